From an optimization exercise on the open Yosys and OpenROAD flow, aimed at small area; shortcuts taken in it are not production practice.
RTL that was checked went through simulation tests only; none was proved equivalent to the original.
Order is by start time. A run may have started before the one above it ended, and the first run may already hold edits.
The series may have gaps, and a smaller design here may also do less where the tests do not look.
No functional check of the RTL was part of runs 1 and 6 to 9.
Power figures rest on the tool's default switching activity, not on a simulated workload.

### flow/config.mk
export PLATFORM = sky130hd
export DESIGN_NAME = maquina_estados
export DESIGN_NICKNAME = maquina_estados
export VERILOG_FILES = /design/flow/design.v
export SDC_FILE = /design/flow/constraint.sdc
export NUM_CORES = 8
export LEC_CHECK = 0
export CAP_MARGIN = 20
export CORE_MARGIN = 2
export CORE_UTILIZATION = 25
export GPL_ROUTABILITY_DRIVEN = 1
export PLACE_DENSITY = 0.4
export SLEW_MARGIN = 20
### flow/design.v
`timescale 1ns / 1ps
module fruta(
	input clk,
	input init,
	input comer,
	input rst,
	output reg [10:0] fruitPositionX,
	output reg [10:0] fruitPositionY,
	output reg [2:0] Rfruta,
	output reg [2:0] Gfruta,
	output reg [1:0] Bfruta
    );
parameter FRUIT_BOX_WIDTH		  	= 10;
parameter Number_of_locationsX	= 80;
parameter Number_of_locationsY	= 60;
reg [10:0] randomX;
reg [10:0] randomY;
reg[6:0] posicionesX;
reg[5:0] posicionesY;
reg comido;
always @ (posedge clk)
	begin
		if (init)
			begin
				fruitPositionX <= 395;
				fruitPositionY <= 295;
				Rfruta <= 3'b111;
				Gfruta <= 3'b000;
				Bfruta <= 2'b00;
				comido <= 0;
			end
		else if (rst)
			begin
				fruitPositionX <= randomX;
				fruitPositionY <= randomY;
			end
		else
			begin
				if (comer == 0) begin
					comido <= 1;
				end else
					begin
						if (comido == 1)
							begin
								comido <= 0;
								fruitPositionX <= randomX;
								fruitPositionY <= randomY;
							end
					end
			end
	end
always @ (posedge clk)
	begin
		if (init)
			posicionesX <= 5;
		else if (posicionesX < 81)
			posicionesX <= posicionesX + 5;
		else
			posicionesX <= 0;
	end
always @ (posedge clk)
	begin
		if (init)
			posicionesY <= 5;
		else if (posicionesY < 61)
			posicionesY <= posicionesY + 3;
		else
			posicionesY <= 0;
	end
always @ (posedge clk)
	begin
		if (init)
			randomX <= 395;
		else if (posicionesX>=80)
			randomX <= 795;
		else if (posicionesX < 1)
			randomX <= 5;
		else
			randomX <= (posicionesX * 10) - 5;
	end
always @ (posedge clk)
	begin
		if (init)
			randomY <= 295;
		else if (posicionesY>=60)
			randomY <= 595;
		else if (posicionesY < 1)
			randomY <= 5;
		else
			randomY <= (posicionesY * 10) - 5;
	end
endmodule
`timescale 1ns / 1ps
module manejo_entradas(
	input clk,
	input rst,
	input arriba,
	input abajo,
	input izquierda,
	input derecha,
	input pausa,
	output reg [2:0] boton_pres
    );
reg nuevoboton;
reg [2:0] bp;
reg nb;
always @ (posedge clk)
	begin
		bp = boton_pres;
		nb = nuevoboton;
		if (rst) begin
			bp = 0;
			nb = 1;
		end
		else if (~arriba && ~abajo && ~izquierda && ~derecha && ~pausa) begin
			nb = 1;
			bp = 0;
		end
		else if (nb == 1) begin
			nb = 0;
			if (arriba) begin
				bp = 1;
			end else if (abajo) begin
				bp = 2;
			end else if (izquierda) begin
				bp = 3;
			end else if (derecha) begin
				bp = 4;
			end else if (pausa) begin
				bp = 5;
			end else begin
				bp = 0;
				end
		end
		boton_pres <= bp;
		nuevoboton <= nb;
	end
endmodule
`timescale 1ns / 1ps
module manejo_memoria(
    input clk,
	 input init,
	 input rst,
	 input LE,
	 input [2:0] boton_pres,  
	 output reg [2:0] memoria  
    );
reg [2:0] RAM [0:5];
reg [2:0] R [0:5];
reg [2:0] indice_encontrado;
integer contador;
reg insertado;
reg obteniendo;
reg obt;
reg encontrado;
reg [2:0] mem;
always @ (posedge clk)
	begin
		for (contador = 0; contador <= 5; contador = contador + 1)
			R[contador] = RAM[contador];
		mem = memoria;
		obt = obteniendo;
		insertado = 0;
		encontrado = 0;
		indice_encontrado = 7;
		if (init)
			begin
				obt = 0;
				mem = 0;
				for (contador = 0; contador <= 5; contador = contador + 1)
					R[contador] = 0;
			end
		else if (rst)
			begin
				mem = 0;
				R[0] = 0;
				R[1] = 0;
				R[2] = 0;
				R[3] = 0;
				R[4] = 0;
				R[5] = 0;
			end
		else
			if (LE == 1)
				begin
					obt = 1;
					insertado = 0;
					indice_encontrado = 7;
					if (boton_pres == 0)
						R[5] = 0;
					else
						for (contador = 5; contador >= 0; contador = contador - 1)
							begin
								if (R[contador] == boton_pres)
									begin
										indice_encontrado = contador;
									end
							end
						if (indice_encontrado == 7)
							begin
								for (contador = 5; contador >= 0; contador = contador - 1)
									if ((R[contador] == 0) && (insertado == 0))
										begin
											insertado = 1;
											R[contador] = boton_pres;
										end
							end
				end
			else
				begin
					if (obt == 1)
						begin
							encontrado = 0;
							obt = 0;
							for (contador = 5; contador >= 0; contador = contador - 1)
								begin
									if (encontrado == 0)
										begin
											if (R[contador] == 1) begin
												R[contador] = 0;
												encontrado = 1;
												mem = 1;
											end else if (R[contador] == 2) begin
												R[contador] = 0;
												encontrado = 1;
												mem = 2;
											end else if (R[contador] == 3) begin
												R[contador] = 0;
												encontrado = 1;
												mem = 3;
											end else if (R[contador] == 4) begin
												R[contador] = 0;
												encontrado = 1;
												mem = 4;
											end else if (R[contador] == 5) begin
												R[contador] = 0;
												encontrado = 1;
												mem = 5;
											end
										end
								end
							if (encontrado == 0)
								mem = 0;
						end
				end
		for (contador = 0; contador <= 5; contador = contador + 1)
			RAM[contador] <= R[contador];
		memoria <= mem;
		obteniendo <= obt;
	end
endmodule
`timescale 1ns / 1ps
module vga_800x600(input wire clk,
input wire init,
input wire en,
input wire clr,
output reg hsync,
output reg vsync,
output reg [10:0] PixelX,
output reg [10:0] PixelY,
output reg vidon
    );
parameter TotalHorizontalPixels = 11'd1040;
parameter HorizontalSyncWidth = 11'd120;
parameter VerticalSyncWidth = 11'd6;
parameter TotalVerticalLines = 11'd666;
parameter HorizontalBackPorchTime = 11'd184 ;
parameter HorizontalFrontPorchTime = 11'd984 ;
parameter VerticalBackPorchTime = 11'd43 ;
parameter VerticalFrontPorchTime = 11'd643;
reg VerticalSyncEnable;
reg [10:0] HorizontalCounter;
reg [10:0] VerticalCounter;
always @(posedge clk)
begin
	if(init == 1)
		begin
			HorizontalCounter <= 0;
			VerticalSyncEnable <= 0;
		end
	else if (en)
	begin
	if(clr == 1)
		HorizontalCounter <= 0;
	else
		begin
			if(HorizontalCounter == TotalHorizontalPixels - 1)
				begin  
					HorizontalCounter<=0;
					VerticalSyncEnable <= 1;
				end
			else
				begin
					HorizontalCounter<=HorizontalCounter+1;
					VerticalSyncEnable <=0;
				end
		end
	end
end
always @(*)
begin
	if((HorizontalCounter<HorizontalSyncWidth))
		hsync = 1;
	else
		hsync = 0;
end
always @(posedge clk)
begin
	if(init == 1)
		VerticalCounter<=0;
	else if (en)
	begin
	if(clr == 1)
		VerticalCounter<=0;
	else
	begin
		if(VerticalSyncEnable == 1)
			begin
				if(VerticalCounter==TotalVerticalLines-1)
					VerticalCounter<=0;
				else
					VerticalCounter<=VerticalCounter+1;
			end
	end
	end
end
always @(*)
begin
	if(VerticalCounter < VerticalSyncWidth)
		vsync = 1;
	else
		vsync = 0;
end
always @(posedge clk)
begin
	if (init == 1)
		begin
			vidon <= 0;
			PixelX<=0;
			PixelY<=0;
		end
	else if (en)
	begin
	if((HorizontalCounter<HorizontalFrontPorchTime) && (HorizontalCounter>HorizontalBackPorchTime) && (VerticalCounter<VerticalFrontPorchTime) && (VerticalCounter>VerticalBackPorchTime))
		begin
			vidon <= 1;
			PixelX<= HorizontalCounter - HorizontalBackPorchTime;
			PixelY<= VerticalCounter - VerticalBackPorchTime;
		end
	else
		begin
			vidon <= 0;
			PixelX<=0;
			PixelY<=0;
		end
	end
end
endmodule
`timescale 1ns / 1ps
module GameLogic(
							 input uclk,
							 input pix_en,
							 input mover,
							 input [10:0] PixelX,
							 input [10:0] PixelY,
							 input rst,
							 input [2:0] accion,
							 output reg [2:0] R,
							 output reg [2:0] G,
							 output reg [1:0] B,
							 output reg reset
							 );
	parameter PLAYER_BOX_WIDTH		  	= 10;
	parameter PLAYER_BOX_WIDTH_HALF	= PLAYER_BOX_WIDTH/2;
	parameter INITIAL_START_POS_X 	= 40;
	parameter INITIAL_START_POS_Y 	= 40;
	wire [10:0] fruitPositionX;
	wire [10:0] fruitPositionY;
	wire [2:0] Rfruta;
	wire [2:0] Gfruta;
	wire [1:0] Bfruta;
	reg comer;
	integer i;
	integer j;
	reg [10:0] stackX [0:40];
	reg [10:0] stackY [0:40];
	reg signed [10:0] UserCurrentPositionX;
	reg signed [10:0] UserCurrentPositionY;
	reg movido;
	reg estaCola;
	reg choque;
	integer ptr;
	reg [10:0] sX [0:40];
	reg [10:0] sY [0:40];
	reg signed [10:0] ux;
	reg signed [10:0] uy;
	reg rs;
	reg cm;
	reg mv;
	integer p;
	reg [2:0] r_n;
	reg [2:0] g_n;
	reg [1:0] b_n;
	 fruta Comida(
	 uclk,
	 rst,
	 comer,
	 reset,
	 fruitPositionX,
	 fruitPositionY,
	 Rfruta,
	 Gfruta,
	 Bfruta
	 );
	always @(posedge uclk)
		begin
		ux = UserCurrentPositionX;
		uy = UserCurrentPositionY;
		rs = reset;
		cm = comer;
		mv = movido;
		p = ptr;
		for (i = 0; i < 41; i = i + 1)
			begin
				sX[i] = stackX[i];
				sY[i] = stackY[i];
			end
		if (rst)
			begin
				ux = INITIAL_START_POS_X + PLAYER_BOX_WIDTH_HALF;
				uy = INITIAL_START_POS_X + PLAYER_BOX_WIDTH_HALF;
				rs = 1;
				p = -1;
				mv = 0;
				cm = 0;
				for ( i = 0; i < 41; i = i + 1)
					begin
						sX[i] = 11'b0;
						sY[i] = 11'b0;
					end
			end
		else
			begin
				rs = 0;
				if (mover == 0) begin
					mv = 1;
					cm = 0;
					rs = 0;
				end else
					if (mv == 1)
						begin
							mv = 0;
							begin
								if (accion != 0)
									begin
										if (ux == fruitPositionX && uy == fruitPositionY)
											begin
												cm = 1;
												if (p == 40)
													p = 40;
												else
													begin
														p = p + 1;
														sX[p] = ux;
														sY[p] = uy;
													end
											end
										else
											begin
												begin
													for (i = 0; i < 41; i = i + 1)
														begin
															if (i==40)	begin
																sX[i]=0;
																sY[i]=0;
															end else
																begin
																	sX[i]=sX[i+1];
																	sY[i]=sY[i+1];
																end
														end
												end
												if (p >= 0)
													begin
														sX[p] = ux;
														sY[p] = uy;
													end
											end
									end
								end
							if (accion == 2) begin
								uy = uy + PLAYER_BOX_WIDTH;
							end
							if (accion == 1) begin
								uy = uy - PLAYER_BOX_WIDTH;
							end
							if (accion == 4) begin
								ux = ux + PLAYER_BOX_WIDTH;
							end
							if (accion == 3) begin
								ux = ux - PLAYER_BOX_WIDTH;
							end
							choque = 0;
							for (i = 0; i < 41; i = i + 1)
								begin
									if (ux == sX[i] &&
										uy == sY[i])
										begin
											choque = 1;
										end
								end
							if (choque)
								begin
									ux = INITIAL_START_POS_X + PLAYER_BOX_WIDTH_HALF;
									uy = INITIAL_START_POS_X + PLAYER_BOX_WIDTH_HALF;
									rs = 1;
									p = -1;
									for ( i = 0; i<41; i = i + 1)
										begin
											sX[i] = 0;
											sY[i] = 0;
										end
								end
							if ($signed(uy) < $signed(1)) begin
									rs = 1;
									p = -1;
									for ( i = 0; i<41; i = i + 1)
										begin
											sX[i] = 0;
											sY[i] = 0;
										end
									ux = INITIAL_START_POS_X + PLAYER_BOX_WIDTH_HALF;
									uy = INITIAL_START_POS_X + PLAYER_BOX_WIDTH_HALF;
							end
							else if ($signed(uy) > $signed(599)) begin
									rs = 1;
									p = -1;
									for ( i = 0; i<41; i = i + 1)
										begin
											sX[i] = 0;
											sY[i] = 0;
										end
									ux = INITIAL_START_POS_X + PLAYER_BOX_WIDTH_HALF;
									uy = INITIAL_START_POS_X + PLAYER_BOX_WIDTH_HALF;
							end
							else if ($signed(ux) < $signed(1)) begin
									rs = 1;
									p = -1;
									for ( i = 0; i<41; i = i + 1)
										begin
											sX[i] = 0;
											sY[i] = 0;
										end
									ux = INITIAL_START_POS_X + PLAYER_BOX_WIDTH_HALF;
									uy = INITIAL_START_POS_X + PLAYER_BOX_WIDTH_HALF;
							end
							else if ($signed(ux) > $signed(799)) begin
									rs = 1;
									p = -1;
									for ( i = 0; i<41; i = i + 1)
										begin
											sX[i] = 0;
											sY[i] = 0;
										end
									ux = INITIAL_START_POS_X + PLAYER_BOX_WIDTH_HALF;
									uy = INITIAL_START_POS_X + PLAYER_BOX_WIDTH_HALF;
							end
						end
			end
		UserCurrentPositionX <= ux;
		UserCurrentPositionY <= uy;
		reset <= rs;
		comer <= cm;
		movido <= mv;
		ptr <= p;
		for (i = 0; i < 41; i = i + 1)
			begin
				stackX[i] <= sX[i];
				stackY[i] <= sY[i];
			end
	end
	always @(posedge uclk)
	begin
		r_n = R;
		g_n = G;
		b_n = B;
		if (rst)
		begin
			r_n = 3'b000;
			g_n = 3'b000;
			b_n = 2'b00;
		end
		else if (pix_en)
		begin
		if (PixelX >= (UserCurrentPositionX - PLAYER_BOX_WIDTH_HALF) &&
			 PixelX <= (UserCurrentPositionX + PLAYER_BOX_WIDTH_HALF) &&
			 PixelY >= (UserCurrentPositionY - PLAYER_BOX_WIDTH_HALF) &&
			 PixelY <= (UserCurrentPositionY + PLAYER_BOX_WIDTH_HALF))
		begin
			r_n = 3'b000;
			g_n = 3'b000;
			b_n = 2'b11;
		end
		else if (PixelX >= (fruitPositionX - PLAYER_BOX_WIDTH_HALF) &&
			 PixelX <= (fruitPositionX + PLAYER_BOX_WIDTH_HALF) &&
			 PixelY >= (fruitPositionY - PLAYER_BOX_WIDTH_HALF) &&
			 PixelY <= (fruitPositionY + PLAYER_BOX_WIDTH_HALF))
		begin
			r_n = Rfruta;
			g_n = Gfruta;
			b_n = Bfruta;
		end
		else
		begin
			estaCola = 0;
			for ( j = 40; j >= 0 ; j = j - 1)
				begin
					if (estaCola == 0)
						begin
						if (PixelX >= (stackX[j] - PLAYER_BOX_WIDTH_HALF) &&
							 PixelX <= (stackX[j] + PLAYER_BOX_WIDTH_HALF) &&
							 PixelY >= (stackY[j] - PLAYER_BOX_WIDTH_HALF) &&
							 PixelY <= (stackY[j] + PLAYER_BOX_WIDTH_HALF))
							begin
								if (stackX[j] > 0 || stackY[j] > 0)
									begin
										estaCola = 1;
										r_n = 3'b000;
										g_n = 3'b000;
										b_n = 2'b11;
									end
							end
						 end
				end
			if (estaCola == 0)
				begin
					r_n = 3'b111;
					g_n = 3'b111;
					b_n = 2'b11;
				end
		end
		end
		R <= r_n;
		G <= g_n;
		B <= b_n;
	end
endmodule
`timescale 1ns / 1ps
module maquina_estados(
	 input clk,  
	 input rst,  
	 input arriba,
	 input abajo,
	 input izquierda,
	 input derecha,
	 input pausa,
	 output hsync,
	 output vsync,
	 output reg [2:0] RED,
	 output reg [2:0] GREEN,
	 output reg [1:0] BLUE
	 );
	parameter TICK = 1000;  
	reg [2:0] accion;  
	parameter Inicio=0, MArr=1, MAba=2, MIzq=3, MDer=4, PArr=5, PAba=6, PDer=7, PIzq= 8;  
	reg [3:0] e_actual;  
	reg [3:0] e_siguiente;  
	wire [2:0] memoria;  
	wire [2:0] boton_pres;  
	reg LE;
	reg mover;
	reg cambiarestado;
	reg [24:0] clk_counter;
	reg clk_50mhz;
	wire pix_en = ~clk_50mhz;  
	wire hsync_out;
	wire vsync_out;
	wire vidon;
	wire [10:0] PixelX;
	wire [10:0] PixelY;
	wire [2:0] RObtenido;
	wire [2:0] GObtenido;
	wire [1:0] BObtenido;
	wire reset;
	reg [2:0] ac;
	reg [3:0] ea;
	reg [3:0] es;
	reg le_n;
	reg mv_n;
	reg ce_n;
	assign hsync = ~hsync_out;
	assign vsync = ~vsync_out;
	manejo_entradas entradas(
	clk,
	rst,
	arriba,
	abajo,
	izquierda,
	derecha,
	pausa,
	boton_pres
    );
	manejo_memoria memoria_movimiento(
   clk,
	rst,
	reset,
	LE,
	boton_pres,  
	memoria  
    );
	 vga_800x600 controlador(
	 .clk(clk),
	 .init(rst),
	 .en(pix_en),
	 .clr(reset),
	 .hsync(hsync_out),
	 .vsync(vsync_out),
	 .PixelX(PixelX),
	 .PixelY(PixelY),
	 .vidon(vidon)
	 );
	 GameLogic pintador(
	 clk,
	 pix_en,
	 mover,
	 PixelX,
	 PixelY,
	 rst,
	 accion,
	 RObtenido,
	 GObtenido,
	 BObtenido,
	 reset
	 );
	always @ (posedge clk)
	   begin
			ac = accion;
			ea = e_actual;
			es = e_siguiente;
			le_n = LE;
			mv_n = mover;
			ce_n = cambiarestado;
			if (rst == 1)
				begin
					ac = 0;
					ea = Inicio;
					es = Inicio;
					le_n = 1;
					mv_n = 0;
					ce_n = 0;
				end
			else if(reset == 1)
			   begin
				   ea = Inicio;
					le_n = 1;
				end
			else
				begin
					mv_n = 0;
					le_n = 1;
					if (clk_counter >= TICK) begin
						ce_n = 1;
					end else if (ce_n == 1)
						begin
							ce_n = 0;
						   le_n = 0;
							case(ea)
								Inicio:begin
									case(memoria)
										0,5:  
											begin
												ac = 0;
												es=Inicio;
											end
										1:  
											begin
												ac = 1;
												es=MArr;
											end
										2:  
											begin
												ac = 2;
												es=MAba;
											end
										3:  
											begin
												ac = 3;
												es=MIzq;
											end
										4:  
											begin
												ac = 4;
												es=MDer;
											end
										default:es=Inicio;
									endcase
								end
								MArr:begin
									case(memoria)
										0,1,2:  
											begin
												ac = 1;  
												es=MArr;
											end
										3:  
											begin
												ac = 3;
												es=MIzq;
											end
										4:  
											begin
												ac = 4;
												es=MDer;
											end
										5:  
											begin
												ac = 0;  
												es=PArr;
											end
										default:es=Inicio;
									endcase
									end
								MAba:begin
									case(memoria)
										0,1,2:  
											begin
												ac = 2;  
												es=MAba;
											end
										3:  
											begin
												ac = 3;
												es=MIzq;
											end
										4:  
											begin
												ac = 4;
												es=MDer;
											end
										5:  
											begin
												ac = 0;  
												es=PAba;
											end
										default:es=Inicio;
									endcase
									end
								MIzq:begin
									case(memoria)
										0,3,4:  
											begin
												ac = 3;  
												es=MIzq;
											end
										1:  
											begin
												ac = 1;
												es=MArr;
											end
										2:  
											begin
												ac = 2;
												es=MAba;
											end
										5:  
											begin
												ac = 0;  
												es=PIzq;
											end
										default:es=Inicio;
									endcase
									end
								MDer:begin
									case(memoria)
										0,3,4:  
											begin
												ac = 4;  
												es=MDer;
											end
										1:  
											begin
												ac = 1;
												es=MArr;
											end
										2:  
											begin
												ac = 2;
												es=MAba;
											end
										5:  
											begin
												ac = 0;  
												es=PDer;
											end
										default:es=Inicio;
									endcase
									end
								PArr:begin
									case(memoria)
										0,1,2,3,4:  
											begin
												ac = 0;  
												es=PArr;
											end
										5:  
											begin
												ac = 1;
												es=MArr;
											end
										default:es=Inicio;
									endcase
									end	
								PAba:begin
									case(memoria)
										0,1,2,3,4:  
											begin
												ac = 0;  
												es=PAba;
											end
										5:  
											begin
												ac = 2;
												es=MAba;
											end
										default:es=Inicio;
									endcase
									end	
								PIzq:begin
									case(memoria)
										0,1,2,3,4:  
											begin
												ac = 0;  
												es=PIzq;
											end
										5:  
											begin
												ac = 3;
												es=MIzq;
											end
										default:es=Inicio;
									endcase
									end
								PDer:begin
									case(memoria)
										0,1,2,3,4:  
											begin
												ac = 0;  
												es=PDer;
											end
										5:  
											begin
												ac = 4;
												es=MDer;
											end
										default:es=Inicio;
									endcase
									end	
								default: es=Inicio; 
							endcase
							ea = es;
							mv_n = 1;
						end
				end
			accion <= ac;
			e_actual <= ea;
			e_siguiente <= es;
			LE <= le_n;
			mover <= mv_n;
			cambiarestado <= ce_n;
		end
		always @(posedge clk)
	 begin
			if (rst)
				clk_50mhz <= 0;
			else
				clk_50mhz <= ~clk_50mhz;
	 end
	always @(posedge clk)
	begin
		if (rst || reset) begin
			clk_counter <= 0;
		end else if (clk_counter >= 0 && clk_counter < TICK + 100) begin
			clk_counter <= clk_counter + 1;
		end else
			begin
				clk_counter <= 0;
			end
	end
	always @(posedge clk)
	 begin
		if (rst)
			begin
			RED[2:0] <= 3'b000;
			GREEN[2:0] <= 3'b000;
			BLUE[1:0] <= 2'b00;
			end
		else if (pix_en)
		begin
		if (vidon)
			begin
				RED[2:0] <= RObtenido;
				GREEN[2:0] <= GObtenido;
				BLUE[1:0] <= BObtenido;
			end
		else
			begin
			RED[2:0] <= 3'b000;
			GREEN[2:0] <= 3'b000;
			BLUE[1:0] <= 2'b00;
			end
		end
	 end
endmodule
### flow/run.sh
#!/bin/bash
# synth_recipe.tcl (not shown) runs the flow's synth.tcl, then flattens the netlist and writes it again
# the make line also repeats each setting of config.mk as NAME=value (left out here)
make -C /OpenROAD-flow-scripts/flow DESIGN_CONFIG=/design/flow/config.mk WORK_HOME=/design/flow/orfs CLKGATE_MAP_FILE= SYNTH_SCRIPT=/design/flow/synth_recipe.tcl finish
### flow/constraint.sdc
create_clock -name core_clock -period 12.0 [get_ports {clk}]
set_input_delay 2.4000 -clock core_clock [delete_from_list [all_inputs] [get_ports {clk}]]
set_output_delay 2.4000 -clock core_clock [all_outputs]
set_load 0.01 [all_outputs]
==> reports/metrics.yaml, run 1 <==
sta:
  fin_ws_ps: 674
  tightest_slew_ps: 1400
  slew-limit-headroom_pct: 6.35
  period_needed_ps: 11330
  max_freq_ghz: 0.0883
  rsz0062_at_grt: "false"
  hold_violations: 0
  clock_skew_ps: 85.2
  maxSlewViolCount: 0
  min_period_over_period_pct: 94.4
  setup-violations-final: 0
  timing.setup.tns_ps: 0
yosys:
  synth_area_leaders: "ha_1, dfxtp_1, xnor2_1"
  yosysSeqAreaShare_pct: 15.0
  synth_edf_count: 0
  synth_top_area_cell: "ha_1"
  synthArstFlopShare_pct: 0
  syn_area_mm2: 0.152
  synth_cell_types: 112
  yosysWarnings: 12
  yosysTopAreaCellShare_pct: 17.3
  synth_area_per_cell_um2: 7.27
  netlist_instances: 20900
  synth_flop_cell: "dfxtp_1"
  ys_ff_latch: 1137
global_route:
  grt_overflow_total: 0
  antenna_found_initial: 155
  grt_max_degree: 144
  grt_pass1_wl_mm: 1380
  track_usage_pct: 31.8
  grt_pass1_vias: 157000
setup_path:
  timing.rr.end: "pintador.stackY[26][4]$_SDFFE_PP0P_"
  arrival_ps: 12220
  crit_chain: "xor2_1 -> nor4_1 -> nand3_4 -> buf_4 -> nor2_4 -> buf_4 -> a21oi_1 -> buf_4 -> o221ai_1 -> xnor2_1 -> nor4_1 -> nand3_1 -> or4_1 -> o2111ai_1 -> nor4_2 -> nand4_4 -> or4_2 -> nor2_4 -> a22o_1"
  worst_path_most_repeated_cell: "buf_4"
  slowest_delay_ps: 1500
  regToRegSetupSlack_ps: 670
  worstPathRequired_ps: 12900
  r2r_cells: 19
  cp_top_family: "simple AND/OR/NAND/NOR gates"
  path_class: "register to register"
  crit_slowest_cell: "or4_2"
  worstSetupEndpointType: "register"
  setup.worst_path.start_class: "register"
  rr_startpoint: "pintador.UserCurrentPositionX[5]$_SDFFE_PP1P_"
  path_max_fanout: 23
  critical_path_buf_inv_count: 3
  critPathLaunch: "pintador.UserCurrentPositionX[5]$_SDFFE_PP1P_"
clocking:
  cts_resized: 0
  cts_max_level: 4
  numCtsBuffers: 166
  clkSinkCount: 1137
  cts_buffer_depth: 4
  clock_latency_ps: 1000
  post_cts_buffers: 0
  clk_pin_slew_worst_paths_ps: 60
  ctsRootBufferMaster: "clkbuf_16"
  postCtsHoldBufs: 0
  tritoncts: "yes"
final_layout:
  final_core_util_pct: 27.7
  area_growth_pct: 10.5
  fillers: 66800
  drive_gt1_share_pct: 6.58
  fin_cells: 28200
  final_common_cell: "ha_1"
  final_cell_mix: "ha_1, nor2_1, a21oi_1"
  final_nets: 22000
die:
  dieWidth_um: 784
  boundaryPins: 17
  initial_core_util_pct: 25.1
  fp.dieArea_mm2: 0.614
  core-area_mm2: 0.606
  die_h_um: 784
  num_rows: 286
placement:
  place_ws_ps: 1620
  dpl.cell_count: 27800
  gp_congestion: 1.02
  dpl.hpwl_mm: 733
  io_buffers: 16
hold_path:
  hp-class: "register to register"
  hold_path.startpoint: "pintador.Comida.randomY[7]$_SDFF_PP0_"
  holdPathEnd: "pintador.Comida.fruitPositionY[7]$_SDFFE_PP0P_"
  whs_path_depth: 2
detailed_routing:
  drc_errors: 0
  dr.first_iter.drc_count: 24400
  wl_mm: 1030
  first_pass_iters: 9
  vias: 173000
  wl_per_cell_um: 36.4
  avgViaCountPerCell: 6.11
  ant_nets: 0
flow_run:
  drv_cap: 0
outcome:
  status: "complete, no violations"
## worst register-to-register path: stages (launching register included)
cell and delay, ps:
dfxtp_4 920, xor2_1 170, nor4_1 770, nand3_4 650
buf_4 520, nor2_4 870, buf_4 500, a21oi_1 150
buf_4 260, o221ai_1 620, xnor2_1 390, nor4_1 120
nand3_1 90, or4_1 700, o2111ai_1 610, nor4_2 440
nand4_4 660, or4_2 1550, nor2_4 940, a22o_1 300
## area by class of cell
| cell class | instances | area [um2] | area share [%] |
|---|---|---|---|
| inverter | 494 | 1880 | 1.12 |
| clock inverter | 65 | 837 | 0.498 |
| tap | 8064 | 10100 | 6.01 |
| sequential | 1137 | 22900 | 13.6 |
| timing repair buffer | 681 | 5730 | 3.41 |
| multi-input combinational | 17400 | 121000 | 72.3 |
| clock buffer | 234 | 4820 | 2.87 |
| antenna | 107 | 268 | 0.159 |
## logic make-up (layout without fill, tap and decap cells)
kind of cell	after synthesis	count (layout)	share of synthesized area, %
simple gates	6405	6405	20.1
fa+ha+maj	2106	2106	17.3
xor+xnor	2490	2490	14.4
flops	1137	1137	15.0
buf+inv	2345	1474	6.02
other cells	1	121	0.00247
compound gates	6341	6341	26.6
mux	90	90	0.598
## cells in the mapped netlist, types with 59 or more instances
cell type,number
a22oi_1,231
o211ai_1,201
o21ai_0,1422
o21a_1,381
a21oi_1,1718
buf_2,204
mux2i_1,84
nor2b_1,274
buf_1,269
a21o_1,585
inv_1,487
dfxtp_1,1137
a31oi_1,150
xor2_1,938
nor3_1,594
or4_1,72
ha_1,2104
and3_1,121
o221ai_1,211
nand4_1,384
a221oi_1,59
o21bai_1,96
o22ai_1,351
a211oi_1,214
nand2b_1,276
nand3_1,612
nor2_1,1892
or3_1,107
xnor2_1,1549
nand2_1,1464
nor4_1,376
clkbuf_1,1346
## how the worst max path moves through the flow
stage	to	slack, ps	cells past startpoint
5_1_grt	pintador.stackY[26][4]$_SDFFE_PP0P_	1340	19
2_1_floorplan	pintador.stackY[25][2]$_SDFFE_PP0P_	6270	23
3_5_place_dp	pintador.stackY[26][4]$_SDFFE_PP0P_	1620	19
6_report	pintador.stackY[26][4]$_SDFFE_PP0P_	670	19
3_3_place_gp	pintador.stackY[22][1]$_SDFFE_PP0P_	1740	19
4_1_cts	pintador.stackY[26][4]$_SDFFE_PP0P_	1560	19
## registers in the layout, summed over array words and instances (netlist names), 4 cells and up
register and cells:
pintador.stackX 451, pintador.stackY 451, pintador.ptr 32, clk_counter 25
memoria_movimiento.RAM 18, controlador.HorizontalCounter 11, controlador.PixelX 11, controlador.PixelY 11
controlador.VerticalCounter 11, pintador.UserCurrentPositionX 11, pintador.UserCurrentPositionY 11, pintador.Comida.fruitPositionX 10
pintador.Comida.fruitPositionY 10, pintador.Comida.randomX 10, pintador.Comida.randomY 10, pintador.Comida.posicionesX 7
pintador.Comida.posicionesY 6, e_actual 4
## per-layer routing
metal	up-vias	GRT usage, %	share of wire [%]
met5	-	0.0235	0.054
met4	76	22.6	8.8
met3	3210	9.10	11
met2	11400	45.7	40
met1	84100	40.5	40
li1	73800	-	-
## metrics by stage
stage | hold WS [ps] | instance area [um2]
after floorplan | 415 | 152000
after global placement | 425 | 162000
after detailed placement | 427 | 162000
after CTS | 426 | 168000
after global routing | 455 | 168000
final | 432 | 168000
Power of run 1 is not shown: the default activity estimate is doubtful for this run.
==> run 2: changes to the inputs <==
==> flow/design.v (replaced) <==
`timescale 1ns / 1ps
module maquina_estados(
	input clk,
	input rst,
	input arriba,
	input abajo,
	input izquierda,
	input derecha,
	input pausa,
	output hsync,
	output vsync,
	output [2:0] RED,
	output [2:0] GREEN,
	output [1:0] BLUE
	);
	reg [2:0] bp;
	wire anyb = arriba | abajo | izquierda | derecha | pausa;
	wire [2:0] code = arriba ? 3'd1 : abajo ? 3'd2 : izquierda ? 3'd3 : derecha ? 3'd4 : 3'd5;
	always @(posedge clk)
		if (rst | ~anyb) bp <= 3'd0;
		else if (bp == 3'd0) bp <= code;
	reg [10:0] cnt;        
	reg reset_r;           
	reg mover;
	reg [1:0] mode;        
	reg [1:0] dir;         
	reg [2:0] mem;         
	wire step = (cnt == 11'd1101) & ~rst & ~reset_r;
	always @(posedge clk) begin
		if (rst | reset_r) cnt <= 11'd0;
		else if (cnt == 11'd1101) cnt <= 11'd1;
		else cnt <= cnt + 11'd1;
		mover <= step;
		if (rst | reset_r) begin
			mode <= 2'd0;
			mem <= 3'd0;
		end else if (step) begin
			mem <= bp;
			case (mode)
				2'd0: if (mem >= 3'd1 && mem <= 3'd4) begin mode <= 2'd1; dir <= mem[1:0] - 2'd1; end
				2'd1: if (mem == 3'd5) mode <= 2'd2;
				      else if (~dir[1] && (mem == 3'd3 || mem == 3'd4)) dir <= mem[1:0] - 2'd1;
				      else if (dir[1] && (mem == 3'd1 || mem == 3'd2)) dir <= mem[1:0] - 2'd1;
				default: if (mem == 3'd5) mode <= 2'd1;
			endcase
		end
	end
	reg c50;
	wire pix_en = ~c50;
	reg [6:0] pq;               
	reg [3:0] pr;
	reg [6:0] vq;               
	reg [3:0] vr;
	reg vse;
	reg clrd;              
	wire p_last = (pq == 7'd85) && (pr == 4'd5);         
	wire p_1038 = (pq == 7'd85) && (pr == 4'd4);
	wire [6:0] pq_inc = pr == 4'd9 ? pq + 7'd1 : pq;
	wire [3:0] pr_inc = pr == 4'd9 ? 4'd0 : pr + 4'd1;
	wire [6:0] hq = clrd ? 7'd109 : p_last ? 7'd109 : pq_inc;   
	wire [3:0] hr = clrd ? 4'd6 : p_last ? 4'd6 : pr_inc;
	wire [6:0] vbq = clrd ? 7'd123 : vq;                           
	wire [3:0] vbr = clrd ? 4'd7 : vr;
	wire v_last = (vbq == 7'd62) && (vbr == 4'd2);
	wire [6:0] vq_inc = v_last ? 7'd123 : (vbr == 4'd9 ? vbq + 7'd1 : vbq);
	wire [3:0] vr_inc = v_last ? 4'd7 : (vbr == 4'd9 ? 4'd0 : vbr + 4'd1);
	always @(posedge clk) begin
		if (rst) c50 <= 1'b0; else c50 <= ~c50;
		if (rst) begin
			pq <= 7'd85; pr <= 4'd5;
			vq <= 7'd123; vr <= 4'd7;
			vse <= 1'b0; clrd <= 1'b0;
		end else if (pix_en) begin
			pq <= hq; pr <= hr;
			clrd <= reset_r;
			if (reset_r) begin
				vq <= vbq; vr <= vbr;
			end else begin
				vse <= ~clrd & p_1038;
				if (vse) begin vq <= vq_inc; vr <= vr_inc; end
				else begin vq <= vbq; vr <= vbr; end
			end
		end
	end
	assign hsync = ~clrd & ~p_last & ((pq <= 7'd85) || (pq >= 7'd122) || (pq == 7'd121 && pr >= 4'd5));
	assign vsync = ~clrd & ((vq <= 7'd62) || (vq >= 7'd125) || (vq == 7'd124 && vr >= 4'd3));
	wire visx = (pq <= 7'd79) && !(pq == 7'd0 && pr == 4'd0);
	wire visy = (vq <= 7'd59) && !(vq == 7'd0 && vr == 4'd0);
	wire vis = visx & visy;
	wire [6:0] cx = vis ? pq : 7'd0;
	wire bx = vis & (pr == 4'd0);
	wire [6:0] cy = vis ? vq : 7'd0;
	wire by = vis & (vr == 4'd0);
	function inbox;
		input [6:0] kx;
		input [5:0] ky;
		input [6:0] cx_, cy_;
		input bx_, by_;
		begin
			inbox = ((kx == cx_) || (bx_ && (kx + 7'd1) == cx_)) &&
			        (({1'b0, ky} == cy_) || (by_ && ({1'b0, ky} + 7'd1) == cy_));
		end
	endfunction
	reg [4:0] mX, nY;      
	reg [4:0] fm, fn;      
	reg first;
	reg comer;
	wire [6:0] fx = (fm == 5'd0) ? 7'd0 : (fm >= 5'd16) ? 7'd79 : ({fm, 2'b00} + {2'b00, fm} - 7'd1);
	wire [5:0] fy = (fn == 5'd0) ? 6'd0 : (fn >= 5'd20) ? 6'd59 : ({fn, 1'b0} + {1'b0, fn} - 6'd1);
	always @(posedge clk) begin
		first <= rst;
		if (rst) begin
			mX <= 5'd0; nY <= 5'd1;
			fm <= 5'd8; fn <= 5'd10;
		end else begin
			mX <= (mX == 5'd17) ? 5'd0 : mX + 5'd1;
			nY <= (nY == 5'd21) ? 5'd0 : nY + 5'd1;
			if (comer | (reset_r & ~first)) begin
				fm <= mX; fn <= nY;
			end
		end
	end
	reg [6:0] hx;
	reg [5:0] hy;
	reg [6:0] tx;          
	reg [5:0] ty;
	reg tv;                
	reg [5:0] nl;          
	reg [5:0] kc;          
	reg pdrop, ppush;      
	reg pv;                
	reg [3:0] ll;          
	reg corner;            
	reg [3:0] nbf;         
	reg [6:0] ax;
	reg [5:0] ay;
	reg [159:0] ring;
	reg a1, a2, ch, chp;   
	wire domove = mover & (mode == 2'd1);
	wire [6:0] nhx = hx + {6'd0, dir == 2'd3} - {6'd0, dir == 2'd2};
	wire [5:0] nhy = hy + {5'd0, dir == 2'd1} - {5'd0, dir == 2'd0};
	wire outb = (dir == 2'd0 && hy == 6'd0) || (dir == 2'd1 && hy == 6'd59) ||
	            (dir == 2'd2 && hx == 7'd0) || (dir == 2'd3 && hx == 7'd79);
	wire eat = (hx == fx) && (hy == fy);
	wire tailhit = tv && (tx == nhx) && (ty == nhy);
	wire coll = nbf[dir] | (eat & tailhit) | outb;
	wire hz = (hx == 7'd0) && (hy == 6'd0);
	wire tz = (tx == 7'd0) && (ty == 6'd0);
	wire [1:0] rel = (dir == ll[3:2]) ? 2'd1 :
	                 (~ll[3] ? (dir == 2'd2 ? 2'd2 : 2'd3) : (dir == 2'd0 ? 2'd2 : 2'd3));
	wire [3:0] lk = ring[159:156];
	wire k0 = (kc == 6'd0);
	wire valid = (kc < nl);
	wire [6:0] axi = k0 ? tx : ax;
	wire [5:0] ayi = k0 ? ty : ay;
	wire vert = ~lk[3];
	wire two = (lk[1:0] == 2'd1);
	wire [6:0] ddx = vert ? ((lk[1:0] == 2'd2) ? 7'h7f : (lk[1:0] == 2'd3) ? 7'd1 : 7'd0)
	                      : (lk[2] ? (two ? 7'd2 : 7'd1) : (two ? 7'h7e : 7'h7f));
	wire [5:0] ddy = ~vert ? ((lk[1:0] == 2'd2) ? 6'h3f : (lk[1:0] == 2'd3) ? 6'd1 : 6'd0)
	                       : (lk[2] ? (two ? 6'd2 : 6'd1) : (two ? 6'h3e : 6'h3f));
	wire [6:0] ex = axi + ddx;
	wire [5:0] ey = ayi + ddy;
	wire resolve = pdrop & k0;
	wire wr = ppush & ~pdrop & (kc == nl);
	wire [3:0] nbhit;
	assign nbhit[0] = (ex == hx) && (ey == hy - 6'd1);
	assign nbhit[1] = (ex == hx) && (ey == hy + 6'd1);
	assign nbhit[2] = (ey == hy) && (ex == hx - 7'd1);
	assign nbhit[3] = (ey == hy) && (ex == hx + 7'd1);
	wire ym = ({1'b0, ey} == vq) || ((vr == 4'd0) && ({1'b0, ey} + 7'd1) == vq);
	wire m1 = valid & ym & (ex == pq + 7'd1);
	wire m2 = valid & ym & (ex == pq + 7'd2);
	wire shift = pix_en & ((pr == 4'd9) | p_last | clrd);
	wire [6:0] pbx = hx - {6'd0, dir == 2'd3} + {6'd0, dir == 2'd2};
	wire [5:0] pby = hy - {5'd0, dir == 2'd1} + {5'd0, dir == 2'd0};
	wire headb = inbox(hx, hy, cx, cy, bx, by);
	wire fruitb = inbox(fx, fy, cx, cy, bx, by);
	wire tailb = tv & ~pdrop & inbox(tx, ty, cx, cy, bx, by);
	wire pushb = pv & inbox(pbx, pby, cx, cy, bx, by);
	wire bodyw = vis ? (ch | (bx & chp)) : corner;
	wire body = bodyw | tailb | pushb;
	wire col_r = ~headb & (fruitb | ~body);
	wire col_b = headb | ~fruitb;
	reg colr, colb, ored, oblue;
	always @(posedge clk) begin
		ax <= ex;
		ay <= ey;
		ring <= {ring[155:0], wr ? ll : lk};
		if (rst) begin
			hx <= 7'd4; hy <= 6'd4;
			reset_r <= 1'b1;
			comer <= 1'b0;
			tv <= 1'b0; nl <= 6'd0; kc <= 6'd0;
			pdrop <= 1'b0; ppush <= 1'b0; pv <= 1'b0;
			corner <= 1'b0; nbf <= 4'd0;
			a1 <= 1'b0; a2 <= 1'b0; ch <= 1'b0; chp <= 1'b0;
		end else begin
			reset_r <= 1'b0;
			comer <= domove & eat;
			kc <= (resolve | kc == 6'd39) ? 6'd0 : kc + 6'd1;
			if (step) pv <= 1'b0;
			if (shift) begin
				chp <= ch; ch <= a1 | m1; a1 <= a2 | m2; a2 <= 1'b0;
			end else begin
				a1 <= a1 | m1; a2 <= a2 | m2;
			end
			if (resolve) begin
				tx <= ex; ty <= ey;
				nl <= nl - 6'd1;
				pdrop <= 1'b0;
				nbf <= 4'd0;
			end else begin
				if (valid) nbf <= nbf | nbhit;
			end
			if (wr) begin
				nl <= nl + 6'd1;
				ppush <= 1'b0;
				ll <= {dir, 2'b00};
			end
			if (domove) begin
				nbf <= 4'd0;
				if (coll) begin
					hx <= 7'd4; hy <= 6'd4;
					reset_r <= 1'b1;
					tv <= 1'b0; nl <= 6'd0;
					pdrop <= 1'b0; ppush <= 1'b0; pv <= 1'b0;
					corner <= 1'b0;
					a1 <= 1'b0; a2 <= 1'b0; ch <= 1'b0; chp <= 1'b0;
				end else begin
					hx <= nhx; hy <= nhy;
					if (eat) begin
						if (~tv) begin
							tx <= hx; ty <= hy; tv <= 1'b1;
							ll <= {dir, 2'b00}; pv <= 1'b1;
							corner <= corner | hz;
						end else if (nl != 6'd40) begin
							ppush <= 1'b1; pv <= 1'b1;
							corner <= corner | hz;
						end else begin
							ll <= {ll[3:2], rel}; pv <= 1'b0;
						end
					end else begin
						if (~tv) pv <= 1'b0;
						else if (nl == 6'd0) begin
							tx <= hx; ty <= hy;
							ll <= {dir, 2'b00}; pv <= 1'b1;
							corner <= (corner & ~tz) | hz;
						end else begin
							pdrop <= 1'b1; ppush <= 1'b1; pv <= 1'b1;
							corner <= (corner & ~tz) | hz;
						end
					end
				end
			end
		end
		if (pix_en) begin
			colr <= col_r;
			colb <= col_b;
		end
		if (rst) begin
			ored <= 1'b0; oblue <= 1'b0;
		end else if (pix_en) begin
			ored <= vis & colr;
			oblue <= vis & colb;
		end
	end
	assign RED = {3{ored}};
	assign GREEN = {3{ored & oblue}};
	assign BLUE = {2{oblue}};
endmodule
==> run 2 against run 1 <==
Flip-flop and latch count down 835; register-to-register slack better by 6300 ps; global-route usage down 18 points; hold slack worse by 120 ps; critical endpoint is now hsync; sequential share of layout area up 19 points; clock skew down 56 ps; routed wire length down 95%; maximum frequency up 83%; core utilization up 0.76 points; die area down 89%; non-clock buffer count down 644; design area down 89%; critical path type is now register to primary output.
==> reports/metrics.yaml, run 2 <==
yosys:
  synth_flop_cell: "dfxtp_1"
  netlist_instances: 1914
  yosysTopAreaCellShare_pct: 33.2
  yosysWarnings: 1
  synthTopCellsByCount: "dfxtp_1, nor2_1, xnor2_1"
  synth_edf_count: 21
  yosysMostFrequentCell: "dfxtp_1"
  synth_area_leaders: "dfxtp_1, ha_1, xnor2_1"
  yosysSeqAreaShare_pct: 36.9
  ys_ff_latch: 302
  synthArstFlopShare_pct: 0
  syn_area_mm2: 0.0169
  synth_cell_types: 97
  synth_top_area_cell: "dfxtp_1"
  synth_area_per_cell_um2: 8.85
final_layout:
  reg.largest.list: "ring (160), cnt (11)"
  diodes: 0
  ff_latch_area_mm2: 0.00626
  drive_gt1_share_pct: 7.00
  multi_input_area_mm2: 0.00979
  largest_reg_flops: 160
  top_register: "ring"
  final_cell_mix: "dfxtp_1, nor2_1, xnor2_1"
  area_growth_pct: 12.8
  fillers: 7004
  final_nets: 1993
  design_area_mm2: 0.0191
  final_common_cell: "dfxtp_1"
placement:
  gp_congestion: 0.892
  io_buffers: 16
  place_area_mm2: 0.0178
  dpl.hpwl_mm: 35.8
setup_path:
  crit_slowest_cell: "dfxtp_1"
  worstSetupEndpointType: "primary output"
  critical_path_buf_inv_count: 2
  worstPathRequired_ps: 9600
  crit_chain: "inv_1 -> ha_1 -> nand3_1 -> nor3_1 -> a21oi_1 -> a21boi_0 -> clkdlybuf4s50_1"
  setup.worst_path.start_class: "register"
  cp.depth: 7
  path_class: "register to primary output"
  arrival_ps: 3780
  slowest_delay_ps: 790
  r2r_cells: 16
  path_max_fanout: 15
  cp_top_family: "compound AO/OA/AOI/OAI gates"
sta:
  max_freq_ghz: 0.162
  clock_skew_ps: 28.9
  hold_violations: 0
  tightest_slew_ps: 1100
  maxSlewViolCount: 0
  min_period_over_period_pct: 51.5
  setup-violations-final: 0
  hold_slack_ps: 314
  slew-limit-headroom_pct: 26.0
  period_needed_ps: 6180
  timing.setup.tns_ps: 0
  rsz0062_at_grt: "false"
detailed_routing:
  wl_per_cell_um: 17.8
  avgViaCountPerCell: 4.88
  ant_nets: 0
  vias: 13500
  first_pass_iters: 6
  dr.first_iter.drc_count: 963
  drc_errors: 0
  wl_mm: 49.3
outcome:
  status: "complete, no violations"
clocking:
  clk_pin_slew_worst_paths_ps: 60
  ctsRootBufferMaster: "clkbuf_16"
  clkSinkCount: 302
  tritoncts: "yes"
  numCtsBuffers: 37
  cts_max_level: 2
  clock_latency_ps: 580
  cts_buffer_depth: 3
  postCtsHoldBufs: 0
  post_cts_buffers: 0
  cts_resized: 0
die:
  die_h_um: 264
  core-area_mm2: 0.0672
  initial_core_util_pct: 25.2
  fp.dieArea_mm2: 0.0699
  num_rows: 95
  boundaryPins: 17
  dieWidth_um: 264
hold_path:
  whs_path_depth: 0
  hp-class: "register to register"
flow_run:
  drv_cap: 0
global_route:
  track_usage_pct: 14.1
  grt_pass1_wl_mm: 77.2
  grt_max_degree: 38
  grt_overflow_total: 0
  antenna_found_initial: 0
  grt_pass1_vias: 13000
power_and_ir_drop:
  power_density_mw_per_mm2: 148
  ir_drop_v: 0.0000845
  totalPowerFinal_uw: 2830
  p_leak_uw: 0.00722
run 2: layout make-up:
cell class / count / area share [%]
clock buffer: 49 / 5.55
inverter: 103 / 2.02
tap: 873 / 5.71
clock inverter: 17 / 1.13
sequential: 302 / 32.7
timing repair buffer: 37 / 1.64
multi-input combinational: 1391 / 51.2
run 2: cells by family (layout without fill, tap and decap cells):
group           count (synthesis)  after routing  synth area share, %
flops                         302            302                 36.9
fa+ha+maj                     114            114                 8.73
mux                            54             54                 3.34
buf+inv                       221            206                 5.35
compound gates                383            383                 14.9
xor+xnor                      225            225                 12.4
simple gates                  615            615                 18.4
run 2: where the power goes:
part           switching, uW  internal [uW]  leakage (uW)
combinational            339            242       0.00414
sequential              48.3           1050       0.00248
clock                    473            677      0.000607
total                    860           1970       0.00722
run 2: final timing paths:
check                       to  slack (ps)          startpoint
max                      hsync        5820  pq[1]$_SDFFE_PP0P_
min          ring[110]$_DFF_P_         310   ring[106]$_DFF_P_
max reg2reg      ch$_SDFF_PP0_        6960    kc[0]$_SDFF_PP0_
min reg2reg  ring[110]$_DFF_P_         310   ring[106]$_DFF_P_
run 2: metrics by stage:
| stage | util, % | cells | worst slack (ps) |
|---|---|---|---|
| 6_report | 28.5 | 2772 | 5820 |
| 5_1_grt | 28.5 | 2772 | 5550 |
| 4_1_cts | 28.5 | 2772 | 5800 |
| 3_5_place_dp | 26.6 | 2706 | 6410 |
| 3_3_place_gp | 26.6 | 2706 | 6590 |
| 2_1_floorplan | - | 1914 | 7840 |
run 2: layer usage:
| metal | global-route usage, % | routed length (um) | vias to the layer above | part of all wire [%] |
|---|---|---|---|---|
| met3 | 2.29 | 2340 | 75 | 4.7 |
| met4 | 4.68 | 1350 | 0 | 2.7 |
| met5 | 0 | 0 | - | 0 |
| li1 | - | - | 6647 | - |
| met2 | 22.0 | 21600 | 268 | 44 |
| met1 | 19.7 | 24100 | 6545 | 49 |
==> run 3: changes to the inputs <==
--- a/flow/design.v
+++ b/flow/design.v
@@ -36,14 +36,21 @@
 			mem <= 3'd0;
 		end else if (step) begin
 			mem <= bp;
-			case (mode)
-				2'd0: if (mem >= 3'd1 && mem <= 3'd4) begin mode <= 2'd1; dir <= mem[1:0] - 2'd1; end
-				2'd1: if (mem == 3'd5) mode <= 2'd2;
-				      else if (~dir[1] && (mem == 3'd3 || mem == 3'd4)) dir <= mem[1:0] - 2'd1;
-				      else if (dir[1] && (mem == 3'd1 || mem == 3'd2)) dir <= mem[1:0] - 2'd1;
-				default: if (mem == 3'd5) mode <= 2'd1;
-			endcase
-		end
+			mode <= nmode;
+			dir <= ndir;
+		end
+	end
+	reg [1:0] nmode, ndir;
+	always @(*) begin
+		nmode = mode;
+		ndir = dir;
+		case (mode)
+			2'd0: if (mem >= 3'd1 && mem <= 3'd4) begin nmode = 2'd1; ndir = mem[1:0] - 2'd1; end
+			2'd1: if (mem == 3'd5) nmode = 2'd2;
+			      else if (~dir[1] && (mem == 3'd3 || mem == 3'd4)) ndir = mem[1:0] - 2'd1;
+			      else if (dir[1] && (mem == 3'd1 || mem == 3'd2)) ndir = mem[1:0] - 2'd1;
+			default: if (mem == 3'd5) nmode = 2'd1;
+		endcase
 	end
 	reg c50;
 	wire pix_en = ~c50;
@@ -87,18 +94,22 @@
 	wire visx = (pq <= 7'd79) && !(pq == 7'd0 && pr == 4'd0);
 	wire visy = (vq <= 7'd59) && !(vq == 7'd0 && vr == 4'd0);
 	wire vis = visx & visy;
-	wire [6:0] cx = vis ? pq : 7'd0;
-	wire bx = vis & (pr == 4'd0);
-	wire [6:0] cy = vis ? vq : 7'd0;
-	wire by = vis & (vr == 4'd0);
+	wire [6:0] cx = pq;
+	wire bx = (pr == 4'd0);
+	wire [6:0] cy = vq;
+	wire by = (vr == 4'd0);
+	wire [6:0] pqm1 = pq - 7'd1;
+	wire [6:0] vqm1 = vq - 7'd1;
+	wire [6:0] cxm1 = pqm1;
+	wire [6:0] cym1 = vqm1;
 	function inbox;
 		input [6:0] kx;
 		input [5:0] ky;
-		input [6:0] cx_, cy_;
+		input [6:0] cx_, cxm1_, cy_, cym1_;
 		input bx_, by_;
 		begin
-			inbox = ((kx == cx_) || (bx_ && (kx + 7'd1) == cx_)) &&
-			        (({1'b0, ky} == cy_) || (by_ && ({1'b0, ky} + 7'd1) == cy_));
+			inbox = ((kx == cx_) || (bx_ && kx == cxm1_)) &&
+			        (({1'b0, ky} == cy_) || (by_ && {1'b0, ky} == cym1_));
 		end
 	endfunction
 	reg [4:0] mX, nY;      
@@ -131,19 +142,21 @@
 	reg pv;                
 	reg [3:0] ll;          
 	reg corner;            
-	reg [3:0] nbf;         
+	reg hitb, hitt;        
 	reg [6:0] ax;
 	reg [5:0] ay;
 	reg [159:0] ring;
-	reg a1, a2, ch, chp;   
+	reg a0, a1, d0, d1, dp;   
 	wire domove = mover & (mode == 2'd1);
-	wire [6:0] nhx = hx + {6'd0, dir == 2'd3} - {6'd0, dir == 2'd2};
-	wire [5:0] nhy = hy + {5'd0, dir == 2'd1} - {5'd0, dir == 2'd0};
+	wire [6:0] hxp = hx + 7'd1, hxm = hx - 7'd1;
+	wire [5:0] hyp = hy + 6'd1, hym = hy - 6'd1;
+	wire [6:0] nhx = (dir == 2'd3) ? hxp : (dir == 2'd2) ? hxm : hx;
+	wire [5:0] nhy = (dir == 2'd1) ? hyp : (dir == 2'd0) ? hym : hy;
 	wire outb = (dir == 2'd0 && hy == 6'd0) || (dir == 2'd1 && hy == 6'd59) ||
 	            (dir == 2'd2 && hx == 7'd0) || (dir == 2'd3 && hx == 7'd79);
 	wire eat = (hx == fx) && (hy == fy);
-	wire tailhit = tv && (tx == nhx) && (ty == nhy);
-	wire coll = nbf[dir] | (eat & tailhit) | outb;
+	wire rev = tv && (ll[1:0] == 2'd0) && (dir == {ll[3], ~ll[2]});
+	wire coll = hitb | (eat & hitt) | (rev & ((nl != 6'd0) | eat)) | outb;
 	wire hz = (hx == 7'd0) && (hy == 6'd0);
 	wire tz = (tx == 7'd0) && (ty == 6'd0);
 	wire [1:0] rel = (dir == ll[3:2]) ? 2'd1 :
@@ -163,25 +176,29 @@
 	wire [5:0] ey = ayi + ddy;
 	wire resolve = pdrop & k0;
 	wire wr = ppush & ~pdrop & (kc == nl);
-	wire [3:0] nbhit;
-	assign nbhit[0] = (ex == hx) && (ey == hy - 6'd1);
-	assign nbhit[1] = (ex == hx) && (ey == hy + 6'd1);
-	assign nbhit[2] = (ey == hy) && (ex == hx - 7'd1);
-	assign nbhit[3] = (ey == hy) && (ex == hx + 7'd1);
-	wire ym = ({1'b0, ey} == vq) || ((vr == 4'd0) && ({1'b0, ey} + 7'd1) == vq);
-	wire m1 = valid & ym & (ex == pq + 7'd1);
-	wire m2 = valid & ym & (ex == pq + 7'd2);
-	wire shift = pix_en & ((pr == 4'd9) | p_last | clrd);
-	wire [6:0] pbx = hx - {6'd0, dir == 2'd3} + {6'd0, dir == 2'd2};
-	wire [5:0] pby = hy - {5'd0, dir == 2'd1} + {5'd0, dir == 2'd0};
-	wire headb = inbox(hx, hy, cx, cy, bx, by);
-	wire fruitb = inbox(fx, fy, cx, cy, bx, by);
-	wire tailb = tv & ~pdrop & inbox(tx, ty, cx, cy, bx, by);
-	wire pushb = pv & inbox(pbx, pby, cx, cy, bx, by);
-	wire bodyw = vis ? (ch | (bx & chp)) : corner;
-	wire body = bodyw | tailb | pushb;
-	wire col_r = ~headb & (fruitb | ~body);
-	wire col_b = headb | ~fruitb;
+	wire [6:0] pnx = (ndir == 2'd3) ? hxp : (ndir == 2'd2) ? hxm : hx;
+	wire [5:0] pny = (ndir == 2'd1) ? hyp : (ndir == 2'd0) ? hym : hy;
+	wire pnhit = valid && (axi == pnx) && (ayi == pny);
+	wire ym = ({1'b0, ey} == vq) || ((vr == 4'd0) && {1'b0, ey} == vqm1);
+	wire [5:0] tpair = pq[6:1] + 6'd1;
+	wire mp = valid & ym & (ex[6:1] == tpair);
+	wire m0 = mp & ~ex[0];
+	wire m1 = mp & ex[0];
+	wire shift = pix_en & (pr == 4'd9) & pq[0];
+	wire [6:0] pbx = (dir == 2'd3) ? hxm : (dir == 2'd2) ? hxp : hx;
+	wire [5:0] pby = (dir == 2'd1) ? hym : (dir == 2'd0) ? hyp : hy;
+	wire headb = inbox(hx, hy, cx, cxm1, cy, cym1, bx, by);
+	wire fruitb = inbox(fx, fy, cx, cxm1, cy, cym1, bx, by);
+	wire tailb = tv & ~pdrop & inbox(tx, ty, cx, cxm1, cy, cym1, bx, by);
+	wire pushb = pv & inbox(pbx, pby, cx, cxm1, cy, cym1, bx, by);
+	wire hcur = pq[0] ? d1 : d0;
+	wire hprev = pq[0] ? d0 : dp;
+	wire f00 = (fm == 5'd0) && (fn == 5'd0);
+	wire headc = vis ? headb : hz;
+	wire fruitc = vis ? fruitb : f00;
+	wire body = vis ? (hcur | (bx & hprev) | tailb | pushb) : corner;
+	wire col_r = ~headc & (fruitc | ~body);
+	wire col_b = headc | ~fruitc;
 	reg colr, colb, ored, oblue;
 	always @(posedge clk) begin
 		ax <= ex;
@@ -193,25 +210,28 @@
 			comer <= 1'b0;
 			tv <= 1'b0; nl <= 6'd0; kc <= 6'd0;
 			pdrop <= 1'b0; ppush <= 1'b0; pv <= 1'b0;
-			corner <= 1'b0; nbf <= 4'd0;
-			a1 <= 1'b0; a2 <= 1'b0; ch <= 1'b0; chp <= 1'b0;
+			corner <= 1'b0; hitb <= 1'b0; hitt <= 1'b0;
+			a0 <= 1'b0; a1 <= 1'b0; d0 <= 1'b0; d1 <= 1'b0; dp <= 1'b0;
 		end else begin
 			reset_r <= 1'b0;
 			comer <= domove & eat;
 			kc <= (resolve | kc == 6'd39) ? 6'd0 : kc + 6'd1;
 			if (step) pv <= 1'b0;
 			if (shift) begin
-				chp <= ch; ch <= a1 | m1; a1 <= a2 | m2; a2 <= 1'b0;
+				dp <= d1; d0 <= a0 | m0; d1 <= a1 | m1; a0 <= 1'b0; a1 <= 1'b0;
 			end else begin
-				a1 <= a1 | m1; a2 <= a2 | m2;
+				a0 <= a0 | m0; a1 <= a1 | m1;
 			end
 			if (resolve) begin
 				tx <= ex; ty <= ey;
 				nl <= nl - 6'd1;
 				pdrop <= 1'b0;
-				nbf <= 4'd0;
-			end else begin
-				if (valid) nbf <= nbf | nbhit;
+				hitb <= 1'b0; hitt <= 1'b0;
+			end else if (pnhit) begin
+				if (k0) hitt <= 1'b1; else hitb <= 1'b1;
+			end
+			if (mover) begin
+				hitb <= 1'b0; hitt <= 1'b0;
 			end
 			if (wr) begin
 				nl <= nl + 6'd1;
@@ -219,14 +239,13 @@
 				ll <= {dir, 2'b00};
 			end
 			if (domove) begin
-				nbf <= 4'd0;
 				if (coll) begin
 					hx <= 7'd4; hy <= 6'd4;
 					reset_r <= 1'b1;
 					tv <= 1'b0; nl <= 6'd0;
 					pdrop <= 1'b0; ppush <= 1'b0; pv <= 1'b0;
 					corner <= 1'b0;
-					a1 <= 1'b0; a2 <= 1'b0; ch <= 1'b0; chp <= 1'b0;
+					a0 <= 1'b0; a1 <= 1'b0; d0 <= 1'b0; d1 <= 1'b0; dp <= 1'b0;
 				end else begin
 					hx <= nhx; hy <= nhy;
 					if (eat) begin
==> run 3 against run 2 <==
Critical path type unchanged; routed wire length fell by 8.6%; maximum frequency grew 9.8%; cell count is 8.7% lower; largest cell class unchanged; combinational power shrank 43%; clock power hardly changed; global-route usage rose by 0.12 points; synthesized cell count shrank 10%; largest power group unchanged; synthesized area shrank 9.1%; design area down 7.7%; sequential share of layout area increased by 2.6 points.
==> reports/metrics.yaml, run 3 <==
power_and_ir_drop:
  power_density_mw_per_mm2: 145
  p_leak_uw: 0.00664
  ir_drop_v: 0.0000985
  totalPowerFinal_uw: 2560
placement:
  dpl.hpwl_mm: 32.7
  io_buffers: 16
  place_ws_ps: 6970
  gp_congestion: 0.858
detailed_routing:
  wl_mm: 45.1
  vias: 12300
  dr.first_iter.drc_count: 935
  ant_nets: 0
  first_pass_iters: 6
  drc_errors: 0
  avgViaCountPerCell: 4.88
  wl_per_cell_um: 17.8
clocking:
  post_cts_buffers: 0
  cts_max_level: 2
  clock_latency_ps: 570
  tritoncts: "yes"
  clkSinkCount: 301
  cts_resized: 0
  ctsRootBufferMaster: "clkbuf_16"
  cts_buffer_depth: 3
  clk_pin_slew_worst_paths_ps: 60
  postCtsHoldBufs: 0
  numCtsBuffers: 38
sta:
  setup-violations-final: 0
  slew-limit-headroom_pct: 38.3
  maxSlewViolCount: 0
  min_period_over_period_pct: 46.9
  max_freq_ghz: 0.178
  hold_violations: 0
  clock_skew_ps: 26.4
  rsz0062_at_grt: "false"
  fin_ws_ps: 6370
  timing.setup.tns_ps: 0
  tightest_slew_ps: 921
  period_needed_ps: 5630
setup_path:
  path_class: "register to primary output"
  arrival_ps: 3230
  timing.rr.end: "tx[4]$_DFFE_PN_"
  slowest_delay_ps: 610
  worstSetupEndpointType: "primary output"
  crit_chain: "inv_1 -> ha_1 -> and3b_1 -> and3_1 -> a31oi_1 -> nor2b_1 -> clkdlybuf4s50_1"
  setup.worst_path.start_class: "register"
  regToRegSetupSlack_ps: 7330
  path_max_fanout: 11
  crit_slowest_cell: "dfxtp_1"
  r2r_cells: 14
  worstPathRequired_ps: 9600
  rr_startpoint: "fm[4]$_SDFFE_PP0P_"
global_route:
  grt_pass1_wl_mm: 70.7
  grt_pass1_vias: 12000
  use_met3_pct: 2.31
  grt.busiest_layer: "met2"
  track_usage_pct: 14.2
  antenna_found_initial: 0
  grt_overflow_total: 0
  grt_use_met1_pct: 19.3
  grt_max_degree: 44
  grtUsageMet2_pct: 22.8
yosys:
  yosysMostFrequentCell: "dfxtp_1"
  yosysTopAreaCellShare_pct: 36.4
  synth_edf_count: 21
  yosysSeqAreaShare_pct: 40.5
  yosysWarnings: 1
  syn_area_mm2: 0.0154
  synthTopCellsByCount: "dfxtp_1, nor2_1, xnor2_1"
  synth_area_leaders: "dfxtp_1, xnor2_1, ha_1"
  synth_area_per_cell_um2: 8.96
  ys_ff_latch: 301
  synth_cell_types: 90
  synthArstFlopShare_pct: 0
  synth_flop_cell: "dfxtp_1"
  netlist_instances: 1720
  synth_top_area_cell: "dfxtp_1"
final_layout:
  largest_reg_flops: 160
  area_growth_pct: 14.5
  final_cell_mix: "dfxtp_1, nor2_1, xnor2_1"
  final_nets: 1793
  top_register: "ring"
  reg.largest.list: "ring (160), cnt (11)"
  final_common_cell: "dfxtp_1"
  diodes: 0
  drive_gt1_share_pct: 6.89
hold_path:
  whs_path_depth: 0
  hp-class: "register to register"
  hold_path.startpoint: "ring[71]$_DFF_P_"
  holdPathEnd: "ring[75]$_DFF_P_"
outcome:
  status: "complete, no violations"
die:
  boundaryPins: 17
  num_rows: 91
  core-area_mm2: 0.0614
  die_h_um: 252
  fp.dieArea_mm2: 0.0636
  dieWidth_um: 252
  initial_core_util_pct: 25.1
flow_run:
  drv_cap: 0
[run 3: layer usage]
layer  vias to the layer above  wire length [um]
li1                       6047                 -
met2                       281             20200
met1                      5941             21600
met3                        70              2030
met5                         -                 0
met4                         0              1220
[run 3: critical path: cells and delay by family, from the launching register on]
kind                     cells  cell delay, ps
adder cells (fa/ha/maj)      1             270
AO/OA/AOI/OAI                1             380
buffers and inverters        2             840
AND/OR/NAND/NOR              3             560
flip-flops                   1             610
[run 3: cell type report]
| type | instances | area, um2 |
|---|---|---|
| clock buffers | 50 | 1040 |
| clock inverters | 20 | 254 |
| fillers | 6455 | 43700 |
| inverters | 88 | 330 |
| multi-input cells | 1244 | 8490 |
| flip-flops and latches | 301 | 6240 |
| well taps | 790 | 988 |
| repair buffers | 38 | 318 |
[run 3: per-stage QoR]
step                hold slack, ps  cell area, um2  std cells  util (%)
finish                         316           17600       2531      28.8
global route                   321           17600       2531      28.8
CTS                            323           17600       2530      28.7
detailed placement             312           16400       2460      26.6
global placement               310           16400       2460      26.6
floorplan                      310           15400       1720         -
[run 3: logic make-up after synthesis]
logic type / synth area share [%]
XOR/XNOR: 11.1
buffers and inverters: 4.51
adder cells (fa/ha/maj): 6.24
multiplexers: 4.06
flip-flops: 40.5
AO/OA/AOI/OAI: 14.2
AND/OR/NAND/NOR: 19.4
[run 3: where the power goes]
group,internal [uW],switching [uW]
Clock,686,465
Sequential,1040,36.3
Combinational,137,192
[run 3: how the worst max path moves through the flow]
stage,cells past startpoint,slack [ps],end,start
2_1_floorplan,7,7690,hsync,pq[1]$_SDFFE_PP0P_
3_3_place_gp,7,7080,hsync,pq[1]$_SDFFE_PP0P_
3_5_place_dp,7,6970,hsync,pq[1]$_SDFFE_PP0P_
4_1_cts,7,6320,hsync,pq[1]$_SDFFE_PP0P_
5_1_grt,7,6170,hsync,pq[1]$_SDFFE_PP0P_
6_report,7,6370,hsync,pq[1]$_SDFFE_PP0P_
==> run 4: changes to the inputs <==
--- a/flow/config.mk
+++ b/flow/config.mk
@@ -7,7 +7,8 @@
 export LEC_CHECK = 0
 export CAP_MARGIN = 20
 export CORE_MARGIN = 2
-export CORE_UTILIZATION = 25
+export CORE_UTILIZATION = 70
+export CTS_BUF_LIST = sky130_fd_sc_hd__clkbuf_4
 export GPL_ROUTABILITY_DRIVEN = 1
-export PLACE_DENSITY = 0.4
+export PLACE_DENSITY = 0.75
 export SLEW_MARGIN = 20
==> run 4 against run 3 <==
Still clean; global-route usage increased by 20 points; maximum frequency fell by 2.1%; routed wire length down 10%; core utilization is 48 points higher; die area fell by 64%; non-clock buffer count shrank 9; first-iteration DRC count up 18%; combinational power barely moved; sequential share of layout area grew 2.1 points; clock-buffer cell count increased by 61; via count rose by 5.3%; largest power group is now registers.
==> reports/metrics.yaml, run 4 <==
clocking:
  postCtsHoldBufs: 0
  post_cts_buffers: 0
  ctsRootBufferMaster: "clkbuf_4"
  tritoncts: "yes"
  cts_resized: 0
  clk_pin_slew_worst_paths_ps: 80
  cts_buffer_depth: 3
  clock_latency_ps: 730
  clkSinkCount: 301
  numCtsBuffers: 75
  cts_max_level: 3
global_route:
  grt_pass1_vias: 12600
  antenna_found_initial: 1
  grt_overflow_total: 0
  grt_pass1_wl_mm: 65.1
  grt_max_degree: 44
  track_usage_pct: 34.5
setup_path:
  worstPathRequired_ps: 9600
  critical_path_buf_inv_count: 2
  crit_slowest_cell: "dfxtp_1"
  crit_chain: "inv_1 -> ha_1 -> and3b_1 -> and3_1 -> a31oi_1 -> nor2b_1 -> clkdlybuf4s50_1"
  setup.worst_path.start_class: "register"
  path_max_fanout: 11
  path_class: "register to primary output"
  worstSetupEndpointType: "primary output"
  slowest_delay_ps: 640
  arrival_ps: 3360
  cp_top_family: "buffers and inverters"
yosys:
  synthArstFlopShare_pct: 0
  yosysSeqAreaShare_pct: 40.5
  yosysTopAreaCellShare_pct: 36.4
  synth_cell_types: 90
  ys_ff_latch: 301
  synth_top_area_cell: "dfxtp_1"
  syn_area_mm2: 0.0154
  synth_edf_count: 21
  netlist_instances: 1720
  synth_flop_cell: "dfxtp_1"
  synthTopCellsByCount: "dfxtp_1, nor2_1, xnor2_1"
  synth_area_leaders: "dfxtp_1, xnor2_1, ha_1"
  synth_area_per_cell_um2: 8.96
  yosysWarnings: 1
  yosysMostFrequentCell: "dfxtp_1"
flow_run:
  drv_cap: 0
sta:
  hold_violations: 0
  slew-limit-headroom_pct: 32.5
  rsz0062_at_grt: "false"
  setup-violations-final: 0
  tightest_slew_ps: 1010
  max_freq_ghz: 0.174
  period_needed_ps: 5760
  maxSlewViolCount: 0
  clock_skew_ps: 42.0
  timing.setup.tns_ps: 0
  min_period_over_period_pct: 48.0
  fin_ws_ps: 6240
detailed_routing:
  dr.first_iter.drc_count: 1099
  ant_nets: 0
  avgViaCountPerCell: 6.26
  first_pass_iters: 6
  vias: 13000
  wl_per_cell_um: 19.4
  wl_mm: 40.4
  drc_errors: 0
final_layout:
  multi_input_area_mm2: 0.00849
  final_nets: 1821
  final_core_util_pct: 76.8
  top_register: "ring"
  final_cell_mix: "dfxtp_1, nor2_1, xnor2_1"
  ff_latch_area_mm2: 0.00624
  fillers: 1603
  final_common_cell: "dfxtp_1"
  area_growth_pct: 8.07
  largest_reg_flops: 160
  drive_gt1_share_pct: 9.52
  reg.largest.list: "ring (160), cnt (11)"
placement:
  dpl.hpwl_mm: 28.1
  gp_congestion: 0.997
  place_ws_ps: 7030
  io_buffers: 16
power_and_ir_drop:
  p_leak_uw: 0.00656
  power_density_mw_per_mm2: 138
  ir_drop_v: 0.000157
hold_path:
  hp-class: "register to register"
die:
  die_h_um: 152
  fp.dieArea_mm2: 0.0232
  dieWidth_um: 152
  boundaryPins: 17
  num_rows: 54
  core-area_mm2: 0.0217
  initial_core_util_pct: 71.1
outcome:
  status: "complete, no violations"
[run 4: cell counts after synthesis]
Identical to the previous run, type by type.
[run 4: logic make-up after synthesis]
logic type / Yosys count / synth area share, %
DFF: 301 / 40.5
muxes: 61 / 4.06
AOI/OAI and AO/OA: 337 / 14.2
and+or+nand+nor: 586 / 19.4
buffers and inverters: 175 / 4.51
xor gates and xnor gates: 185 / 11.1
adders and majority gates: 75 / 6.24
[run 4: final timing paths]
check	start	to	slack (ps)	cells past startpoint
max	pq[1]$_SDFFE_PP0P_	hsync	6240	7
min	ring[54]$_DFF_P_	ring[58]$_DFF_P_	290	0
max reg2reg	kc[0]$_SDFF_PP0_	d0$_SDFF_PP0_	7310	16
min reg2reg	ring[54]$_DFF_P_	ring[58]$_DFF_P_	290	0
[run 4: worst register-to-register path: stages, from the launching register on]
cell and delay [ps]:
dfxtp_1 370, inv_1 80, ha_1 210, nor4b_2 170, buf_4 180, nand2_1 540, mux2_2 460, ha_1 310
a21o_1 150, a21oi_1 260, o21ai_0 140, a211oi_1 510, xnor3_1 340, xor2_1 160, o21ai_1 320, nand4b_1 190
a211oi_1 220
[run 4: metal layers]
metal	share of wire [%]	GRT usage [%]	up-vias
met1	41	44.6	6071
li1	-	-	6159
met3	7.8	6.48	149
met5	0	0	-
met4	4.8	17.3	0
met2	46	56.0	618
[run 4: stage by stage]
stage | hold slack (ps) | cell area (um2) | total power (uW) | std cells
4_1_cts | 275 | 16700 | 2310 | 2076
6_report | 288 | 16700 | 2290 | 2077
2_1_floorplan | 310 | 15400 | 1330 | 1720
5_1_grt | 292 | 16700 | 2390 | 2077
3_3_place_gp | 310 | 15700 | 1400 | 1942
3_5_place_dp | 312 | 15700 | 1410 | 1942
[run 4: area by class of cell]
class,instances,area share [%]
flip-flops and latches,301,37.4
well taps,280,2.10
inverters,88,1.98
repair buffers,29,1.52
clock inverters,23,0.984
diodes,1,0.0150
multi-input cells,1244,51.0
clock buffers,111,5.00
[run 4: report_power, final]
part           internal, uW  switching [uW]
logic                   138             191
clock network           472             425
registers              1040            31.9
==> run 5: changes to the inputs <==
--- a/flow/config.mk
+++ b/flow/config.mk
@@ -7,8 +7,9 @@
 export LEC_CHECK = 0
 export CAP_MARGIN = 20
 export CORE_MARGIN = 2
-export CORE_UTILIZATION = 70
-export CTS_BUF_LIST = sky130_fd_sc_hd__clkbuf_4
+export CORE_UTILIZATION = 50
+export CTS_BUF_LIST = sky130_fd_sc_hd__clkbuf_2 sky130_fd_sc_hd__clkbuf_4
+export CTS_CLUSTER_SIZE = 30
 export GPL_ROUTABILITY_DRIVEN = 1
-export PLACE_DENSITY = 0.75
+export PLACE_DENSITY = 0.6
 export SLEW_MARGIN = 20
==> run 5 against run 4 <==
Non-clock buffer count grew 2; global-route usage shrank 9.6 points; clock-buffer cell count shrank 6; total power shrank 1.4%; synthesized cell count is the same; via count shrank 2.9%; combinational power shrank 2%; routed wire length is essentially flat; die area grew 39%; hold slack lost 31 ps.
==> reports/metrics.yaml, run 5 <==
outcome:
  status: "complete, no violations"
power_and_ir_drop:
  power_density_mw_per_mm2: 135
  p_leak_uw: 0.00657
  ir_drop_v: 0.0000801
global_route:
  grtUsageMet2_pct: 38.0
  grt.busiest_layer: "met2"
  use_met3_pct: 4.98
  grt_max_degree: 42
  track_usage_pct: 24.9
  grt_use_met1_pct: 34.0
  grt_pass1_vias: 12200
  antenna_found_initial: 2
  grt_overflow_total: 0
  grt_pass1_wl_mm: 64.7
setup_path:
  arrival_ps: 3320
  path_class: "register to primary output"
  worstSetupEndpointType: "primary output"
  path_max_fanout: 11
  worstPathRequired_ps: 9600
  setup.worst_path.start_class: "register"
final_layout:
  largest_reg_flops: 160
  fillers: 2846
  top_register: "ring"
  final_nets: 1828
  final_common_cell: "dfxtp_1"
  drive_gt1_share_pct: 9.38
  reg.largest.list: "ring (160), cnt (11)"
  final_cell_mix: "dfxtp_1, nor2_1, xnor2_1"
  multi_input_area_mm2: 0.00849
  ff_latch_area_mm2: 0.00624
  area_growth_pct: 9.07
  fin_cells: 2201
detailed_routing:
  avgViaCountPerCell: 5.73
  ant_nets: 0
  dr.first_iter.drc_count: 946
  first_pass_iters: 5
  wl_mm: 40.3
  vias: 12600
  wl_per_cell_um: 18.3
  drc_errors: 0
placement:
  io_buffers: 16
  gp_congestion: 0.904
  dpl.cell_count: 2060
  dpl.hpwl_mm: 28.5
yosys:
  yosysWarnings: 1
  synth_top_area_cell: "dfxtp_1"
  yosysTopAreaCellShare_pct: 36.4
  synthArstFlopShare_pct: 0
  synth_flop_cell: "dfxtp_1"
  syn_area_mm2: 0.0154
  yosysSeqAreaShare_pct: 40.5
  synth_area_leaders: "dfxtp_1, xnor2_1, ha_1"
  synth_edf_count: 21
  synthTopCellsByCount: "dfxtp_1, nor2_1, xnor2_1"
  ys_ff_latch: 301
  netlist_instances: 1720
  synth_area_per_cell_um2: 8.96
  yosysMostFrequentCell: "dfxtp_1"
  synth_cell_types: 90
clocking:
  clock_latency_ps: 790
  postCtsHoldBufs: 0
  ctsRootBufferMaster: "clkbuf_4"
  cts_resized: 0
  cts_max_level: 3
  tritoncts: "yes"
  clk_pin_slew_worst_paths_ps: 60
  post_cts_buffers: 0
  clkSinkCount: 301
  numCtsBuffers: 80
  cts_buffer_depth: 3
hold_path:
  hp-class: "register to register"
die:
  dieWidth_um: 180
  initial_core_util_pct: 50.5
  boundaryPins: 17
  die_h_um: 180
  num_rows: 64
  core-area_mm2: 0.0305
  fp.dieArea_mm2: 0.0322
sta:
  period_needed_ps: 5720
  max_freq_ghz: 0.175
  hold_violations: 0
  setup-violations-final: 0
  slew-limit-headroom_pct: 27.6
  clock_skew_ps: 82.5
  tightest_slew_ps: 1080
  timing.setup.tns_ps: 0
  maxSlewViolCount: 0
  min_period_over_period_pct: 47.7
  rsz0062_at_grt: "false"
flow_run:
  drv_cap: 0
-- run 5: cell counts after synthesis --
Identical to the previous run, type by type.
-- run 5: worst max-delay path, cell delays in order (launching register included) --
cell and delay, ps:
dfxtp_1 590, inv_1 280, ha_1 270, and3b_1 170, and3_1 180, a31oi_1 330
nor2b_1 210, clkdlybuf4s50_1 550
-- run 5: layer usage --
metal  wire [um]  part of all wire, %
met1       18500                   46
met4        1530                  3.8
met5           0                    0
met3        2560                  6.4
met2       17800                   44
-- run 5: cells by family (layout without fill, tap and decap cells) --
group	count (synthesis)	in the layout	synth area share (%)
and+or+nand+nor	586	586	19.4
DFF	301	301	40.5
AOI/OAI and AO/OA	337	337	14.2
other	0	3	0
adders and majority gates	75	75	6.24
xor gates and xnor gates	185	185	11.1
muxes	61	61	4.06
buffers and inverters	175	257	4.51
-- run 5: worst paths after layout --
kind,endpoint,startpoint,slack [ps],cells after the start
worst max-delay path,hsync,pq[1]$_SDFFE_PP0P_,6280,7
worst min register to register,ring[14]$_DFF_P_,ring[10]$_DFF_P_,260,0
worst max register to register,d1$_SDFF_PP0_,kc[2]$_SDFF_PP0_,7460,13
worst min-delay path,ring[14]$_DFF_P_,ring[10]$_DFF_P_,260,0
-- run 5: area by class of cell --
cell class,instances,area share [%]
Inverter,88,1.97
Sequential cell,301,37.1
Tap cell,396,2.95
Clock buffer,105,4.69
Clock inverter,33,1.18
Timing Repair Buffer,31,1.59
Antenna cell,3,0.0447
Multi-Input combinational cell,1244,50.5
-- run 5: report_power, final --
| group | total (uW) | internal (uW) | switching, uW |
|---|---|---|---|
| clock | 871 | 454 | 417 |
| combinational | 322 | 137 | 185 |
| sequential | 1070 | 1040 | 31.6 |
| total | 2260 | 1630 | 634 |
-- run 5: per-stage QoR --
step,hold WS (ps),total power [uW],worst slack (ps),util (%),cell area (um2)
floorplan,310,1330,7690,-,15400
global placement,310,1410,7120,51.8,15800
detailed placement,312,1410,7040,51.8,15800
CTS,282,2300,6200,55.1,16800
global route,299,2390,5970,55.1,16800
finish,257,2260,6280,55.1,16800
==> run 6: changes to the inputs <==
--- a/flow/design.v
+++ b/flow/design.v
@@ -113,21 +113,22 @@
 		end
 	endfunction
 	reg [4:0] mX, nY;      
-	reg [4:0] fm, fn;      
+	reg [6:0] fx;          
+	reg [5:0] fy;
 	reg first;
 	reg comer;
-	wire [6:0] fx = (fm == 5'd0) ? 7'd0 : (fm >= 5'd16) ? 7'd79 : ({fm, 2'b00} + {2'b00, fm} - 7'd1);
-	wire [5:0] fy = (fn == 5'd0) ? 6'd0 : (fn >= 5'd20) ? 6'd59 : ({fn, 1'b0} + {1'b0, fn} - 6'd1);
+	wire [6:0] rx = (mX == 5'd0) ? 7'd0 : (mX >= 5'd16) ? 7'd79 : ({mX, 2'b00} + {2'b00, mX} - 7'd1);
+	wire [5:0] ry = (nY == 5'd0) ? 6'd0 : (nY >= 5'd20) ? 6'd59 : ({nY, 1'b0} + {1'b0, nY} - 6'd1);
 	always @(posedge clk) begin
 		first <= rst;
 		if (rst) begin
 			mX <= 5'd0; nY <= 5'd1;
-			fm <= 5'd8; fn <= 5'd10;
+			fx <= 7'd39; fy <= 6'd29;
 		end else begin
 			mX <= (mX == 5'd17) ? 5'd0 : mX + 5'd1;
 			nY <= (nY == 5'd21) ? 5'd0 : nY + 5'd1;
 			if (comer | (reset_r & ~first)) begin
-				fm <= mX; fn <= nY;
+				fx <= rx; fy <= ry;
 			end
 		end
 	end
@@ -139,7 +140,6 @@
 	reg [5:0] nl;          
 	reg [5:0] kc;          
 	reg pdrop, ppush;      
-	reg pv;                
 	reg [3:0] ll;          
 	reg corner;            
 	reg hitb, hitt;        
@@ -161,9 +161,11 @@
 	wire tz = (tx == 7'd0) && (ty == 6'd0);
 	wire [1:0] rel = (dir == ll[3:2]) ? 2'd1 :
 	                 (~ll[3] ? (dir == 2'd2 ? 2'd2 : 2'd3) : (dir == 2'd0 ? 2'd2 : 2'd3));
-	wire [3:0] lk = ring[159:156];
+	wire [3:0] lr = ring[159:156];
+	wire wr;
+	wire [3:0] lk = wr ? ll : lr;       
 	wire k0 = (kc == 6'd0);
-	wire valid = (kc < nl);
+	wire valid = (kc < nl) | wr;
 	wire [6:0] axi = k0 ? tx : ax;
 	wire [5:0] ayi = k0 ? ty : ay;
 	wire vert = ~lk[3];
@@ -175,7 +177,7 @@
 	wire [6:0] ex = axi + ddx;
 	wire [5:0] ey = ayi + ddy;
 	wire resolve = pdrop & k0;
-	wire wr = ppush & ~pdrop & (kc == nl);
+	assign wr = ppush & (kc == nl);
 	wire [6:0] pnx = (ndir == 2'd3) ? hxp : (ndir == 2'd2) ? hxm : hx;
 	wire [5:0] pny = (ndir == 2'd1) ? hyp : (ndir == 2'd0) ? hym : hy;
 	wire pnhit = valid && (axi == pnx) && (ayi == pny);
@@ -185,42 +187,56 @@
 	wire m0 = mp & ~ex[0];
 	wire m1 = mp & ex[0];
 	wire shift = pix_en & (pr == 4'd9) & pq[0];
-	wire [6:0] pbx = (dir == 2'd3) ? hxm : (dir == 2'd2) ? hxp : hx;
-	wire [5:0] pby = (dir == 2'd1) ? hym : (dir == 2'd0) ? hyp : hy;
-	wire headb = inbox(hx, hy, cx, cxm1, cy, cym1, bx, by);
+	wire push = domove & ~coll & (eat ? (~tv | (nl != 6'd40)) : tv);
+	wire ph = push & hrow;
+	wire hxa = (hx[6:1] == tpair);
+	wire pd0 = ph & hxe & ~hx[0];
+	wire pd1 = ph & hxe & hx[0];
+	wire pdp = ph & hxb;
+	wire pa0 = ph & hxa & ~hx[0];
+	wire pa1 = ph & hxa & hx[0];
+	wire hxn = (hx[6:1] == pq[6:1] + 6'd2);
+	wire pn0 = ph & hxn & ~hx[0];
+	wire pn1 = ph & hxn & hx[0];
+	reg q0, q1;            
+	wire hrow = ({1'b0, hy} == cy) || (by && {1'b0, hy} == cym1);
+	wire hxe = (hx[6:1] == pq[6:1]);
+	wire hxb = (hx == pqm1);
+	wire headb = hrow && ((hxe && hx[0] == pq[0]) || (bx && hxb));
 	wire fruitb = inbox(fx, fy, cx, cxm1, cy, cym1, bx, by);
 	wire tailb = tv & ~pdrop & inbox(tx, ty, cx, cxm1, cy, cym1, bx, by);
-	wire pushb = pv & inbox(pbx, pby, cx, cxm1, cy, cym1, bx, by);
 	wire hcur = pq[0] ? d1 : d0;
 	wire hprev = pq[0] ? d0 : dp;
-	wire f00 = (fm == 5'd0) && (fn == 5'd0);
+	wire f00 = (fx == 7'd0) && (fy == 6'd0);
 	wire headc = vis ? headb : hz;
 	wire fruitc = vis ? fruitb : f00;
-	wire body = vis ? (hcur | (bx & hprev) | tailb | pushb) : corner;
+	wire body = vis ? (hcur | (bx & hprev) | tailb) : corner;
 	wire col_r = ~headc & (fruitc | ~body);
 	wire col_b = headc | ~fruitc;
 	reg colr, colb, ored, oblue;
 	always @(posedge clk) begin
 		ax <= ex;
 		ay <= ey;
-		ring <= {ring[155:0], wr ? ll : lk};
+		ring <= {ring[155:0], lk};
 		if (rst) begin
 			hx <= 7'd4; hy <= 6'd4;
 			reset_r <= 1'b1;
 			comer <= 1'b0;
 			tv <= 1'b0; nl <= 6'd0; kc <= 6'd0;
-			pdrop <= 1'b0; ppush <= 1'b0; pv <= 1'b0;
+			pdrop <= 1'b0; ppush <= 1'b0;
 			corner <= 1'b0; hitb <= 1'b0; hitt <= 1'b0;
-			a0 <= 1'b0; a1 <= 1'b0; d0 <= 1'b0; d1 <= 1'b0; dp <= 1'b0;
+			a0 <= 1'b0; a1 <= 1'b0; d0 <= 1'b0; d1 <= 1'b0; dp <= 1'b0; q0 <= 1'b0; q1 <= 1'b0;
 		end else begin
 			reset_r <= 1'b0;
 			comer <= domove & eat;
 			kc <= (resolve | kc == 6'd39) ? 6'd0 : kc + 6'd1;
-			if (step) pv <= 1'b0;
 			if (shift) begin
-				dp <= d1; d0 <= a0 | m0; d1 <= a1 | m1; a0 <= 1'b0; a1 <= 1'b0;
+				dp <= d1 | pd1; d0 <= a0 | m0 | pa0; d1 <= a1 | m1 | pa1;
+				a0 <= q0 | pn0; a1 <= q1 | pn1; q0 <= 1'b0; q1 <= 1'b0;
 			end else begin
-				a0 <= a0 | m0; a1 <= a1 | m1;
+				dp <= dp | pdp; d0 <= d0 | pd0; d1 <= d1 | pd1;
+				a0 <= a0 | m0 | pa0; a1 <= a1 | m1 | pa1;
+				q0 <= q0 | pn0; q1 <= q1 | pn1;
 			end
 			if (resolve) begin
 				tx <= ex; ty <= ey;
@@ -243,30 +259,30 @@
 					hx <= 7'd4; hy <= 6'd4;
 					reset_r <= 1'b1;
 					tv <= 1'b0; nl <= 6'd0;
-					pdrop <= 1'b0; ppush <= 1'b0; pv <= 1'b0;
+					pdrop <= 1'b0; ppush <= 1'b0;
 					corner <= 1'b0;
-					a0 <= 1'b0; a1 <= 1'b0; d0 <= 1'b0; d1 <= 1'b0; dp <= 1'b0;
+					a0 <= 1'b0; a1 <= 1'b0; d0 <= 1'b0; d1 <= 1'b0; dp <= 1'b0; q0 <= 1'b0; q1 <= 1'b0;
 				end else begin
 					hx <= nhx; hy <= nhy;
 					if (eat) begin
 						if (~tv) begin
 							tx <= hx; ty <= hy; tv <= 1'b1;
-							ll <= {dir, 2'b00}; pv <= 1'b1;
+							ll <= {dir, 2'b00};
 							corner <= corner | hz;
 						end else if (nl != 6'd40) begin
-							ppush <= 1'b1; pv <= 1'b1;
+							ppush <= 1'b1;
 							corner <= corner | hz;
 						end else begin
-							ll <= {ll[3:2], rel}; pv <= 1'b0;
+							ll <= {ll[3:2], rel};
 						end
 					end else begin
-						if (~tv) pv <= 1'b0;
+						if (~tv) begin end
 						else if (nl == 6'd0) begin
 							tx <= hx; ty <= hy;
-							ll <= {dir, 2'b00}; pv <= 1'b1;
+							ll <= {dir, 2'b00};
 							corner <= (corner & ~tz) | hz;
 						end else begin
-							pdrop <= 1'b1; ppush <= 1'b1; pv <= 1'b1;
+							pdrop <= 1'b1; ppush <= 1'b1;
 							corner <= (corner & ~tz) | hz;
 						end
 					end
==> flow/config.mk (replaced) <==
export PLATFORM = sky130hd
export DESIGN_NAME = maquina_estados
export DESIGN_NICKNAME = maquina_estados
export VERILOG_FILES = /design/flow/design.v
export SDC_FILE = /design/flow/constraint.sdc
export NUM_CORES = 8
export LEC_CHECK = 0
export CAP_MARGIN = 20
export CORE_MARGIN = 2
export CORE_UTILIZATION = 70
export CTS_BUF_LIST = sky130_fd_sc_hd__clkbuf_8
export CTS_CLUSTER_DIAMETER = 50
export CTS_CLUSTER_SIZE = 16
export GPL_ROUTABILITY_DRIVEN = 1
export PLACE_DENSITY = 0.75
export SLEW_MARGIN = 20
==> run 6 against run 5 <==
Register-to-register slack lost 450 ps; via count shrank 11%; non-clock buffer count is the same; largest cell class unchanged; largest power group unchanged.
==> reports/metrics.yaml, run 6 <==
final_layout:
  top_register: "ring"
  design_area_mm2: 0.0152
  area_growth_pct: 5.40
  final_cell_mix: "dfxtp_1, nand2_1, nor2_1"
  final_nets: 1623
  final_common_cell: "dfxtp_1"
  largest_reg_flops: 160
  fillers: 1495
  diodes: 0
  fin_cells: 1824
  drive_gt1_share_pct: 6.24
  reg.largest.list: "ring (160), cnt (11)"
sta:
  hold_violations: 0
  timing.setup.tns_ps: 0
  max_freq_ghz: 0.181
  min_period_over_period_pct: 46.0
  setup-violations-final: 0
  maxSlewViolCount: 0
  period_needed_ps: 5520
  clock_skew_ps: 36.5
  slew-limit-headroom_pct: 45.5
  tightest_slew_ps: 812
  rsz0062_at_grt: "false"
detailed_routing:
  vias: 11200
  first_pass_iters: 7
  ant_nets: 0
  drc_errors: 0
  wl_per_cell_um: 18.8
  wl_mm: 34.3
  dr.first_iter.drc_count: 880
  avgViaCountPerCell: 6.15
flow_run:
  drv_cap: 0
die:
  dieWidth_um: 148
  num_rows: 52
  initial_core_util_pct: 71.4
  die_h_um: 148
  boundaryPins: 17
  fp.dieArea_mm2: 0.0218
  core-area_mm2: 0.0202
clocking:
  tritoncts: "yes"
  cts_resized: 0
  numCtsBuffers: 27
  ctsRootBufferMaster: "clkbuf_8"
  post_cts_buffers: 0
  postCtsHoldBufs: 0
  clkSinkCount: 305
  clk_pin_slew_worst_paths_ps: 90
  cts_buffer_depth: 3
  clock_latency_ps: 590
  cts_max_level: 1
yosys:
  yosysMostFrequentCell: "dfxtp_1"
  synth_area_leaders: "dfxtp_1, xnor2_1, ha_1"
  netlist_instances: 1561
  yosysWarnings: 1
  synth_area_per_cell_um2: 9.26
  synth_cell_types: 92
  syn_area_mm2: 0.0145
  synth_edf_count: 21
  synth_flop_cell: "dfxtp_1"
  ys_ff_latch: 305
  yosysTopAreaCellShare_pct: 39.3
  synthTopCellsByCount: "dfxtp_1, nand2_1, nor2_1"
  synthArstFlopShare_pct: 0
  yosysSeqAreaShare_pct: 43.7
  synth_top_area_cell: "dfxtp_1"
setup_path:
  rr_startpoint: "nl[3]$_SDFF_PP0_"
  timing.rr.end: "d0$_SDFF_PP0_"
  worstSetupEndpointType: "primary output"
  critPathLaunch: "pq[1]$_SDFFE_PP0P_"
  slowest_delay_ps: 660
  worstPathRequired_ps: 9600
  r2r_cells: 17
  critPathCapture: "hsync"
  path_max_fanout: 12
  regToRegSetupSlack_ps: 7010
  arrival_ps: 3120
  path_class: "register to primary output"
  crit_slowest_cell: "dfxtp_1"
  crit_chain: "inv_1 -> ha_1 -> nand2_1 -> nor4_1 -> a31oi_1 -> a21boi_0 -> clkdlybuf4s50_1"
  setup.worst_path.start_class: "register"
global_route:
  grt_overflow_total: 0
  grt_pass1_vias: 10900
  track_usage_pct: 31.4
  grt_max_degree: 35
  grt_pass1_wl_mm: 55.3
  antenna_found_initial: 1
power_and_ir_drop:
  power_density_mw_per_mm2: 135
  p_leak_uw: 0.00604
  ir_drop_v: 0.000132
placement:
  dpl.cell_count: 1778
  gp_congestion: 0.981
  io_buffers: 16
  place_area_mm2: 0.0147
  dpl.hpwl_mm: 24.7
outcome:
  status: "complete, no violations"
hold_path:
  hp-class: "register to register"
-- run 6: worst min-delay path by stage --
stage / start / endpoint / slack, ps / cells after the start
2_1_floorplan: ring[96]$_DFF_P_ / ring[100]$_DFF_P_ / 310 / 0
3_3_place_gp: ring[28]$_DFF_P_ / ring[32]$_DFF_P_ / 310 / 0
3_5_place_dp: ring[125]$_DFF_P_ / ring[129]$_DFF_P_ / 310 / 0
4_1_cts: ring[87]$_DFF_P_ / ring[91]$_DFF_P_ / 330 / 0
5_1_grt: ring[90]$_DFF_P_ / ring[94]$_DFF_P_ / 330 / 0
6_report: ring[126]$_DFF_P_ / ring[130]$_DFF_P_ / 330 / 0
-- run 6: cells by family after synthesis --
kind of cell | count (synthesis) | synth area share, %
mux | 29 | 2.37
compound gates | 272 | 12.4
simple gates | 529 | 18.0
buf+inv | 163 | 4.75
flops | 305 | 43.7
fa+ha+maj | 79 | 7.00
xor+xnor | 184 | 11.8
-- run 6: power by group --
part / internal (uW) / switching [uW] / total [uW] / leakage, uW
combinational: 152 / 193 / 345 / 0.00324
sequential: 1060 / 41.5 / 1100 / 0.00250
clock: 263 / 354 / 617 / 0.000296
total: 1470 / 588 / 2060 / 0.00604
-- run 6: cell type report --
type	count	area, um2	share of cell area [%]
Multi-Input combinational cell	1093	7460	49.0
Clock buffer	30	413	2.71
Tap cell	270	338	2.22
Clock inverter	16	145	0.953
Timing Repair Buffer	31	268	1.76
Sequential cell	305	6320	41.5
Inverter	79	297	1.95
-- run 6: per-stage QoR --
step | util [%] | power (uW) | hold WS (ps) | setup WS [ps]
2_1_floorplan | - | 1380 | 310 | 7510
3_3_place_gp | 72.5 | 1450 | 310 | 7160
3_5_place_dp | 72.5 | 1460 | 312 | 7090
4_1_cts | 75.2 | 2060 | 327 | 6480
5_1_grt | 75.3 | 2150 | 332 | 6290
6_report | 75.3 | 2060 | 327 | 6480
-- run 6: critical path: cells and delay by family (launching register included) --
family | cells | cell delay, ps
fa+ha+maj | 1 | 260
flops | 1 | 660
buf+inv | 2 | 840
compound gates | 2 | 590
simple gates | 2 | 160
-- run 6: metal layers --
layer  GRT usage [%]  up-vias  part of all wire, %
li1                -     5341                    -
met1            40.2     5355                   42
met2            54.2      421                   48
met3            4.07       90                  6.6
met4            11.8        2                  3.8
met5               0        -                0.035
==> run 7: changes to the inputs <==
--- a/flow/design.v
+++ b/flow/design.v
@@ -19,17 +19,18 @@
 	always @(posedge clk)
 		if (rst | ~anyb) bp <= 3'd0;
 		else if (bp == 3'd0) bp <= code;
-	reg [10:0] cnt;        
+	reg [10:0] cnt;
 	reg reset_r;           
 	reg mover;
 	reg [1:0] mode;        
 	reg [1:0] dir;         
 	reg [2:0] mem;         
-	wire step = (cnt == 11'd1101) & ~rst & ~reset_r;
+	wire cnt_end = (cnt == 11'h33c);
+	wire step = cnt_end & ~rst & ~reset_r;
 	always @(posedge clk) begin
-		if (rst | reset_r) cnt <= 11'd0;
-		else if (cnt == 11'd1101) cnt <= 11'd1;
-		else cnt <= cnt + 11'd1;
+		if (rst | reset_r) cnt <= 11'h001;
+		else if (cnt_end) cnt <= 11'h002;
+		else cnt <= {cnt[9:0], cnt[10] ^ cnt[8]};
 		mover <= step;
 		if (rst | reset_r) begin
 			mode <= 2'd0;
@@ -112,21 +113,24 @@
 			        (({1'b0, ky} == cy_) || (by_ && {1'b0, ky} == cym1_));
 		end
 	endfunction
-	reg [4:0] mX, nY;      
+	reg [6:0] rx;
+	reg [5:0] ry;
+	reg rx2, ry2;
 	reg [6:0] fx;          
 	reg [5:0] fy;
 	reg first;
 	reg comer;
-	wire [6:0] rx = (mX == 5'd0) ? 7'd0 : (mX >= 5'd16) ? 7'd79 : ({mX, 2'b00} + {2'b00, mX} - 7'd1);
-	wire [5:0] ry = (nY == 5'd0) ? 6'd0 : (nY >= 5'd20) ? 6'd59 : ({nY, 1'b0} + {1'b0, nY} - 6'd1);
 	always @(posedge clk) begin
 		first <= rst;
 		if (rst) begin
-			mX <= 5'd0; nY <= 5'd1;
+			rx <= 7'd0; rx2 <= 1'b0;
+			ry <= 6'd2; ry2 <= 1'b0;
 			fx <= 7'd39; fy <= 6'd29;
 		end else begin
-			mX <= (mX == 5'd17) ? 5'd0 : mX + 5'd1;
-			nY <= (nY == 5'd21) ? 5'd0 : nY + 5'd1;
+			rx2 <= (rx == 7'd79) & ~rx2;
+			rx <= rx2 ? 7'd0 : (rx == 7'd79) ? 7'd79 : (rx == 7'd0) ? 7'd4 : rx + 7'd5;
+			ry2 <= (ry == 6'd59) & ~ry2;
+			ry <= ry2 ? 6'd0 : (ry == 6'd59) ? 6'd59 : (ry == 6'd0) ? 6'd2 : ry + 6'd3;
 			if (comer | (reset_r & ~first)) begin
 				fx <= rx; fy <= ry;
 			end
==> flow/flow/run.sh (new file) <==
#!/bin/bash
# Layout flow: the standard flow (standard.sh), except that synthesis maps the
# combinational logic with an area-oriented ABC script (flow/abc_area.script) in place
# of ORFS's abc_speed.script. Registers, synthesis passes, flattening and renaming are
# the standard ones (same synth_recipe.tcl); only the ABC mapping script differs.
set -euo pipefail
here=$(pwd)
rm -rf "$here/scripts_area"
cp -r "$FLOW_HOME/scripts" "$here/scripts_area"
cp "$here/flow/abc_area.script" "$here/scripts_area/abc_speed.script"
# standard.sh's make command, with SCRIPTS_DIR pointing at the copy, for synthesis only
sed "s#^make -C #make SCRIPTS_DIR=$here/scripts_area -C #" standard.sh > std_area.sh
grep -q "SCRIPTS_DIR=$here/scripts_area" std_area.sh
bash std_area.sh synth > synth.log 2>&1
# the rest of the layout, unchanged
bash standard.sh > layout.log 2>&1
==> flow/flow/abc_area.script (new file) <==
&get -n
&st
&dch -f
&nf -a -R 1000
&st
&syn2
&dch -f
&nf -a -R 1000
&st
&syn2
&dch -f
&nf -a -R 1000
&put
topo
stime -c
dnsize -c
==> flow/standard.sh (new file) <==
#!/bin/bash
# synth_recipe.tcl (not shown) runs the flow's synth.tcl, then flattens the netlist and writes it again
# the make line also repeats each setting of config.mk as NAME=value (left out here)
make -C /OpenROAD-flow-scripts/flow DESIGN_CONFIG=/design/flow/config.mk WORK_HOME=/design/flow/orfs CLKGATE_MAP_FILE= SYNTH_SCRIPT=/design/flow/synth_recipe.tcl "${@:-finish}"
removed: flow/run.sh
==> run 7 against run 6 <==
Sequential power barely moved; hold slack gained 1.4 ps; clock-buffer cell count up 1; clock power decreased by 1%; worst setup slack worse by 40 ps; design area down 8.1%; critical path type is now register to register; global-route usage shrank 0.57 points.
==> reports/metrics.yaml, run 7 <==
power_and_ir_drop:
  p_comb_share_pct: 13.6
  swShare_pct: 28.1
  power.switching_uw: 567
  p_leak_uw: 0.00532
  ir_drop_v: 0.000163
  pwr-share-seq_pct: 56.1
  power_density_mw_per_mm2: 144
  power_frac_clock_pct: 30.3
  internal_power_uw: 1450
final_layout:
  top_register: "ring"
  reg.largest.list: "ring (160), cnt (11)"
  largest_reg_flops: 160
  final_cell_mix: "dfxtp_1, nand2_1, nor2_1"
  drive_gt1_share_pct: 3.17
  final_nets: 1496
  area_growth_pct: 7.47
  fin_cells: 1680
  fillers: 1267
  final_common_cell: "dfxtp_1"
global_route:
  track_usage_pct: 30.8
  grt_overflow_total: 0
  antenna_found_initial: 1
  grt_max_degree: 52
  grt_pass1_wl_mm: 49.1
  grt_pass1_vias: 9591
sta:
  slew-limit-headroom_pct: 37.2
  max_freq_ghz: 0.180
  timing.setup.tns_ps: 0
  min_period_over_period_pct: 46.3
  tightest_slew_ps: 940
  fin_ws_ps: 6450
  rsz0062_at_grt: "false"
  clock_skew_ps: 21.1
  maxSlewViolCount: 0
  period_needed_ps: 5550
  setup-violations-final: 0
  hold_violations: 0
yosys:
  syn_area_mm2: 0.0130
  synth_edf_count: 21
  synthTopCellsByCount: "dfxtp_1, nand2_1, nor2_1"
  synth_flop_cell: "dfxtp_1"
  yosysWarnings: 1
  synth_top_area_cell: "dfxtp_1"
  synthArstFlopShare_pct: 0
  yosysSeqAreaShare_pct: 49.3
  yosysTopAreaCellShare_pct: 44.4
  yosysMostFrequentCell: "dfxtp_1"
  synth_area_leaders: "dfxtp_1, xnor2_1, ha_1"
  synth_cell_types: 55
  netlist_instances: 1392
  ys_ff_latch: 310
  synth_area_per_cell_um2: 9.36
placement:
  place_ws_ps: 6570
  gp_congestion: 0.967
  dpl.hpwl_mm: 21.6
  dpl.cell_count: 1634
  io_buffers: 16
clocking:
  numCtsBuffers: 28
  postCtsHoldBufs: 0
  tritoncts: "yes"
  cts_resized: 0
  post_cts_buffers: 0
  clkSinkCount: 310
  cts_max_level: 1
  clock_latency_ps: 590
  ctsRootBufferMaster: "clkbuf_8"
  clk_pin_slew_worst_paths_ps: 90
  cts_buffer_depth: 3
die:
  fp.dieArea_mm2: 0.0197
  core-area_mm2: 0.0181
  num_rows: 49
  boundaryPins: 17
  die_h_um: 140
  initial_core_util_pct: 72.0
  dieWidth_um: 140
setup_path:
  path_max_fanout: 21
  setup.worst_path.start_class: "register"
  worstPathRequired_ps: 12490
  worstSetupEndpointType: "register"
  arrival_ps: 6050
  regToRegSetupSlack_ps: 6450
  path_class: "register to register"
hold_path:
  hp-class: "register to register"
detailed_routing:
  wl_per_cell_um: 18.2
  ant_nets: 0
  first_pass_iters: 5
  wl_mm: 30.5
  dr.first_iter.drc_count: 824
  vias: 10200
  drc_errors: 0
  avgViaCountPerCell: 6.06
flow_run:
  drv_cap: 0
outcome:
  status: "complete, no violations"
-- run 7: final timing paths --
path | to | depth (start not counted) | startpoint
worst max-delay path | a1$_SDFF_PP0_ | 22 | nl[2]$_SDFF_PP0_
worst max register to register | a1$_SDFF_PP0_ | 22 | nl[2]$_SDFF_PP0_
worst min-delay path | ring[78]$_DFF_P_ | 0 | ring[74]$_DFF_P_
worst min register to register | ring[78]$_DFF_P_ | 0 | ring[74]$_DFF_P_
-- run 7: area by class of cell --
| type | count | area (um2) | share of cell area, % |
|---|---|---|---|
| Antenna cell | 1 | 2.50 | 0.0179 |
| Inverter | 65 | 244 | 1.74 |
| Clock buffer | 31 | 427 | 3.05 |
| Sequential cell | 310 | 6420 | 45.8 |
| Timing Repair Buffer | 20 | 185 | 1.32 |
| Clock inverter | 14 | 124 | 0.885 |
| Multi-Input combinational cell | 1010 | 6310 | 45.1 |
| Tap cell | 229 | 287 | 2.05 |
-- run 7: power by group through the flow --
stage	registers, uW	logic (uW)	clock network (uW)
6_report	1130	273	611
5_1_grt	1140	303	661
4_1_cts	1130	270	623
3_5_place_dp	1150	267	0
3_3_place_gp	1150	262	0
2_1_floorplan	1140	211	0
-- run 7: through the flow --
stage	total power, uW	utilization [%]	instance area (um2)	hold slack, ps
final	2010	77.4	14000	328
after detailed placement	1420	74.3	13400	312
after global routing	2100	77.4	14000	336
after global placement	1410	74.3	13400	311
after CTS	2020	77.4	14000	330
after floorplan	1350	-	13000	310
-- run 7: kinds of logic (layout without fill, tap and decap cells) --
logic type,Yosys count,count (layout),synth area share [%]
AND/OR/NAND/NOR,505,505,17.8
flip-flops,310,310,49.3
AO/OA/AOI/OAI,266,266,12.7
XOR/XNOR,168,168,11.3
buffers and inverters,72,130,2.28
adder cells (fa/ha/maj),54,54,5.30
multiplexers,17,17,1.34
other,0,1,0
-- run 7: routing by layer --
layer  wire length [um]  up-vias  track usage, %  share of wire [%]
met2              13600      406            48.9                 44
met3               2540       79            4.99                8.3
li1                   -     4947               -                  -
met4                994        0            9.84                3.3
met1              13400     4754            43.4                 44
met5                  0        -               0                  0
-- run 7: worst max-delay path: stages, from the launching register on --
cell and delay, ps:
dfxtp_1 490, clkinv_1 150, ha_1 300, and4_1 210, and3_1 190, nand2_1 540
mux2i_1 480, clkinv_1 220, o21ai_0 210, ha_1 200, clkinv_1 80, fa_1 400
xnor2_1 390, xor2_1 100, or4_1 410, nor3_1 270, nand2_1 90, nand3_1 100
o21a_1 150, nand4_1 110, o211ai_1 140, nor2_1 60, a211oi_1 200
==> run 8: changes to the inputs <==
==> flow/run.sh (new file) <==
#!/bin/bash
# synth_recipe.tcl (not shown) runs the flow's synth.tcl, then flattens the netlist and writes it again
# the make line also repeats each setting of config.mk as NAME=value (left out here)
make -C /OpenROAD-flow-scripts/flow DESIGN_CONFIG=/design/flow/config.mk WORK_HOME=/design/flow/orfs CLKGATE_MAP_FILE= SYNTH_SCRIPT=/design/flow/synth_recipe.tcl finish
removed: flow/flow/run.sh
removed: flow/flow/abc_area.script
removed: flow/standard.sh
==> run 8 against run 7 <==
Still clean on timing, DRC and antenna; design area increased by 6.2%; critical path type is now register to primary output; sequential share of layout area decreased by 2.7 points; largest cell class is now multi-input combinational cells; combinational power increased by 16%; cell count increased by 4.9%; total power increased by 2.4%; largest power group unchanged.
==> reports/metrics.yaml, run 8 <==
placement:
  io_buffers: 16
  gp_congestion: 0.980
  dpl.cell_count: 1715
  place_area_mm2: 0.0143
  dpl.hpwl_mm: 23.0
final_layout:
  top_register: "ring"
  multi_input_area_mm2: 0.00703
  drive_gt1_share_pct: 6.43
  reg.largest.list: "ring (160), cnt (11)"
  final_cell_mix: "dfxtp_1, nor2_1, nand2_1"
  final_nets: 1536
  design_area_mm2: 0.0149
  fin_cells: 1763
  area_growth_pct: 4.95
  fillers: 1525
  final_core_util_pct: 74.2
  largest_reg_flops: 160
  ff_latch_area_mm2: 0.00642
  diodes: 0
  final_common_cell: "dfxtp_1"
die:
  die_h_um: 146
  num_rows: 52
  fp.dieArea_mm2: 0.0214
  core-area_mm2: 0.0200
  initial_core_util_pct: 70.7
  dieWidth_um: 146
  boundaryPins: 17
yosys:
  syn_area_mm2: 0.0142
  yosys.area_share.simple_pct: 17.8
  yosysMostFrequentCell: "dfxtp_1"
  synthAdderAreaFrac_pct: 4.88
  synth_area_per_cell_um2: 9.38
  synthTopCellsByCount: "dfxtp_1, nor2_1, nand2_1"
  synth_xor_area_share_pct: 10.6
  synth_top_area_cell: "dfxtp_1"
  netlist_instances: 1510
  synth_edf_count: 21
  synthArstFlopShare_pct: 0
  synth_top_family_by_area: "simple AND/OR/NAND/NOR gates"
  yosysSeqAreaShare_pct: 45.3
  synth_flop_cell: "dfxtp_1"
  yosysTopAreaCellShare_pct: 40.8
  synth_area_leaders: "dfxtp_1, xnor2_1, ha_1"
  ys_ff_latch: 310
  synth_cell_types: 85
  synth-compound-area-share_pct: 12.3
  synthMuxAreaShare_pct: 3.93
  yosysWarnings: 1
setup_path:
  slowest_delay_ps: 700
  crit_chain: "inv_1 -> ha_1 -> nand3_1 -> nor3_1 -> a31oi_1 -> a21boi_0 -> clkdlybuf4s50_1"
  path_class: "register to primary output"
  setup.worst_path.start_class: "register"
  worstPathRequired_ps: 9600
  worstSetupEndpointType: "primary output"
  cp_top_family: "buffers and inverters"
  critical_path_buf_inv_count: 2
  crit_slowest_cell: "dfxtp_1"
  arrival_ps: 3010
  path_max_fanout: 14
detailed_routing:
  first_pass_iters: 6
  vias: 10700
  avgViaCountPerCell: 6.08
  drc_errors: 0
  ant_nets: 0
  wl_met3_mm: 2.75
  wl_mm: 32.6
  drt-met1-wl_mm: 14.4
  wl_met2_mm: 14.5
  wl_per_cell_um: 18.5
  dr.first_iter.drc_count: 887
  top_layer: "met4"
global_route:
  antenna_found_initial: 0
  track_usage_pct: 30.7
  grt_pass1_wl_mm: 53.5
  grt_overflow_total: 0
  grt_max_degree: 45
  grt_pass1_vias: 10300
sta:
  slew-limit-headroom_pct: 36.0
  hold_violations: 0
  timing.setup.tns_ps: 0
  hold_slack_ps: 323
  tightest_slew_ps: 960
  setup-violations-final: 0
  clock_skew_ps: 34.4
  max_freq_ghz: 0.185
  period_needed_ps: 5410
  min_period_over_period_pct: 45.1
  maxSlewViolCount: 0
  rsz0062_at_grt: "false"
power_and_ir_drop:
  swShare_pct: 28.6
  power_frac_clock_pct: 29.7
  power.switching_uw: 589
  p_leak_uw: 0.00586
  power_density_mw_per_mm2: 139
  p_comb_share_pct: 15.4
  pwr-share-seq_pct: 54.9
  internal_power_uw: 1470
  ir_drop_v: 0.000141
clocking:
  tritoncts: "yes"
  postCtsHoldBufs: 0
  numCtsBuffers: 28
  clk_pin_slew_worst_paths_ps: 90
  post_cts_buffers: 0
  clock_latency_ps: 590
  cts_buffer_depth: 3
  cts_max_level: 1
  clkSinkCount: 310
  ctsRootBufferMaster: "clkbuf_8"
  cts_resized: 0
hold_path:
  hp-class: "register to register"
outcome:
  status: "complete, no violations"
flow_run:
  drv_cap: 0
==> run 8: cell count changes in the layout (fill, tap and decap cells not counted), moves of 9 or more <==
cell / change
nand4_1: +17
nand2_1: -66
and2_1: +11
clkinv_1: -64
inv_1: +70
nor2_1: -20
xnor2_1: -12
a22oi_1: -9
nor3_1: +14
mux2_2: +9
buf_4: +10
mux2i_1: +30
==> run 8: metrics by stage <==
| step | worst slack, ps | power [uW] |
|---|---|---|
| CTS | 6560 | 2070 |
| finish | 6590 | 2060 |
| detailed placement | 7050 | 1470 |
| floorplan | 7760 | 1390 |
| global placement | 7280 | 1460 |
| global route | 6430 | 2160 |
==> run 8: worst paths after layout <==
path / start / endpoint / slack [ps] / cells after the start
setup / recovery: pq[3]$_SDFFE_PP0P_ / hsync / 6590 / 7
hold / removal: ring[50]$_DFF_P_ / ring[54]$_DFF_P_ / 320 / 0
setup reg to reg: kc[2]$_SDFF_PP0_ / a0$_SDFF_PP0_ / 7030 / 16
hold reg to reg: ring[50]$_DFF_P_ / ring[54]$_DFF_P_ / 320 / 0
==> run 8: cell type report <==
cell class	instances	area share [%]
clock inverter	17	0.867
sequential	310	43.2
inverter	72	1.82
clock buffer	31	2.87
timing repair buffer	30	1.75
multi-input combinational	1033	47.3
tap	270	2.27
==> run 8: cells by family (layout without fill, tap and decap cells) <==
group | after synthesis | after routing
adder cells (fa/ha/maj) | 54 | 54
buffers and inverters | 167 | 150
AND/OR/NAND/NOR | 491 | 491
multiplexers | 54 | 54
AO/OA/AOI/OAI | 268 | 268
flip-flops | 310 | 310
XOR/XNOR | 166 | 166
==> run 8: worst reg2reg max path: cells and delay by family (launching register included) <==
family	cells	cell delay, ps
compound gates	3	710
xor+xnor	2	510
fa+ha+maj	3	820
buf+inv	1	70
flops	1	660
mux	1	470
simple gates	6	1660
==> run 8: power by group through the flow <==
| stage | clock network [uW] | logic [uW] | registers, uW |
|---|---|---|---|
| 5_1_grt | 665 | 352 | 1140 |
| 2_1_floorplan | 0 | 269 | 1120 |
| 3_3_place_gp | 0 | 304 | 1150 |
| 4_1_cts | 629 | 315 | 1130 |
| 3_5_place_dp | 0 | 312 | 1150 |
| 6_report | 613 | 318 | 1130 |
==> run 8: layer usage <==
layer | up-vias | track usage (%)
li1 | 5200 | -
met3 | 72 | 5.59
met4 | 0 | 8.98
met5 | - | 0
met1 | 5044 | 43.9
met2 | 410 | 48.1
==> run 9: changes to the inputs <==
==> flow/flow/run.sh (new file) <==
#!/bin/bash
# Layout flow: the standard flow (standard.sh), except that synthesis maps the
# combinational logic with an area-oriented ABC script (flow/abc_area.script) in place
# of ORFS's abc_speed.script. Registers, synthesis passes, flattening and renaming are
# the standard ones (same synth_recipe.tcl); only the ABC mapping script differs.
set -euo pipefail
here=$(pwd)
rm -rf "$here/scripts_area"
cp -r "$FLOW_HOME/scripts" "$here/scripts_area"
cp "$here/flow/abc_area.script" "$here/scripts_area/abc_speed.script"
# standard.sh's make command, with SCRIPTS_DIR pointing at the copy, for synthesis only
sed "s#^make -C #make SCRIPTS_DIR=$here/scripts_area -C #" standard.sh > std_area.sh
grep -q "SCRIPTS_DIR=$here/scripts_area" std_area.sh
bash std_area.sh synth > synth.log 2>&1
# the rest of the layout, unchanged
bash standard.sh > layout.log 2>&1
==> flow/flow/abc_area.script (new file) <==
&get -n
&st
&deepsyn -T 60
&dch -f
&nf -a -R 1000
&put
topo
stime -c
dnsize -c
==> flow/standard.sh (new file) <==
#!/bin/bash
# synth_recipe.tcl (not shown) runs the flow's synth.tcl, then flattens the netlist and writes it again
# the make line also repeats each setting of config.mk as NAME=value (left out here)
make -C /OpenROAD-flow-scripts/flow DESIGN_CONFIG=/design/flow/config.mk WORK_HOME=/design/flow/orfs CLKGATE_MAP_FILE= SYNTH_SCRIPT=/design/flow/synth_recipe.tcl "${@:-finish}"
removed: flow/run.sh
==> run 9 against run 8 <==
First-iteration DRC count grew 23%; design area fell by 8.8%; synthesized area fell by 12%; clock skew down 12 ps; combinational power down 15%; largest power group unchanged; highest routed layer unchanged.
==> reports/metrics.yaml, run 9 <==
setup_path:
  worstPathRequired_ps: 9600
  path_class: "register to primary output"
  path_max_fanout: 11
  critPathLaunch: "pq[1]$_SDFFE_PP0P_"
  rr_startpoint: "nl[2]$_SDFF_PP0_"
  worstSetupEndpointType: "primary output"
  arrival_ps: 3060
  setup.worst_path.start_class: "register"
placement:
  place_ws_ps: 6750
  dpl.cell_count: 1522
  place_area_mm2: 0.0129
  dpl.hpwl_mm: 21.0
  io_buffers: 16
  gp_congestion: 1.01
final_layout:
  drive_gt1_share_pct: 3.95
  final_cell_mix: "dfxtp_1, nor2_1, nand2_1"
  largest_reg_flops: 160
  final_nets: 1388
  top_register: "ring"
  final_common_cell: "dfxtp_1"
  ff_latch_area_mm2: 0.00642
  fillers: 1188
  multi_input_area_mm2: 0.00577
  diodes: 0
  design_area_mm2: 0.0136
  fin_cells: 1568
  reg.largest.list: "ring (160), cnt (11)"
  area_growth_pct: 8.49
global_route:
  grt_pass1_wl_mm: 46.9
  grt_pass1_vias: 9112
  antenna_found_initial: 0
  track_usage_pct: 31.7
  grt_max_degree: 24
  grt_overflow_total: 0
yosys:
  synth_cell_types: 62
  synthTopCellsByCount: "dfxtp_1, nor2_1, nand2_1"
  synthArstFlopShare_pct: 0
  synth_flop_cell: "dfxtp_1"
  synth_edf_count: 21
  yosysMostFrequentCell: "dfxtp_1"
  yosysSeqAreaShare_pct: 51.3
  syn_area_mm2: 0.0125
  synth_top_area_cell: "dfxtp_1"
  synth_area_leaders: "dfxtp_1, xnor2_1, ha_1"
  synth_area_per_cell_um2: 9.76
  yosysTopAreaCellShare_pct: 46.3
  netlist_instances: 1281
  ys_ff_latch: 310
  yosysWarnings: 1
detailed_routing:
  wl_mm: 29.5
  dr.first_iter.drc_count: 1094
  avgViaCountPerCell: 6.17
  ant_nets: 0
  first_pass_iters: 5
  wl_per_cell_um: 18.8
  drc_errors: 0
  vias: 9667
sta:
  max_freq_ghz: 0.183
  clock_skew_ps: 22.8
  maxSlewViolCount: 0
  hold_slack_ps: 327
  timing.setup.tns_ps: 0
  slew-limit-headroom_pct: 42.3
  tightest_slew_ps: 864
  period_needed_ps: 5460
  hold_violations: 0
  fin_ws_ps: 6540
  min_period_over_period_pct: 45.5
  rsz0062_at_grt: "false"
  setup-violations-final: 0
power_and_ir_drop:
  power_density_mw_per_mm2: 152
  p_leak_uw: 0.00505
  ir_drop_v: 0.000148
clocking:
  postCtsHoldBufs: 0
  tritoncts: "yes"
  cts_resized: 0
  ctsRootBufferMaster: "clkbuf_8"
  numCtsBuffers: 28
  post_cts_buffers: 0
  cts_max_level: 1
  clk_pin_slew_worst_paths_ps: 90
  clkSinkCount: 310
  cts_buffer_depth: 3
  clock_latency_ps: 590
die:
  fp.dieArea_mm2: 0.0189
  dieWidth_um: 138
  die_h_um: 138
  boundaryPins: 17
  num_rows: 48
  core-area_mm2: 0.0174
  initial_core_util_pct: 72.0
hold_path:
  hold_path.startpoint: "ring[19]$_DFF_P_"
  hp-class: "register to register"
outcome:
  status: "complete, no violations"
flow_run:
  drv_cap: 0
run 9: layout make-up:
class / count / area share, %
clock inverters: 17 / 1.51
multi-input cells: 891 / 42.6
flip-flops and latches: 310 / 47.3
clock buffers: 29 / 2.94
repair buffers: 23 / 1.57
inverters: 73 / 2.02
well taps: 225 / 2.08
run 9: power by group:
part	leakage, uW	switching (uW)	internal, uW
logic	0.00220	158	112
registers	0.00253	45.4	1080
clock network	0.000322	363	304
total	0.00505	567	1490
run 9: worst paths after layout:
path	slack [ps]	cells past startpoint	endpoint
max reg2reg	6630	22	d0$_SDFF_PP0_
max	6540	6	hsync
min	330	0	ring[23]$_DFF_P_
min reg2reg	330	0	ring[23]$_DFF_P_
run 9: critical path, stage by stage (launching register included):
cell and delay [ps]:
dfxtp_1 670, clkinv_1 340, ha_1 310, a2111oi_0 380, o21ai_0 140, and2_0 170
clkdlybuf4s50_1 470
run 9: metrics by stage:
stage               utilization (%)  power, uW
floorplan                         -       1340
global placement               74.6       1400
detailed placement             74.6       1410
CTS                            78.0       2060
global route                   78.1       2140
finish                         78.1       2060
run 9: per-layer routing:
layer | up-vias | global-route usage, % | part of all wire, %
met5 | - | 0 | 0
met4 | 0 | 12.1 | 3.4
met3 | 89 | 6.33 | 8.5
met2 | 447 | 48.7 | 43
met1 | 4533 | 44.4 | 45
li1 | 4598 | - | -
run 9: kinds of logic (layout without fill, tap and decap cells):
logic type | Yosys count | in the layout | share of synthesized area [%]
simple gates | 422 | 422 | 15.9
flops | 310 | 310 | 51.3
compound gates | 261 | 261 | 13.6
xor+xnor | 139 | 139 | 9.74
buf+inv | 80 | 142 | 2.61
fa+ha+maj | 54 | 54 | 5.53
mux | 15 | 15 | 1.20
==> run 10: changes to the inputs <==
--- a/flow/design.v
+++ b/flow/design.v
@@ -118,10 +118,8 @@
 	reg rx2, ry2;
 	reg [6:0] fx;          
 	reg [5:0] fy;
-	reg first;
 	reg comer;
 	always @(posedge clk) begin
-		first <= rst;
 		if (rst) begin
 			rx <= 7'd0; rx2 <= 1'b0;
 			ry <= 6'd2; ry2 <= 1'b0;
@@ -131,7 +129,7 @@
 			rx <= rx2 ? 7'd0 : (rx == 7'd79) ? 7'd79 : (rx == 7'd0) ? 7'd4 : rx + 7'd5;
 			ry2 <= (ry == 6'd59) & ~ry2;
 			ry <= ry2 ? 6'd0 : (ry == 6'd59) ? 6'd59 : (ry == 6'd0) ? 6'd2 : ry + 6'd3;
-			if (comer | (reset_r & ~first)) begin
+			if (comer | (reset_r & (cnt != 11'h001))) begin
 				fx <= rx; fy <= ry;
 			end
 		end
@@ -146,7 +144,7 @@
 	reg pdrop, ppush;      
 	reg [3:0] ll;          
 	reg corner;            
-	reg hitb, hitt;        
+	reg hit;               
 	reg [6:0] ax;
 	reg [5:0] ay;
 	reg [159:0] ring;
@@ -160,7 +158,7 @@
 	            (dir == 2'd2 && hx == 7'd0) || (dir == 2'd3 && hx == 7'd79);
 	wire eat = (hx == fx) && (hy == fy);
 	wire rev = tv && (ll[1:0] == 2'd0) && (dir == {ll[3], ~ll[2]});
-	wire coll = hitb | (eat & hitt) | (rev & ((nl != 6'd0) | eat)) | outb;
+	wire coll = hit | (rev & ((nl != 6'd0) | eat)) | outb;
 	wire hz = (hx == 7'd0) && (hy == 6'd0);
 	wire tz = (tx == 7'd0) && (ty == 6'd0);
 	wire [1:0] rel = (dir == ll[3:2]) ? 2'd1 :
@@ -228,7 +226,7 @@
 			comer <= 1'b0;
 			tv <= 1'b0; nl <= 6'd0; kc <= 6'd0;
 			pdrop <= 1'b0; ppush <= 1'b0;
-			corner <= 1'b0; hitb <= 1'b0; hitt <= 1'b0;
+			corner <= 1'b0; hit <= 1'b0;
 			a0 <= 1'b0; a1 <= 1'b0; d0 <= 1'b0; d1 <= 1'b0; dp <= 1'b0; q0 <= 1'b0; q1 <= 1'b0;
 		end else begin
 			reset_r <= 1'b0;
@@ -246,12 +244,12 @@
 				tx <= ex; ty <= ey;
 				nl <= nl - 6'd1;
 				pdrop <= 1'b0;
-				hitb <= 1'b0; hitt <= 1'b0;
-			end else if (pnhit) begin
-				if (k0) hitt <= 1'b1; else hitb <= 1'b1;
+				hit <= 1'b0;
+			end else if (pnhit & (~k0 | eat)) begin
+				hit <= 1'b1;
 			end
-			if (mover) begin
-				hitb <= 1'b0; hitt <= 1'b0;
+			if (mover | comer) begin
+				hit <= 1'b0;
 			end
 			if (wr) begin
 				nl <= nl + 6'd1;
==> flow/flow/run.sh (replaced) <==
#!/bin/bash
# Layout flow: the standard flow (standard.sh) with two changes:
#  - synthesis maps the combinational logic with an area-oriented ABC script
#    (flow/abc_area.script) in place of ORFS's abc_speed.script; registers, synthesis
#    passes, flattening and renaming stay the standard ones (same synth_recipe.tcl);
#  - clock tree synthesis runs without dummy loads (flow/cts_args).
# Each step's output goes to its own log in this folder (synth.log, layout.log).
set -euo pipefail
here=$(pwd)
rm -rf "$here/scripts_area"
cp -r "$FLOW_HOME/scripts" "$here/scripts_area"
cp "$here/flow/abc_area.script" "$here/scripts_area/abc_speed.script"
cts=$(tr '\n' ' ' < "$here/flow/cts_args")
sed "s#^make -C #make SCRIPTS_DIR=$here/scripts_area CTS_ARGS='$cts' -C #" standard.sh > std_mod.sh
grep -q "SCRIPTS_DIR=$here/scripts_area CTS_ARGS=" std_mod.sh
bash std_mod.sh synth > synth.log 2>&1
bash std_mod.sh > layout.log 2>&1
==> flow/flow/cts_args (new file) <==
-sink_clustering_enable -repair_clock_nets -dont_use_dummy_load -sink_clustering_size 16 -sink_clustering_max_diameter 50 -buf_list sky130_fd_sc_hd__clkbuf_8
--- a/flow/config.mk
+++ b/flow/config.mk
@@ -8,9 +8,6 @@
 export CAP_MARGIN = 20
 export CORE_MARGIN = 2
 export CORE_UTILIZATION = 70
-export CTS_BUF_LIST = sky130_fd_sc_hd__clkbuf_8
-export CTS_CLUSTER_DIAMETER = 50
-export CTS_CLUSTER_SIZE = 16
 export GPL_ROUTABILITY_DRIVEN = 1
 export PLACE_DENSITY = 0.75
 export SLEW_MARGIN = 20
==> run 10 against run 9 <==
Still clean on timing, DRC and antenna; sequential power about the same; sequential share of layout area grew 0.94 points; critical path depth grew 12; die area shrank 1.0%; design area is 2.6% lower; worst setup slack worse by 630 ps; routed wire length shrank 0.64%; largest power group unchanged.
==> reports/metrics.yaml, run 10 <==
final_layout:
  reg.largest.list: "ring (160), cnt (11)"
  top_register: "ring"
  area_growth_pct: 6.84
  final_common_cell: "dfxtp_1"
  final_nets: 1382
  largest_reg_flops: 160
  final_cell_mix: "dfxtp_1, nor2_1, nand2_1"
  fillers: 1251
  final_core_util_pct: 76.4
  drive_gt1_share_pct: 2.88
detailed_routing:
  wl_met2_mm: 13.3
  ant_nets: 0
  avgViaCountPerCell: 6.15
  top_layer: "met4"
  drt-met1-wl_mm: 12.6
  dr.first_iter.drc_count: 915
  wl_met3_mm: 2.49
  first_pass_iters: 5
  drc_errors: 0
  wl_per_cell_um: 19.0
  vias: 9504
  wl_mm: 29.3
global_route:
  grt_max_degree: 29
  grt_overflow_total: 0
  grt_pass1_wl_mm: 47.2
  grt_pass1_vias: 9075
  antenna_found_initial: 1
  track_usage_pct: 32.2
clocking:
  tritoncts: "yes"
  post_cts_buffers: 0
  numCtsBuffers: 27
  clock_latency_ps: 590
  cts_max_level: 1
  cts_buffer_depth: 3
  clk_pin_slew_worst_paths_ps: 90
  ctsRootBufferMaster: "clkbuf_8"
  clkSinkCount: 308
  cts_resized: 0
  postCtsHoldBufs: 0
setup_path:
  worstSetupEndpointType: "register"
  crit_slowest_cell: "a2111oi_0"
  path_class: "register to register"
  path_max_fanout: 12
  setup.worst_path.start_class: "register"
  worstPathRequired_ps: 12460
  arrival_ps: 6540
  slowest_delay_ps: 850
  cp_top_family: "compound AO/OA/AOI/OAI gates"
  crit_chain: "clkinv_1 -> ha_1 -> nand2_1 -> nor2_1 -> and2_0 -> mux2i_1 -> o22ai_1 -> a31o_1 -> fa_1 -> xor2_1 -> xnor2_1 -> a21oi_1 -> o211ai_1 -> a2111oi_0 -> o21ai_0 -> a2111oi_0 -> a221oi_1 -> o22ai_1"
  critical_path_buf_inv_count: 1
yosys:
  synth_cell_types: 58
  synth_area_leaders: "dfxtp_1, xnor2_1, ha_1"
  synth_area_per_cell_um2: 9.72
  ys_ff_latch: 308
  yosysWarnings: 1
  synth_edf_count: 21
  synth_top_area_cell: "dfxtp_1"
  synth_flop_cell: "dfxtp_1"
  yosysMostFrequentCell: "dfxtp_1"
  syn_area_mm2: 0.0124
  synthArstFlopShare_pct: 0
  netlist_instances: 1272
  yosysTopAreaCellShare_pct: 46.5
  yosysSeqAreaShare_pct: 51.6
  synthTopCellsByCount: "dfxtp_1, nor2_1, nand2_1"
hold_path:
  hp-class: "register to register"
sta:
  min_period_over_period_pct: 50.7
  timing.setup.tns_ps: 0
  period_needed_ps: 6080
  setup-violations-final: 0
  clock_skew_ps: 79.7
  hold_violations: 0
  max_freq_ghz: 0.164
  slew-limit-headroom_pct: 30.1
  maxSlewViolCount: 0
  tightest_slew_ps: 1040
  rsz0062_at_grt: "false"
outcome:
  status: "complete, no violations"
die:
  core-area_mm2: 0.0173
  fp.dieArea_mm2: 0.0187
  num_rows: 48
  die_h_um: 137
  dieWidth_um: 137
  boundaryPins: 17
  initial_core_util_pct: 71.5
placement:
  io_buffers: 16
  gp_congestion: 0.937
  dpl.hpwl_mm: 21.0
flow_run:
  drv_cap: 0
power_and_ir_drop:
  totalPowerFinal_uw: 1890
  p_leak_uw: 0.00500
  power_density_mw_per_mm2: 143
  ir_drop_v: 0.000128
[run 10: power by group]
part,switching [uW],internal [uW],total [uW]
Sequential,43.3,1070,1120
Combinational,153,115,268
Clock,309,200,509
[run 10: kinds of logic (layout without fill, tap and decap cells)]
group | after synthesis | after routing | share of synthesized area, %
AO/OA/AOI/OAI | 242 | 242 | 12.6
XOR/XNOR | 139 | 139 | 9.85
multiplexers | 15 | 15 | 1.21
other | 0 | 1 | 0
adder cells (fa/ha/maj) | 54 | 54 | 5.59
flip-flops | 308 | 308 | 51.6
buffers and inverters | 73 | 120 | 2.43
AND/OR/NAND/NOR | 441 | 441 | 16.7
[run 10: cell type report]
class,instances,area [um2],share of cell area (%)
sequential,308,6380,48.3
multi-input combinational,891,5690,43.1
inverter,66,248,1.88
clock buffer,27,372,2.81
timing repair buffer,27,243,1.84
tap,225,282,2.13
antenna,1,2.50,0.0189
[run 10: through the flow]
stage / hold WS [ps] / area [um2] / cells / setup WS, ps
finish: 307 / 13200 / 1545 / 5920
global route: 291 / 13200 / 1544 / 5320
CTS: 286 / 13200 / 1544 / 5920
detailed placement: 312 / 12800 / 1517 / 6060
global placement: 310 / 12800 / 1517 / 6310
floorplan: 310 / 12400 / 1272 / 7260
[run 10: worst paths after layout]
path | start | to | slack, ps | cells past startpoint
worst max-delay path | nl[2]$_SDFF_PP0_ | d0$_SDFF_PP0_ | 5920 | 18
worst min-delay path | ring[3]$_DFF_P_ | ring[7]$_DFF_P_ | 310 | 0
worst max register to register | nl[2]$_SDFF_PP0_ | d0$_SDFF_PP0_ | 5920 | 18
worst min register to register | ring[3]$_DFF_P_ | ring[7]$_DFF_P_ | 310 | 0
[run 10: per-layer routing]
layer / GRT usage (%) / vias up
met5: 0 / -
met4: 11.5 / 0
met3: 6.04 / 77
met2: 51.6 / 384
met1: 43.7 / 4477
li1: - / 4566
==> run 11: changes to the inputs <==
==> flow/flow/run.sh (replaced) <==
#!/bin/bash
# Layout flow: the standard flow (standard.sh) with three changes:
#  - synthesis maps the combinational logic with an area-oriented ABC script
#    (flow/abc_area.script) in place of ORFS's abc_speed.script; registers, synthesis
#    passes, flattening and renaming stay the standard ones (same synth_recipe.tcl);
#  - clock tree synthesis runs without dummy loads (flow/cts_args);
#  - every input and output port still gets its buffer, a buf_1 (flow/port_args).
# Each step's output goes to its own log in this folder (synth.log, layout.log).
set -euo pipefail
here=$(pwd)
rm -rf "$here/scripts_area"
cp -r "$FLOW_HOME/scripts" "$here/scripts_area"
cp "$here/flow/abc_area.script" "$here/scripts_area/abc_speed.script"
cts=$(tr '\n' ' ' < "$here/flow/cts_args")
ports=$(tr '\n' ' ' < "$here/flow/port_args")
sed "s#^make -C #make SCRIPTS_DIR=$here/scripts_area CTS_ARGS='$cts' BUFFER_PORTS_ARGS='$ports' -C #" standard.sh > std_mod.sh
grep -q "SCRIPTS_DIR=$here/scripts_area CTS_ARGS=" std_mod.sh
bash std_mod.sh synth > synth.log 2>&1
bash std_mod.sh > layout.log 2>&1
==> flow/flow/port_args (new file) <==
-buffer_cell sky130_fd_sc_hd__buf_1
==> run 11 against run 10 <==
Non-clock buffer count stayed put; maximum frequency is 1.1% higher; core utilization down 0.43 points; hold slack lost 5.7 ps; synthesized cell count did not move; critical endpoint unchanged; largest cell class unchanged.
==> reports/metrics.yaml, run 11 <==
outcome:
  status: "complete, no violations"
sta:
  slew-limit-headroom_pct: 26.8
  max_freq_ghz: 0.166
  hold_violations: 0
  tightest_slew_ps: 1090
  rsz0062_at_grt: "false"
  clock_skew_ps: 77.5
  period_needed_ps: 6020
  min_period_over_period_pct: 50.2
  timing.setup.tns_ps: 0
  setup-violations-final: 0
  maxSlewViolCount: 0
setup_path:
  setup.worst_path.start_class: "register"
  crit_chain: "clkinv_1 -> ha_1 -> nand2_1 -> nor2_1 -> and2_0 -> mux2i_1 -> o22ai_1 -> a31o_1 -> fa_1 -> xor2_1 -> xnor2_1 -> a21oi_1 -> o211ai_1 -> a2111oi_0 -> o21ai_0 -> a2111oi_0 -> a221oi_1 -> o22ai_1"
  crit_slowest_cell: "a2111oi_0"
  path_class: "register to register"
  worstPathRequired_ps: 12470
  slowest_delay_ps: 860
  regToRegSetupSlack_ps: 5980
  worstSetupEndpointType: "register"
  arrival_ps: 6480
  path_max_fanout: 12
yosys:
  yosysMostFrequentCell: "dfxtp_1"
  synthTopCellsByCount: "dfxtp_1, nor2_1, nand2_1"
  synth_cell_types: 58
  synth_top_area_cell: "dfxtp_1"
  yosysSeqAreaShare_pct: 51.6
  synth_edf_count: 21
  synth_area_leaders: "dfxtp_1, xnor2_1, ha_1"
  netlist_instances: 1272
  ys_ff_latch: 308
  synthArstFlopShare_pct: 0
  syn_area_mm2: 0.0124
  synth_area_per_cell_um2: 9.72
  yosysTopAreaCellShare_pct: 46.5
  yosysWarnings: 1
  synth_flop_cell: "dfxtp_1"
detailed_routing:
  drc_errors: 0
  vias: 9452
  avgViaCountPerCell: 6.11
  wl_mm: 29.0
  wl_per_cell_um: 18.7
  first_pass_iters: 5
  ant_nets: 0
  dr.first_iter.drc_count: 731
die:
  boundaryPins: 17
  num_rows: 48
  die_h_um: 137
  initial_core_util_pct: 71.5
  fp.dieArea_mm2: 0.0187
  dieWidth_um: 137
  core-area_mm2: 0.0173
clocking:
  ctsRootBufferMaster: "clkbuf_8"
  cts_max_level: 1
  clkSinkCount: 308
  cts_resized: 0
  cts_buffer_depth: 3
  postCtsHoldBufs: 0
  clk_pin_slew_worst_paths_ps: 90
  post_cts_buffers: 0
  tritoncts: "yes"
  clock_latency_ps: 600
  numCtsBuffers: 29
global_route:
  track_usage_pct: 31.4
  antenna_found_initial: 0
  grt_pass1_wl_mm: 46.3
  grt_overflow_total: 0
  grt_max_degree: 29
  grt_pass1_vias: 8977
placement:
  gp_congestion: 0.970
  place_area_mm2: 0.0127
  dpl.hpwl_mm: 20.9
  io_buffers: 16
final_layout:
  multi_input_area_mm2: 0.00569
  reg.largest.list: "ring (160), cnt (11)"
  area_growth_pct: 6.23
  top_register: "ring"
  final_cell_mix: "dfxtp_1, nor2_1, nand2_1"
  diodes: 0
  ff_latch_area_mm2: 0.00638
  final_common_cell: "dfxtp_1"
  drive_gt1_share_pct: 3.03
  largest_reg_flops: 160
  final_nets: 1384
  fillers: 1238
  design_area_mm2: 0.0131
hold_path:
  hp-class: "register to register"
flow_run:
  drv_cap: 0
power_and_ir_drop:
  ir_drop_v: 0.000147
  p_leak_uw: 0.00498
  power_density_mw_per_mm2: 145
run 11: cell counts after synthesis:
No cell type changed its count.
run 11: kinds of logic (layout without fill, tap and decap cells):
logic type	count (synthesis)	count (layout)	share of synthesized area, %
xor+xnor	139	139	9.85
compound gates	242	242	12.6
flops	308	308	51.6
mux	15	15	1.21
fa+ha+maj	54	54	5.59
simple gates	441	441	16.7
buf+inv	73	122	2.43
run 11: per-stage QoR:
step	std cells	hold WS (ps)	total power [uW]	setup WS (ps)	utilization [%]
final	1546	302	1900	5980	75.9
after global routing	1546	292	1980	5520	75.9
after CTS	1546	296	1910	5970	75.9
after detailed placement	1517	312	1400	6130	73.6
after global placement	1517	310	1390	6280	73.6
after floorplan	1272	310	1330	7260	-
run 11: path summary, 6_finish.rpt:
check,start,to,cells after the start
worst min-delay path,ring[7]$_DFF_P_,ring[11]$_DFF_P_,0
worst max-delay path,nl[2]$_SDFF_PP0_,d0$_SDFF_PP0_,18
worst max register to register,nl[2]$_SDFF_PP0_,d0$_SDFF_PP0_,18
worst min register to register,ring[7]$_DFF_P_,ring[11]$_DFF_P_,0
run 11: critical path, delay by kind of cell, from the launching register on:
| kind | cells | cell delay (ps) |
|---|---|---|
| AND/OR/NAND/NOR | 3 | 750 |
| flip-flops | 1 | 430 |
| multiplexers | 1 | 550 |
| XOR/XNOR | 2 | 510 |
| buffers and inverters | 1 | 170 |
| AO/OA/AOI/OAI | 9 | 2710 |
| adder cells (fa/ha/maj) | 2 | 760 |
run 11: final cells by class:
cell class | instances | area share, %
Clock buffer | 29 | 3.04
Inverter | 66 | 1.89
Multi-Input combinational cell | 891 | 43.3
Sequential cell | 308 | 48.5
Tap cell | 225 | 2.14
Timing Repair Buffer | 27 | 1.09
run 11: metal layers:
layer / GRT usage, % / up-vias / wire length [um]
met1: 43.3 / 4411 / 12700
li1: - / 4580 / -
met5: 0 / - / 0
met3: 5.67 / 80 / 2440
met4: 10.3 / 0 / 835
met2: 50.4 / 381 / 13000
run 11: power by group:
group	total, uW	switching (uW)	internal (uW)
registers	1120	42.8	1070
logic	265	153	112
clock network	523	309	214
total	1900	504	1400
==> run 12: changes to the inputs <==
==> flow/flow/cts_args (replaced) <==
-sink_clustering_enable -repair_clock_nets -dont_use_dummy_load -sink_clustering_size 10 -sink_clustering_max_diameter 40 -buf_list sky130_fd_sc_hd__clkbuf_4
==> run 12 against run 11 <==
Still clean on timing, DRC and antenna; design area down 0.68%; die area stayed put; flip-flop and latch count unchanged; critical path depth unchanged; non-clock buffer count stayed put; critical path type unchanged; critical endpoint is now a1$_SDFF_PP0_; highest routed layer unchanged.
==> reports/metrics.yaml, run 12 <==
die:
  die_h_um: 137
  num_rows: 48
  core-area_mm2: 0.0173
  initial_core_util_pct: 71.5
  dieWidth_um: 137
  fp.dieArea_mm2: 0.0187
  boundaryPins: 17
flow_run:
  drv_cap: 0
final_layout:
  reg.largest.list: "ring (160), cnt (11)"
  fillers: 1274
  final_cell_mix: "dfxtp_1, nor2_1, nand2_1"
  drive_gt1_share_pct: 3.90
  top_register: "ring"
  multi_input_area_mm2: 0.00569
  largest_reg_flops: 160
  area_growth_pct: 5.52
  design_area_mm2: 0.0130
  final_core_util_pct: 75.4
  final_nets: 1396
  ff_latch_area_mm2: 0.00638
  final_common_cell: "dfxtp_1"
detailed_routing:
  vias: 9516
  first_pass_iters: 7
  ant_nets: 0
  avgViaCountPerCell: 6.10
  wl_per_cell_um: 18.8
  top_layer: "met4"
  wl_mm: 29.4
  drt-met1-wl_mm: 12.8
  dr.first_iter.drc_count: 671
  drc_errors: 0
  wl_met2_mm: 13.2
  wl_met3_mm: 2.37
yosys:
  yosysTopAreaCellShare_pct: 46.5
  synth_cell_types: 58
  yosysMostFrequentCell: "dfxtp_1"
  synth_edf_count: 21
  yosysWarnings: 1
  netlist_instances: 1272
  synth_area_leaders: "dfxtp_1, xnor2_1, ha_1"
  synth_area_per_cell_um2: 9.72
  yosysSeqAreaShare_pct: 51.6
  synthArstFlopShare_pct: 0
  synth_flop_cell: "dfxtp_1"
  syn_area_mm2: 0.0124
  ys_ff_latch: 308
  synth_top_area_cell: "dfxtp_1"
  synthTopCellsByCount: "dfxtp_1, nor2_1, nand2_1"
global_route:
  grt_pass1_wl_mm: 46.9
  grt_overflow_total: 0
  grt_pass1_vias: 9153
  track_usage_pct: 32.0
  grt_max_degree: 29
  antenna_found_initial: 1
placement:
  gp_congestion: 0.970
  place_area_mm2: 0.0127
  dpl.hpwl_mm: 20.9
  io_buffers: 16
hold_path:
  hold_path.startpoint: "ring[104]$_DFF_P_"
  hp-class: "register to register"
setup_path:
  setup.worst_path.start_class: "register"
  crit_slowest_cell: "a2111oi_0"
  crit_chain: "clkinv_1 -> ha_1 -> nand2_1 -> nor2_1 -> and2_0 -> mux2i_1 -> o22ai_1 -> a31o_1 -> fa_1 -> xor2_1 -> xnor2_1 -> a21oi_1 -> o211ai_1 -> a2111oi_0 -> o21ai_0 -> a2111oi_0 -> a221oi_1 -> o22ai_1"
  path_max_fanout: 12
  arrival_ps: 6610
  worstPathRequired_ps: 12530
  slowest_delay_ps: 900
  worstSetupEndpointType: "register"
  path_class: "register to register"
  rr_startpoint: "nl[2]$_SDFF_PP0_"
  critPathLaunch: "nl[2]$_SDFF_PP0_"
power_and_ir_drop:
  p_leak_uw: 0.00496
  totalPowerFinal_uw: 1850
  power_density_mw_per_mm2: 142
  ir_drop_v: 0.000126
clocking:
  numCtsBuffers: 41
  tritoncts: "yes"
  postCtsHoldBufs: 0
  cts_max_level: 2
  clkSinkCount: 308
  cts_resized: 0
  cts_buffer_depth: 3
  clock_latency_ps: 660
  post_cts_buffers: 0
  ctsRootBufferMaster: "clkbuf_4"
  clk_pin_slew_worst_paths_ps: 100
sta:
  setup-violations-final: 0
  timing.setup.tns_ps: 0
  maxSlewViolCount: 0
  period_needed_ps: 6080
  slew-limit-headroom_pct: 35.8
  hold_slack_ps: 305
  hold_violations: 0
  min_period_over_period_pct: 50.7
  max_freq_ghz: 0.164
  rsz0062_at_grt: "false"
  tightest_slew_ps: 939
  clock_skew_ps: 97.3
outcome:
  status: "complete, no violations"
[run 12: cell types whose count changed in the layout (fill, tap and decap cells not counted)]
cell      change
clkbuf_4     +41
o21ai_1       +1
clkbuf_8     -29
diode_2       +1
o21ai_0       -1
[run 12: stage by stage]
step | worst slack [ps] | std cells
after floorplan | 7260 | 1272
after global placement | 6280 | 1517
after detailed placement | 6130 | 1517
after CTS | 5990 | 1558
after global routing | 5530 | 1559
final | 5920 | 1559
[run 12: cell families after synthesis]
| family | count (synthesis) | synth area share, % |
|---|---|---|
| AO/OA/AOI/OAI | 242 | 12.6 |
| XOR/XNOR | 139 | 9.85 |
| adder cells (fa/ha/maj) | 54 | 5.59 |
| buffers and inverters | 73 | 2.43 |
| flip-flops | 308 | 51.6 |
| multiplexers | 15 | 1.21 |
| AND/OR/NAND/NOR | 441 | 16.7 |
[run 12: final timing paths]
kind	endpoint	slack (ps)	cells past startpoint
max reg2reg	a1$_SDFF_PP0_	5920	18
min reg2reg	ring[108]$_DFF_P_	300	0
max	a1$_SDFF_PP0_	5920	18
min	ring[108]$_DFF_P_	300	0
[run 12: layout make-up]
type / count / area share (%)
multi-input cells: 891 / 43.6
inverters: 66 / 1.90
repair buffers: 27 / 1.09
diodes: 1 / 0.0192
clock buffers: 41 / 2.36
flip-flops and latches: 308 / 48.9
well taps: 225 / 2.16
[run 12: worst max-delay path, delay by kind of cell, from the launching register on]
kind            cells  cell delay [ps]
compound gates      9             2820
xor+xnor            2              480
flops               1              430
simple gates        3              770
buf+inv             1              170
mux                 1              550
fa+ha+maj           2              790
[run 12: metal layers]
metal,vias to the layer above,track usage (%)
li1,4611,-
met1,4431,43.5
met2,381,50.3
met3,93,6.41
met4,0,12.8
met5,-,0
[run 12: power breakdown]
group,internal [uW],switching (uW),leakage (uW)
clock network,158,308,0.000189
registers,1070,43.0,0.00252
logic,113,153,0.00225
total,1340,505,0.00496
==> run 13: changes to the inputs <==
==> flow/flow/cts_args (replaced) <==
-sink_clustering_enable -repair_clock_nets -dont_use_dummy_load -sink_clustering_size 8 -sink_clustering_max_diameter 35 -buf_list sky130_fd_sc_hd__clkbuf_4
==> run 13 against run 12 <==
Register-to-register slack improved by 100 ps; sequential share of layout area fell by 0.22 points; via count up 0.92%; combinational power about the same.
==> reports/metrics.yaml, run 13 <==
outcome:
  status: "complete, no violations"
final_layout:
  area_growth_pct: 6.00
  final_core_util_pct: 75.8
  drive_gt1_share_pct: 4.47
  design_area_mm2: 0.0131
  fillers: 1259
  final_common_cell: "dfxtp_1"
  top_register: "ring"
  final_cell_mix: "dfxtp_1, nor2_1, nand2_1"
  largest_reg_flops: 160
  reg.largest.list: "ring (160), cnt (11)"
  final_nets: 1404
clocking:
  tritoncts: "yes"
  postCtsHoldBufs: 0
  ctsRootBufferMaster: "clkbuf_4"
  cts_buffer_depth: 3
  post_cts_buffers: 0
  clock_latency_ps: 680
  clkSinkCount: 308
  cts_max_level: 2
  clk_pin_slew_worst_paths_ps: 90
  numCtsBuffers: 49
  cts_resized: 0
yosys:
  synth_flop_cell: "dfxtp_1"
  synthArstFlopShare_pct: 0
  syn_area_mm2: 0.0124
  synth_edf_count: 21
  synth_area_leaders: "dfxtp_1, xnor2_1, ha_1"
  synth_top_family_by_area: "simple AND/OR/NAND/NOR gates"
  yosysTopAreaCellShare_pct: 46.5
  netlist_instances: 1272
  yosysSeqAreaShare_pct: 51.6
  yosysWarnings: 1
  synthTopCellsByCount: "dfxtp_1, nor2_1, nand2_1"
  yosys.area_share.simple_pct: 16.7
  synth_area_per_cell_um2: 9.72
  synth-compound-area-share_pct: 12.6
  ys_ff_latch: 308
  synthAdderAreaFrac_pct: 5.59
  synthMuxAreaShare_pct: 1.21
  synth_cell_types: 58
  synth_xor_area_share_pct: 9.85
  synth_top_area_cell: "dfxtp_1"
  yosysMostFrequentCell: "dfxtp_1"
sta:
  setup-violations-final: 0
  hold_slack_ps: 296
  maxSlewViolCount: 0
  tightest_slew_ps: 963
  fin_ws_ps: 6020
  hold_violations: 0
  rsz0062_at_grt: "false"
  timing.setup.tns_ps: 0
  min_period_over_period_pct: 49.8
  clock_skew_ps: 115
  slew-limit-headroom_pct: 35.1
  period_needed_ps: 5980
  max_freq_ghz: 0.167
detailed_routing:
  avgViaCountPerCell: 6.13
  wl_per_cell_um: 18.8
  dr.first_iter.drc_count: 644
  ant_nets: 0
  drc_errors: 0
  first_pass_iters: 7
  wl_mm: 29.5
  vias: 9604
setup_path:
  critical_path_buf_inv_count: 1
  cp_top_family: "compound AO/OA/AOI/OAI gates"
  worstSetupEndpointType: "register"
  critPathLaunch: "nl[2]$_SDFF_PP0_"
  slowest_delay_ps: 860
  arrival_ps: 6510
  crit_chain: "clkinv_1 -> ha_1 -> nand2_1 -> nor2_1 -> and2_0 -> mux2i_1 -> o22ai_1 -> a31o_1 -> fa_1 -> xor2_1 -> xnor2_1 -> a21oi_1 -> o211ai_1 -> a2111oi_0 -> o21ai_0 -> a2111oi_0 -> a221oi_1 -> o22ai_1"
  path_class: "register to register"
  rr_startpoint: "nl[2]$_SDFF_PP0_"
  worstPathRequired_ps: 12530
  crit_slowest_cell: "a2111oi_0"
  path_max_fanout: 12
  setup.worst_path.start_class: "register"
power_and_ir_drop:
  p_comb_share_pct: 14.1
  power.switching_uw: 511
  power_frac_clock_pct: 26.6
  p_leak_uw: 0.00500
  power_density_mw_per_mm2: 144
  ir_drop_v: 0.000134
  swShare_pct: 27.1
  pwr-share-seq_pct: 59.2
  internal_power_uw: 1370
die:
  fp.dieArea_mm2: 0.0187
  num_rows: 48
  core-area_mm2: 0.0173
  die_h_um: 137
  boundaryPins: 17
  initial_core_util_pct: 71.5
  dieWidth_um: 137
global_route:
  grt_pass1_wl_mm: 47.1
  grt_overflow_total: 0
  grt_pass1_vias: 9232
  track_usage_pct: 32.1
  grt_max_degree: 29
  antenna_found_initial: 2
placement:
  dpl.hpwl_mm: 20.9
  io_buffers: 16
  place_ws_ps: 6130
  place_area_mm2: 0.0127
  gp_congestion: 0.970
hold_path:
  hold_path.startpoint: "ring[104]$_DFF_P_"
  hp-class: "register to register"
flow_run:
  drv_cap: 0
## run 13: cell counts after synthesis
No cell type changed its count.
## run 13: power by group through the flow
stage | combinational (uW) | clock (uW) | sequential, uW
global route | 296 | 550 | 1120
CTS | 263 | 514 | 1110
finish | 266 | 502 | 1120
floorplan | 208 | 0 | 1120
detailed placement | 261 | 0 | 1140
global placement | 252 | 0 | 1140
## run 13: cell families (layout without fill, tap and decap cells)
kind of cell    Yosys count  count (layout)
other cells               0               1
fa+ha+maj                54              54
xor+xnor                139             139
mux                      15              15
flops                   308             308
buf+inv                  73             142
compound gates          242             242
simple gates            441             441
## run 13: metal layers
layer  track usage [%]  vias to the layer above  share of wire [%]
met2              50.5                      441                 45
met4              13.5                        2                3.3
met5                 0                        -              0.044
met1              43.3                     4444                 43
met3              6.59                       89                8.5
li1                  -                     4628                  -
## run 13: final cells by class
class	count	area (um2)	share of cell area, %
Sequential cell	308	6380	48.6
Clock buffer	49	368	2.81
Tap cell	225	282	2.15
Multi-Input combinational cell	891	5690	43.4
Timing Repair Buffer	27	143	1.09
Antenna cell	1	2.50	0.0191
Inverter	66	248	1.89
## run 13: worst paths after layout
path	end	slack [ps]	depth (start not counted)
worst max-delay path	a1$_SDFF_PP0_	6020	18
worst min-delay path	ring[108]$_DFF_P_	300	0
worst max register to register	a1$_SDFF_PP0_	6020	18
worst min register to register	ring[108]$_DFF_P_	300	0
## run 13: per-stage QoR
step | instances | power, uW
4_1_cts | 1566 | 1890
2_1_floorplan | 1272 | 1330
6_report | 1567 | 1880
3_3_place_gp | 1517 | 1390
5_1_grt | 1567 | 1970
3_5_place_dp | 1517 | 1400
==> run 14: changes to the inputs <==
==> flow/flow/cts_args (replaced) <==
-sink_clustering_enable -repair_clock_nets -dont_use_dummy_load -sink_clustering_size 18 -sink_clustering_max_diameter 55 -buf_list sky130_fd_sc_hd__clkbuf_8
==> run 14 against run 13 <==
Still clean; synthesized area stayed put; register-to-register slack got worse by 40 ps; global-route usage fell by 0.46 points; design area is 0.20% lower; maximum frequency decreased by 0.74%; critical path depth is 3 higher; sequential power is essentially flat; routed wire length down 0.55%.
==> reports/metrics.yaml, run 14 <==
setup_path:
  worstPathRequired_ps: 12490
  arrival_ps: 6510
  path_class: "register to register"
  worstSetupEndpointType: "register"
  path_max_fanout: 12
  setup.worst_path.start_class: "register"
detailed_routing:
  avgViaCountPerCell: 6.14
  ant_nets: 0
  drc_errors: 0
  first_pass_iters: 5
  dr.first_iter.drc_count: 841
  wl_mm: 29.3
  wl_per_cell_um: 19.0
  vias: 9461
final_layout:
  top_register: "ring"
  design_area_mm2: 0.0131
  reg.largest.list: "ring (160), cnt (11)"
  final_nets: 1380
  final_cell_mix: "dfxtp_1, nor2_1, nand2_1"
  diodes: 0
  final_common_cell: "dfxtp_1"
  drive_gt1_share_pct: 2.73
  multi_input_area_mm2: 0.00569
  area_growth_pct: 5.79
  fillers: 1247
  ff_latch_area_mm2: 0.00638
  largest_reg_flops: 160
power_and_ir_drop:
  ir_drop_v: 0.000139
  power_density_mw_per_mm2: 144
  totalPowerFinal_uw: 1880
  p_leak_uw: 0.00495
sta:
  clock_skew_ps: 68.0
  tightest_slew_ps: 1030
  min_period_over_period_pct: 50.2
  maxSlewViolCount: 0
  max_freq_ghz: 0.166
  hold_violations: 0
  timing.setup.tns_ps: 0
  period_needed_ps: 6020
  slew-limit-headroom_pct: 30.5
  setup-violations-final: 0
  rsz0062_at_grt: "false"
outcome:
  status: "complete, no violations"
die:
  initial_core_util_pct: 71.5
  fp.dieArea_mm2: 0.0187
  core-area_mm2: 0.0173
  num_rows: 48
  die_h_um: 137
  boundaryPins: 17
  dieWidth_um: 137
yosys:
  synth_edf_count: 21
  syn_area_mm2: 0.0124
  synthTopCellsByCount: "dfxtp_1, nor2_1, nand2_1"
  synth_area_leaders: "dfxtp_1, xnor2_1, ha_1"
  netlist_instances: 1272
  synthArstFlopShare_pct: 0
  synth_area_per_cell_um2: 9.72
  yosysTopAreaCellShare_pct: 46.5
  synth_flop_cell: "dfxtp_1"
  synth_top_area_cell: "dfxtp_1"
  yosysMostFrequentCell: "dfxtp_1"
  yosysSeqAreaShare_pct: 51.6
  synth_cell_types: 58
  ys_ff_latch: 308
  yosysWarnings: 1
clocking:
  clock_latency_ps: 590
  post_cts_buffers: 0
  cts_buffer_depth: 3
  numCtsBuffers: 25
  postCtsHoldBufs: 0
  cts_resized: 0
  clkSinkCount: 308
  tritoncts: "yes"
  cts_max_level: 1
  clk_pin_slew_worst_paths_ps: 110
  ctsRootBufferMaster: "clkbuf_8"
global_route:
  grt_pass1_wl_mm: 46.6
  grt_overflow_total: 0
  grt_pass1_vias: 8969
  grt_max_degree: 29
  antenna_found_initial: 1
  track_usage_pct: 31.7
placement:
  place_area_mm2: 0.0127
  dpl.hpwl_mm: 20.9
  io_buffers: 16
  gp_congestion: 0.970
hold_path:
  hp-class: "register to register"
flow_run:
  drv_cap: 0
run 14: power breakdown:
part           switching (uW)  internal (uW)  total (uW)  leakage, uW
logic                     154            113         266      0.00225
clock network             309            186         495     0.000180
registers                43.5           1070        1120      0.00252
total                     506           1370        1880      0.00495
run 14: kinds of logic after synthesis:
family / count (synthesis) / synth area share, %
buffers and inverters: 73 / 2.43
AOI/OAI and AO/OA: 242 / 12.6
xor gates and xnor gates: 139 / 9.85
DFF: 308 / 51.6
and+or+nand+nor: 441 / 16.7
muxes: 15 / 1.21
adders and majority gates: 54 / 5.59
run 14: area by class of cell:
class | instances | share of cell area, %
flip-flops and latches | 308 | 48.7
clock buffers | 25 | 2.63
repair buffers | 27 | 1.09
inverters | 66 | 1.89
multi-input cells | 891 | 43.5
well taps | 225 | 2.15
run 14: final timing paths:
path / from / to / cells after the start / slack, ps
setup / recovery: nl[2]$_SDFF_PP0_ / d1$_SDFF_PP0_ / 21 / 5980
hold / removal: ring[8]$_DFF_P_ / ring[12]$_DFF_P_ / 0 / 310
setup reg to reg: nl[2]$_SDFF_PP0_ / d1$_SDFF_PP0_ / 21 / 5980
hold reg to reg: ring[8]$_DFF_P_ / ring[12]$_DFF_P_ / 0 / 310
run 14: worst max-delay path, cell delays in order, from the launching register on:
cell and delay (ps):
dfxtp_1 430, clkinv_1 170, ha_1 330, nand2_1 60, nor2_1 160, and2_0 550, nor2_1 70, or2_0 310
clkinv_1 120, nand2_1 70, o22ai_1 490, a31o_1 230, ha_1 250, a21o_1 160, a21oi_1 260, xnor2_1 300
xnor2_1 120, a2111oi_0 340, o21ai_0 170, a2111oi_0 910, a221oi_1 220, o22ai_1 230
run 14: per-layer routing:
layer	wire [um]	global-route usage, %	share of wire (%)
met1	12800	43.5	44
met5	14	0	0.048
met3	2310	5.74	7.9
met2	13200	50.2	45
met4	1030	11.6	3.5
run 14: stage by stage:
step / worst slack [ps] / cells / hold slack (ps) / util, %
6_report: 5980 / 1542 / 311 / 75.6
5_1_grt: 5460 / 1542 / 315 / 75.6
4_1_cts: 5990 / 1542 / 307 / 75.6
3_5_place_dp: 6130 / 1517 / 312 / 73.6
3_3_place_gp: 6280 / 1517 / 310 / 73.6
2_1_floorplan: 7260 / 1272 / 310 / -
==> run 15: changes to the inputs <==
--- a/flow/design.v
+++ b/flow/design.v
@@ -110,7 +110,7 @@
 		input bx_, by_;
 		begin
 			inbox = ((kx == cx_) || (bx_ && kx == cxm1_)) &&
-			        (({1'b0, ky} == cy_) || (by_ && {1'b0, ky} == cym1_));
+			        ((ky == cy_[5:0]) || (by_ && ky == cym1_[5:0]));
 		end
 	endfunction
 	reg [6:0] rx;
@@ -183,7 +183,7 @@
 	wire [6:0] pnx = (ndir == 2'd3) ? hxp : (ndir == 2'd2) ? hxm : hx;
 	wire [5:0] pny = (ndir == 2'd1) ? hyp : (ndir == 2'd0) ? hym : hy;
 	wire pnhit = valid && (axi == pnx) && (ayi == pny);
-	wire ym = ({1'b0, ey} == vq) || ((vr == 4'd0) && {1'b0, ey} == vqm1);
+	wire ym = (ey == vq[5:0]) || ((vr == 4'd0) && ey == vqm1[5:0]);
 	wire [5:0] tpair = pq[6:1] + 6'd1;
 	wire mp = valid & ym & (ex[6:1] == tpair);
 	wire m0 = mp & ~ex[0];
@@ -201,7 +201,7 @@
 	wire pn0 = ph & hxn & ~hx[0];
 	wire pn1 = ph & hxn & hx[0];
 	reg q0, q1;            
-	wire hrow = ({1'b0, hy} == cy) || (by && {1'b0, hy} == cym1);
+	wire hrow = (hy == cy[5:0]) || (by && hy == cym1[5:0]);
 	wire hxe = (hx[6:1] == pq[6:1]);
 	wire hxb = (hx == pqm1);
 	wire headb = hrow && ((hxe && hx[0] == pq[0]) || (bx && hxb));
==> flow/flow/cts_args (replaced) <==
-sink_clustering_enable -repair_clock_nets -dont_use_dummy_load -sink_clustering_size 28 -sink_clustering_max_diameter 50 -buf_list sky130_fd_sc_hd__clkbuf_16
==> run 15 against run 14 <==
Highest routed layer is now met4; hold slack lost 16 ps; sequential share of layout area fell by 1.2 points; clock skew up 9.7 ps; largest power group unchanged; routed wire length is 1.7% higher; critical path type unchanged; largest cell class unchanged; core utilization increased by 2.0 points; sequential power barely moved; clock power rose by 47%; design area up 2.6%; critical path depth rose by 2; still clean on timing, DRC and antenna.
==> reports/metrics.yaml, run 15 <==
setup_path:
  arrival_ps: 6620
  regToRegSetupSlack_ps: 5840
  path_max_fanout: 13
  rr_startpoint: "nl[3]$_SDFF_PP0_"
  worstSetupEndpointType: "register"
  crit_slowest_cell: "and2_0"
  setup.worst_path.start_class: "register"
  r2r_cells: 23
  timing.rr.end: "d1$_SDFF_PP0_"
  path_class: "register to register"
  crit_chain: "clkinv_1 -> ha_1 -> nand4_1 -> nor2_1 -> and2_0 -> mux2i_1 -> nand2_1 -> o21ai_0 -> clkinv_1 -> fa_1 -> clkinv_1 -> a21o_1 -> a21oi_1 -> xnor2_1 -> xnor2_1 -> and3_1 -> a2111oi_0 -> a31oi_1 -> or4_1 -> nor4b_1 -> nand2_1 -> o211a_1 -> o22ai_1"
  critPathCapture: "d1$_SDFF_PP0_"
  worstPathRequired_ps: 12460
  worst_path_most_repeated_cell: "clkinv_1"
  critPathLaunch: "nl[3]$_SDFF_PP0_"
  slowest_delay_ps: 560
final_layout:
  final_nets: 1383
  area_growth_pct: 8.20
  reg.largest.list: "ring (160), cnt (11)"
  final_core_util_pct: 77.6
  diodes: 0
  final_common_cell: "dfxtp_1"
  largest_reg_flops: 160
  final_cell_mix: "dfxtp_1, nor2_1, nand2_1"
  drive_gt1_share_pct: 2.58
  top_register: "ring"
detailed_routing:
  ant_nets: 0
  wl_mm: 29.8
  avgViaCountPerCell: 6.23
  dr.first_iter.drc_count: 919
  first_pass_iters: 8
  drc_errors: 0
  wl_per_cell_um: 19.3
  vias: 9621
yosys:
  synth_flop_cell: "dfxtp_1"
  synthArstFlopShare_pct: 0
  yosysSeqAreaShare_pct: 51.4
  synth_cell_types: 57
  synth_area_per_cell_um2: 9.71
  synthTopCellsByCount: "dfxtp_1, nor2_1, nand2_1"
  yosysWarnings: 1
  yosysTopAreaCellShare_pct: 46.3
  ys_ff_latch: 308
  synth_area_leaders: "dfxtp_1, xnor2_1, ha_1"
  netlist_instances: 1277
  syn_area_mm2: 0.0124
  yosysMostFrequentCell: "dfxtp_1"
  synth_top_area_cell: "dfxtp_1"
  synth_edf_count: 21
placement:
  gp_congestion: 0.996
  dpl.hpwl_mm: 20.9
  io_buffers: 16
power_and_ir_drop:
  totalPowerFinal_uw: 2120
  power_density_mw_per_mm2: 158
  p_leak_uw: 0.00498
  ir_drop_v: 0.000153
global_route:
  antenna_found_initial: 0
  grt_max_degree: 29
  grt_overflow_total: 0
  grt_pass1_wl_mm: 47.1
  track_usage_pct: 32.1
  grt_pass1_vias: 9155
clocking:
  postCtsHoldBufs: 0
  cts_resized: 0
  ctsRootBufferMaster: "clkbuf_16"
  clkSinkCount: 308
  cts_buffer_depth: 3
  tritoncts: "yes"
  clk_pin_slew_worst_paths_ps: 80
  post_cts_buffers: 0
  cts_max_level: 1
  clock_latency_ps: 560
  numCtsBuffers: 27
sta:
  rsz0062_at_grt: "false"
  timing.setup.tns_ps: 0
  max_freq_ghz: 0.162
  min_period_over_period_pct: 51.3
  tightest_slew_ps: 1080
  slew-limit-headroom_pct: 27.4
  period_needed_ps: 6160
  maxSlewViolCount: 0
  setup-violations-final: 0
  clock_skew_ps: 77.7
  hold_violations: 0
die:
  dieWidth_um: 137
  fp.dieArea_mm2: 0.0188
  core-area_mm2: 0.0173
  boundaryPins: 17
  initial_core_util_pct: 71.7
  num_rows: 48
  die_h_um: 137
hold_path:
  hp-class: "register to register"
  whs_path_depth: 0
  hold_path.startpoint: "ring[0]$_DFF_P_"
flow_run:
  drv_cap: 0
outcome:
  status: "complete, no violations"
run 15: cell count changes after synthesis, sizes merged, moves of 7 or more:
cell    before  now
nor2       147  121
xor2        38   51
a21oi       62   71
xnor2      101   82
o21ai       45   64
o22ai       31   15
a211oi      17    7
nand3       28   38
a22oi        5   20
nand4       23   11
clkinv      66   73
run 15: layout make-up:
class | instances | area (um2)
sequential | 308 | 6380
multi-input combinational | 889 | 5700
fill | 1175 | 3870
clock buffer | 27 | 676
tap | 225 | 282
inverter | 73 | 274
timing repair buffer | 23 | 113
run 15: worst min path at each step:
stage / end / slack [ps]
floorplan: ring[100]$_DFF_P_ / 310
global placement: ring[103]$_DFF_P_ / 310
detailed placement: ring[19]$_DFF_P_ / 310
CTS: ring[14]$_DFF_P_ / 300
global route: ring[4]$_DFF_P_ / 290
finish: ring[4]$_DFF_P_ / 300
run 15: cell families (layout without fill, tap and decap cells):
| family | after synthesis | in the layout | share of synthesized area [%] |
|---|---|---|---|
| buf+inv | 80 | 123 | 2.63 |
| compound gates | 268 | 268 | 13.8 |
| fa+ha+maj | 54 | 54 | 5.57 |
| xor+xnor | 133 | 133 | 9.39 |
| mux | 12 | 12 | 0.968 |
| flops | 308 | 308 | 51.4 |
| simple gates | 422 | 422 | 16.2 |
run 15: per-stage QoR:
stage	hold WS [ps]	instances	cell area, um2	setup WS, ps
2_1_floorplan	310	1277	12400	6930
3_5_place_dp	312	1518	12700	6050
6_report	296	1545	13400	5840
3_3_place_gp	310	1518	12700	6410
5_1_grt	292	1545	13400	5290
4_1_cts	297	1545	13400	5940
run 15: routing by layer:
metal / vias to the layer above / GRT usage, % / part of all wire, %
li1: 4607 / - / -
met1: 4482 / 45.1 / 43
met5: - / 0 / 0
met4: 0 / 11.2 / 3.7
met2: 452 / 50.9 / 44
met3: 80 / 4.63 / 9.3
run 15: report_power, final:
group	internal (uW)	leakage [uW]	switching, uW
clock network	393	0.000333	337
registers	1070	0.00252	44.8
logic	111	0.00213	162
total	1580	0.00498	544
run 15: critical path: cells and delay by family (launching register included):
kind / cells / cell delay (ps)
flops: 1 / 410
buf+inv: 3 / 430
mux: 1 / 500
fa+ha+maj: 2 / 810
simple gates: 8 / 2210
xor+xnor: 2 / 460
compound gates: 7 / 1260
==> run 16: changes to the inputs <==
==> flow/flow/cts_args (replaced) <==
-sink_clustering_enable -repair_clock_nets -dont_use_dummy_load -sink_clustering_size 9 -sink_clustering_max_diameter 30 -buf_list sky130_fd_sc_hd__clkbuf_4
==> run 16 against run 15 <==
Design area decreased by 2.2%; global-route usage fell by 0.57 points; first-iteration DRC count fell by 16%; die area unchanged; total power down 11%; sequential power hardly changed; hold slack better by 16 ps; worst setup slack better by 100 ps; clock-buffer cell count rose by 24; maximum frequency is 1.7% higher; core utilization down 1.7 points; critical path type unchanged; highest routed layer unchanged.
==> reports/metrics.yaml, run 16 <==
outcome:
  status: "complete, no violations"
yosys:
  synth_area_leaders: "dfxtp_1, xnor2_1, ha_1"
  synth_edf_count: 21
  synth_cell_types: 57
  syn_area_mm2: 0.0124
  yosysTopAreaCellShare_pct: 46.3
  synth_area_per_cell_um2: 9.71
  netlist_instances: 1277
  yosysMostFrequentCell: "dfxtp_1"
  synth_top_area_cell: "dfxtp_1"
  synthArstFlopShare_pct: 0
  ys_ff_latch: 308
  synth_flop_cell: "dfxtp_1"
  synthTopCellsByCount: "dfxtp_1, nor2_1, nand2_1"
  yosysWarnings: 1
  yosysSeqAreaShare_pct: 51.4
sta:
  hold_violations: 0
  fin_ws_ps: 5940
  slew-limit-headroom_pct: 30.3
  setup-violations-final: 0
  clock_skew_ps: 53.3
  tightest_slew_ps: 1040
  maxSlewViolCount: 0
  timing.setup.tns_ps: 0
  rsz0062_at_grt: "false"
  min_period_over_period_pct: 50.5
  period_needed_ps: 6060
  max_freq_ghz: 0.165
final_layout:
  area_growth_pct: 5.86
  drive_gt1_share_pct: 4.32
  design_area_mm2: 0.0131
  final_cell_mix: "dfxtp_1, nor2_1, nand2_1"
  final_nets: 1407
  largest_reg_flops: 160
  fillers: 1268
  final_common_cell: "dfxtp_1"
  top_register: "ring"
  reg.largest.list: "ring (160), cnt (11)"
detailed_routing:
  avgViaCountPerCell: 6.22
  first_pass_iters: 6
  wl_mm: 29.1
  ant_nets: 0
  dr.first_iter.drc_count: 769
  drc_errors: 0
  vias: 9765
  wl_per_cell_um: 18.5
die:
  dieWidth_um: 137
  core-area_mm2: 0.0173
  die_h_um: 137
  fp.dieArea_mm2: 0.0188
  num_rows: 48
  initial_core_util_pct: 71.7
  boundaryPins: 17
flow_run:
  drv_cap: 0
clocking:
  clock_latency_ps: 670
  post_cts_buffers: 0
  clkSinkCount: 308
  tritoncts: "yes"
  clk_pin_slew_worst_paths_ps: 80
  cts_buffer_depth: 3
  numCtsBuffers: 51
  cts_max_level: 2
  ctsRootBufferMaster: "clkbuf_4"
  cts_resized: 0
  postCtsHoldBufs: 0
power_and_ir_drop:
  power_density_mw_per_mm2: 144
  p_leak_uw: 0.00489
  ir_drop_v: 0.000143
placement:
  dpl.hpwl_mm: 20.9
  place_area_mm2: 0.0127
  gp_congestion: 0.996
  place_ws_ps: 6050
  io_buffers: 16
setup_path:
  path_max_fanout: 13
  arrival_ps: 6650
  path_class: "register to register"
  worstSetupEndpointType: "register"
  worstPathRequired_ps: 12590
  setup.worst_path.start_class: "register"
global_route:
  use_met3_pct: 6.70
  antenna_found_initial: 1
  grt_pass1_vias: 9271
  grtUsageMet2_pct: 48.3
  grt_overflow_total: 0
  grt.busiest_layer: "met2"
  grt_use_met1_pct: 43.5
  grt_pass1_wl_mm: 46.3
  grt_max_degree: 26
  track_usage_pct: 31.5
hold_path:
  hp-class: "register to register"
[run 16: final cells by class]
cell class,count,area (um2),share of cell area (%)
diodes,1,2.50,0.0191
inverters,73,274,2.09
repair buffers,23,113,0.858
flip-flops and latches,308,6380,48.6
clock buffers,51,383,2.92
multi-input cells,889,5700,43.4
well taps,225,282,2.14
[run 16: metal layers]
| metal | vias up | part of all wire (%) | routed length (um) |
|---|---|---|---|
| met2 | 441 | 44 | 12700 |
| met3 | 76 | 9.3 | 2700 |
| met4 | 0 | 3.3 | 972 |
| met1 | 4574 | 44 | 12600 |
| li1 | 4674 | - | - |
| met5 | - | 0 | 0 |
[run 16: logic make-up (layout without fill, tap and decap cells)]
group	Yosys count	after routing	synth area share [%]
simple gates	422	422	16.2
compound gates	268	268	13.8
buf+inv	80	147	2.63
fa+ha+maj	54	54	5.57
mux	12	12	0.968
flops	308	308	51.4
xor+xnor	133	133	9.39
other cells	0	1	0
[run 16: final timing paths]
check                                 startpoint               to  slack, ps  cells past startpoint
worst min-delay path             ring[0]$_DFF_P_  ring[4]$_DFF_P_        310                      0
worst max-delay path            nl[3]$_SDFF_PP0_    d1$_SDFF_PP0_       5940                     23
worst min register to register   ring[0]$_DFF_P_  ring[4]$_DFF_P_        310                      0
worst max register to register  nl[3]$_SDFF_PP0_    d1$_SDFF_PP0_       5940                     23
[run 16: critical path: stages, from the launching register on]
cell and delay (ps):
dfxtp_1 410, clkinv_1 180, ha_1 350, nand4_1 100, nor2_1 130, and2_0 560
mux2i_1 510, nand2_1 130, o21ai_0 330, clkinv_1 160, fa_1 450, clkinv_1 60
a21o_1 100, a21oi_1 70, xnor2_1 250, xnor2_1 140, and3_1 210, a2111oi_0 340
a31oi_1 100, or4_1 530, nor4b_1 450, nand2_1 140, o211a_1 170, o22ai_1 140
[run 16: through the flow]
stage                     cells  hold WS, ps  util [%]  total power [uW]
after floorplan            1277          310         -              1330
after global placement     1518          310      73.7              1390
after detailed placement   1518          312      73.7              1400
after CTS                  1569          310      75.9              1900
after global routing       1570          302      75.9              1980
final                      1570          312      75.9              1890
[run 16: report_power, final]
| group | total [uW] | internal (uW) | switching (uW) | leakage, uW |
|---|---|---|---|---|
| Clock | 504 | 194 | 310 | 0.000235 |
| Combinational | 268 | 110 | 158 | 0.00213 |
| Sequential | 1120 | 1070 | 45.2 | 0.00252 |
| Total | 1890 | 1380 | 513 | 0.00489 |
==> run 17: changes to the inputs <==
==> flow/flow/cts_args (replaced) <==
-sink_clustering_enable -repair_clock_nets -dont_use_dummy_load -sink_clustering_size 10 -sink_clustering_max_diameter 40 -buf_list sky130_fd_sc_hd__clkbuf_4
==> run 17 against run 16 <==
Cell count fell by 0.57%; first-iteration DRC count rose by 13%; maximum frequency up 0.46%; critical path depth did not move; core utilization down 0.39 points; combinational power is essentially flat; synthesized area did not move; register-to-register slack improved by 30 ps; sequential power about the same; total power decreased by 1.8%; worst setup slack gained 28 ps; critical path type unchanged; largest power group unchanged.
==> reports/metrics.yaml, run 17 <==
outcome:
  status: "complete, no violations"
power_and_ir_drop:
  ir_drop_v: 0.000146
  p_leak_uw: 0.00484
  power_frac_clock_pct: 25.3
  swShare_pct: 27.6
  internal_power_uw: 1340
  power.switching_uw: 512
  p_comb_share_pct: 14.5
  pwr-share-seq_pct: 60.2
  power_density_mw_per_mm2: 142
clocking:
  cts_resized: 0
  cts_max_level: 2
  clk_pin_slew_worst_paths_ps: 110
  clock_latency_ps: 660
  numCtsBuffers: 42
  postCtsHoldBufs: 0
  ctsRootBufferMaster: "clkbuf_4"
  tritoncts: "yes"
  clkSinkCount: 308
  cts_buffer_depth: 3
  post_cts_buffers: 0
yosys:
  synth_area_per_cell_um2: 9.71
  synth_flop_cell: "dfxtp_1"
  synth_cell_types: 57
  synth_top_family_by_area: "simple AND/OR/NAND/NOR gates"
  synthMuxAreaShare_pct: 0.968
  yosysTopAreaCellShare_pct: 46.3
  synthTopCellsByCount: "dfxtp_1, nor2_1, nand2_1"
  synthAdderAreaFrac_pct: 5.57
  synth_area_leaders: "dfxtp_1, xnor2_1, ha_1"
  yosysWarnings: 1
  synth_edf_count: 21
  netlist_instances: 1277
  yosysSeqAreaShare_pct: 51.4
  synth_xor_area_share_pct: 9.39
  synth_top_area_cell: "dfxtp_1"
  synth-compound-area-share_pct: 13.8
  yosys.area_share.simple_pct: 16.2
  syn_area_mm2: 0.0124
  ys_ff_latch: 308
  synthArstFlopShare_pct: 0
  yosysMostFrequentCell: "dfxtp_1"
setup_path:
  path_max_fanout: 13
  worstPathRequired_ps: 12580
  arrival_ps: 6610
  r2r_cells: 23
  setup.worst_path.start_class: "register"
  path_class: "register to register"
  worstSetupEndpointType: "register"
placement:
  dpl.hpwl_mm: 20.9
  io_buffers: 16
  gp_congestion: 0.996
sta:
  tightest_slew_ps: 1010
  rsz0062_at_grt: "false"
  timing.setup.tns_ps: 0
  maxSlewViolCount: 0
  setup-violations-final: 0
  hold_violations: 0
  min_period_over_period_pct: 50.2
  clock_skew_ps: 75.3
  hold_slack_ps: 292
  period_needed_ps: 6030
  max_freq_ghz: 0.166
  slew-limit-headroom_pct: 32.0
die:
  boundaryPins: 17
  dieWidth_um: 137
  initial_core_util_pct: 71.7
  core-area_mm2: 0.0173
  num_rows: 48
  die_h_um: 137
  fp.dieArea_mm2: 0.0188
final_layout:
  largest_reg_flops: 160
  drive_gt1_share_pct: 3.67
  multi_input_area_mm2: 0.00570
  final_cell_mix: "dfxtp_1, nor2_1, nand2_1"
  top_register: "ring"
  final_nets: 1398
  final_common_cell: "dfxtp_1"
  fillers: 1277
  area_growth_pct: 5.32
  reg.largest.list: "ring (160), cnt (11)"
  ff_latch_area_mm2: 0.00638
global_route:
  grt_pass1_wl_mm: 46.1
  antenna_found_initial: 1
  grt_pass1_vias: 9109
  track_usage_pct: 31.4
  grt_max_degree: 26
  grt_overflow_total: 0
detailed_routing:
  drc_errors: 0
  dr.first_iter.drc_count: 871
  avgViaCountPerCell: 6.22
  first_pass_iters: 10
  ant_nets: 0
  wl_per_cell_um: 18.6
  wl_mm: 29.0
  vias: 9702
hold_path:
  whs_path_depth: 0
  hp-class: "register to register"
flow_run:
  drv_cap: 0
[run 17: changes by cell type in the layout (fill, tap and decap cells not counted)]
cell      change
clkbuf_4      -9
[run 17: area by class of cell]
cell class              instances  area share (%)
flip-flops and latches        308            48.8
multi-input cells             889            43.6
clock buffers                  42            2.41
well taps                     225            2.15
inverters                      73            2.10
repair buffers                 23           0.862
diodes                          1          0.0192
[run 17: stage by stage]
stage | setup WS [ps] | std cells | total power (uW) | instance area [um2] | util, %
final | 5970 | 1561 | 1860 | 13100 | 75.5
after global routing | 5400 | 1561 | 1940 | 13100 | 75.5
after CTS | 6020 | 1560 | 1860 | 13100 | 75.5
after detailed placement | 6050 | 1518 | 1400 | 12700 | 73.7
after global placement | 6410 | 1518 | 1390 | 12700 | 73.7
after floorplan | 6930 | 1277 | 1330 | 12400 | -
[run 17: worst paths after layout]
| kind | from | endpoint | slack (ps) |
|---|---|---|---|
| setup / recovery | nl[3]$_SDFF_PP0_ | d1$_SDFF_PP0_ | 5970 |
| hold / removal | ring[6]$_DFF_P_ | ring[10]$_DFF_P_ | 290 |
| setup reg to reg | nl[3]$_SDFF_PP0_ | d1$_SDFF_PP0_ | 5970 |
| hold reg to reg | ring[6]$_DFF_P_ | ring[10]$_DFF_P_ | 290 |
[run 17: power groups by stage]
stage                     clock network (uW)  registers, uW  logic [uW]
after global routing                     517           1120         298
after floorplan                            0           1120         208
after detailed placement                   0           1140         264
after CTS                                483           1120         265
final                                    470           1120         268
after global placement                     0           1140         256
[run 17: metal layers]
layer,vias to the layer above,track usage (%),wire (um)
met3,92,6.44,2660
met5,-,0,0
li1,4640,-,-
met2,450,48.2,12600
met1,4520,44.0,12800
met4,0,11.2,1000
[run 17: cell families (layout without fill, tap and decap cells)]
family	after synthesis	after routing
flops	308	308
simple gates	422	422
compound gates	268	268
buf+inv	80	138
mux	12	12
other cells	0	1
fa+ha+maj	54	54
xor+xnor	133	133
[run 17: worst max-delay path, cell delays in order (launching register included)]
cell	delay, ps
dfxtp_1	420
clkinv_1	170
ha_1	350
nand4_1	100
nor2_1	130
and2_0	560
mux2i_1	490
nand2_1	120
o21ai_0	330
clkinv_1	160
fa_1	460
clkinv_1	70
a21o_1	110
a21oi_1	70
xnor2_1	250
xnor2_1	140
and3_1	200
a2111oi_0	350
a31oi_1	100
or4_1	530
nor4b_1	440
nand2_1	110
o211a_1	150
o22ai_1	140
==> run 18: changes to the inputs <==
--- a/flow/design.v
+++ b/flow/design.v
@@ -150,10 +150,9 @@
 	reg [159:0] ring;
 	reg a0, a1, d0, d1, dp;   
 	wire domove = mover & (mode == 2'd1);
-	wire [6:0] hxp = hx + 7'd1, hxm = hx - 7'd1;
-	wire [5:0] hyp = hy + 6'd1, hym = hy - 6'd1;
-	wire [6:0] nhx = (dir == 2'd3) ? hxp : (dir == 2'd2) ? hxm : hx;
-	wire [5:0] nhy = (dir == 2'd1) ? hyp : (dir == 2'd0) ? hym : hy;
+	wire [1:0] sd = mover ? dir : ndir;
+	wire [6:0] nhx = hx + ((sd == 2'd3) ? 7'd1 : (sd == 2'd2) ? 7'h7f : 7'd0);
+	wire [5:0] nhy = hy + ((sd == 2'd1) ? 6'd1 : (sd == 2'd0) ? 6'h3f : 6'd0);
 	wire outb = (dir == 2'd0 && hy == 6'd0) || (dir == 2'd1 && hy == 6'd59) ||
 	            (dir == 2'd2 && hx == 7'd0) || (dir == 2'd3 && hx == 7'd79);
 	wire eat = (hx == fx) && (hy == fy);
@@ -180,9 +179,7 @@
 	wire [5:0] ey = ayi + ddy;
 	wire resolve = pdrop & k0;
 	assign wr = ppush & (kc == nl);
-	wire [6:0] pnx = (ndir == 2'd3) ? hxp : (ndir == 2'd2) ? hxm : hx;
-	wire [5:0] pny = (ndir == 2'd1) ? hyp : (ndir == 2'd0) ? hym : hy;
-	wire pnhit = valid && (axi == pnx) && (ayi == pny);
+	wire pnhit = valid && (axi == nhx) && (ayi == nhy);
 	wire ym = (ey == vq[5:0]) || ((vr == 4'd0) && ey == vqm1[5:0]);
 	wire [5:0] tpair = pq[6:1] + 6'd1;
 	wire mp = valid & ym & (ex[6:1] == tpair);
==> run 18 against run 17 <==
Sequential power hardly changed; routed wire length is 3.5% lower; synthesized area is 0.20% lower; cell count is 1.7% lower; maximum frequency is 8.1% higher; combinational power is 7% lower; hold slack better by 25 ps; clock-buffer cell count stayed put; critical path type unchanged.
==> reports/metrics.yaml, run 18 <==
outcome:
  status: "complete, no violations"
hold_path:
  hp-class: "register to register"
sta:
  max_freq_ghz: 0.179
  clock_skew_ps: 61.6
  hold_slack_ps: 317
  rsz0062_at_grt: "false"
  period_needed_ps: 5580
  setup-violations-final: 0
  maxSlewViolCount: 0
  slew-limit-headroom_pct: 27.7
  min_period_over_period_pct: 46.5
  timing.setup.tns_ps: 0
  hold_violations: 0
  tightest_slew_ps: 1070
die:
  core-area_mm2: 0.0173
  boundaryPins: 17
  dieWidth_um: 137
  initial_core_util_pct: 71.6
  die_h_um: 137
  fp.dieArea_mm2: 0.0188
  num_rows: 48
clocking:
  clk_pin_slew_worst_paths_ps: 100
  cts_resized: 0
  cts_buffer_depth: 3
  postCtsHoldBufs: 0
  clock_latency_ps: 650
  numCtsBuffers: 42
  clkSinkCount: 308
  ctsRootBufferMaster: "clkbuf_4"
  post_cts_buffers: 0
  tritoncts: "yes"
  cts_max_level: 2
yosys:
  yosysSeqAreaShare_pct: 51.5
  synth_area_leaders: "dfxtp_1, ha_1, xnor2_1"
  synth_edf_count: 21
  syn_area_mm2: 0.0124
  synthArstFlopShare_pct: 0
  ys_ff_latch: 308
  synth_top_area_cell: "dfxtp_1"
  synthTopCellsByCount: "dfxtp_1, nor2_1, nand2_1"
  synth_area_per_cell_um2: 9.90
  yosysWarnings: 1
  netlist_instances: 1250
  synth_cell_types: 60
  synth_flop_cell: "dfxtp_1"
  yosysTopAreaCellShare_pct: 46.4
  yosysMostFrequentCell: "dfxtp_1"
power_and_ir_drop:
  power.switching_uw: 503
  swShare_pct: 27.3
  pwr-share-seq_pct: 60.9
  internal_power_uw: 1340
  p_comb_share_pct: 13.6
  ir_drop_v: 0.000158
  totalPowerFinal_uw: 1840
  p_leak_uw: 0.00502
  power_density_mw_per_mm2: 141
  power_frac_clock_pct: 25.5
detailed_routing:
  wl_per_cell_um: 18.2
  avgViaCountPerCell: 6.07
  ant_nets: 0
  top_layer: "met5"
  first_pass_iters: 6
  drc_errors: 0
  wl_met3_mm: 2.49
  vias: 9318
  wl_mm: 28.0
  dr.first_iter.drc_count: 805
  wl_met2_mm: 12.3
  drt-met1-wl_mm: 12.5
global_route:
  antenna_found_initial: 2
  grt_pass1_vias: 8942
  track_usage_pct: 30.7
  grt_max_degree: 31
  grt_pass1_wl_mm: 44.9
  grt_overflow_total: 0
final_layout:
  top_register: "ring"
  largest_reg_flops: 160
  area_growth_pct: 5.42
  final_cell_mix: "dfxtp_1, nor2_1, nand2_1"
  reg.largest.list: "ring (160), cnt (11)"
  drive_gt1_share_pct: 3.90
  final_nets: 1381
  final_common_cell: "dfxtp_1"
setup_path:
  worstPathRequired_ps: 12530
  arrival_ps: 6100
  path_max_fanout: 15
  worstSetupEndpointType: "register"
  setup.worst_path.start_class: "register"
  path_class: "register to register"
placement:
  gp_congestion: 0.977
  io_buffers: 16
  dpl.hpwl_mm: 20.1
flow_run:
  drv_cap: 0
## run 18: changes by cell type after synthesis, sizes merged, moves of 8 or more
cell / previous run / this run
nor3: 45 / 32
clkinv: 73 / 87
a22o: 11 / 19
a222oi: 4 / 13
nand3: 38 / 22
nor2: 121 / 108
a22oi: 20 / 10
and3: 22 / 14
o21ai: 64 / 56
## run 18: area by class of cell
type                       instances  area, um2
antenna                            1       2.50
timing repair buffer              24        120
clock buffer                      42        315
inverter                          87        327
fill                            1275       4250
sequential                       308       6380
tap                              225        282
multi-input combinational        848       5630
## run 18: worst paths after layout
path / startpoint / to / slack, ps / depth (start not counted)
hold / removal: ring[76]$_DFF_P_ / ring[80]$_DFF_P_ / 320 / 0
setup / recovery: nl[3]$_SDFF_PP0_ / d0$_SDFF_PP0_ / 6420 / 22
hold reg to reg: ring[76]$_DFF_P_ / ring[80]$_DFF_P_ / 320 / 0
setup reg to reg: nl[3]$_SDFF_PP0_ / d0$_SDFF_PP0_ / 6420 / 22
## run 18: through the flow
step	utilization [%]	std cells	setup WS, ps	instance area (um2)
after floorplan	-	1250	7240	12400
after global placement	73.6	1492	6710	12700
after detailed placement	73.6	1492	6510	12700
after CTS	75.4	1534	6450	13000
after global routing	75.4	1535	5760	13100
final	75.4	1535	6420	13100
## run 18: routing by layer
layer  vias to the layer above  GRT usage, %
met5                         -             0
met4                         2          10.5
met3                        70          6.89
met2                       378          47.3
met1                      4320          42.6
li1                       4548             -
## run 18: cell families (layout without fill, tap and decap cells)
group                      Yosys count  after routing  synth area share (%)
muxes                               11             11                 0.889
other                                0              1                     0
xor gates and xnor gates           120            120                  8.49
adders and majority gates           63             63                  6.61
DFF                                308            308                  51.5
and+or+nand+nor                    389            389                  15.3
AOI/OAI and AO/OA                  265            265                  14.2
buffers and inverters               94            153                  3.06
## run 18: worst max-delay path, cell delays in order (launching register included)
cell	delay, ps
dfxtp_1	430
clkinv_1	170
ha_1	330
nand4_1	90
nor2_1	170
and2_0	650
mux2i_1	420
clkinv_1	200
o21ai_0	360
o21ai_0	240
fa_1	470
a21oi_1	140
nor2_1	50
nor2_1	110
xnor2_1	190
xor2_1	280
o21ai_0	120
a221o_1	370
a21oi_1	130
nand4_1	180
nor2_1	140
nor3_1	70
o22ai_1	140
## run 18: power by group through the flow
stage	sequential (uW)	clock (uW)	combinational, uW
6_report	1120	469	250
5_1_grt	1130	518	279
4_1_cts	1120	481	246
3_5_place_dp	1140	0	244
3_3_place_gp	1140	0	238
2_1_floorplan	1130	0	192
==> run 19: changes to the inputs <==
==> flow/flow/abc_area.script (replaced) <==
&get -n
&st
&deepsyn -J 200 -T 900
&dch -f
&nf -a -R 1000
&put
topo
stime -c
dnsize -c
==> run 19 against run 18 <==
Worst setup slack improved by 180 ps; register-to-register slack improved by 180 ps; cell count increased by 0.13%; die area decreased by 0.53%; non-clock buffer count decreased by 2; maximum frequency increased by 3.4%; combinational power increased by 2%; synthesized area decreased by 0.55%.
==> reports/metrics.yaml, run 19 <==
outcome:
  status: "complete, no violations"
final_layout:
  largest_reg_flops: 160
  drive_gt1_share_pct: 3.66
  final_core_util_pct: 75.2
  ff_latch_area_mm2: 0.00638
  final_cell_mix: "dfxtp_1, nor2_1, nand2_1"
  area_growth_pct: 5.29
  fin_cells: 1537
  final_nets: 1383
  top_register: "ring"
  reg.largest.list: "ring (160), cnt (11)"
  fillers: 1262
  final_common_cell: "dfxtp_1"
  multi_input_area_mm2: 0.00559
setup_path:
  r2r_cells: 25
  path_max_fanout: 10
  path_class: "register to register"
  setup.worst_path.start_class: "register"
  arrival_ps: 5950
  worstPathRequired_ps: 12560
  worstSetupEndpointType: "register"
power_and_ir_drop:
  power.switching_uw: 504
  internal_power_uw: 1340
  p_leak_uw: 0.00499
  swShare_pct: 27.3
  power_density_mw_per_mm2: 142
  power_frac_clock_pct: 25.3
  ir_drop_v: 0.000130
  p_comb_share_pct: 13.9
  pwr-share-seq_pct: 60.9
detailed_routing:
  vias: 9374
  drc_errors: 0
  ant_nets: 0
  first_pass_iters: 6
  dr.first_iter.drc_count: 840
  wl_mm: 28.0
  wl_per_cell_um: 18.2
  avgViaCountPerCell: 6.10
clocking:
  ctsRootBufferMaster: "clkbuf_4"
  cts_max_level: 2
  clk_pin_slew_worst_paths_ps: 100
  tritoncts: "yes"
  cts_resized: 0
  clkSinkCount: 308
  cts_buffer_depth: 3
  numCtsBuffers: 42
  post_cts_buffers: 0
  postCtsHoldBufs: 0
  clock_latency_ps: 650
die:
  initial_core_util_pct: 71.4
  boundaryPins: 17
  core-area_mm2: 0.0172
  die_h_um: 137
  num_rows: 48
  dieWidth_um: 137
  fp.dieArea_mm2: 0.0187
yosys:
  synth_edf_count: 21
  netlist_instances: 1254
  yosysWarnings: 1
  ys_ff_latch: 308
  synth_flop_cell: "dfxtp_1"
  synth_cell_types: 59
  yosysMostFrequentCell: "dfxtp_1"
  synth_area_per_cell_um2: 9.82
  synthArstFlopShare_pct: 0
  synth_area_leaders: "dfxtp_1, ha_1, xnor2_1"
  synth_top_area_cell: "dfxtp_1"
  synthTopCellsByCount: "dfxtp_1, nor2_1, nand2_1"
  syn_area_mm2: 0.0123
  yosysSeqAreaShare_pct: 51.8
  yosysTopAreaCellShare_pct: 46.7
sta:
  clock_skew_ps: 68.0
  period_needed_ps: 5390
  setup-violations-final: 0
  timing.setup.tns_ps: 0
  slew-limit-headroom_pct: 33.8
  tightest_slew_ps: 984
  max_freq_ghz: 0.185
  maxSlewViolCount: 0
  rsz0062_at_grt: "false"
  hold_violations: 0
  fin_ws_ps: 6610
  min_period_over_period_pct: 44.9
global_route:
  grt_use_met1_pct: 42.5
  antenna_found_initial: 1
  grt_overflow_total: 0
  use_met3_pct: 7.37
  grt.busiest_layer: "met2"
  grt_max_degree: 24
  grt_pass1_wl_mm: 44.3
  grt_pass1_vias: 8621
  grtUsageMet2_pct: 46.3
  track_usage_pct: 30.4
placement:
  gp_congestion: 0.965
  dpl.hpwl_mm: 20.2
  place_ws_ps: 6700
  io_buffers: 16
  dpl.cell_count: 1494
hold_path:
  whs_path_depth: 0
  hp-class: "register to register"
flow_run:
  drv_cap: 0
==> run 19: area by class of cell <==
class | instances | share of cell area (%)
sequential | 308 | 49.2
antenna | 1 | 0.0193
multi-input combinational | 862 | 43.2
timing repair buffer | 22 | 0.811
inverter | 77 | 2.23
tap | 225 | 2.17
clock buffer | 42 | 2.43
==> run 19: logic make-up (layout without fill, tap and decap cells) <==
family                     count (synthesis)  in the layout  synth area share (%)
muxes                                     10             10                 0.813
adders and majority gates                 63             63                  6.65
buffers and inverters                     84            141                  2.77
and+or+nand+nor                          404            404                  15.7
DFF                                      308            308                  51.8
other                                      0              1                     0
AOI/OAI and AO/OA                        269            269                  14.0
xor gates and xnor gates                 116            116                  8.25
==> run 19: final timing paths <==
check / start / endpoint / slack [ps]
worst min-delay path: ring[122]$_DFF_P_ / ring[126]$_DFF_P_ / 270
worst max-delay path: nl[2]$_SDFF_PP0_ / d0$_SDFF_PP0_ / 6610
worst min register to register: ring[122]$_DFF_P_ / ring[126]$_DFF_P_ / 270
worst max register to register: nl[2]$_SDFF_PP0_ / d0$_SDFF_PP0_ / 6610
==> run 19: routing by layer <==
| layer | part of all wire, % | vias up |
|---|---|---|
| li1 | - | 4539 |
| met1 | 44 | 4314 |
| met2 | 43 | 428 |
| met3 | 10 | 93 |
| met4 | 3.1 | 0 |
| met5 | 0 | - |
==> run 19: per-stage QoR <==
step                instance area, um2  power [uW]  hold slack, ps
finish                           13000        1840             268
global route                     13000        1930             262
CTS                              13000        1850             248
detailed placement               12600        1390             312
global placement                 12600        1380             310
floorplan                        12300        1320             310
==> run 19: power groups by stage <==
| stage | registers (uW) | logic, uW | clock network (uW) |
|---|---|---|---|
| after floorplan | 1130 | 194 | 0 |
| after global placement | 1140 | 244 | 0 |
| after detailed placement | 1140 | 250 | 0 |
| after CTS | 1120 | 251 | 480 |
| after global routing | 1130 | 283 | 517 |
| final | 1120 | 256 | 465 |
==> run 19: worst max-delay path: stages (launching register included) <==
cell and delay (ps):
dfxtp_1 410, clkinv_1 180, ha_1 340, nand2_1 50, nor2_1 170, and2_0 470, mux2i_1 310, clkinv_1 110
o21ai_0 640, a31o_1 210, clkinv_1 90, fa_1 440, clkinv_1 60, a21o_1 100, a21oi_1 90, xnor2_1 280
xnor2_1 110, a221oi_1 200, o21ai_0 180, nor4_1 210, nand4_1 160, nor2_1 110, nor2_1 40, o21ai_0 70
clkinv_1 110, o22ai_1 160
==> run 20: changes to the inputs <==
--- a/flow/design.v
+++ b/flow/design.v
@@ -156,8 +156,7 @@
 	wire outb = (dir == 2'd0 && hy == 6'd0) || (dir == 2'd1 && hy == 6'd59) ||
 	            (dir == 2'd2 && hx == 7'd0) || (dir == 2'd3 && hx == 7'd79);
 	wire eat = (hx == fx) && (hy == fy);
-	wire rev = tv && (ll[1:0] == 2'd0) && (dir == {ll[3], ~ll[2]});
-	wire coll = hit | (rev & ((nl != 6'd0) | eat)) | outb;
+	wire coll = hit | outb;
 	wire hz = (hx == 7'd0) && (hy == 6'd0);
 	wire tz = (tx == 7'd0) && (ty == 6'd0);
 	wire [1:0] rel = (dir == ll[3:2]) ? 2'd1 :
==> run 20 against run 19 <==
Routed wire length up 0.86%; largest cell class unchanged; global-route usage up 0.65 points; first-iteration DRC count up 14%; cell count down 1.0%; die area down 0.15%; non-clock buffer count down 1.
==> reports/metrics.yaml, run 20 <==
clocking:
  ctsRootBufferMaster: "clkbuf_4"
  numCtsBuffers: 41
  postCtsHoldBufs: 0
  tritoncts: "yes"
  clk_pin_slew_worst_paths_ps: 90
  clock_latency_ps: 660
  cts_resized: 0
  clkSinkCount: 308
  cts_max_level: 2
  post_cts_buffers: 0
  cts_buffer_depth: 3
die:
  initial_core_util_pct: 71.3
  die_h_um: 137
  num_rows: 48
  core-area_mm2: 0.0172
  fp.dieArea_mm2: 0.0186
  dieWidth_um: 137
  boundaryPins: 17
hold_path:
  holdPathEnd: "ring[10]$_DFF_P_"
  hp-class: "register to register"
  hold_path.startpoint: "ring[6]$_DFF_P_"
  whs_path_depth: 0
final_layout:
  fillers: 1282
  reg.largest.list: "ring (160), cnt (11)"
  fin_cells: 1521
  final_common_cell: "dfxtp_1"
  largest_reg_flops: 160
  top_register: "ring"
  drive_gt1_share_pct: 3.55
  area_growth_pct: 5.18
  final_cell_mix: "dfxtp_1, nor2_1, nand2_1"
  final_nets: 1367
sta:
  hold_violations: 0
  period_needed_ps: 5680
  maxSlewViolCount: 0
  tightest_slew_ps: 1010
  timing.setup.tns_ps: 0
  setup-violations-final: 0
  min_period_over_period_pct: 47.3
  max_freq_ghz: 0.176
  slew-limit-headroom_pct: 32.0
  clock_skew_ps: 68.2
  rsz0062_at_grt: "false"
setup_path:
  rr_startpoint: "nl[3]$_SDFF_PP0_"
  path_max_fanout: 10
  arrival_ps: 6220
  r2r_cells: 22
  path_class: "register to register"
  setup.worst_path.start_class: "register"
  worstPathRequired_ps: 12550
  worstSetupEndpointType: "register"
  timing.rr.end: "a1$_SDFF_PP0_"
  regToRegSetupSlack_ps: 6320
yosys:
  yosysMostFrequentCell: "dfxtp_1"
  syn_area_mm2: 0.0123
  synthArstFlopShare_pct: 0
  ys_ff_latch: 308
  synth_top_area_cell: "dfxtp_1"
  synth_cell_types: 64
  netlist_instances: 1240
  yosysTopAreaCellShare_pct: 46.7
  synth_area_per_cell_um2: 9.91
  synthTopCellsByCount: "dfxtp_1, nor2_1, nand2_1"
  synth_edf_count: 21
  yosysWarnings: 1
  synth_area_leaders: "dfxtp_1, ha_1, edfxtp_1"
  synth_flop_cell: "dfxtp_1"
  yosysSeqAreaShare_pct: 51.9
power_and_ir_drop:
  power_density_mw_per_mm2: 143
  ir_drop_v: 0.000144
  p_leak_uw: 0.00492
global_route:
  track_usage_pct: 31.0
  grt_max_degree: 27
  grt_pass1_wl_mm: 45.1
  antenna_found_initial: 1
  grt_pass1_vias: 8656
  grt_overflow_total: 0
flow_run:
  drv_cap: 0
placement:
  dpl.hpwl_mm: 20.3
  io_buffers: 16
  gp_congestion: 1.03
  dpl.cell_count: 1479
detailed_routing:
  wl_mm: 28.2
  dr.first_iter.drc_count: 959
  avgViaCountPerCell: 6.14
  first_pass_iters: 5
  drc_errors: 0
  wl_per_cell_um: 18.6
  vias: 9333
  ant_nets: 0
outcome:
  status: "complete, no violations"
-- run 20: cell count changes after synthesis, sizes merged, moves of 5 or more --
cell	before	now
nand4	20	15
a21o	8	13
nor2b	13	8
and3	19	13
nand3	18	25
a22oi	6	15
nor2	116	109
nand2	108	101
nor3	39	32
-- run 20: worst max path at each step --
stage / start / slack [ps] / end
global route: nl[3]$_SDFF_PP0_ / 6040 / d1$_SDFF_PP0_
global placement: nl[3]$_SDFF_PP0_ / 6670 / d1$_SDFF_PP0_
finish: nl[3]$_SDFF_PP0_ / 6320 / a1$_SDFF_PP0_
detailed placement: nl[3]$_SDFF_PP0_ / 6500 / d1$_SDFF_PP0_
CTS: nl[3]$_SDFF_PP0_ / 6500 / a1$_SDFF_PP0_
floorplan: nl[3]$_SDFF_PP0_ / 7460 / d1$_SDFF_PP0_
-- run 20: metal layers --
| metal | GRT usage [%] | wire [um] | vias to the layer above |
|---|---|---|---|
| li1 | - | - | 4511 |
| met1 | 44.2 | 12400 | 4291 |
| met4 | 10.0 | 761 | 0 |
| met3 | 6.85 | 2790 | 82 |
| met2 | 47.2 | 12300 | 449 |
| met5 | 0 | 0 | - |
-- run 20: critical path, cell delays in order (launching register included) --
cell and delay [ps]:
dfxtp_1 440, clkinv_1 160, ha_1 320, nand4_1 90
nor2_1 170, nand2_1 260, nor2_1 150, or2_0 270
nand2b_1 130, o22ai_1 520, a31o_1 210, clkinv_1 90
fa_1 430, clkinv_1 70, a21oi_1 60, o21bai_1 210
xor2_1 300, o221ai_1 150, a211oi_1 200, nand4_1 120
a2111oi_0 820, a221oi_1 250, o22ai_1 190
-- run 20: report_power, final --
| group | switching [uW] | total [uW] | leakage (uW) | internal [uW] |
|---|---|---|---|---|
| clock network | 305 | 462 | 0.000189 | 157 |
| registers | 49.0 | 1120 | 0.00252 | 1070 |
| logic | 153 | 258 | 0.00221 | 104 |
-- run 20: final cells by class --
type | instances | area [um2] | area share (%)
repair buffers | 21 | 97.6 | 0.755
inverters | 78 | 293 | 2.26
multi-input cells | 847 | 5570 | 43.1
flip-flops and latches | 308 | 6380 | 49.3
diodes | 1 | 2.50 | 0.0194
well taps | 225 | 282 | 2.18
clock buffers | 41 | 308 | 2.38
-- run 20: cell families (layout without fill, tap and decap cells) --
| group | Yosys count | in the layout | share of synthesized area (%) |
|---|---|---|---|
| AOI/OAI and AO/OA | 279 | 279 | 14.8 |
| xor gates and xnor gates | 116 | 116 | 8.27 |
| adders and majority gates | 63 | 63 | 6.66 |
| buffers and inverters | 85 | 140 | 2.81 |
| DFF | 308 | 308 | 51.9 |
| muxes | 7 | 7 | 0.580 |
| other | 0 | 1 | 0 |
| and+or+nand+nor | 382 | 382 | 15.0 |
-- run 20: per-stage QoR --
step	hold slack (ps)	setup WS, ps	instance area (um2)	total power (uW)	util (%)
after global routing	317	6040	12900	1930	75.0
after global placement	310	6670	12600	1390	73.2
final	313	6320	12900	1840	75.0
after detailed placement	312	6500	12600	1400	73.2
after floorplan	310	7460	12300	1330	-
after CTS	312	6500	12900	1850	75.0
==> run 21: changes to the inputs <==
--- a/flow/design.v
+++ b/flow/design.v
@@ -139,7 +139,8 @@
 	reg [6:0] tx;          
 	reg [5:0] ty;
 	reg tv;                
-	reg [5:0] nl;          
+	reg rn;                
+	reg full;              
 	reg [5:0] kc;          
 	reg pdrop, ppush;      
 	reg [3:0] ll;          
@@ -159,13 +160,15 @@
 	wire coll = hit | outb;
 	wire hz = (hx == 7'd0) && (hy == 6'd0);
 	wire tz = (tx == 7'd0) && (ty == 6'd0);
-	wire [1:0] rel = (dir == ll[3:2]) ? 2'd1 :
-	                 (~ll[3] ? (dir == 2'd2 ? 2'd2 : 2'd3) : (dir == 2'd0 ? 2'd2 : 2'd3));
+	wire turnh = ll[3] & ~dir[1];       
+	wire [3:0] ll2 = (dir == ll[3:2]) ? {ll[3:2], 2'd1} :
+	                 turnh ? {dir, 1'b1, ll[2]} : {ll[3:2], 1'b1, dir[0]};
+	localparam [3:0] EMPTY = 4'b1010;
 	wire [3:0] lr = ring[159:156];
 	wire wr;
 	wire [3:0] lk = wr ? ll : lr;       
 	wire k0 = (kc == 6'd0);
-	wire valid = (kc < nl) | wr;
+	wire valid = tv & (lk != EMPTY);
 	wire [6:0] axi = k0 ? tx : ax;
 	wire [5:0] ayi = k0 ? ty : ay;
 	wire vert = ~lk[3];
@@ -177,7 +180,7 @@
 	wire [6:0] ex = axi + ddx;
 	wire [5:0] ey = ayi + ddy;
 	wire resolve = pdrop & k0;
-	assign wr = ppush & (kc == nl);
+	assign wr = ppush & rn & (lr == EMPTY);   
 	wire pnhit = valid && (axi == nhx) && (ayi == nhy);
 	wire ym = (ey == vq[5:0]) || ((vr == 4'd0) && ey == vqm1[5:0]);
 	wire [5:0] tpair = pq[6:1] + 6'd1;
@@ -185,7 +188,7 @@
 	wire m0 = mp & ~ex[0];
 	wire m1 = mp & ex[0];
 	wire shift = pix_en & (pr == 4'd9) & pq[0];
-	wire push = domove & ~coll & (eat ? (~tv | (nl != 6'd40)) : tv);
+	wire push = domove & ~coll & (eat ? (~tv | ~full) : tv);
 	wire ph = push & hrow;
 	wire hxa = (hx[6:1] == tpair);
 	wire pd0 = ph & hxe & ~hx[0];
@@ -215,12 +218,14 @@
 	always @(posedge clk) begin
 		ax <= ex;
 		ay <= ey;
-		ring <= {ring[155:0], lk};
+		ring <= {ring[155:0], (~tv | resolve) ? EMPTY : lk};
+		rn <= (resolve | kc == 6'd39) ? 1'b1 : rn & (lk != EMPTY);
+		if (kc == 6'd39) full <= tv & (lk != EMPTY);
 		if (rst) begin
 			hx <= 7'd4; hy <= 6'd4;
 			reset_r <= 1'b1;
 			comer <= 1'b0;
-			tv <= 1'b0; nl <= 6'd0; kc <= 6'd0;
+			tv <= 1'b0; kc <= 6'd0;
 			pdrop <= 1'b0; ppush <= 1'b0;
 			corner <= 1'b0; hit <= 1'b0;
 			a0 <= 1'b0; a1 <= 1'b0; d0 <= 1'b0; d1 <= 1'b0; dp <= 1'b0; q0 <= 1'b0; q1 <= 1'b0;
@@ -238,7 +243,6 @@
 			end
 			if (resolve) begin
 				tx <= ex; ty <= ey;
-				nl <= nl - 6'd1;
 				pdrop <= 1'b0;
 				hit <= 1'b0;
 			end else if (pnhit & (~k0 | eat)) begin
@@ -248,7 +252,6 @@
 				hit <= 1'b0;
 			end
 			if (wr) begin
-				nl <= nl + 6'd1;
 				ppush <= 1'b0;
 				ll <= {dir, 2'b00};
 			end
@@ -256,7 +259,7 @@
 				if (coll) begin
 					hx <= 7'd4; hy <= 6'd4;
 					reset_r <= 1'b1;
-					tv <= 1'b0; nl <= 6'd0;
+					tv <= 1'b0;
 					pdrop <= 1'b0; ppush <= 1'b0;
 					corner <= 1'b0;
 					a0 <= 1'b0; a1 <= 1'b0; d0 <= 1'b0; d1 <= 1'b0; dp <= 1'b0; q0 <= 1'b0; q1 <= 1'b0;
@@ -267,19 +270,14 @@
 							tx <= hx; ty <= hy; tv <= 1'b1;
 							ll <= {dir, 2'b00};
 							corner <= corner | hz;
-						end else if (nl != 6'd40) begin
+						end else if (~full) begin
 							ppush <= 1'b1;
 							corner <= corner | hz;
 						end else begin
-							ll <= {ll[3:2], rel};
+							ll <= ll2;
 						end
 					end else begin
-						if (~tv) begin end
-						else if (nl == 6'd0) begin
-							tx <= hx; ty <= hy;
-							ll <= {dir, 2'b00};
-							corner <= (corner & ~tz) | hz;
-						end else begin
+						if (tv) begin
 							pdrop <= 1'b1; ppush <= 1'b1;
 							corner <= (corner & ~tz) | hz;
 						end
==> run 21 against run 20 <==
Clock power is 2% lower; global-route usage is 0.24 points lower; synthesized area is 3.1% lower; cell count is 3.3% lower; critical endpoint is now vsync; flip-flop and latch count is 4 lower; sequential power hardly changed; maximum frequency is 12% higher; clock skew is 23 ps higher; clock-buffer cell count is 1 lower; hold slack worse by 26 ps; sequential share of layout area is 0.95 points higher; critical path depth is 16 lower.
==> reports/metrics.yaml, run 21 <==
placement:
  io_buffers: 16
  place_area_mm2: 0.0122
  dpl.hpwl_mm: 19.6
  dpl.cell_count: 1430
  gp_congestion: 1.02
clocking:
  ctsRootBufferMaster: "clkbuf_4"
  numCtsBuffers: 40
  postCtsHoldBufs: 0
  cts_resized: 0
  post_cts_buffers: 0
  clock_latency_ps: 650
  tritoncts: "yes"
  clk_pin_slew_worst_paths_ps: 100
  cts_buffer_depth: 3
  clkSinkCount: 304
  cts_max_level: 2
outcome:
  status: "complete, no violations"
setup_path:
  slowest_delay_ps: 710
  worstPathRequired_ps: 9600
  regToRegSetupSlack_ps: 7030
  rr_startpoint: "ring[157]$_DFF_P_"
  timing.rr.end: "a0$_SDFF_PP0_"
  arrival_ps: 2670
  critical_path_buf_inv_count: 2
  path_max_fanout: 13
  crit_chain: "clkinv_1 -> ha_1 -> a2111oi_0 -> o21a_1 -> a311oi_1 -> buf_1"
  setup.worst_path.start_class: "register"
  cp_top_family: "flip-flops"
  critPathCapture: "vsync"
  crit_slowest_cell: "dfxtp_1"
  path_class: "register to primary output"
  cp.depth: 6
  critPathLaunch: "vq[0]$_SDFFE_PP1N_"
  r2r_cells: 18
  worstSetupEndpointType: "primary output"
final_layout:
  top_register: "ring"
  design_area_mm2: 0.0125
  reg.largest.list: "ring (160), cnt (11)"
  area_growth_pct: 5.28
  final_cell_mix: "dfxtp_1, nand2_1, nor2_1"
  largest_reg_flops: 160
  fin_cells: 1471
  drive_gt1_share_pct: 3.68
  final_common_cell: "dfxtp_1"
  final_nets: 1315
die:
  initial_core_util_pct: 71.9
  core-area_mm2: 0.0166
  dieWidth_um: 134
  die_h_um: 134
  fp.dieArea_mm2: 0.0181
  num_rows: 47
  boundaryPins: 17
detailed_routing:
  ant_nets: 0
  wl_per_cell_um: 18.5
  drc_errors: 0
  wl_mm: 27.2
  vias: 9030
  avgViaCountPerCell: 6.14
  dr.first_iter.drc_count: 834
  first_pass_iters: 5
sta:
  rsz0062_at_grt: "false"
  setup-violations-final: 0
  hold_violations: 0
  slew-limit-headroom_pct: 42.6
  tightest_slew_ps: 854
  period_needed_ps: 5070
  clock_skew_ps: 91.1
  max_freq_ghz: 0.197
  timing.setup.tns_ps: 0
  maxSlewViolCount: 0
  min_period_over_period_pct: 42.3
global_route:
  grt_pass1_wl_mm: 44.1
  track_usage_pct: 30.8
  grt_pass1_vias: 8654
  grt_overflow_total: 0
  grt_max_degree: 24
  antenna_found_initial: 3
yosys:
  synth_edf_count: 22
  yosysMostFrequentCell: "dfxtp_1"
  yosysSeqAreaShare_pct: 52.9
  yosysTopAreaCellShare_pct: 47.4
  synth_flop_cell: "dfxtp_1"
  yosysWarnings: 1
  synthTopCellsByCount: "dfxtp_1, nand2_1, nor2_1"
  synth_area_per_cell_um2: 9.96
  synth_top_area_cell: "dfxtp_1"
  syn_area_mm2: 0.0119
  ys_ff_latch: 304
  netlist_instances: 1196
  synth_area_leaders: "dfxtp_1, edfxtp_1, ha_1"
  synth_cell_types: 61
  synthArstFlopShare_pct: 0
power_and_ir_drop:
  swShare_pct: 28.3
  p_leak_uw: 0.00466
  p_comb_share_pct: 16.2
  power_density_mw_per_mm2: 150
  internal_power_uw: 1340
  ir_drop_v: 0.000130
  pwr-share-seq_pct: 59.6
  power.switching_uw: 531
  power_frac_clock_pct: 24.2
hold_path:
  hp-class: "register to register"
  hold_path.startpoint: "ring[62]$_DFF_P_"
flow_run:
  drv_cap: 0
run 21: worst register-to-register path: stages, from the launching register on:
cell	delay, ps
dfxtp_1	360
nand4_1	150
or3_1	380
o21ai_0	660
nand2_1	220
o22ai_1	510
or2_0	230
clkinv_1	100
fa_1	440
clkinv_1	60
a21oi_1	50
o21bai_1	220
xor2_1	370
o211ai_1	160
a211oi_1	280
nand4_1	170
nor4_1	250
nor3_1	90
o22ai_1	180
run 21: how the worst min path moves through the flow:
| stage | slack [ps] | end | cells after the start |
|---|---|---|---|
| finish | 290 | ring[66]$_DFF_P_ | 0 |
| global route | 290 | ring[22]$_DFF_P_ | 0 |
| CTS | 290 | ring[66]$_DFF_P_ | 0 |
| detailed placement | 310 | ring[43]$_DFF_P_ | 0 |
| global placement | 310 | ring[150]$_DFF_P_ | 0 |
| floorplan | 310 | ring[100]$_DFF_P_ | 0 |
run 21: logic make-up after synthesis:
| logic type | Yosys count | synth area share (%) |
|---|---|---|
| xor gates and xnor gates | 104 | 7.64 |
| adders and majority gates | 56 | 6.13 |
| AOI/OAI and AO/OA | 277 | 15.2 |
| muxes | 8 | 0.672 |
| buffers and inverters | 78 | 2.68 |
| and+or+nand+nor | 369 | 14.8 |
| DFF | 304 | 52.9 |
run 21: final cells by class:
cell class / instances / area, um2
Fill cell: 1204 / 4040
Inverter: 71 / 267
Multi-Input combinational cell: 814 / 5300
Timing Repair Buffer: 21 / 97.6
Tap cell: 220 / 275
Sequential cell: 304 / 6310
Antenna cell: 1 / 2.50
Clock buffer: 40 / 300
run 21: power by group through the flow:
stage	Sequential (uW)	Combinational, uW	Clock [uW]
2_1_floorplan	1120	234	0
3_3_place_gp	1140	289	0
3_5_place_dp	1140	297	0
4_1_cts	1120	299	469
5_1_grt	1120	335	507
6_report	1120	305	454
run 21: per-stage QoR:
stage	hold WS, ps	power, uW	utilization (%)	worst slack, ps
floorplan	310	1360	-	7790
global placement	310	1430	73.8	7360
detailed placement	312	1440	73.8	7320
CTS	285	1880	75.6	6920
global route	289	1960	75.7	6620
finish	287	1880	75.7	6930
run 21: metal layers:
layer / part of all wire, % / track usage (%) / routed length [um] / vias up
met4: 3.3 / 12.3 / 892 / 2
li1: - / - / - / 4366
met2: 43 / 46.3 / 11700 / 425
met5: 0.037 / 0 / 10 / -
met3: 10 / 7.55 / 2720 / 85
met1: 44 / 43.2 / 11900 / 4152
==> run 22: changes to the inputs <==
--- a/flow/design.v
+++ b/flow/design.v
@@ -67,11 +67,9 @@
 	wire [3:0] pr_inc = pr == 4'd9 ? 4'd0 : pr + 4'd1;
 	wire [6:0] hq = clrd ? 7'd109 : p_last ? 7'd109 : pq_inc;   
 	wire [3:0] hr = clrd ? 4'd6 : p_last ? 4'd6 : pr_inc;
-	wire [6:0] vbq = clrd ? 7'd123 : vq;                           
-	wire [3:0] vbr = clrd ? 4'd7 : vr;
-	wire v_last = (vbq == 7'd62) && (vbr == 4'd2);
-	wire [6:0] vq_inc = v_last ? 7'd123 : (vbr == 4'd9 ? vbq + 7'd1 : vbq);
-	wire [3:0] vr_inc = v_last ? 4'd7 : (vbr == 4'd9 ? 4'd0 : vbr + 4'd1);
+	wire v_last = (vq == 7'd62) && (vr == 4'd2);
+	wire [6:0] vq_inc = v_last ? 7'd123 : (vr == 4'd9 ? vq + 7'd1 : vq);
+	wire [3:0] vr_inc = v_last ? 4'd7 : (vr == 4'd9 ? 4'd0 : vr + 4'd1);
 	always @(posedge clk) begin
 		if (rst) c50 <= 1'b0; else c50 <= ~c50;
 		if (rst) begin
@@ -81,12 +79,13 @@
 		end else if (pix_en) begin
 			pq <= hq; pr <= hr;
 			clrd <= reset_r;
-			if (reset_r) begin
-				vq <= vbq; vr <= vbr;
-			end else begin
+			if (~reset_r) begin
 				vse <= ~clrd & p_1038;
-				if (vse) begin vq <= vq_inc; vr <= vr_inc; end
-				else begin vq <= vbq; vr <= vbr; end
+				if (clrd) begin
+					vq <= 7'd123; vr <= vse ? 4'd8 : 4'd7;
+				end else if (vse) begin
+					vq <= vq_inc; vr <= vr_inc;
+				end
 			end
 		end
 	end
==> flow/flow/run.sh (replaced) <==
#!/bin/bash
# Layout flow: the standard flow (standard.sh) with these changes:
#  - synthesis maps the combinational logic with an area-oriented ABC script
#    (flow/abc_area.script) in place of ORFS's abc_speed.script; registers, synthesis
#    passes, flattening and renaming stay the standard ones (same synth_recipe.tcl);
#  - clock tree synthesis runs without dummy loads (flow/cts_args);
#  - every input and output port still gets its buffer, a buf_1 (flow/port_args), and
#    outputs that share a net are split in synthesis with buf_1 in place of buf_4.
# Each step's output goes to its own log in this folder (synth.log, layout.log).
set -euo pipefail
here=$(pwd)
rm -rf "$here/scripts_area"
cp -r "$FLOW_HOME/scripts" "$here/scripts_area"
cp "$here/flow/abc_area.script" "$here/scripts_area/abc_speed.script"
cts=$(tr '\n' ' ' < "$here/flow/cts_args")
ports=$(tr '\n' ' ' < "$here/flow/port_args")
sed "s#^make -C #make SCRIPTS_DIR=$here/scripts_area CTS_ARGS='$cts' BUFFER_PORTS_ARGS='$ports' MIN_BUF_CELL_AND_PORTS='sky130_fd_sc_hd__buf_1 A X' -C #" standard.sh > std_mod.sh
grep -q "SCRIPTS_DIR=$here/scripts_area CTS_ARGS=" std_mod.sh
bash std_mod.sh synth > synth.log 2>&1
bash std_mod.sh > layout.log 2>&1
==> run 22 against run 21 <==
Still clean on timing, DRC and antenna; synthesized cell count fell by 1.0%; clock power rose by 2%; core utilization barely moved; synthesized area fell by 0.75%; flip-flop and latch count did not move; register-to-register slack improved by 130 ps; maximum frequency fell by 3.7%; critical endpoint is now hsync; highest routed layer is now met4.
==> reports/metrics.yaml, run 22 <==
die:
  dieWidth_um: 134
  initial_core_util_pct: 71.6
  core-area_mm2: 0.0165
  num_rows: 47
  boundaryPins: 17
  fp.dieArea_mm2: 0.0180
  die_h_um: 134
final_layout:
  final_core_util_pct: 75.6
  final_nets: 1304
  fillers: 1168
  final_common_cell: "dfxtp_1"
  area_growth_pct: 5.68
  largest_reg_flops: 160
  top_register: "ring"
  reg.largest.list: "ring (160), cnt (11)"
  design_area_mm2: 0.0125
  final_cell_mix: "dfxtp_1, nor2_1, nand2_1"
  drive_gt1_share_pct: 3.87
sta:
  min_period_over_period_pct: 43.9
  max_freq_ghz: 0.190
  rsz0062_at_grt: "false"
  slew-limit-headroom_pct: 24.4
  hold_violations: 0
  clock_skew_ps: 88.4
  period_needed_ps: 5270
  fin_ws_ps: 6730
  tightest_slew_ps: 1120
  timing.setup.tns_ps: 0
  setup-violations-final: 0
  maxSlewViolCount: 0
detailed_routing:
  vias: 9105
  avgViaCountPerCell: 6.23
  wl_per_cell_um: 19.0
  wl_mm: 27.8
  drc_errors: 0
  first_pass_iters: 5
  dr.first_iter.drc_count: 756
  ant_nets: 0
setup_path:
  setup.worst_path.start_class: "register"
  path_class: "register to primary output"
  path_max_fanout: 11
  worstSetupEndpointType: "primary output"
  worstPathRequired_ps: 9600
  arrival_ps: 2870
clocking:
  postCtsHoldBufs: 0
  cts_resized: 0
  clk_pin_slew_worst_paths_ps: 100
  cts_max_level: 2
  post_cts_buffers: 0
  clock_latency_ps: 670
  tritoncts: "yes"
  numCtsBuffers: 41
  cts_buffer_depth: 3
  ctsRootBufferMaster: "clkbuf_4"
  clkSinkCount: 304
power_and_ir_drop:
  power_density_mw_per_mm2: 152
  p_leak_uw: 0.00476
  internal_power_uw: 1350
  pwr-share-seq_pct: 59.0
  power.switching_uw: 543
  swShare_pct: 28.7
  totalPowerFinal_uw: 1890
  p_comb_share_pct: 16.6
  power_frac_clock_pct: 24.4
  ir_drop_v: 0.000128
yosys:
  netlist_instances: 1184
  synth_area_leaders: "dfxtp_1, edfxtp_1, ha_1"
  synth_area_per_cell_um2: 9.99
  synth_cell_types: 60
  synthArstFlopShare_pct: 0
  synth_edf_count: 22
  synth_top_area_cell: "dfxtp_1"
  ys_ff_latch: 304
  yosysMostFrequentCell: "dfxtp_1"
  yosysWarnings: 1
  yosysTopAreaCellShare_pct: 47.7
  syn_area_mm2: 0.0118
  synthTopCellsByCount: "dfxtp_1, nor2_1, nand2_1"
  synth_flop_cell: "dfxtp_1"
  yosysSeqAreaShare_pct: 53.3
global_route:
  antenna_found_initial: 1
  track_usage_pct: 31.6
  grt_max_degree: 26
  grt_pass1_vias: 8738
  grt_pass1_wl_mm: 44.9
  grt_overflow_total: 0
placement:
  io_buffers: 16
  gp_congestion: 0.987
  place_area_mm2: 0.0122
  place_ws_ps: 7310
  dpl.hpwl_mm: 20.3
outcome:
  status: "complete, no violations"
hold_path:
  hp-class: "register to register"
flow_run:
  drv_cap: 0
-- run 22: cell count changes after synthesis, sizes merged, moves of 6 or more --
cell | previous run | this run
mux2i | 8 | 15
and3 | 6 | 16
nor3 | 24 | 39
xor2 | 36 | 42
nor4 | 23 | 17
nand2 | 105 | 88
and2 | 23 | 9
nand2b | 10 | 3
a21oi | 72 | 81
-- run 22: cell type report --
cell class,count,area [um2],area share [%]
diodes,1,2.50,0.0200
clock buffers,41,308,2.46
inverters,75,282,2.25
multi-input cells,798,5210,41.7
flip-flops and latches,304,6310,50.5
well taps,220,275,2.20
repair buffers,23,113,0.901
-- run 22: kinds of logic after synthesis --
| group | count (synthesis) | share of synthesized area, % |
|---|---|---|
| AOI/OAI and AO/OA | 274 | 14.9 |
| and+or+nand+nor | 348 | 14.0 |
| xor gates and xnor gates | 107 | 7.92 |
| DFF | 304 | 53.3 |
| adders and majority gates | 54 | 5.97 |
| muxes | 15 | 1.27 |
| buffers and inverters | 82 | 2.60 |
-- run 22: through the flow --
stage / hold slack (ps) / cells
floorplan: 310 / 1184
global placement: 310 / 1420
detailed placement: 312 / 1420
CTS: 320 / 1461
global route: 322 / 1462
finish: 308 / 1462
-- run 22: power by group through the flow --
stage               clock network [uW]  registers (uW)  logic (uW)
floorplan                            0            1120         238
global placement                     0            1140         293
detailed placement                   0            1140         306
CTS                                474            1110         307
global route                       510            1120         342
finish                             463            1120         314
-- run 22: routing by layer --
metal	GRT usage [%]	vias to the layer above	share of wire, %
met5	0	-	0
met4	10.8	0	2.7
met3	7.75	77	9.2
met2	49.9	420	45
met1	42.8	4264	43
li1	-	4344	-
-- run 22: final timing paths --
path | from | endpoint | slack, ps | cells past startpoint
setup / recovery | pq[1]$_SDFFE_PP0P_ | hsync | 6730 | 6
hold / removal | ring[5]$_DFF_P_ | ring[9]$_DFF_P_ | 310 | 0
setup reg to reg | mem[0]$_SDFFE_PP0P_ | hit$_SDFFE_PP0P_ | 7160 | 21
hold reg to reg | ring[5]$_DFF_P_ | ring[9]$_DFF_P_ | 310 | 0
-- run 22: critical path, cell delays in order, from the launching register on --
cell and delay, ps:
dfxtp_1 640, clkinv_1 320, ha_1 290, a2111oi_0 550, nor3_1 80, a21boi_0 210, buf_1 170
==> run 23: changes to the inputs <==
--- a/flow/design.v
+++ b/flow/design.v
@@ -61,19 +61,19 @@
 	reg [3:0] vr;
 	reg vse;
 	reg clrd;              
-	wire p_last = (pq == 7'd85) && (pr == 4'd5);         
-	wire p_1038 = (pq == 7'd85) && (pr == 4'd4);
+	wire p_last = (pq == 7'd85) && (pr == 4'd4);         
+	wire p_1038 = (pq == 7'd85) && (pr == 4'd3);
 	wire [6:0] pq_inc = pr == 4'd9 ? pq + 7'd1 : pq;
 	wire [3:0] pr_inc = pr == 4'd9 ? 4'd0 : pr + 4'd1;
 	wire [6:0] hq = clrd ? 7'd109 : p_last ? 7'd109 : pq_inc;   
-	wire [3:0] hr = clrd ? 4'd6 : p_last ? 4'd6 : pr_inc;
+	wire [3:0] hr = clrd ? 4'd5 : p_last ? 4'd5 : pr_inc;
 	wire v_last = (vq == 7'd62) && (vr == 4'd2);
 	wire [6:0] vq_inc = v_last ? 7'd123 : (vr == 4'd9 ? vq + 7'd1 : vq);
 	wire [3:0] vr_inc = v_last ? 4'd7 : (vr == 4'd9 ? 4'd0 : vr + 4'd1);
 	always @(posedge clk) begin
 		if (rst) c50 <= 1'b0; else c50 <= ~c50;
 		if (rst) begin
-			pq <= 7'd85; pr <= 4'd5;
+			pq <= 7'd85; pr <= 4'd4;
 			vq <= 7'd123; vr <= 4'd7;
 			vse <= 1'b0; clrd <= 1'b0;
 		end else if (pix_en) begin
@@ -89,18 +89,18 @@
 			end
 		end
 	end
-	assign hsync = ~clrd & ~p_last & ((pq <= 7'd85) || (pq >= 7'd122) || (pq == 7'd121 && pr >= 4'd5));
+	assign hsync = ~clrd & ~p_last & ((pq <= 7'd85) || (pq >= 7'd122) || (pq == 7'd121 && pr >= 4'd4));
 	assign vsync = ~clrd & ((vq <= 7'd62) || (vq >= 7'd125) || (vq == 7'd124 && vr >= 4'd3));
-	wire visx = (pq <= 7'd79) && !(pq == 7'd0 && pr == 4'd0);
+	wire visx = (pq <= 7'd79) && !(pq == 7'd79 && pr == 4'd9);
 	wire visy = (vq <= 7'd59) && !(vq == 7'd0 && vr == 4'd0);
 	wire vis = visx & visy;
 	wire [6:0] cx = pq;
-	wire bx = (pr == 4'd0);
+	wire bx = (pr == 4'd9);      
 	wire [6:0] cy = vq;
 	wire by = (vr == 4'd0);
-	wire [6:0] pqm1 = pq - 7'd1;
+	wire [6:0] pqp1 = pq + 7'd1;
 	wire [6:0] vqm1 = vq - 7'd1;
-	wire [6:0] cxm1 = pqm1;
+	wire [6:0] cxm1 = pqp1;
 	wire [6:0] cym1 = vqm1;
 	function inbox;
 		input [6:0] kx;
@@ -148,7 +148,7 @@
 	reg [6:0] ax;
 	reg [5:0] ay;
 	reg [159:0] ring;
-	reg a0, a1, d0, d1, dp;   
+	reg a0, a1, d0, d1;    
 	wire domove = mover & (mode == 2'd1);
 	wire [1:0] sd = mover ? dir : ndir;
 	wire [6:0] nhx = hx + ((sd == 2'd3) ? 7'd1 : (sd == 2'd2) ? 7'h7f : 7'd0);
@@ -186,13 +186,12 @@
 	wire mp = valid & ym & (ex[6:1] == tpair);
 	wire m0 = mp & ~ex[0];
 	wire m1 = mp & ex[0];
-	wire shift = pix_en & (pr == 4'd9) & pq[0];
+	wire shift = pix_en & bx & pq[0];
 	wire push = domove & ~coll & (eat ? (~tv | ~full) : tv);
 	wire ph = push & hrow;
 	wire hxa = (hx[6:1] == tpair);
 	wire pd0 = ph & hxe & ~hx[0];
 	wire pd1 = ph & hxe & hx[0];
-	wire pdp = ph & hxb;
 	wire pa0 = ph & hxa & ~hx[0];
 	wire pa1 = ph & hxa & hx[0];
 	wire hxn = (hx[6:1] == pq[6:1] + 6'd2);
@@ -201,16 +200,16 @@
 	reg q0, q1;            
 	wire hrow = (hy == cy[5:0]) || (by && hy == cym1[5:0]);
 	wire hxe = (hx[6:1] == pq[6:1]);
-	wire hxb = (hx == pqm1);
+	wire hxb = (hx == pqp1);
 	wire headb = hrow && ((hxe && hx[0] == pq[0]) || (bx && hxb));
 	wire fruitb = inbox(fx, fy, cx, cxm1, cy, cym1, bx, by);
 	wire tailb = tv & ~pdrop & inbox(tx, ty, cx, cxm1, cy, cym1, bx, by);
 	wire hcur = pq[0] ? d1 : d0;
-	wire hprev = pq[0] ? d0 : dp;
+	wire hnext = pq[0] ? (a0 | m0) : d1;
 	wire f00 = (fx == 7'd0) && (fy == 6'd0);
 	wire headc = vis ? headb : hz;
 	wire fruitc = vis ? fruitb : f00;
-	wire body = vis ? (hcur | (bx & hprev) | tailb) : corner;
+	wire body = vis ? (hcur | (bx & hnext) | tailb) : corner;
 	wire col_r = ~headc & (fruitc | ~body);
 	wire col_b = headc | ~fruitc;
 	reg colr, colb, ored, oblue;
@@ -227,16 +226,16 @@
 			tv <= 1'b0; kc <= 6'd0;
 			pdrop <= 1'b0; ppush <= 1'b0;
 			corner <= 1'b0; hit <= 1'b0;
-			a0 <= 1'b0; a1 <= 1'b0; d0 <= 1'b0; d1 <= 1'b0; dp <= 1'b0; q0 <= 1'b0; q1 <= 1'b0;
+			a0 <= 1'b0; a1 <= 1'b0; d0 <= 1'b0; d1 <= 1'b0; q0 <= 1'b0; q1 <= 1'b0;
 		end else begin
 			reset_r <= 1'b0;
 			comer <= domove & eat;
 			kc <= (resolve | kc == 6'd39) ? 6'd0 : kc + 6'd1;
 			if (shift) begin
-				dp <= d1 | pd1; d0 <= a0 | m0 | pa0; d1 <= a1 | m1 | pa1;
+				d0 <= a0 | m0 | pa0; d1 <= a1 | m1 | pa1;
 				a0 <= q0 | pn0; a1 <= q1 | pn1; q0 <= 1'b0; q1 <= 1'b0;
 			end else begin
-				dp <= dp | pdp; d0 <= d0 | pd0; d1 <= d1 | pd1;
+				d0 <= d0 | pd0; d1 <= d1 | pd1;
 				a0 <= a0 | m0 | pa0; a1 <= a1 | m1 | pa1;
 				q0 <= q0 | pn0; q1 <= q1 | pn1;
 			end
@@ -261,7 +260,7 @@
 					tv <= 1'b0;
 					pdrop <= 1'b0; ppush <= 1'b0;
 					corner <= 1'b0;
-					a0 <= 1'b0; a1 <= 1'b0; d0 <= 1'b0; d1 <= 1'b0; dp <= 1'b0; q0 <= 1'b0; q1 <= 1'b0;
+					a0 <= 1'b0; a1 <= 1'b0; d0 <= 1'b0; d1 <= 1'b0; q0 <= 1'b0; q1 <= 1'b0;
 				end else begin
 					hx <= nhx; hy <= nhy;
 					if (eat) begin
==> run 23 against run 22 <==
First-iteration DRC count increased by 36%; via count increased by 1.0%; global-route usage increased by 0.95 points; routed wire length increased by 2.6%; worst setup slack improved by 140 ps; critical path type unchanged; largest power group unchanged.
==> reports/metrics.yaml, run 23 <==
outcome:
  status: "complete, no violations"
detailed_routing:
  wl_per_cell_um: 19.5
  ant_nets: 0
  wl_met2_mm: 12.7
  drt-met1-wl_mm: 12.0
  vias: 9197
  first_pass_iters: 7
  top_layer: "met4"
  avgViaCountPerCell: 6.29
  dr.first_iter.drc_count: 1025
  wl_mm: 28.5
  drc_errors: 0
  wl_met3_mm: 2.69
setup_path:
  slowest_delay_ps: 720
  crit_slowest_cell: "dfxtp_1"
  regToRegSetupSlack_ps: 6950
  timing.rr.end: "colr$_DFFE_PN_"
  r2r_cells: 16
  worstSetupEndpointType: "primary output"
  critPathCapture: "hsync"
  rr_startpoint: "kc[3]$_SDFF_PP0_"
  crit_chain: "clkinv_1 -> ha_1 -> a221oi_1 -> o21ai_0 -> a31oi_1 -> nor2b_1 -> buf_1"
  path_class: "register to primary output"
  worstPathRequired_ps: 9600
  critPathLaunch: "pq[1]$_SDFFE_PP0P_"
  path_max_fanout: 11
  setup.worst_path.start_class: "register"
  arrival_ps: 2730
yosys:
  syn_area_mm2: 0.0118
  netlist_instances: 1187
  ys_ff_latch: 303
  yosysWarnings: 1
  synthTopCellsByCount: "dfxtp_1, nor2_1, nand2_1"
  yosysTopAreaCellShare_pct: 47.6
  synth_area_per_cell_um2: 9.96
  yosysSeqAreaShare_pct: 53.2
  synth_area_leaders: "dfxtp_1, edfxtp_1, ha_1"
  synth_flop_cell: "dfxtp_1"
  synth_edf_count: 22
  synthArstFlopShare_pct: 0
  synth_cell_types: 60
  synth_top_area_cell: "dfxtp_1"
  yosysMostFrequentCell: "dfxtp_1"
final_layout:
  fin_cells: 1463
  reg.largest.list: "ring (160), cnt (11)"
  design_area_mm2: 0.0125
  largest_reg_flops: 160
  area_growth_pct: 5.64
  fillers: 1168
  final_cell_mix: "dfxtp_1, nor2_1, nand2_1"
  final_core_util_pct: 75.6
  final_nets: 1305
  top_register: "ring"
  drive_gt1_share_pct: 3.86
  final_common_cell: "dfxtp_1"
placement:
  dpl.hpwl_mm: 20.5
  dpl.cell_count: 1423
  place_area_mm2: 0.0122
  gp_congestion: 0.976
  io_buffers: 16
sta:
  period_needed_ps: 5130
  setup-violations-final: 0
  clock_skew_ps: 60.2
  rsz0062_at_grt: "false"
  maxSlewViolCount: 0
  timing.setup.tns_ps: 0
  tightest_slew_ps: 1100
  hold_violations: 0
  min_period_over_period_pct: 42.7
  slew-limit-headroom_pct: 26.6
  max_freq_ghz: 0.195
power_and_ir_drop:
  p_leak_uw: 0.00476
  power_density_mw_per_mm2: 151
  ir_drop_v: 0.000129
  totalPowerFinal_uw: 1890
flow_run:
  drv_cap: 0
clocking:
  post_cts_buffers: 0
  clk_pin_slew_worst_paths_ps: 100
  tritoncts: "yes"
  postCtsHoldBufs: 0
  cts_buffer_depth: 3
  cts_max_level: 2
  numCtsBuffers: 39
  clock_latency_ps: 650
  clkSinkCount: 303
  cts_resized: 0
  ctsRootBufferMaster: "clkbuf_4"
global_route:
  grt_pass1_wl_mm: 45.6
  track_usage_pct: 32.5
  grt_overflow_total: 0
  grt_pass1_vias: 8876
  antenna_found_initial: 2
  grt_max_degree: 28
die:
  fp.dieArea_mm2: 0.0180
  die_h_um: 134
  num_rows: 47
  initial_core_util_pct: 71.6
  boundaryPins: 17
  dieWidth_um: 134
  core-area_mm2: 0.0165
hold_path:
  hold_path.startpoint: "ring[11]$_DFF_P_"
  hp-class: "register to register"
run 23: cell types whose count changed after synthesis, moves of 5 or more:
cell,previous run,this run
o22ai_1,24,12
and2_0,9,16
a222oi_1,4,17
xor2_1,42,35
nand3_1,27,34
a21oi_1,81,70
and3_1,16,9
or2_0,5,11
clkinv_1,75,85
nor3_1,39,34
run 23: worst max-delay path: cells and delay by family (launching register included):
kind                     cells  cell delay, ps
buffers and inverters        2             430
AND/OR/NAND/NOR              1              60
adder cells (fa/ha/maj)      1             290
AO/OA/AOI/OAI                3             590
flip-flops                   1             720
run 23: worst min-delay path by stage:
| stage | end | slack, ps | cells after the start |
|---|---|---|---|
| finish | ring[15]$_DFF_P_ | 320 | 0 |
| global route | ring[82]$_DFF_P_ | 330 | 0 |
| CTS | ring[82]$_DFF_P_ | 330 | 0 |
| detailed placement | ring[115]$_DFF_P_ | 310 | 0 |
| global placement | ring[4]$_DFF_P_ | 310 | 0 |
| floorplan | ring[100]$_DFF_P_ | 310 | 0 |
run 23: final cells by class:
cell class	count	area, um2	share of cell area (%)
antenna	1	2.50	0.0200
clock buffer	39	293	2.34
inverter	85	319	2.55
multi-input combinational	792	5200	41.7
sequential	303	6290	50.3
tap	220	275	2.20
timing repair buffer	23	113	0.901
run 23: metal layers:
layer / vias to the layer above / track usage, %
met5: - / 0
met4: 0 / 14.6
met3: 92 / 6.80
met2: 438 / 50.6
met1: 4342 / 44.1
li1: 4325 / -
run 23: stage by stage:
step | hold slack (ps) | worst slack (ps)
after floorplan | 310 | 7940
after global placement | 310 | 7450
after detailed placement | 312 | 7210
after CTS | 326 | 6940
after global routing | 328 | 6700
final | 323 | 6870
run 23: report_power, final:
group          switching, uW  internal (uW)
registers               49.0           1060
clock network            298            150
logic                    196            132
total                    543           1350
run 23: kinds of logic after synthesis:
family / synth area share, %
compound gates: 14.6
xor+xnor: 7.41
fa+ha+maj: 5.97
buf+inv: 2.92
flops: 53.2
mux: 1.10
simple gates: 14.8
==> run 24: changes to the inputs <==
--- a/flow/config.mk
+++ b/flow/config.mk
@@ -9,5 +9,6 @@
 export CORE_MARGIN = 2
 export CORE_UTILIZATION = 70
 export GPL_ROUTABILITY_DRIVEN = 1
+export GPL_TIMING_DRIVEN = 0
 export PLACE_DENSITY = 0.75
 export SLEW_MARGIN = 20
==> run 24 against run 23 <==
Routed wire length fell by 3.8%; largest cell class unchanged; worst setup slack got worse by 170 ps; total power rose by 0.54%; sequential power barely moved; critical path type is now register to register; still clean; critical endpoint is now colr$_DFFE_PN_.
==> reports/metrics.yaml, run 24 <==
setup_path:
  slowest_delay_ps: 710
  path_max_fanout: 16
  critPathCapture: "colr$_DFFE_PN_"
  critical_path_buf_inv_count: 1
  path_class: "register to register"
  crit_chain: "nor3_1 -> nand3b_1 -> mux2i_1 -> clkinv_1 -> ha_1 -> a21o_1 -> a21oi_1 -> xnor2_1 -> xnor2_1 -> a2111oi_0 -> nand3_1 -> a221oi_1 -> o2111ai_1 -> o21bai_1 -> nand3_1 -> a21o_1"
  crit_slowest_cell: "nand3b_1"
  regToRegSetupSlack_ps: 6700
  critPathLaunch: "kc[3]$_SDFF_PP0_"
  r2r_cells: 16
  cp_top_family: "compound AO/OA/AOI/OAI gates"
  arrival_ps: 5690
  cp.depth: 16
  worstSetupEndpointType: "register"
  worstPathRequired_ps: 12390
  timing.rr.end: "colr$_DFFE_PN_"
  rr_startpoint: "kc[3]$_SDFF_PP0_"
  setup.worst_path.start_class: "register"
sta:
  tightest_slew_ps: 1150
  period_needed_ps: 5300
  slew-limit-headroom_pct: 23.1
  fin_ws_ps: 6700
  setup-violations-final: 0
  max_freq_ghz: 0.189
  hold_slack_ps: 299
  rsz0062_at_grt: "false"
  timing.setup.tns_ps: 0
  hold_violations: 0
  min_period_over_period_pct: 44.2
  maxSlewViolCount: 0
  clock_skew_ps: 65.7
placement:
  gp_congestion: 0.992
  dpl.hpwl_mm: 19.6
  place_ws_ps: 6800
  io_buffers: 16
  dpl.cell_count: 1424
power_and_ir_drop:
  p_comb_share_pct: 17.4
  p_leak_uw: 0.00475
  pwr-share-seq_pct: 58.5
  ir_drop_v: 0.000121
  power_frac_clock_pct: 24.1
  power.switching_uw: 550
  internal_power_uw: 1350
  power_density_mw_per_mm2: 152
  totalPowerFinal_uw: 1900
  swShare_pct: 29.0
detailed_routing:
  top_layer: "met4"
  wl_mm: 27.4
  wl_per_cell_um: 18.7
  ant_nets: 0
  wl_met2_mm: 12.3
  wl_met3_mm: 2.62
  drc_errors: 0
  drt-met1-wl_mm: 11.7
  avgViaCountPerCell: 6.20
  first_pass_iters: 6
  vias: 9078
  dr.first_iter.drc_count: 840
final_layout:
  final_cell_mix: "dfxtp_1, nor2_1, nand2_1"
  largest_reg_flops: 160
  drive_gt1_share_pct: 3.78
  reg.largest.list: "ring (160), cnt (11)"
  multi_input_area_mm2: 0.00522
  top_register: "ring"
  fin_cells: 1465
  final_nets: 1307
  final_common_cell: "dfxtp_1"
  fillers: 1197
  ff_latch_area_mm2: 0.00629
  area_growth_pct: 5.70
global_route:
  antenna_found_initial: 1
  grt_max_degree: 28
  track_usage_pct: 31.2
  grt_overflow_total: 0
  grt_pass1_vias: 8710
  grt_pass1_wl_mm: 44.3
flow_run:
  drv_cap: 0
clocking:
  clock_latency_ps: 640
  cts_buffer_depth: 3
  clkSinkCount: 303
  tritoncts: "yes"
  clk_pin_slew_worst_paths_ps: 110
  cts_max_level: 2
  postCtsHoldBufs: 0
  ctsRootBufferMaster: "clkbuf_4"
  cts_resized: 0
  numCtsBuffers: 40
  post_cts_buffers: 0
yosys:
  yosysTopAreaCellShare_pct: 47.6
  yosysSeqAreaShare_pct: 53.2
  synth_cell_types: 60
  yosysWarnings: 1
  synthArstFlopShare_pct: 0
  synth_area_leaders: "dfxtp_1, edfxtp_1, ha_1"
  ys_ff_latch: 303
  synth_top_area_cell: "dfxtp_1"
  synth_area_per_cell_um2: 9.96
  synth_flop_cell: "dfxtp_1"
  yosysMostFrequentCell: "dfxtp_1"
  synth_edf_count: 22
  syn_area_mm2: 0.0118
  netlist_instances: 1187
  synthTopCellsByCount: "dfxtp_1, nor2_1, nand2_1"
die:
  core-area_mm2: 0.0165
  initial_core_util_pct: 71.6
  num_rows: 47
  dieWidth_um: 134
  fp.dieArea_mm2: 0.0180
  die_h_um: 134
  boundaryPins: 17
outcome:
  status: "complete, no violations"
hold_path:
  hp-class: "register to register"
-- run 24: changes by cell type in the layout (fill, tap and decap cells not counted), moves of 2 or more --
cell / before / now
buf_1: 16 / 22
buf_4: 7 / 0
nor3_1: 34 / 32
nor3_2: 0 / 2
-- run 24: logic make-up (layout without fill, tap and decap cells) --
family | Yosys count | in the layout | share of synthesized area (%)
buffers and inverters | 92 | 149 | 2.92
AO/OA/AOI/OAI | 259 | 259 | 14.6
flip-flops | 303 | 303 | 53.2
other | 0 | 1 | 0
multiplexers | 13 | 13 | 1.10
AND/OR/NAND/NOR | 366 | 366 | 14.8
XOR/XNOR | 100 | 100 | 7.41
adder cells (fa/ha/maj) | 54 | 54 | 5.97
-- run 24: through the flow --
| step | instance area (um2) | utilization, % |
|---|---|---|
| 2_1_floorplan | 11800 | - |
| 4_1_cts | 12500 | 75.6 |
| 3_5_place_dp | 12200 | 73.8 |
| 6_report | 12500 | 75.6 |
| 3_3_place_gp | 12200 | 73.6 |
| 5_1_grt | 12500 | 75.6 |
-- run 24: worst min path at each step --
stage	startpoint	to	slack, ps	cells after the start
2_1_floorplan	ring[96]$_DFF_P_	ring[100]$_DFF_P_	310	0
3_3_place_gp	ring[1]$_SDFF_PP1_	ring[5]$_DFF_P_	310	0
3_5_place_dp	ring[43]$_DFF_P_	ring[47]$_DFF_P_	310	0
4_1_cts	ring[75]$_DFF_P_	ring[79]$_DFF_P_	300	0
5_1_grt	ring[12]$_DFF_P_	ring[16]$_DFF_P_	300	0
6_report	ring[75]$_DFF_P_	ring[79]$_DFF_P_	300	0
-- run 24: power by group through the flow --
| stage | Sequential, uW | Combinational (uW) | Clock (uW) |
|---|---|---|---|
| finish | 1110 | 330 | 458 |
| global placement | 1130 | 312 | 0 |
| global route | 1120 | 364 | 503 |
| floorplan | 1120 | 249 | 0 |
| detailed placement | 1130 | 322 | 0 |
| CTS | 1110 | 324 | 467 |
-- run 24: worst reg2reg max path: stages, from the launching register on --
cell and delay (ps):
dfxtp_1 370, nor3_1 310, nand3b_1 710, mux2i_1 680, clkinv_1 250, ha_1 350
a21o_1 180, a21oi_1 230, xnor2_1 230, xnor2_1 160, a2111oi_0 330, nand3_1 160
a221oi_1 280, o2111ai_1 240, o21bai_1 260, nand3_1 120, a21o_1 240
-- run 24: area by class of cell --
type,count,share of cell area [%]
Timing Repair Buffer,17,0.581
Clock buffer,40,2.40
Buffer,7,0.210
Sequential cell,303,50.3
Inverter,85,2.56
Tap cell,220,2.20
Multi-Input combinational cell,792,41.7
Antenna cell,1,0.0200
-- run 24: routing by layer --
metal,vias up,global-route usage (%)
met4,0,11.1
met2,399,48.6
met5,-,0
li1,4332,-
met1,4266,43.9
met3,81,5.78

## separate check: timing with driven ports
Ports are ideal in the flow. The routed layouts listed here were re-timed in OpenROAD.
Step 1: set_driving_cell puts a clkbuf_16 on clk and a buf_2 on each other input, an assumption about the parent block.
Step 2 also shifts input and output timing later by t, the mid clock arrival at the registers, as if the neighbouring blocks saw the same clock.
a / b / c = ideal / step 1 / step 2; a / b = the first two.
run	t (ns)	slack for setup (ns)	hold slack, ns
run 1	1.077	0.674 / 0.674 / 0.674	0.432 / 0.432 / 0.432
run 2	0.617	5.817 / 5.762 / 6.379	0.314 / 0.314 / 0.314
run 3	0.616	6.367 / 6.307 / 6.923	0.316 / 0.316 / 0.316
run 4	0.740	6.244 / 6.204 / 6.943	0.288 / 0.288 / 0.288
run 5	0.794	6.278 / 6.230 / 7.024	0.257 / 0.257 / 0.257
run 6	0.619	6.485 / 6.441 / 7.012	0.327 / 0.327 / 0.327
run 7	0.617	6.445 / 6.445 / 6.445	0.328 / 0.328 / 0.328
run 8	0.612	6.590 / 6.549 / 7.033	0.323 / 0.323 / 0.323
run 9	0.623	6.541 / 6.500 / 6.632	0.327 / 0.327 / 0.327
run 10	0.589	5.916 / 5.916 / 5.916	0.307 / 0.307 / 0.307
run 11	0.602	5.982 / 5.982 / 5.982	0.302 / 0.302 / 0.302
run 12	0.654	5.916 / 5.916 / 5.916	0.305 / 0.305 / 0.305
run 13	0.674	6.020 / 6.020 / 6.020	0.296 / 0.296 / 0.296
run 14	0.596	5.975 / 5.975 / 5.975	0.311 / 0.311 / 0.311
run 15	0.566	5.842 / 5.842 / 5.842	0.296 / 0.296 / 0.296
run 16	0.681	5.943 / 5.943 / 5.943	0.312 / 0.312 / 0.312
run 17	0.666	5.971 / 5.971 / 5.971	0.292 / 0.292 / 0.292
run 18	0.655	6.422 / 6.422 / 6.422	0.317 / 0.317 / 0.317
run 19	0.656	6.606 / 6.606 / 6.606	0.268 / 0.268 / 0.268
run 20	0.658	6.322 / 6.322 / 6.322	0.313 / 0.313 / 0.313
run 21	0.644	6.927 / 6.889 / 7.029	0.287 / 0.287 / 0.287
run 22	0.664	6.732 / 6.692 / 7.162	0.308 / 0.308 / 0.308
run 23	0.665	6.873 / 6.831 / 6.945	0.323 / 0.323 / 0.323
run 24	0.646	6.701 / 6.701 / 6.701	0.299 / 0.299 / 0.299
After both steps every run listed still meets setup and hold.
